Background: an optimization exercise with open tools, aiming at small area. Do not read the settings as production practice.
Where RTL was checked, it was by simulation tests only, not by an equivalence proof against the original.
Runs are listed by start time; runs that overlapped did not see each other's results, and the first one shown may already differ from the original design.
The series may have gaps, and a smaller design here may also do less where the tests do not look.
For run 1, only the layout was checked, not whether the RTL still works.
Power is estimated from default activity; no workload was simulated.

==> flow/design.v <==
`default_nettype	none
module	bigadd(i_clk, i_sync, i_a, i_b, o_r, o_sync);
	parameter	NCLOCKS = 1;
	input	wire		i_clk, i_sync;
	input	wire	[63:0]	i_a, i_b;
	output	wire	[63:0]	o_r;
	output	wire	o_sync;
	generate
	if (NCLOCKS == 0)
	begin
		assign	o_sync= i_sync;
		assign	o_r = i_a + i_b;
	end else if (NCLOCKS == 1)
	begin
		reg		r_sync;
		reg	[63:0]	r_out;
		always @(posedge i_clk)
			r_sync <= i_sync;
		always @(posedge i_clk)
			r_out <= i_a+i_b;
		assign	o_sync = r_sync;
		assign	o_r = r_out;
	end else  
	begin
		reg		r_sync, r_pps;
		reg	[31:0]	r_hi, r_low;
		reg		f_sync;
		reg	[63:0]	f_r;
		always @(posedge i_clk)
			r_sync <= i_sync;
		always @(posedge i_clk)
			{ r_pps, r_low } <= i_a[31:0] + i_b[31:0];
		always @(posedge i_clk)
			r_hi <= i_a[63:32] + i_b[63:32];
		always @(posedge i_clk)
			f_sync <= r_sync;
		always @(posedge i_clk)
			f_r[31:0] <= r_low;
		always @(posedge i_clk)
			f_r[63:32] <= r_hi + { 31'h00, r_pps };
		assign	o_sync = f_sync;
		assign	o_r    = f_r;
	end endgenerate
endmodule
`default_nettype	none
module	bigsub(i_clk, i_sync, i_a, i_b, o_r, o_sync);
	parameter	NCLOCKS = 1;
	input	wire	i_clk, i_sync;
	input	wire	[63:0]	i_a, i_b;
	output	wire	[63:0]	o_r;
	output	wire	o_sync;
	generate
	if (NCLOCKS == 0)
	begin
		assign	o_sync= i_sync;
		assign	o_r = i_a - i_b;
	end else if (NCLOCKS == 1)
	begin
		reg		r_sync;
		reg	[63:0]	r_out;
		always @(posedge i_clk)
			r_sync <= i_sync;
		always @(posedge i_clk)
			r_out <= i_a - i_b;
		assign	o_sync = r_sync;
		assign	o_r = r_out;
	end else  
	begin
		reg		r_sync, r_pps;
		reg	[31:0]	r_hi, r_low;
		reg	[63:0]	f_r;
		reg		f_sync;
		wire	[63:0]	i_b_n;
		assign		i_b_n = ~i_b;
		always @(posedge i_clk)
			r_sync <= i_sync;
		always @(posedge i_clk)
			{ r_pps, r_low } <= i_a[31:0] + i_b_n[31:0] + 1'b1;
		always @(posedge i_clk)
			r_hi <= i_a[63:32] + i_b_n[63:32];
		always @(posedge i_clk)
			f_sync <= r_sync;
		always @(posedge i_clk)
			f_r[31:0] <= r_low;
		always @(posedge i_clk)
			f_r[63:32] <= r_hi + { 31'h00, r_pps };
		assign	o_sync = f_sync;
		assign	o_r    = f_r;
	end endgenerate
endmodule
`default_nettype	none
module	bigsmpy(i_clk, i_sync, i_sgn, i_a, i_b, o_r, o_sync);
	parameter	NCLOCKS = 1;
	input	wire		i_clk, i_sync, i_sgn;
	input	wire	[31:0]	i_a, i_b;
	output	reg	[63:0]	o_r;
	output	reg		o_sync;
	generate
	if (NCLOCKS == 1)
	begin
		wire	signed	[31:0]	w_sa, w_sb;
		wire		[31:0]	w_ua, w_ub;
		assign	w_sa = i_a;
		assign	w_sb = i_b;
		assign	w_ua = i_a;
		assign	w_ub = i_b;
		always @(posedge i_clk)
		begin
			o_sync <= i_sync;
			if (i_sgn)
				o_r <= w_sa * w_sb;
			else
				o_r <= w_ua * w_ub;
		end
	end else if (NCLOCKS == 2)
	begin
		reg	r_sync;
		reg	signed	[31:0]	r_sa, r_sb;
		wire		[31:0]	w_ua, w_ub;
		always @(posedge i_clk)
		begin
			r_sync <=i_sync;
			r_sa <= i_a;
			r_sb <= i_b;
		end
		assign	w_ua = r_sa;
		assign	w_ub = r_sb;
		always @(posedge i_clk)
		begin
			o_sync <= r_sync;
			if (i_sgn)
				o_r <= r_sa * r_sb;
			else
				o_r <= w_ua * w_ub;
		end
	end else if (NCLOCKS == 5)
	begin
		reg	[3:0]	r_s;
		reg		r_mpy_signed;
		reg	[31:0]	r_mpy_a_input, r_mpy_b_input;
		always @(posedge i_clk)
		begin
			if (i_sgn)
			begin
				r_mpy_a_input <= {(~i_a[31]), i_a[30:0] };
				r_mpy_b_input <= {(~i_b[31]), i_b[30:0] };
			end else begin
				r_mpy_a_input <= i_a[31:0];
				r_mpy_b_input <= i_b[31:0];
			end
			r_mpy_signed <= i_sgn;
			r_s[0] <= i_sync;
		end
		reg	[31:0]	pp_f, pp_o, pp_i, pp_l;
		reg	[32:0]	pp_s;
		always @(posedge i_clk)
		begin
			pp_f <= r_mpy_a_input[31:16] * r_mpy_b_input[31:16];
			pp_o <= r_mpy_a_input[31:16] * r_mpy_b_input[15: 0];
			pp_i <= r_mpy_a_input[15: 0] * r_mpy_b_input[31:16];
			pp_l <= r_mpy_a_input[15: 0] * r_mpy_b_input[15: 0];
			if (r_mpy_signed)
				pp_s <= 32'h8000_0000 - (r_mpy_a_input[31:0]
					+ r_mpy_b_input[31:0]);
			else
				pp_s <= 33'h0;
			r_s[1] <= r_s[0];
		end
		reg	[32:0]	partial_mpy_oi, partial_mpy_lo;
		reg	[31:0]	partial_mpy_hi;
		always @(posedge i_clk)
		begin
			partial_mpy_lo[30: 0] <= pp_l[30:0];
			partial_mpy_lo[32:31] <= pp_s[0] + pp_l[31];
			partial_mpy_oi[32: 0] <= pp_o + pp_i;
			partial_mpy_hi[31: 0] <= pp_s[32:1] + pp_f;
			r_s[2] <= r_s[1];
		end
		reg		partial_mpy_2cl, partial_mpy_2ch;
		reg	[31:0]	partial_mpy_2lo, partial_mpy_2hi;
		always @(posedge i_clk)
		begin
			partial_mpy_2lo[15:0] <= partial_mpy_lo[15:0];
			{ partial_mpy_2cl, partial_mpy_2lo[31:16] }
				<= { 1'b0, partial_mpy_oi[15:0]}
						+ partial_mpy_lo[32:16];
			{ partial_mpy_2ch, partial_mpy_2hi[16:0] }
				<= partial_mpy_oi[32:16] + partial_mpy_hi[16:0];
			partial_mpy_2hi[31:16] <= { partial_mpy_2hi[31:17],
							1'b0 };
			r_s[3] <= r_s[2];
		end
		always @(posedge i_clk)
		begin
			o_r[31: 0] <= partial_mpy_2lo[31:0];
			o_r[63:32] <= partial_mpy_2hi
				+ { 14'h0, partial_mpy_2ch, 1'b0,
						15'h0, partial_mpy_2cl };
			o_sync <= r_s[3];
		end
	end endgenerate
endmodule
`default_nettype    none
module    gpsclock(i_clk, i_rst, i_pps, o_pps, o_led,
            o_tracking, o_count, o_step, o_err, o_locked, o_dbg);
    parameter [31:0] DEFAULT_STEP = 32'h0fa0_3c21; 
    parameter   RW=64;  
    parameter   DW=32;  
    parameter   ONE_SECOND = 0;
    parameter   NPW=RW-DW;  
    parameter   HRW=RW/2;  
    input wire    i_clk, i_rst;
    input wire    i_pps;     
    output reg    o_pps;     
    output reg    o_led;     
    output reg              o_tracking;  
    output reg [(RW-1):0]   o_count,  
                            o_step,  
                            o_err;  
    output    reg           o_locked;  
    output    wire    [1:0] o_dbg;
    reg    pps_d, ck_pps, lst_pps;
    wire    tick;         
    wire                new_config;
    wire   [5:0]        r_alpha;
    wire   [(DW-1):0]   r_beta, r_gamma, r_def_step;
    wire   [(RW-1):0]   pre_step;
    reg  err_tick, shift_tick, mpy_aux, mpy_sync_two,
         delay_step_clk, step_carry_tick;
    wire sub_tick, fltr_tick;
    wire           config_filter_errors;
    reg    [(RW-1):0]    pre_count_correction, r_count_correction,
                r_filtered_err;
    wire    [(RW-1):0]    count_correction;
    reg    [(HRW-1):0]    step_correction;
    reg    [(HRW-1):0]    delayed_step_correction, delayed_step;
    reg    signed [(HRW-1):0]    mpy_input;
    wire        [(RW-1):0]    w_mpy_out;
    wire    signed [(RW-1):0]    filter_sub_count, filtered_err;
    reg    [7:0]    lost_ticks;
    reg        dly_config;
    wire        w_tick_enable;
    reg    [31:0]    tick_enable_counter;
    reg        tick_enable_carry;
    reg    cnt_carry;
    reg    [31:0]    p_count;
    reg    [(HRW):0]    step_correction_plus_carry;
    wire    w_step_correct_unused;
    wire    [(RW-1):0]    new_step;
    reg    delayed_carry;
    reg    signed [(RW-1):0] shift_hi, shift_lo;
    reg    [(RW-1):0]    r_mpy_err;
    reg    no_pulse;
    reg    [32:0]    time_since_pps;
    reg    [2:0]    count_valid_ticks;
    assign     r_def_step = DEFAULT_STEP;
    assign     pre_step = { 16'h00,
            (({ r_def_step[27:0], 20'h00 })>>r_def_step[31:28])};
    assign     config_filter_errors = 1'b1;
    assign     r_alpha = 6'h2;
    assign     r_beta  = 32'h14bda12f;
    assign     r_gamma = 32'h1f533ae8;
    assign     new_config = 1'b0;
    always @(posedge i_clk)
    if (i_rst)
        dly_config <= 1'b0;
    else
        dly_config <= new_config;
    always @(posedge i_clk)
    if (i_rst)
    begin
        pps_d  <= 1'b0;
        ck_pps <= 1'b0;
        lst_pps <= 1'b0;
    end else
    begin  
        pps_d <= i_pps;
        ck_pps <= pps_d;
        lst_pps <= ck_pps;
    end
    always @(posedge i_clk)
    if (i_rst) begin 
        tick_enable_carry   <= 0;
        tick_enable_counter <= 0;
    end 
    else 
    begin
        if ((ck_pps)&&(~lst_pps))
            { tick_enable_carry, tick_enable_counter } <= 0;
        else if (tick_enable_carry)
            tick_enable_counter <= 32'hffff_ffff;
        else
            {tick_enable_carry, tick_enable_counter}
                <= o_step[(RW-3):(RW-34)]
                    + tick_enable_counter + 1'b1;
    end
    assign    w_tick_enable = tick_enable_carry;
    assign    tick= (ck_pps)&&(~lst_pps)&&(w_tick_enable);
    always @(posedge i_clk)
        if (i_rst)
            lost_ticks <= 0;
        else if ((ck_pps)&&(~lst_pps)&&(!w_tick_enable))
            lost_ticks <= lost_ticks+1'b1;
    assign    o_dbg[0] = tick;
    assign    o_dbg[1] = w_tick_enable;
    always @(posedge i_clk)
    if (i_rst) begin 
        o_count    <= 0;
        p_count    <= 0;
        cnt_carry  <= 0;
        o_pps      <= 0;
    end
    else begin
        { cnt_carry, p_count }      <= p_count[31:0] + r_count_correction[31:0];
        { o_pps, o_count[63:32] }   <= o_count[63:32]
                + r_count_correction[63:32]
                + { 31'h00, cnt_carry };
        if (r_count_correction[(RW-1)])
            o_pps <= 1'b0;
        o_count[31:0] <= p_count;
    end
    always @(posedge i_clk)
    if (i_rst) 
        step_correction_plus_carry <= 0;
    else
        if (step_carry_tick)
            step_correction_plus_carry
                <= { step_correction[(HRW-1)],step_correction }
                    + { 32'h00, delayed_carry };
    bigadd    getnewstep(i_clk, 1'b0, o_step,
            { { (HRW-1){step_correction_plus_carry[HRW]} }, 
                step_correction_plus_carry},
            new_step, w_step_correct_unused);
    always @(posedge i_clk)
        if ((i_rst)||(dly_config))
            o_step <= pre_step;
        else if ((o_tracking) && (tick))
             o_step <= new_step;
    always @(posedge i_clk)
    if (i_rst)
        { delayed_carry, delayed_step } <= 0;
    else 
        if ((i_rst)||(dly_config))
            { delayed_carry, delayed_step } <= 0;
        else if (delay_step_clk)
            { delayed_carry, delayed_step } <= delayed_step
                    + delayed_step_correction;
    always @(posedge i_clk)
        if (i_rst)
            o_err <= 0;
        else if (tick)
            o_err <= ONE_SECOND - o_count;
    always @(posedge i_clk)
        if (i_rst)
            err_tick <= 1'b0;
        else
            err_tick <= tick;
    bigsub    suberri(i_clk, err_tick, o_err,
            filtered_err, filter_sub_count, sub_tick);
    always @(posedge i_clk)
    if (i_rst)
    begin
        shift_tick <= 1'b0;
        shift_hi   <= 0;
        shift_lo   <= 0;
    end else
    begin
        shift_tick<= sub_tick;
        if (sub_tick)
        begin
            shift_hi <= { {(HRW){filter_sub_count[(RW-1)]}},
                filter_sub_count[(RW-1):HRW] }>>r_alpha;
            shift_lo <= filter_sub_count[(RW-1):0]>>r_alpha;
        end else begin
            shift_hi <= 0;
            shift_lo <= 0;
        end
    end
    bigadd adderr(i_clk, shift_tick, r_filtered_err,
            { shift_hi[(HRW-1):0], shift_lo[(HRW-1):0] },
            filtered_err, fltr_tick);
    always @(posedge i_clk)
        if (i_rst)
            r_filtered_err <= 0;
        else if (fltr_tick)
            r_filtered_err <= filtered_err;
        else if ((dly_config)||(!o_tracking))
            r_filtered_err <= 0;
    always @(posedge i_clk)
        if (i_rst)
            r_mpy_err <= 0;
        else if (err_tick)
        r_mpy_err <= (config_filter_errors) ? r_filtered_err : o_err;
    always @(posedge i_clk)
        if (i_rst)
            mpy_input <= 0;
        else if (err_tick)
            mpy_input <= r_beta;
        else
            mpy_input <= r_gamma;
    always @(posedge i_clk)
        if (i_rst)
            mpy_aux <= 1'b0;
        else
            mpy_aux <= err_tick;
    wire       mpy_sync;
    wire signed [(RW-1):0]    w_mpy_input, w_mpy_err;
    assign w_mpy_input = { {(RW-DW){mpy_input[(DW-1)]}},
                        mpy_input[(DW-1):0]};
    assign w_mpy_err   = { {(RW-NPW){r_mpy_err[(RW-1)]}},
                        r_mpy_err[(RW-1):(RW-NPW)]};
    bigsmpy #(.NCLOCKS(1))
        mpyi(i_clk, mpy_aux, 1'b1, w_mpy_input[31:0], w_mpy_err[31:0],
            w_mpy_out, mpy_sync);
    always @(posedge i_clk)
        if (i_rst)
            mpy_sync_two <= 1'b0;
        else
            mpy_sync_two <= mpy_sync;
    always @(posedge i_clk)
    if (i_rst) begin
        step_correction         <= 0;
        delayed_step_correction <= 0;
        pre_count_correction    <= 0;
    end
    else begin 
        if (mpy_sync_two) begin  
            step_correction <= w_mpy_out[(RW-1):HRW];
            delayed_step_correction <= w_mpy_out[(HRW-1):0];
        end
        if (mpy_sync)     
            pre_count_correction <= w_mpy_out;
    end 
    wire    count_correction_strobe;
    bigadd    ccounts(i_clk, mpy_sync_two, o_step, pre_count_correction, 
            count_correction, count_correction_strobe);
    always @(posedge i_clk)
    if (i_rst) begin 
        r_count_correction <= 0 ;
    end 
    else begin 
        if (count_correction_strobe)
            r_count_correction <= count_correction;
        else
            r_count_correction <= o_step;
    end 
    always @(posedge i_clk)
    if (i_rst) begin
        delay_step_clk <= 0;
        step_carry_tick <= 1'b0;
    end 
    else begin 
        delay_step_clk <= mpy_sync_two;
        step_carry_tick <= delay_step_clk;
    end 
    always @(posedge i_clk)
    if (i_rst) begin 
        no_pulse <= 1'b1;
        time_since_pps <= 33'hffffffff;
    end 
    else begin 
        if (tick)
        begin
            time_since_pps <= 0;
            no_pulse <= 0;
        end else if (time_since_pps[32:29] == 4'hf)
        begin
            time_since_pps <= 33'hffffffff;
            no_pulse <= 1'b1;
        end else
            time_since_pps <= time_since_pps + pre_step[(RW-1):HRW];
    end 
    always @(posedge i_clk)
        if (i_rst)
            o_led <= 1'b0;
        else if (no_pulse)
            o_led <= o_count[(RW-1)];
        else
            o_led <= ((time_since_pps[31:28] == 4'h0)
                ||(o_count[(RW-1):(RW-4)]== 4'h0));
    always @(posedge i_clk)
        if (i_rst)
            count_valid_ticks <= 3'h0;
        else if ((tick)&&(count_valid_ticks < 3'h7))
            count_valid_ticks <= count_valid_ticks+1;
        else if (no_pulse)
            count_valid_ticks <= 3'h0;
    always @(posedge i_clk)
    if (i_rst) begin 
        o_tracking <= 1'b0;
    end
    else begin 
        if (dly_config)  
            o_tracking <= 1'b0;
        else if ((tick)&&(&count_valid_ticks))
            o_tracking <= 1'b1;
        else if ((tick)||(count_valid_ticks == 0))
            o_tracking <= 1'b0;
    end 
    always @(posedge i_clk)
        if (i_rst)
            o_locked <= 1'b0;
        else if ((o_tracking)&&(tick)&&(
            ((   o_err[(RW-1)])&&(o_err[(RW-1):(RW-8)]==8'hff))
            ||((~o_err[(RW-1)])&&(o_err[(RW-1):(RW-8)]==8'h00))))
            o_locked <= 1'b1;
        else if (tick)
            o_locked <= 1'b0;
endmodule
==> flow/run.sh <==
#!/bin/bash
# synth_recipe.tcl (not shown) runs the flow's synth.tcl, then flattens the netlist and writes it again
# the make line also repeats each setting of config.mk as NAME=value (left out here)
make -C /OpenROAD-flow-scripts/flow DESIGN_CONFIG=/design/flow/config.mk WORK_HOME=/design/flow/orfs CLKGATE_MAP_FILE= SYNTH_SCRIPT=/design/flow/synth_recipe.tcl finish
==> flow/config.mk <==
export PLATFORM = sky130hd
export DESIGN_NAME = gpsclock
export DESIGN_NICKNAME = gpsclock
export VERILOG_FILES = /design/flow/design.v
export SDC_FILE = /design/flow/constraint.sdc
export NUM_CORES = 4
export LEC_CHECK = 0
export CAP_MARGIN = 20
export CORE_MARGIN = 2
export CORE_UTILIZATION = 40
export SLEW_MARGIN = 20
==> flow/constraint.sdc <==
create_clock -name core_clock -period 10.0 [get_ports {i_clk}]
set_input_delay 2.0000 -clock core_clock [delete_from_list [all_inputs] [get_ports {i_clk}]]
set_output_delay 2.0000 -clock core_clock [all_outputs]
set_load 0.01 [all_outputs]
==> flow_metrics.py, run 1 <==
metrics = {
    "cts": {
        "post_cts_resized": 0,
        "tritoncts": "yes",
        "root_buffer": "clkbuf_16",
        "insertion_delay_ps": 760,
        "cts_hold_buf": 0,
        "clock_sinks": 1048,
        "ctsLongestPathBuffers": 3,
        "cts_max_level": 3,
        "cts_buffers": 113,
        "cts_setup_buffers": 0,
        "cts.clk_slew.worst_paths_ps": 70,
    },
    "place": {
        "dp_cells": 11000,
        "routabilityCongestion": 1.00,
        "place_hpwl_um": 195000,
        "numPortBuffers": 200,
    },
    "setup_path": {
        "worstSetupStartpoint": "mpy_input[23]",
        "cpMostUsedCell": "inv_1",
        "worstSetupStartpointType": "flop",
        "r2r_setup_slack_ps": 1060,
        "cp.required_ps": 10630,
        "crit_type": "reg2reg",
        "r2r-end": "mpyi.o_r[56]",
        "endpoint": "mpyi.o_r[56]",
        "critical_path.endpoint_type": "flop",
        "cp.arrival_ps": 9570,
        "cpPeakStageDelay_ps": 570,
        "cp_top_family": "adder cells",
        "timing.rr.start": "mpy_input[23]",
        "path_max_fanout": 12,
        "path_buf_inv": 8,
        "slowest_stage": "fa_1",
        "rr_worst_depth": 29,
        "crit_cells": 29,
    },
    "synthesis": {
        "yosysUniqueCellTypes": 89,
        "synth_fp_nets": 9942,
        "ys_seq_elements": 1048,
        "seq_area_frac_synth": 0.273,
        "ys_warn_count": 4,
        "synth-main-ff-cell": "dfxtp_1",
        "async_reset_ff_frac": 0,
        "avgSynthCellArea_um2": 9.02,
        "netlist_instances": 8532,
        "mappedNetlistArea_mm2": 0.0769,
        "synth_edf_count": 0,
    },
    "global_routing": {
        "grt_pass1_vias": 59200,
        "grt_pass1_wl_um": 360000,
        "antenna_found_initial": 12,
        "grt_max_degree": 133,
        "grt_overflow_total": 0,
        "track_usage": 0.238,
    },
    "route": {
        "met1Wirelength_um": 106000,
        "drt_drc_violations_left": 0,
        "antenna_left": 0,
        "wl_per_cell_um": 21.2,
        "viasPerCell": 5.33,
        "drt-pass1-iter-count": 7,
        "met2_length_um": 111000,
        "wl_um": 237000,
        "wl_met3_um": 12100,
        "drt_iter0_drc": 3753,
        "top_layer": "met5",
        "dr_total_vias": 59700,
    },
    "layout": {
        "regArea_mm2": 0.0210,
        "drive_gt1_frac": 0.0371,
        "final_cells": 11200,
        "multi_input_area_mm2": 0.0509,
        "nets": 10000,
        "area_growth_pct": 11.0,
        "fillers": 18500,
    },
    "floorplanning": {
        "fp-row-count": 160,
        "dieArea_mm2": 0.196,
        "die_h_um": 443,
        "coreArea_mm2": 0.191,
        "initial_utilization": 0.404,
        "die_x_um": 443,
        "ios": 201,
    },
    "power_and_ir_drop": {
        "power_density_mw_per_mm2": 111,
        "leakagePower_nw": 41.0,
        "vdd_drop_max_mv": 0.127,
    },
    "sta": {
        "worst_pin_slew_ps": 1080,
        "skew_ps": 34.4,
        "fin_crit_ps": 8940,
        "rsz0062_at_grt": "no",
        "tns_ps": 0,
        "maxSlewViolCount": 0,
        "fin_hold_ws_ps": 331,
        "relSlewSlack": 0.282,
        "period_share": 0.894,
        "finalHoldViolCount": 0,
        "setup_viol": 0,
        "clock.fmax_mhz": 112,
    },
    "status": {
        "status": "finished clean",
    },
    "run": {
        "maxCapViolCount": 0,
    },
    "min_path": {
        "hold_path_class": "reg2reg",
    },
}
==> cell families (layout without fill, tap and decap cells) <==
logic type / Yosys count / count (layout) / synth area share
other: 2 / 6 / 0.0000976
adder cells (fa/ha/maj): 1410 / 1410 / 0.291
flip-flops: 1048 / 1048 / 0.273
AND/OR/NAND/NOR: 2206 / 2206 / 0.134
multiplexers: 250 / 250 / 0.0325
AO/OA/AOI/OAI: 1721 / 1721 / 0.141
buffers and inverters: 1344 / 1498 / 0.0658
XOR/XNOR: 551 / 551 / 0.0627
==> registers in the layout (all words and copies together) (netlist names), 3 cells and up <==
| name | cells |
|---|---|
| adderr.genblk1.genblk1.r_out | 64 |
| ccounts.genblk1.genblk1.r_out | 64 |
| getnewstep.genblk1.genblk1.r_out | 64 |
| mpyi.o_r | 64 |
| o_count | 64 |
| o_err | 64 |
| o_step | 64 |
| pre_count_correction | 64 |
| r_count_correction | 64 |
| r_filtered_err | 64 |
| suberri.genblk1.genblk1.r_out | 62 |
| step_correction_plus_carry | 33 |
| time_since_pps | 33 |
| delayed_step | 32 |
| delayed_step_correction | 32 |
| p_count | 32 |
| r_mpy_err | 32 |
| shift_lo | 32 |
| step_correction | 32 |
| tick_enable_counter | 32 |
| adderr.i_b | 30 |
| count_valid_ticks | 3 |
| mpy_input | 3 |
==> cell type report <==
cell class	instances	share of cell area
multi-input combinational	6140	0.596
sequential	1048	0.246
inverter	1041	0.0458
clock buffer	151	0.0376
tap	2511	0.0368
timing repair buffer	247	0.0279
clock inverter	59	0.00931
antenna	4	0.000117
==> metal layers <==
layer  global-route usage  up-vias
li1                     -    28700
met1                0.320    29100
met2                0.396     1602
met3               0.0310      330
met4               0.0785        2
met5                    0        -
==> how the worst min path moves through the flow <==
| stage | start | end | slack, ps | depth (start not counted) |
|---|---|---|---|---|
| after floorplan | shift_tick | adderr.genblk1.genblk1.r_sync | 310 | 0 |
| final | shift_tick | adderr.genblk1.genblk1.r_sync | 330 | 0 |
| after CTS | shift_tick | adderr.genblk1.genblk1.r_sync | 330 | 0 |
| after global placement | shift_tick | adderr.genblk1.genblk1.r_sync | 310 | 0 |
| after detailed placement | shift_tick | adderr.genblk1.genblk1.r_sync | 320 | 0 |
| after global routing | shift_tick | adderr.genblk1.genblk1.r_sync | 330 | 0 |
==> per-stage QoR <==
stage | setup WS, ps | utilization | total power, mW | area (um2)
final | 1060 | 0.448 | 9.45 | 85400
after global routing | 499 | 0.448 | 9.79 | 85400
after CTS | 1150 | 0.448 | 9.55 | 85400
after detailed placement | 1190 | 0.427 | 5.06 | 81300
after global placement | 1300 | 0.427 | 5.04 | 81300
after floorplan | 1700 | - | 4.88 | 76900
==> power breakdown <==
part	internal (mW)	switching [mW]	total, mW
clock network	2.63	1.85	4.48
logic	0.264	0.344	0.609
registers	4.25	0.103	4.36
==> placed cells by master, fill, tap and decap left out, types with 275 or more instances in the layout <==
| master | instances |
|---|---|
| o21ai_0 | 275 |
| dfxtp_1 | 1039 |
| nand2_1 | 625 |
| nor2_1 | 745 |
| inv_1 | 1037 |
| fa_1 | 637 |
| xnor2_1 | 344 |
| a21o_1 | 292 |
| ha_1 | 770 |
| a21oi_1 | 635 |
==> Yosys cell counts, types with 68 or more instances <==
| library cell | instances | area share |
|---|---|---|
| dfxtp_1 | 1048 | 0.27 |
| xnor2_1 | 344 | 0.039 |
| nor3_1 | 84 | 0.0055 |
| inv_1 | 1037 | 0.051 |
| nand2_1 | 627 | 0.031 |
| mux2i_1 | 250 | 0.033 |
| o21bai_1 | 77 | 0.0075 |
| a211oi_1 | 81 | 0.0079 |
| nand3_1 | 136 | 0.0088 |
| a21oi_1 | 635 | 0.041 |
| ha_1 | 770 | 0.13 |
| o21a_1 | 75 | 0.0073 |
| nand4_1 | 98 | 0.0080 |
| clkbuf_1 | 272 | 0.013 |
| xor2_1 | 207 | 0.024 |
| and2_1 | 119 | 0.0097 |
| nand2b_1 | 68 | 0.0055 |
| nor2_1 | 747 | 0.036 |
| nor2b_1 | 110 | 0.0089 |
| fa_1 | 637 | 0.17 |
| a21o_1 | 292 | 0.028 |
| o21ai_0 | 275 | 0.018 |
==> run 2, diff against run 1 <==
==> flow/design.v (replaced) <==
`default_nettype    none
module    gpsclock(i_clk, i_rst, i_pps, o_pps, o_led,
            o_tracking, o_count, o_step, o_err, o_locked, o_dbg);
    parameter [31:0] DEFAULT_STEP = 32'h0fa0_3c21; 
    localparam  RW=64, HRW=32;
    input wire    i_clk, i_rst;
    input wire    i_pps;
    output reg    o_pps;
    output reg    o_led;
    output reg              o_tracking;
    output reg [(RW-1):0]   o_count, o_step, o_err;
    output reg              o_locked;
    output wire    [1:0]    o_dbg;
    localparam [47:0] PRE_STEP48 = { DEFAULT_STEP[27:0], 20'h00 }
                        >> DEFAULT_STEP[31:28];
    localparam [63:0] PRE_STEP = { 16'h00, PRE_STEP48 };
    localparam [32:0] TSTEP    = { 1'b0, PRE_STEP[63:32] };
    localparam [32:0] BETA   = 33'h0_14bd_a12f;
    localparam [32:0] GAMMA  = 33'h0_1f53_3ae8;
    localparam [32:0] NBETA  = -BETA;
    localparam [32:0] NGAMMA = -GAMMA;
    localparam [16:0] LED_END1   = 17'd4194;     
    localparam [16:0] LED_START2 = 17'd67106;    
    localparam [16:0] LED_END2   = 17'd71299;    
    localparam [16:0] TIMEOUT    = 17'd125824;   
    reg    pps_d, ck_pps, lst_pps;
    always @(posedge i_clk)
    if (i_rst)
        { pps_d, ck_pps, lst_pps } <= 3'b000;
    else
        { pps_d, ck_pps, lst_pps } <= { i_pps, pps_d, ck_pps };
    wire    pps_edge = ck_pps && !lst_pps;
    reg    [31:0]    tick_enable_counter;
    reg              tick_enable_carry;
    always @(posedge i_clk)
    if (i_rst)
        { tick_enable_carry, tick_enable_counter } <= 0;
    else if (pps_edge)
        { tick_enable_carry, tick_enable_counter } <= 0;
    else if (tick_enable_carry)
        tick_enable_counter <= 32'hffff_ffff;
    else
        { tick_enable_carry, tick_enable_counter }
            <= o_step[61:30] + tick_enable_counter + 1'b1;
    wire    tick = pps_edge && tick_enable_carry;
    assign  o_dbg = { tick_enable_carry, tick };
    reg    [6:1]    t;
    always @(posedge i_clk)
    if (i_rst)
        t <= 0;
    else
        t <= { t[5:1], tick };
    reg    [31:0]    p_count;
    reg              cnt_carry;
    reg    [63:0]    r_count_correction;
    always @(posedge i_clk)
    if (i_rst)
    begin
        o_count   <= 0;
        p_count   <= 0;
        cnt_carry <= 0;
        o_pps     <= 0;
    end else begin
        { cnt_carry, p_count } <= p_count + r_count_correction[31:0];
        { o_pps, o_count[63:32] } <= o_count[63:32]
                + r_count_correction[63:32]
                + { 31'h00, cnt_carry };
        if (r_count_correction[63])
            o_pps <= 1'b0;
        o_count[31:0] <= p_count;
    end
    reg    [63:0]    r_filtered_err;
    reg    [63:0]    beta_prod, gamma_prod;
    reg    [31:0]    step_correction, delayed_step;
    reg              delayed_carry;
    reg    [4:0]     mpy_idx;
    reg              mpy_busy;
    wire signed [63:0] filter_diff = o_err - r_filtered_err;
    wire signed [63:0] filter_step = filter_diff >>> 2;
    always @(posedge i_clk)
    if (i_rst)
        r_filtered_err <= 0;
    else if (!o_tracking)
        r_filtered_err <= 0;
    else if (t[1])
        r_filtered_err <= r_filtered_err + filter_step;
    wire            mpy_bit  = r_filtered_err[HRW + mpy_idx];
    wire            mpy_last = (mpy_idx == 5'd31);
    wire    [32:0]  beta_op  = (!mpy_bit) ? 33'h0
                            : (mpy_last ? NBETA : BETA);
    wire    [32:0]  gamma_op = (!mpy_bit) ? 33'h0
                            : (mpy_last ? NGAMMA : GAMMA);
    wire    [32:0]  beta_sum  = { beta_prod[63], beta_prod[63:32] }
                            + beta_op;
    wire    [32:0]  gamma_sum = { gamma_prod[63], gamma_prod[63:32] }
                            + gamma_op;
    wire            mpy_hold = |t[5:1];
    always @(posedge i_clk)
    if (i_rst)
    begin
        beta_prod  <= 0;
        gamma_prod <= 0;
        mpy_idx    <= 0;
        mpy_busy   <= 0;
    end else if (mpy_hold)
    begin
    end else if (t[6] || !o_tracking)
    begin
        beta_prod  <= 0;
        gamma_prod <= 0;
        mpy_idx    <= 0;
        mpy_busy   <= t[6] && o_tracking;
    end else if (mpy_busy)
    begin
        beta_prod  <= { beta_sum,  beta_prod[31:1] };
        gamma_prod <= { gamma_sum, gamma_prod[31:1] };
        mpy_idx    <= mpy_idx + 1'b1;
        if (mpy_last)
            mpy_busy <= 1'b0;
    end
    always @(posedge i_clk)
    if (i_rst)
        step_correction <= 0;
    else if (t[6])
        step_correction <= gamma_prod[63:32];
    always @(posedge i_clk)
    if (i_rst)
        { delayed_carry, delayed_step } <= 0;
    else if (t[5])
        { delayed_carry, delayed_step } <= delayed_step
                + gamma_prod[31:0];
    always @(posedge i_clk)
    if (i_rst)
        r_count_correction <= 0;
    else if (t[5])
        r_count_correction <= o_step + beta_prod;
    else
        r_count_correction <= o_step;
    always @(posedge i_clk)
    if (i_rst)
        o_step <= PRE_STEP;
    else if (o_tracking && tick)
        o_step <= o_step + { {(HRW){step_correction[HRW-1]}},
                    step_correction } + { 63'h0, delayed_carry };
    always @(posedge i_clk)
    if (i_rst)
        o_err <= 0;
    else if (tick)
        o_err <= 64'h0 - o_count;
    reg    [16:0]    since_tick;
    reg              no_pulse;
    always @(posedge i_clk)
    if (i_rst)
    begin
        no_pulse   <= 1'b1;
        since_tick <= 0;
    end else if (tick)
    begin
        no_pulse   <= 1'b0;
        since_tick <= 0;
    end else begin
        if (since_tick == TIMEOUT)
            no_pulse <= 1'b1;
        since_tick <= since_tick + 1'b1;
    end
    wire    led_window = (since_tick <= LED_END1)
            || ((since_tick >= LED_START2) && (since_tick <= LED_END2));
    always @(posedge i_clk)
    if (i_rst)
        o_led <= 1'b0;
    else if (no_pulse)
        o_led <= o_count[63];
    else
        o_led <= led_window || (o_count[63:60] == 4'h0);
    reg    [2:0]    count_valid_ticks;
    always @(posedge i_clk)
    if (i_rst)
        count_valid_ticks <= 3'h0;
    else if (tick && (count_valid_ticks < 3'h7))
        count_valid_ticks <= count_valid_ticks + 1'b1;
    else if (no_pulse)
        count_valid_ticks <= 3'h0;
    always @(posedge i_clk)
    if (i_rst)
        o_tracking <= 1'b0;
    else if (tick && (&count_valid_ticks))
        o_tracking <= 1'b1;
    else if (tick || (count_valid_ticks == 0))
        o_tracking <= 1'b0;
    always @(posedge i_clk)
    if (i_rst)
        o_locked <= 1'b0;
    else if (tick)
        o_locked <= o_tracking && ((o_err[63:56] == 8'hff)
                    || (o_err[63:56] == 8'h00));
endmodule
==> run 2 against run 1 <==
  * Clock skew is 9.7 ps lower
  * Power is 37% lower
  * Worst setup slack better by 2200 ps
  * Maximum frequency is 33% higher
  * Non-clock buffer count is 16 lower
  * Sequential power is 41% lower
  * Routed wire length is 45% lower
  * Clock power is 33% lower
==> flow_metrics.py, run 2 <==
metrics = {
    "sta": {
        "maxSlewViolCount": 0,
        "tns_ps": 0,
        "period_share": 0.670,
        "relSlewSlack": 0.198,
        "setup_viol": 0,
        "fin_crit_ps": 6700,
        "worst_pin_slew_ps": 1200,
        "skew_ps": 24.6,
        "clock.fmax_mhz": 149,
        "rsz0062_at_grt": "no",
        "finalHoldViolCount": 0,
    },
    "synthesis": {
        "synth.area.top_cells": "dfxtp_1, ha_1, a21oi_1",
        "ys_seq_elements": 619,
        "async_reset_ff_frac": 0,
        "mappedNetlistArea_mm2": 0.0439,
        "seq_area_frac_synth": 0.282,
        "synth_common_cells": "nor2_1, dfxtp_1, a21oi_1, ha_1, nand2_1",
        "synth_top_area_share": 0.282,
        "synth_area_leader_cell": "dfxtp_1",
        "synth_edf_count": 0,
        "netlist_instances": 5484,
        "avgSynthCellArea_um2": 8.01,
        "synth-main-ff-cell": "dfxtp_1",
        "yosysMostFrequentCell": "nor2_1",
        "yosysUniqueCellTypes": 83,
        "ys_warn_count": 1,
        "synth_fp_nets": 5946,
    },
    "cts": {
        "cts_setup_buffers": 0,
        "clock_sinks": 619,
        "cts_buffers": 76,
        "cts_hold_buf": 0,
        "tritoncts": "yes",
        "root_buffer": "clkbuf_16",
        "insertion_delay_ps": 640,
        "cts.clk_slew.worst_paths_ps": 60,
        "ctsLongestPathBuffers": 3,
        "cts_max_level": 3,
        "post_cts_resized": 0,
    },
    "global_routing": {
        "grt_pass1_wl_um": 206000,
        "grt_pass1_vias": 37000,
        "antenna_found_initial": 0,
        "track_usage": 0.227,
        "grt_max_degree": 211,
        "grt_overflow_total": 0,
    },
    "setup_path": {
        "critical_path.endpoint_type": "flop",
        "cp.required_ps": 10570,
        "crit_type": "reg2reg",
        "worstSetupStartpointType": "flop",
        "r2r_setup_slack_ps": 3300,
        "path_max_fanout": 6,
        "cp.arrival_ps": 7270,
    },
    "status": {
        "status": "finished clean",
    },
    "floorplanning": {
        "dieArea_mm2": 0.113,
        "die_h_um": 335,
        "die_x_um": 335,
        "fp-row-count": 121,
        "initial_utilization": 0.404,
        "ios": 201,
        "coreArea_mm2": 0.109,
    },
    "layout": {
        "fin_area_mm2": 0.0498,
        "area_growth_pct": 13.4,
        "nets": 6027,
        "drive_gt1_frac": 0.0440,
        "fillers": 10800,
        "mostFrequentLayoutCells": "nor2_1, dfxtp_1, a21oi_1",
        "n_antenna_cell": 0,
        "layout_commonest_cell": "nor2_1",
    },
    "power_and_ir_drop": {
        "p_switching_mw": 1.45,
        "fin_total_pwr_mw": 5.97,
        "p_int_mw": 4.52,
        "seqPwrFrac": 0.428,
        "vdd_drop_max_mv": 0.103,
        "switching_share": 0.243,
        "p_comb_frac": 0.072,
        "power_density_mw_per_mm2": 120,
        "leakagePower_nw": 21.8,
        "pwr-share-clk": 0.500,
    },
    "route": {
        "dr_total_vias": 39500,
        "antenna_left": 0,
        "wl_per_cell_um": 18.7,
        "drt_iter0_drc": 2588,
        "drt-pass1-iter-count": 6,
        "wl_um": 131000,
        "viasPerCell": 5.62,
        "drt_drc_violations_left": 0,
    },
    "run": {
        "maxCapViolCount": 0,
    },
    "place": {
        "place_hpwl_um": 97900,
        "placed_area_mm2": 0.0471,
        "routabilityCongestion": 0.922,
        "numPortBuffers": 200,
    },
    "min_path": {
        "hold_path_class": "reg2reg",
    },
}
-- run 2: changes by cell type after synthesis, sizes merged, moves of 40 or more --
cell    previous run  this run
dfxtp           1048       619
and2             120        41
nor2             748       630
ha               770       448
a21oi            635       531
a21o             292       248
nand2            629       447
mux2i            250       146
inv             1038       197
fa               637        11
nand4             99        59
xnor2            344       232
a22oi              6       107
clkbuf           272       204
-- run 2: cell families after synthesis --
family          after synthesis  share of synthesized area
simple gates               1768                      0.189
compound gates             1642                      0.239
flops                       619                      0.282
fa+ha+maj                   459                      0.133
buf+inv                     427                     0.0367
xor+xnor                    411                     0.0819
mux                         158                     0.0389
-- run 2: metal layers --
layer,global-route usage,vias to the layer above,part of all wire
met1,0.312,18500,0.48
met4,0.0759,0,0.031
met2,0.368,814,0.45
li1,-,20000,-
met5,0,-,0
met3,0.0249,181,0.042
-- run 2: path summary, 6_finish.rpt --
| path | from | end | cells after the start |
|---|---|---|---|
| worst max-delay path | r_filtered_err[27] | r_filtered_err[63] | 24 |
| worst min register to register | t[4] | t[5] | 1 |
| worst max register to register | r_filtered_err[27] | r_filtered_err[63] | 24 |
| worst min-delay path | t[4] | t[5] | 1 |
-- run 2: power groups by stage --
stage	sequential, mW	combinational [mW]	clock [mW]
after floorplan	2.59	0.316	0
after CTS	2.55	0.433	3.06
after detailed placement	2.61	0.431	0
after global placement	2.61	0.424	0
after global routing	2.56	0.482	3.15
final	2.56	0.433	2.98
-- run 2: layout make-up --
cell class	count	area, um2	share of cell area
well taps	1414	1770	0.0355
inverters	199	747	0.0150
clock buffers	97	2220	0.0445
flip-flops and latches	619	12400	0.249
multi-input cells	4438	30000	0.602
repair buffers	231	2250	0.0452
clock inverters	35	465	0.00934
-- run 2: metrics by stage --
stage / setup WS, ps / utilization / hold WS, ps / std cells
after global routing: 2790 / 0.458 / 463 / 7033
after detailed placement: 3390 / 0.433 / 446 / 6901
after CTS: 3380 / 0.458 / 454 / 7033
final: 3300 / 0.458 / 452 / 7033
after floorplan: 4390 / - / 403 / 5484
after global placement: 3460 / 0.433 / 432 / 6901
-- run 2: worst max-delay path, stage by stage, from the launching register on --
cell and delay [ps]:
dfxtp_1 370, inv_1 60, ha_1 360, a21oi_1 210, o21ai_0 160, a2111oi_0 970, nand2_1 130, o41ai_1 570
a211oi_1 290, nor3_1 460, nor3_1 170, nand2b_1 190, xnor2_1 130, ha_1 390, nand2_1 140, nor3_1 430
and3_1 270, and2_1 160, a2111o_1 170, nand2_1 100, o21ai_0 180, o22ai_1 90, or3_1 340, a31oi_1 180
a41o_1 100
==> run 3, diff against run 2 <==
--- a/flow/design.v
+++ b/flow/design.v
@@ -44,12 +44,26 @@
             <= o_step[61:30] + tick_enable_counter + 1'b1;
     wire    tick = pps_edge && tick_enable_carry;
     assign  o_dbg = { tick_enable_carry, tick };
-    reg    [6:1]    t;
-    always @(posedge i_clk)
-    if (i_rst)
-        t <= 0;
-    else
-        t <= { t[5:1], tick };
+    reg    [6:0]    seq_cnt;
+    reg             seq_active;
+    always @(posedge i_clk)
+    if (i_rst)
+        seq_active <= 1'b0;
+    else if (tick)
+        seq_active <= 1'b1;
+    else if (seq_cnt == 7'd98)
+        seq_active <= 1'b0;
+    always @(posedge i_clk)
+    if (tick)
+        seq_cnt <= 0;
+    else if (seq_active)
+        seq_cnt <= seq_cnt + 1'b1;
+    wire    filter_step = seq_active && (seq_cnt <= 7'd65);
+    wire    mpy_start   = seq_active && (seq_cnt == 7'd66);
+    wire    mpy_step    = seq_active && (seq_cnt >= 7'd67);
+    wire    mpy_last    = (seq_cnt == 7'd98);
+    wire    use_prod    = seq_active && (seq_cnt == 7'd4);
+    wire    hold_prod   = seq_active && (seq_cnt <= 7'd4);
     reg    [31:0]    p_count;
     reg              cnt_carry;
     reg    [63:0]    r_count_correction;
@@ -70,22 +84,43 @@
         o_count[31:0] <= p_count;
     end
     reg    [63:0]    r_filtered_err;
+    reg              f_dcarry, f_scarry, f_dly1, f_dly2, f_d63;
+    wire    f_ebit = o_err[seq_cnt[5:0]];
+    wire    f_fbit = r_filtered_err[0];
+    wire    f_dbit = f_ebit ^ !f_fbit ^ f_dcarry;
+    wire    f_dsel = seq_cnt[6] ? f_d63 : f_dbit;
+    wire    f_sbit = f_dly2 ^ f_dsel ^ f_scarry;
+    always @(posedge i_clk)
+    if (tick)
+    begin
+        f_dcarry <= 1'b1;
+        f_scarry <= 1'b0;
+    end else if (filter_step)
+    begin
+        f_dcarry <= (f_ebit & !f_fbit) | (f_ebit & f_dcarry)
+                    | (!f_fbit & f_dcarry);
+        if (seq_cnt >= 7'd2)
+            f_scarry <= (f_dly2 & f_dsel) | (f_dly2 & f_scarry)
+                    | (f_dsel & f_scarry);
+    end
+    always @(posedge i_clk)
+    begin
+        f_dly1 <= f_fbit;
+        f_dly2 <= f_dly1;
+        if (!seq_cnt[6])
+            f_d63 <= f_dbit;
+    end
+    always @(posedge i_clk)
+    if (i_rst || !o_tracking)
+        r_filtered_err <= 0;
+    else if (filter_step)
+        r_filtered_err <= { f_sbit, r_filtered_err[63:1] };
+    else if (mpy_step)
+        r_filtered_err[63:32] <= { r_filtered_err[32],
+                    r_filtered_err[63:33] };
     reg    [63:0]    beta_prod, gamma_prod;
     reg    [31:0]    step_correction, delayed_step;
-    reg              delayed_carry;
-    reg    [4:0]     mpy_idx;
-    reg              mpy_busy;
-    wire signed [63:0] filter_diff = o_err - r_filtered_err;
-    wire signed [63:0] filter_step = filter_diff >>> 2;
-    always @(posedge i_clk)
-    if (i_rst)
-        r_filtered_err <= 0;
-    else if (!o_tracking)
-        r_filtered_err <= 0;
-    else if (t[1])
-        r_filtered_err <= r_filtered_err + filter_step;
-    wire            mpy_bit  = r_filtered_err[HRW + mpy_idx];
-    wire            mpy_last = (mpy_idx == 5'd31);
+    wire            mpy_bit  = r_filtered_err[HRW];
     wire    [32:0]  beta_op  = (!mpy_bit) ? 33'h0
                             : (mpy_last ? NBETA : BETA);
     wire    [32:0]  gamma_op = (!mpy_bit) ? 33'h0
@@ -93,46 +128,31 @@
     wire    [32:0]  beta_sum  = { beta_prod[63], beta_prod[63:32] }
                             + beta_op;
     wire    [32:0]  gamma_sum = { gamma_prod[63], gamma_prod[63:32] }
-                            + gamma_op;
-    wire            mpy_hold = |t[5:1];
-    always @(posedge i_clk)
-    if (i_rst)
+                            + gamma_op + { 32'h0, gamma_prod[0] };
+    wire            mpy_clear = i_rst || mpy_start
+                            || (!o_tracking && !hold_prod);
+    always @(posedge i_clk)
+    if (mpy_clear)
     begin
         beta_prod  <= 0;
-        gamma_prod <= 0;
-        mpy_idx    <= 0;
-        mpy_busy   <= 0;
-    end else if (mpy_hold)
-    begin
-    end else if (t[6] || !o_tracking)
-    begin
-        beta_prod  <= 0;
-        gamma_prod <= 0;
-        mpy_idx    <= 0;
-        mpy_busy   <= t[6] && o_tracking;
-    end else if (mpy_busy)
+        gamma_prod <= { 32'h0, delayed_step };
+    end else if (mpy_step)
     begin
         beta_prod  <= { beta_sum,  beta_prod[31:1] };
         gamma_prod <= { gamma_sum, gamma_prod[31:1] };
-        mpy_idx    <= mpy_idx + 1'b1;
-        if (mpy_last)
-            mpy_busy <= 1'b0;
-    end
-    always @(posedge i_clk)
-    if (i_rst)
-        step_correction <= 0;
-    else if (t[6])
+    end
+    always @(posedge i_clk)
+    if (mpy_start)
         step_correction <= gamma_prod[63:32];
     always @(posedge i_clk)
     if (i_rst)
-        { delayed_carry, delayed_step } <= 0;
-    else if (t[5])
-        { delayed_carry, delayed_step } <= delayed_step
-                + gamma_prod[31:0];
+        delayed_step <= 0;
+    else if (use_prod)
+        delayed_step <= gamma_prod[31:0];
     always @(posedge i_clk)
     if (i_rst)
         r_count_correction <= 0;
-    else if (t[5])
+    else if (use_prod)
         r_count_correction <= o_step + beta_prod;
     else
         r_count_correction <= o_step;
@@ -141,7 +161,7 @@
         o_step <= PRE_STEP;
     else if (o_tracking && tick)
         o_step <= o_step + { {(HRW){step_correction[HRW-1]}},
-                    step_correction } + { 63'h0, delayed_carry };
+                    step_correction };
     always @(posedge i_clk)
     if (i_rst)
         o_err <= 0;
==> run 3 against run 2 <==
  * Still clean
  * Clock-buffer cell count is 3 higher
  * Critical path depth decreased by 10
  * Sequential share of layout area up 4.7 points
  * First-iteration DRC count up 38%
  * Non-clock buffer count is 14 higher
  * Utilization shrank 0.14 points
  * Register-to-register slack better by 1600 ps
  * Power fell by 7.0%
  * Critical endpoint is now beta_prod[57]
==> flow_metrics.py, run 3 <==
metrics = {
    "status": {
        "status": "finished clean",
    },
    "synthesis": {
        "seq_area_frac_synth": 0.335,
        "synth_common_cells": "nand2_1, a21oi_1, dfxtp_1, nor2_1, o21ai_0",
        "synth_mux_area_frac": 0.0150,
        "synth_top_area_share": 0.286,
        "synth.area.top_cells": "dfxtp_1, nand2_1, ha_1",
        "synth-main-ff-cell": "dfxtp_1",
        "yosys.area_share.simple": 0.216,
        "synth_edf_count": 64,
        "synth_fp_nets": 5260,
        "synth_compound_area_frac": 0.231,
        "async_reset_ff_frac": 0,
        "synth_fa_ha_area_frac": 0.0816,
        "ys_seq_elements": 619,
        "yosysUniqueCellTypes": 91,
        "mappedNetlistArea_mm2": 0.0389,
        "ys_warn_count": 1,
        "yosysMostFrequentCell": "nand2_1",
        "synth_top_family_by_area": "compound AO/OA/AOI/OAI gates",
        "netlist_instances": 5009,
        "synth_xor_area_frac": 0.0769,
        "avgSynthCellArea_um2": 7.76,
        "synth_area_leader_cell": "dfxtp_1",
    },
    "floorplanning": {
        "ios": 201,
        "fp-row-count": 114,
        "die_h_um": 316,
        "die_x_um": 316,
        "coreArea_mm2": 0.0964,
        "initial_utilization": 0.403,
        "dieArea_mm2": 0.0997,
    },
    "sta": {
        "maxSlewViolCount": 0,
        "rsz0062_at_grt": "no",
        "relSlewSlack": 0.287,
        "period_share": 0.513,
        "skew_ps": 31.9,
        "clock.fmax_mhz": 195,
        "tns_ps": 0,
        "fin_crit_ps": 5130,
        "finalHoldViolCount": 0,
        "worst_pin_slew_ps": 1070,
        "setup_viol": 0,
    },
    "global_routing": {
        "antenna_found_initial": 1,
        "grt_pass1_vias": 32900,
        "grt_pass1_wl_um": 183000,
        "grt_max_degree": 81,
        "track_usage": 0.226,
        "grt_overflow_total": 0,
    },
    "setup_path": {
        "worstSetupStartpointType": "flop",
        "critical_path.endpoint_type": "flop",
        "path_max_fanout": 72,
        "crit_type": "reg2reg",
        "cp.arrival_ps": 5650,
        "cp.required_ps": 10520,
    },
    "power_and_ir_drop": {
        "switching_share": 0.240,
        "pwr-share-clk": 0.475,
        "leakagePower_nw": 16.5,
        "seqPwrFrac": 0.463,
        "power_density_mw_per_mm2": 126,
        "vdd_drop_max_mv": 0.107,
        "p_int_mw": 4.22,
        "p_switching_mw": 1.33,
        "p_comb_frac": 0.062,
    },
    "route": {
        "wl_per_cell_um": 18.4,
        "drt-pass1-iter-count": 6,
        "viasPerCell": 5.67,
        "drt_drc_violations_left": 0,
        "drt_iter0_drc": 3569,
        "dr_total_vias": 35900,
        "antenna_left": 0,
        "wl_um": 117000,
    },
    "place": {
        "routabilityCongestion": 0.915,
        "numPortBuffers": 200,
        "place_hpwl_um": 83100,
    },
    "layout": {
        "n_antenna_cell": 0,
        "layout_commonest_cell": "nand2_1",
        "drive_gt1_frac": 0.0448,
        "nets": 5261,
        "mostFrequentLayoutCells": "nand2_1, a21oi_1, dfxtp_1",
        "final_core_util": 0.456,
        "area_growth_pct": 13.2,
    },
    "cts": {
        "cts_max_level": 3,
        "cts_setup_buffers": 0,
        "post_cts_resized": 0,
        "cts_buffers": 69,
        "ctsLongestPathBuffers": 3,
        "insertion_delay_ps": 640,
        "root_buffer": "clkbuf_16",
        "tritoncts": "yes",
        "cts_hold_buf": 0,
        "cts.clk_slew.worst_paths_ps": 60,
        "clock_sinks": 619,
    },
    "min_path": {
        "hold_path_class": "reg2reg",
    },
    "run": {
        "maxCapViolCount": 0,
    },
}
==> run 3: stage by stage <==
stage | instances | hold slack [ps] | worst slack, ps | total power [mW] | area [um2]
floorplan | 5009 | 310 | 5250 | 2.88 | 38900
global placement | 6215 | 314 | 5100 | 2.97 | 41700
detailed placement | 6215 | 315 | 5010 | 2.97 | 41700
CTS | 6342 | 335 | 4990 | 5.62 | 44000
global route | 6342 | 346 | 4550 | 5.76 | 44000
finish | 6342 | 334 | 4870 | 5.55 | 44000
==> run 3: logic make-up after synthesis <==
family                     Yosys count
xor gates and xnor gates           341
buffers and inverters              441
DFF                                619
muxes                               32
adders and majority gates          248
and+or+nand+nor                   1860
AOI/OAI and AO/OA                 1468
==> run 3: worst max-delay path, stage by stage, from the launching register on <==
cell      delay (ps)
dfxtp_4          670
buf_4            690
ha_1             310
inv_1             70
fa_1             410
nor2b_1          170
a211oi_1         330
a311oi_1         110
o41ai_1          670
a32oi_1          250
o32ai_2          460
a21oi_1          130
a211o_1          320
xor2_1           140
a22o_1           210
==> run 3: worst paths after layout <==
kind	from	end	slack, ps	depth (start not counted)
max	r_filtered_err[32]	beta_prod[57]	4870	14
min	f_dly1	f_dly2	330	0
max reg2reg	r_filtered_err[32]	beta_prod[57]	4870	14
min reg2reg	f_dly1	f_dly2	330	0
==> run 3: final cells by class <==
cell class	count	area (um2)
multi-input cells	3949	24200
inverters	126	473
well taps	1276	1600
fillers	9706	52400
repair buffers	245	2340
clock buffers	100	2030
flip-flops and latches	619	13000
clock inverters	27	320
==> run 3: metal layers <==
layer,vias to the layer above,global-route usage,routed length [um]
li1,17900,-,-
met1,16800,0.324,56100
met2,1108,0.343,49500
met3,188,0.0344,7270
met4,0,0.0848,3770
met5,-,0,0
==> run 3: power by group through the flow <==
stage / combinational, mW / clock [mW] / sequential, mW
floorplan: 0.259 / 0 / 2.62
global route: 0.390 / 2.80 / 2.57
detailed placement: 0.344 / 0 / 2.63
global placement: 0.341 / 0 / 2.63
finish: 0.345 / 2.64 / 2.57
CTS: 0.346 / 2.71 / 2.57
==> run 4, diff against run 3 <==
==> flow/design.v (replaced) <==
`default_nettype    none
module    gps_rca(i_a, i_b, i_c, o_s, o_c);
    parameter    W = 16;
    input   wire    [W-1:0]    i_a, i_b;
    input   wire               i_c;
    output  wire    [W-1:0]    o_s;
    output  wire               o_c;
    wire    [W:0]    c;
    assign  c[0] = i_c;
    genvar  k;
    generate for (k = 0; k < W; k = k + 1)
    begin : BIT
        assign o_s[k]   = i_a[k] ^ i_b[k] ^ c[k];
        assign c[k+1]   = (i_a[k] & i_b[k]) | (i_a[k] & c[k])
                        | (i_b[k] & c[k]);
    end endgenerate
    assign  o_c = c[W];
endmodule
module    gps_csadd32(i_a, i_b, i_c, o_s, o_c);
    input   wire    [31:0]    i_a, i_b;
    input   wire              i_c;
    output  wire    [31:0]    o_s;
    output  wire              o_c;
    wire    [15:0]    lo, hi0, hi1;
    wire              clo, c0, c1;
    gps_rca #(16) lower(i_a[15:0],  i_b[15:0],  i_c,  lo,  clo);
    gps_rca #(16) upper0(i_a[31:16], i_b[31:16], 1'b0, hi0, c0);
    gps_rca #(16) upper1(i_a[31:16], i_b[31:16], 1'b1, hi1, c1);
    assign  o_s = { (clo ? hi1 : hi0), lo };
    assign  o_c = clo ? c1 : c0;
endmodule
`default_nettype    none
module    gpsclock(i_clk, i_rst, i_pps, o_pps, o_led,
            o_tracking, o_count, o_step, o_err, o_locked, o_dbg);
    parameter [31:0] DEFAULT_STEP = 32'h0fa0_3c21; 
    input wire    i_clk, i_rst;
    input wire    i_pps;
    output reg    o_pps;
    output reg    o_led;
    output reg              o_tracking;
    output reg    [63:0]    o_count, o_step, o_err;
    output reg              o_locked;
    output wire    [1:0]    o_dbg;
    localparam [47:0] PRE_STEP48 = { DEFAULT_STEP[27:0], 20'h00 }
                        >> DEFAULT_STEP[31:28];
    localparam [63:0] PRE_STEP = { 16'h00, PRE_STEP48 };
    localparam [32:0] BETA   = 33'h0_14bd_a12f;
    localparam [32:0] GAMMA  = 33'h0_1f53_3ae8;
    localparam [32:0] NBETA  = -BETA;
    localparam [32:0] NGAMMA = -GAMMA;
    localparam [16:0] LED_END1   = 17'd4194;     
    localparam [16:0] LED_START2 = 17'd67106;    
    localparam [16:0] LED_END2   = 17'd71299;    
    localparam [16:0] TIMEOUT    = 17'd125824;   
    reg    pps_d, ck_pps, lst_pps;
    always @(posedge i_clk)
    if (i_rst)
        { pps_d, ck_pps, lst_pps } <= 3'b000;
    else
        { pps_d, ck_pps, lst_pps } <= { i_pps, pps_d, ck_pps };
    wire    pps_edge = ck_pps && !lst_pps;
    reg    [31:0]    tick_enable_counter;
    reg              tick_enable_carry;
    wire   [31:0]    tec_sum;
    wire             tec_carry;
    gps_csadd32 tecadd(o_step[61:30], tick_enable_counter, 1'b1,
                tec_sum, tec_carry);
    always @(posedge i_clk)
    if (i_rst)
        { tick_enable_carry, tick_enable_counter } <= 0;
    else if (pps_edge)
        { tick_enable_carry, tick_enable_counter } <= 0;
    else if (tick_enable_carry)
        tick_enable_counter <= 32'hffff_ffff;
    else
        { tick_enable_carry, tick_enable_counter }
            <= { tec_carry, tec_sum };
    wire    tick = pps_edge && tick_enable_carry;
    assign  o_dbg = { tick_enable_carry, tick };
    reg    [12:0]    seq_cnt;
    reg              seq_active;
    always @(posedge i_clk)
    if (i_rst)
        seq_active <= 1'b0;
    else if (tick)
        seq_active <= 1'b1;
    else if (seq_cnt == 13'h183f)
        seq_active <= 1'b0;
    always @(posedge i_clk)
    if (tick)
        seq_cnt <= 0;
    else if (seq_active)
        seq_cnt <= seq_cnt + 1'b1;
    wire    [5:0]    sq_r = seq_cnt[5:0];     
    wire    [4:0]    sq_i = seq_cnt[10:6];    
    wire    ph_gamma  = seq_active && (seq_cnt[12:11] == 2'b00);
    wire    ph_filter = seq_active && (seq_cnt[12:11] == 2'b01)
                    && (seq_cnt[10:7] == 4'h0) && (seq_cnt[6:0] <= 7'd65);
    wire    ph_beta   = seq_active && (seq_cnt[12:11] == 2'b10);
    wire    ph_step   = seq_active && (seq_cnt[12:11] == 2'b11);
    wire    ph_mpy    = ph_gamma || ph_beta;
    wire    use_prod  = seq_active && (seq_cnt == 13'd4);
    reg    step_changed;
    always @(posedge i_clk)
    if (tick)
        step_changed <= o_tracking;
    reg    [31:0]    p_count;
    reg              cnt_carry;
    reg    [63:0]    r_count_correction;
    wire   [31:0]    cnt_lo_sum, cnt_hi_sum;
    wire             cnt_lo_carry, cnt_hi_carry;
    gps_csadd32 cntlo(p_count, r_count_correction[31:0], 1'b0,
                cnt_lo_sum, cnt_lo_carry);
    gps_csadd32 cnthi(o_count[63:32], r_count_correction[63:32], cnt_carry,
                cnt_hi_sum, cnt_hi_carry);
    always @(posedge i_clk)
    if (i_rst)
    begin
        o_count   <= 0;
        p_count   <= 0;
        cnt_carry <= 0;
        o_pps     <= 0;
    end else begin
        { cnt_carry, p_count } <= { cnt_lo_carry, cnt_lo_sum };
        o_count[63:32] <= cnt_hi_sum;
        o_pps <= cnt_hi_carry && !r_count_correction[63];
        o_count[31:0] <= p_count;
    end
    reg    [63:0]    r_filtered_err;
    reg    [63:0]    beta_acc;     
    reg    [63:0]    gamma_acc;    
    always @(posedge i_clk)
    if (i_rst)
        r_count_correction <= 0;
    else if (use_prod && step_changed)
        r_count_correction <= beta_acc;
    else
        r_count_correction <= o_step;
    wire            m_x    = r_filtered_err[32];
    wire    [5:0]   m_k    = sq_r - { 1'b0, sq_i };
    wire            m_inb  = (sq_r >= { 1'b0, sq_i });
    wire    [32:0]  m_c33  = (sq_i == 5'd31)
                        ? (ph_gamma ? NGAMMA : NBETA)
                        : (ph_gamma ? GAMMA  : BETA);
    wire    [63:0]  m_c    = { 31'h0, m_c33 };
    wire            m_cbit = m_inb && m_c[m_k];
    wire            m_abit = m_x && m_cbit;
    wire            m_pbit = ph_gamma ? gamma_acc[0] : beta_acc[0];
    reg             m_carry;
    wire            m_cin  = (sq_r != 0) && m_carry;
    wire            m_sum  = m_pbit ^ m_abit ^ m_cin;
    always @(posedge i_clk)
        m_carry <= (m_pbit & m_abit) | (m_pbit & m_cin) | (m_abit & m_cin);
    wire            n_obit = o_step[sq_r];
    wire            n_hi   = sq_r[5];
    reg             n_sign, n_c32, n_carry, r_carry;
    wire            n_sbit = n_hi ? n_sign : gamma_acc[32];
    wire            n_cin  = (sq_r != 0) && n_carry;
    wire            n_bit  = n_obit ^ n_sbit ^ n_cin;
    wire            n_cout = (n_obit & n_sbit) | (n_obit & n_cin)
                        | (n_sbit & n_cin);
    wire            r_cin  = (sq_r != 0) && r_carry;
    wire            r_bit  = beta_acc[0] ^ n_bit ^ r_cin;
    always @(posedge i_clk)
    begin
        n_carry <= n_cout;
        r_carry <= (beta_acc[0] & n_bit) | (beta_acc[0] & r_cin)
                | (n_bit & r_cin);
        if (ph_step && (sq_r == 6'd0))
            n_sign <= gamma_acc[63];
        if (ph_step && (sq_r == 6'd31))
            n_c32 <= n_cout;
    end
    reg              f_dcarry, f_scarry, f_dly1, f_dly2, f_d63;
    wire    [6:0]    f_j    = seq_cnt[6:0];
    wire             f_ebit = o_err[f_j[5:0]];
    wire             f_fbit = r_filtered_err[0];
    wire             f_dbit = f_ebit ^ !f_fbit ^ f_dcarry;
    wire             f_dsel = f_j[6] ? f_d63 : f_dbit;
    wire             f_sbit = f_dly2 ^ f_dsel ^ f_scarry;
    always @(posedge i_clk)
    if (!ph_filter)
    begin
        f_dcarry <= 1'b1;
        f_scarry <= 1'b0;
    end else begin
        f_dcarry <= (f_ebit & !f_fbit) | (f_ebit & f_dcarry)
                    | (!f_fbit & f_dcarry);
        if (f_j >= 7'd2)
            f_scarry <= (f_dly2 & f_dsel) | (f_dly2 & f_scarry)
                    | (f_dsel & f_scarry);
    end
    always @(posedge i_clk)
    begin
        f_dly1 <= f_fbit;
        f_dly2 <= f_dly1;
        if (!f_j[6])
            f_d63 <= f_dbit;
    end
    always @(posedge i_clk)
    if (i_rst || (!o_tracking && !ph_gamma))
        r_filtered_err <= 0;
    else if (ph_filter)
        r_filtered_err <= { f_sbit, r_filtered_err[63:1] };
    else if (ph_mpy && (sq_r == 6'd63))
        r_filtered_err[63:32] <= { r_filtered_err[32],
                    r_filtered_err[63:33] };
    always @(posedge i_clk)
    if (i_rst)
        gamma_acc <= 0;
    else if (tick)
        gamma_acc <= { 32'h0, gamma_acc[31:0] };
    else if (ph_gamma)
        gamma_acc <= { m_sum, gamma_acc[63:1] };
    else if (ph_step)
        gamma_acc <= { gamma_acc[0], gamma_acc[63:33],
                (n_hi ? gamma_acc[32] : n_bit), gamma_acc[31:1] };
    always @(posedge i_clk)
    if (ph_filter)
        beta_acc <= 0;
    else if (ph_beta)
        beta_acc <= { m_sum, beta_acc[63:1] };
    else if (ph_step)
        beta_acc <= { r_bit, beta_acc[63:1] };
    wire            s_up = n_c32 && !n_sign;
    wire            s_dn = n_sign && !n_c32;
    wire    [32:0]  s_flip;
    assign  s_flip[0] = s_up || s_dn;
    genvar  gk;
    generate for (gk = 0; gk < 32; gk = gk + 1)
    begin : STEPHI
        assign s_flip[gk+1] = s_flip[gk] && (o_step[32+gk] ^ s_dn);
    end endgenerate
    always @(posedge i_clk)
    if (i_rst)
        o_step <= PRE_STEP;
    else if (o_tracking && tick)
        o_step <= { o_step[63:32] ^ s_flip[31:0], gamma_acc[63:32] };
    reg              cnt_lo_nz;
    wire    [63:0]   neg_or;
    assign  neg_or[0]  = 1'b0;
    assign  neg_or[32] = cnt_lo_nz;
    generate for (gk = 1; gk < 64; gk = gk + 1)
    begin : NEG
        if (gk != 32)
        begin : OR
            assign neg_or[gk] = neg_or[gk-1] | o_count[gk-1];
        end
    end endgenerate
    always @(posedge i_clk)
    if (i_rst)
        cnt_lo_nz <= 1'b0;
    else
        cnt_lo_nz <= |p_count;
    always @(posedge i_clk)
    if (i_rst)
        o_err <= 0;
    else if (tick)
        o_err <= o_count ^ neg_or;
    reg    [16:0]    since_tick;
    reg              no_pulse;
    always @(posedge i_clk)
    if (i_rst)
    begin
        no_pulse   <= 1'b1;
        since_tick <= 0;
    end else if (tick)
    begin
        no_pulse   <= 1'b0;
        since_tick <= 0;
    end else begin
        if (since_tick == TIMEOUT)
            no_pulse <= 1'b1;
        since_tick <= since_tick + 1'b1;
    end
    wire    led_window = (since_tick <= LED_END1)
            || ((since_tick >= LED_START2) && (since_tick <= LED_END2));
    always @(posedge i_clk)
    if (i_rst)
        o_led <= 1'b0;
    else if (no_pulse)
        o_led <= o_count[63];
    else
        o_led <= led_window || (o_count[63:60] == 4'h0);
    reg    [2:0]    count_valid_ticks;
    always @(posedge i_clk)
    if (i_rst)
        count_valid_ticks <= 3'h0;
    else if (tick && (count_valid_ticks < 3'h7))
        count_valid_ticks <= count_valid_ticks + 1'b1;
    else if (no_pulse)
        count_valid_ticks <= 3'h0;
    always @(posedge i_clk)
    if (i_rst)
        o_tracking <= 1'b0;
    else if (tick && (&count_valid_ticks))
        o_tracking <= 1'b1;
    else if (tick || (count_valid_ticks == 0))
        o_tracking <= 1'b0;
    always @(posedge i_clk)
    if (i_rst)
        o_locked <= 1'b0;
    else if (tick)
        o_locked <= o_tracking && ((o_err[63:56] == 8'hff)
                    || (o_err[63:56] == 8'h00));
endmodule
==> run 4 against run 3 <==
  * Maximum frequency decreased by 43%
  * Die area decreased by 34%
  * Clock power decreased by 18%
  * Still clean
  * Sequential power decreased by 9.3%
  * Combinational power decreased by 22%
  * Clock-buffer cell count decreased by 6
  * Clock skew decreased by 12 ps
  * Sequential share of layout area increased by 8.4 points
==> flow_metrics.py, run 4 <==
metrics = {
    "status": {
        "status": "finished clean",
    },
    "sta": {
        "worst_pin_slew_ps": 1010,
        "tns_ps": 0,
        "relSlewSlack": 0.322,
        "setup_viol": 0,
        "finalHoldViolCount": 0,
        "fin_crit_ps": 9000,
        "skew_ps": 19.4,
        "period_share": 0.900,
        "rsz0062_at_grt": "no",
        "fin_ws_ps": 1000,
        "clock.fmax_mhz": 111,
        "maxSlewViolCount": 0,
    },
    "place": {
        "place_hpwl_um": 43600,
        "dp_cells": 3836,
        "post-place-ws_ps": 963,
        "routabilityCongestion": 0.831,
        "numPortBuffers": 200,
    },
    "synthesis": {
        "synth_top_area_share": 0.444,
        "synth_fp_nets": 3131,
        "synth.area.top_cells": "dfxtp_1, nand2_1, a21oi_1",
        "synth_area_leader_cell": "dfxtp_1",
        "synth-main-ff-cell": "dfxtp_1",
        "synth_common_cells": "nand2_1, dfxtp_1, a21oi_1, nor2_1, clkbuf_1",
        "yosysMostFrequentCell": "nand2_1",
        "ys_seq_elements": 568,
        "mappedNetlistArea_mm2": 0.0255,
        "async_reset_ff_frac": 0,
        "netlist_instances": 2943,
        "yosysUniqueCellTypes": 73,
        "seq_area_frac_synth": 0.448,
        "synth_edf_count": 3,
        "avgSynthCellArea_um2": 8.65,
        "ys_warn_count": 1,
    },
    "route": {
        "wl_um": 64000,
        "drt_drc_violations_left": 0,
        "wl_per_cell_um": 16.2,
        "viasPerCell": 5.11,
        "antenna_left": 0,
        "drt-pass1-iter-count": 5,
        "dr_total_vias": 20200,
        "drt_iter0_drc": 1385,
    },
    "setup_path": {
        "crit_type": "reg2reg",
        "cp.required_ps": 10510,
        "path_max_fanout": 5,
        "worstSetupStartpointType": "flop",
        "rr_worst_depth": 25,
        "critical_path.endpoint_type": "flop",
        "cp.arrival_ps": 9510,
    },
    "cts": {
        "clock_sinks": 568,
        "insertion_delay_ps": 630,
        "post_cts_resized": 0,
        "cts.clk_slew.worst_paths_ps": 60,
        "ctsLongestPathBuffers": 3,
        "cts_hold_buf": 0,
        "root_buffer": "clkbuf_16",
        "cts_buffers": 59,
        "tritoncts": "yes",
        "cts_setup_buffers": 0,
        "cts_max_level": 2,
    },
    "global_routing": {
        "busiest_layer": "met2",
        "grt_use_met2": 0.331,
        "use_met1": 0.248,
        "track_usage": 0.193,
        "antenna_found_initial": 2,
        "grt_pass1_wl_um": 104000,
        "grt_max_degree": 122,
        "grt_overflow_total": 0,
        "grt_pass1_vias": 19900,
        "grt_util_met3": 0.0278,
    },
    "floorplanning": {
        "ios": 201,
        "initial_utilization": 0.404,
        "die_h_um": 256,
        "fp-row-count": 92,
        "die_x_um": 256,
        "dieArea_mm2": 0.0657,
        "coreArea_mm2": 0.0630,
    },
    "run": {
        "maxCapViolCount": 0,
    },
    "power_and_ir_drop": {
        "vdd_drop_max_mv": 0.141,
        "leakagePower_nw": 10.9,
        "fin_total_pwr_mw": 4.77,
        "power_density_mw_per_mm2": 159,
    },
    "layout": {
        "nets": 3239,
        "drive_gt1_frac": 0.0674,
        "area_growth_pct": 17.8,
        "final_cells": 3946,
        "fillers": 5967,
        "final_core_util": 0.476,
        "layout_commonest_cell": "nand2_1",
        "mostFrequentLayoutCells": "nand2_1, dfxtp_1, a21oi_1",
    },
    "min_path": {
        "holdPathStages": 0,
        "hold_path_class": "reg2reg",
    },
}
-- run 4: power by group --
group	switching (mW)	internal (mW)
clock network	0.921	1.24
logic	0.142	0.127
registers	0.0344	2.30
-- run 4: routing by layer --
layer  part of all wire  wire (um)  up-vias
met1               0.45      28600     9640
li1                   -          -     9977
met5                  0          0        -
met3              0.043       2750      111
met4              0.030       1920        0
met2               0.48      30700      448
-- run 4: kinds of logic (layout without fill, tap and decap cells) --
family | count (synthesis) | count (layout) | synth area share
buffers and inverters | 288 | 444 | 0.0437
flip-flops | 568 | 568 | 0.448
adder cells (fa/ha/maj) | 185 | 185 | 0.106
AND/OR/NAND/NOR | 1187 | 1187 | 0.203
AO/OA/AOI/OAI | 549 | 549 | 0.118
XOR/XNOR | 109 | 109 | 0.0375
other | 0 | 1 | 0
multiplexers | 57 | 57 | 0.0440
-- run 4: cell type report --
cell class	count	area, um2	share of cell area
Antenna cell	1	2.50	0.0000835
Clock buffer	94	1780	0.0593
Clock inverter	15	148	0.00493
Inverter	110	413	0.0138
Multi-Input combinational cell	2087	13000	0.433
Sequential cell	568	11400	0.380
Tap cell	846	1060	0.0353
Timing Repair Buffer	225	2190	0.0732
-- run 4: path summary, 6_finish.rpt --
check,endpoint,slack [ps],from
max,tick_enable_carry,1000,o_step[30]
min,f_dly2,320,f_dly1
max reg2reg,tick_enable_carry,1000,o_step[30]
min reg2reg,f_dly2,320,f_dly1
-- run 4: through the flow --
step	instance area (um2)	hold WS, ps
2_1_floorplan	25500	310
3_3_place_gp	28000	312
3_5_place_dp	28000	313
4_1_cts	30000	327
5_1_grt	30000	344
6_report	30000	324
-- run 4: critical path, stage by stage, from the launching register on --
cell,delay [ps]
dfxtp_1,340
inv_1,70
ha_1,140
inv_1,50
fa_1,400
fa_1,440
fa_1,420
fa_1,430
fa_1,430
fa_1,430
fa_1,420
fa_1,430
fa_1,440
fa_1,430
fa_1,430
fa_1,430
fa_1,430
fa_1,430
fa_1,450
nor2b_1,160
o211ai_1,220
o2bb2ai_1,230
o21ai_0,200
a2111oi_0,660
nor3_1,110
o31a_1,250
==> run 5, diff against run 4 <==
--- a/flow/config.mk
+++ b/flow/config.mk
@@ -8,4 +8,6 @@
 export CAP_MARGIN = 20
 export CORE_MARGIN = 2
 export CORE_UTILIZATION = 40
+export CTS_BUF_LIST = sky130_fd_sc_hd__clkbuf_4
+export CTS_CLUSTER_SIZE = 20
 export SLEW_MARGIN = 20
==> run 5 against run 4 <==
  * Still clean on timing, DRC and antenna
  * Synthesized area did not move
  * Cell count rose by 4.1%
  * Die area did not move
  * Clock skew rose by 42 ps
  * Routed wire length rose by 0.96%
  * Design area barely moved
  * Largest power group unchanged
==> flow_metrics.py, run 5 <==
metrics = {
    "power_and_ir_drop": {
        "seqPwrFrac": 0.503,
        "switching_share": 0.251,
        "p_switching_mw": 1.16,
        "leakagePower_nw": 11.1,
        "pwr-share-clk": 0.439,
        "vdd_drop_max_mv": 0.104,
        "p_comb_frac": 0.058,
        "p_int_mw": 3.47,
        "power_density_mw_per_mm2": 155,
    },
    "cts": {
        "cts_max_level": 4,
        "root_buffer": "clkbuf_4",
        "cts_buffers": 156,
        "cts_setup_buffers": 0,
        "ctsLongestPathBuffers": 3,
        "post_cts_resized": 0,
        "insertion_delay_ps": 990,
        "tritoncts": "yes",
        "clock_sinks": 568,
        "cts.clk_slew.worst_paths_ps": 60,
        "cts_hold_buf": 0,
    },
    "setup_path": {
        "r2r_setup_slack_ps": 1020,
        "cp.required_ps": 10840,
        "cp.arrival_ps": 9820,
        "path_max_fanout": 4,
        "crit_type": "reg2reg",
        "critical_path.endpoint_type": "flop",
        "worstSetupStartpointType": "flop",
    },
    "route": {
        "dr_total_vias": 20700,
        "drt-pass1-iter-count": 6,
        "viasPerCell": 5.05,
        "wl_per_cell_um": 15.7,
        "wl_um": 64600,
        "antenna_left": 0,
        "drt_iter0_drc": 1233,
        "drt_drc_violations_left": 0,
    },
    "synthesis": {
        "synth_top_family_by_area": "simple AND/OR/NAND/NOR gates",
        "synth_edf_count": 3,
        "synth_area_leader_cell": "dfxtp_1",
        "ys_warn_count": 1,
        "synth-main-ff-cell": "dfxtp_1",
        "yosysMostFrequentCell": "nand2_1",
        "synth.area.top_cells": "dfxtp_1, nand2_1, a21oi_1",
        "synth_common_cells": "nand2_1, dfxtp_1, a21oi_1, nor2_1, clkbuf_1",
        "ys_seq_elements": 568,
        "synth_fp_nets": 3131,
        "synth_xor_area_frac": 0.0375,
        "synth_mux_area_frac": 0.0440,
        "yosys.area_share.simple": 0.203,
        "synth_compound_area_frac": 0.118,
        "yosysUniqueCellTypes": 73,
        "avgSynthCellArea_um2": 8.65,
        "netlist_instances": 2943,
        "synth_fa_ha_area_frac": 0.106,
        "async_reset_ff_frac": 0,
        "mappedNetlistArea_mm2": 0.0255,
        "seq_area_frac_synth": 0.448,
        "synth_top_area_share": 0.444,
    },
    "floorplanning": {
        "ios": 201,
        "fp-row-count": 92,
        "die_x_um": 256,
        "dieArea_mm2": 0.0657,
        "initial_utilization": 0.404,
        "coreArea_mm2": 0.0630,
        "die_h_um": 256,
    },
    "global_routing": {
        "grt_max_degree": 122,
        "antenna_found_initial": 4,
        "grt_overflow_total": 0,
        "track_usage": 0.197,
        "grt_pass1_wl_um": 105000,
        "grt_pass1_vias": 20600,
    },
    "sta": {
        "relSlewSlack": 0.301,
        "skew_ps": 61.0,
        "worst_pin_slew_ps": 1050,
        "period_share": 0.898,
        "maxSlewViolCount": 0,
        "finalHoldViolCount": 0,
        "tns_ps": 0,
        "fin_crit_ps": 8980,
        "rsz0062_at_grt": "no",
        "clock.fmax_mhz": 111,
        "setup_viol": 0,
    },
    "min_path": {
        "hold_path_class": "reg2reg",
    },
    "place": {
        "numPortBuffers": 200,
        "place_hpwl_um": 43600,
        "dp_cells": 3836,
        "routabilityCongestion": 0.831,
    },
    "layout": {
        "mostFrequentLayoutCells": "nand2_1, dfxtp_1, a21oi_1",
        "final_cells": 4106,
        "area_growth_pct": 17.8,
        "drive_gt1_frac": 0.110,
        "fillers": 6072,
        "final_core_util": 0.476,
        "layout_commonest_cell": "nand2_1",
        "nets": 3336,
    },
    "run": {
        "maxCapViolCount": 0,
    },
    "status": {
        "status": "finished clean",
    },
}
## run 5: kinds of logic after synthesis
family | after synthesis
AND/OR/NAND/NOR | 1187
flip-flops | 568
adder cells (fa/ha/maj) | 185
buffers and inverters | 288
AO/OA/AOI/OAI | 549
multiplexers | 57
XOR/XNOR | 109
## run 5: path summary, 6_finish.rpt
kind | start | end | cells past startpoint
max | o_count[32] | o_count[63] | 25
min | f_dly1 | f_dly2 | 0
max reg2reg | o_count[32] | o_count[63] | 25
min reg2reg | f_dly1 | f_dly2 | 0
## run 5: power groups by stage
| stage | Sequential, mW | Clock [mW] | Combinational, mW |
|---|---|---|---|
| 6_report | 2.33 | 2.03 | 0.269 |
| 5_1_grt | 2.34 | 2.23 | 0.309 |
| 4_1_cts | 2.33 | 2.11 | 0.274 |
| 3_5_place_dp | 2.38 | 0 | 0.269 |
| 3_3_place_gp | 2.38 | 0 | 0.263 |
| 2_1_floorplan | 2.38 | 0 | 0.189 |
## run 5: metrics by stage
stage | worst slack (ps) | hold slack [ps] | total power [mW] | cell area [um2]
after floorplan | 1470 | 310 | 2.56 | 25500
after global placement | 1130 | 312 | 2.65 | 28000
after detailed placement | 963 | 313 | 2.65 | 28000
after CTS | 936 | 328 | 4.72 | 30000
after global routing | 518 | 343 | 4.88 | 30000
final | 1020 | 327 | 4.64 | 30000
## run 5: routing by layer
layer  routed length [um]  vias to the layer above  part of all wire  global-route usage
li1                     -                    10300                 -                   -
met1                28400                     9854              0.44               0.242
met2                31300                      501              0.48               0.333
met3                 3350                      108             0.052              0.0436
met4                 1620                        0             0.025              0.0841
met5                    0                        -                 0                   0
## run 5: layout make-up
type / count / area, um2 / area share
multi-input cells: 2087 / 13000 / 0.433
well taps: 846 / 1060 / 0.0353
repair buffers: 225 / 2190 / 0.0732
clock inverters: 47 / 282 / 0.00939
flip-flops and latches: 568 / 11400 / 0.380
clock buffers: 220 / 1650 / 0.0551
diodes: 3 / 7.51 / 0.000250
inverters: 110 / 413 / 0.0138
## run 5: worst max-delay path: stages (launching register included)
cell and delay [ps]:
dfxtp_1 310, inv_1 100, fa_1 190, inv_1 50, fa_1 420, fa_1 430, fa_1 430, fa_1 440
fa_1 430, fa_1 420, fa_1 420, fa_1 430, fa_1 420, fa_1 420, fa_1 430, fa_1 430
fa_1 430, fa_1 430, fa_1 460, nor2b_1 190, o211ai_1 220, a21o_1 290, o21ai_0 330, a21oi_1 160
o21bai_1 230, mux2_2 350
==> run 6, diff against run 5 <==
--- a/flow/design.v
+++ b/flow/design.v
@@ -48,10 +48,10 @@
     localparam [32:0] GAMMA  = 33'h0_1f53_3ae8;
     localparam [32:0] NBETA  = -BETA;
     localparam [32:0] NGAMMA = -GAMMA;
-    localparam [16:0] LED_END1   = 17'd4194;     
-    localparam [16:0] LED_START2 = 17'd67106;    
-    localparam [16:0] LED_END2   = 17'd71299;    
-    localparam [16:0] TIMEOUT    = 17'd125824;   
+    localparam [16:0] LFSR_LED_OFF1 = 17'h04389;    
+    localparam [16:0] LFSR_LED_ON2  = 17'h1a60b;    
+    localparam [16:0] LFSR_LED_OFF2 = 17'h0fae8;    
+    localparam [16:0] LFSR_TIMEOUT  = 17'h110c3;    
     reg    pps_d, ck_pps, lst_pps;
     always @(posedge i_clk)
     if (i_rst)
@@ -59,53 +59,81 @@
     else
         { pps_d, ck_pps, lst_pps } <= { i_pps, pps_d, ck_pps };
     wire    pps_edge = ck_pps && !lst_pps;
-    reg    [31:0]    tick_enable_counter;
-    reg              tick_enable_carry;
-    wire   [31:0]    tec_sum;
-    wire             tec_carry;
-    gps_csadd32 tecadd(o_step[61:30], tick_enable_counter, 1'b1,
-                tec_sum, tec_carry);
-    always @(posedge i_clk)
-    if (i_rst)
-        { tick_enable_carry, tick_enable_counter } <= 0;
-    else if (pps_edge)
-        { tick_enable_carry, tick_enable_counter } <= 0;
-    else if (tick_enable_carry)
-        tick_enable_counter <= 32'hffff_ffff;
-    else
-        { tick_enable_carry, tick_enable_counter }
-            <= { tec_carry, tec_sum };
+    reg    [15:0]    tec_lo, tec_hi;
+    reg              tec_c, tick_enable_carry;
+    wire   [15:0]    tec_lo_sum, tec_hi_sum;
+    wire             tec_lo_carry, tec_hi_carry;
+    gps_rca #(16) teclo(tec_lo, o_step[45:30], 1'b1,
+                tec_lo_sum, tec_lo_carry);
+    gps_rca #(16) techi(tec_hi, o_step[61:46], tec_c,
+                tec_hi_sum, tec_hi_carry);
+    always @(posedge i_clk)
+    if (i_rst || pps_edge)
+    begin
+        tick_enable_carry <= 1'b0;
+        { tec_hi, tec_c, tec_lo } <= 0;
+    end else begin
+        tick_enable_carry <= tick_enable_carry || tec_hi_carry
+                    || ((&tec_hi_sum) && tec_lo_carry);
+        { tec_hi, tec_c, tec_lo } <= { tec_hi_sum, tec_lo_carry,
+                    tec_lo_sum };
+    end
     wire    tick = pps_edge && tick_enable_carry;
     assign  o_dbg = { tick_enable_carry, tick };
-    reg    [12:0]    seq_cnt;
-    reg              seq_active;
+    reg    [5:0]     rot;
+    reg    [6:0]     seq_blk;
+    reg              seq_pend, seq_active;
+    reg    [2:0]     tick_dly;     
+    always @(posedge i_clk)
+    if (i_rst)
+        rot <= 0;
+    else
+        rot <= rot + 1'b1;
+    wire    blk_end = (rot == 6'd63);
     always @(posedge i_clk)
     if (i_rst)
+    begin
+        seq_pend   <= 1'b0;
         seq_active <= 1'b0;
-    else if (tick)
-        seq_active <= 1'b1;
-    else if (seq_cnt == 13'h183f)
+    end else if (tick)
+    begin
+        seq_pend   <= 1'b1;
         seq_active <= 1'b0;
+    end else if (blk_end)
+    begin
+        if (seq_pend)
+            seq_active <= 1'b1;
+        else if (seq_blk == 7'd96)
+            seq_active <= 1'b0;
+        seq_pend <= 1'b0;
+    end
     always @(posedge i_clk)
-    if (tick)
-        seq_cnt <= 0;
-    else if (seq_active)
-        seq_cnt <= seq_cnt + 1'b1;
-    wire    [5:0]    sq_r = seq_cnt[5:0];     
-    wire    [4:0]    sq_i = seq_cnt[10:6];    
-    wire    ph_gamma  = seq_active && (seq_cnt[12:11] == 2'b00);
-    wire    ph_filter = seq_active && (seq_cnt[12:11] == 2'b01)
-                    && (seq_cnt[10:7] == 4'h0) && (seq_cnt[6:0] <= 7'd65);
-    wire    ph_beta   = seq_active && (seq_cnt[12:11] == 2'b10);
-    wire    ph_step   = seq_active && (seq_cnt[12:11] == 2'b11);
+    if (blk_end)
+        seq_blk <= seq_pend ? 7'h7f : (seq_blk + 1'b1);
+    always @(posedge i_clk)
+    if (i_rst)
+        tick_dly <= 0;
+    else if (tick)
+        tick_dly <= 3'd1;
+    else if (tick_dly != 0)
+        tick_dly <= tick_dly + 1'b1;
+    wire    [5:0]    sq_r = rot;              
+    wire    [4:0]    sq_i = seq_blk[4:0];     
+    wire    ph_gamma  = seq_active && (seq_blk[6:5] == 2'b00);
+    wire    ph_filter = seq_active && ((seq_blk == 7'd32)
+                    || ((seq_blk == 7'd33) && (rot[5:1] == 0)));
+    wire    ph_beta   = seq_active && (seq_blk[6:5] == 2'b10);
+    wire    ph_step   = seq_active && (seq_blk == 7'd96);
     wire    ph_mpy    = ph_gamma || ph_beta;
-    wire    use_prod  = seq_active && (seq_cnt == 13'd4);
+    wire    use_prod  = (tick_dly == 3'd5);
+    wire    gamma_hold = seq_pend || ph_gamma
+                    || (seq_active && (seq_blk == 7'h7f));
     reg    step_changed;
     always @(posedge i_clk)
     if (tick)
         step_changed <= o_tracking;
     reg    [31:0]    p_count;
-    reg              cnt_carry;
+    reg              cnt_carry, rst_d;
     reg    [63:0]    r_count_correction;
     wire   [31:0]    cnt_lo_sum, cnt_hi_sum;
     wire             cnt_lo_carry, cnt_hi_carry;
@@ -114,7 +142,9 @@
     gps_csadd32 cnthi(o_count[63:32], r_count_correction[63:32], cnt_carry,
                 cnt_hi_sum, cnt_hi_carry);
     always @(posedge i_clk)
-    if (i_rst)
+        rst_d <= i_rst;
+    always @(posedge i_clk)
+    if (i_rst || rst_d)
     begin
         o_count   <= 0;
         p_count   <= 0;
@@ -130,13 +160,18 @@
     reg    [63:0]    beta_acc;     
     reg    [63:0]    gamma_acc;    
     always @(posedge i_clk)
-    if (i_rst)
-        r_count_correction <= 0;
-    else if (use_prod && step_changed)
+    if (use_prod && step_changed)
         r_count_correction <= beta_acc;
     else
         r_count_correction <= o_step;
-    wire            m_x    = r_filtered_err[32];
+    reg             m_x, m_xnext, f_zero;
+    always @(posedge i_clk)
+    begin
+        if (rot == { 1'b0, sq_i + 1'b1 })
+            m_xnext <= r_filtered_err[32] && !f_zero;
+        if (blk_end)
+            m_x <= m_xnext;
+    end
     wire    [5:0]   m_k    = sq_r - { 1'b0, sq_i };
     wire            m_inb  = (sq_r >= { 1'b0, sq_i });
     wire    [32:0]  m_c33  = (sq_i == 5'd31)
@@ -145,7 +180,9 @@
     wire    [63:0]  m_c    = { 31'h0, m_c33 };
     wire            m_cbit = m_inb && m_c[m_k];
     wire            m_abit = m_x && m_cbit;
-    wire            m_pbit = ph_gamma ? gamma_acc[0] : beta_acc[0];
+    wire            m_first = (sq_i == 5'd0);
+    wire            m_pbit = ph_gamma ? (gamma_acc[0] && !(m_first && rot[5]))
+                        : (beta_acc[0] && !m_first);
     reg             m_carry;
     wire            m_cin  = (sq_r != 0) && m_carry;
     wire            m_sum  = m_pbit ^ m_abit ^ m_cin;
@@ -172,9 +209,9 @@
             n_c32 <= n_cout;
     end
     reg              f_dcarry, f_scarry, f_dly1, f_dly2, f_d63;
-    wire    [6:0]    f_j    = seq_cnt[6:0];
+    wire    [6:0]    f_j    = { seq_blk[0], rot };
     wire             f_ebit = o_err[f_j[5:0]];
-    wire             f_fbit = r_filtered_err[0];
+    wire             f_fbit = r_filtered_err[0] && !f_zero;
     wire             f_dbit = f_ebit ^ !f_fbit ^ f_dcarry;
     wire             f_dsel = f_j[6] ? f_d63 : f_dbit;
     wire             f_sbit = f_dly2 ^ f_dsel ^ f_scarry;
@@ -198,27 +235,28 @@
             f_d63 <= f_dbit;
     end
     always @(posedge i_clk)
-    if (i_rst || (!o_tracking && !ph_gamma))
-        r_filtered_err <= 0;
-    else if (ph_filter)
-        r_filtered_err <= { f_sbit, r_filtered_err[63:1] };
-    else if (ph_mpy && (sq_r == 6'd63))
-        r_filtered_err[63:32] <= { r_filtered_err[32],
-                    r_filtered_err[63:33] };
+    if (i_rst || (!o_tracking && !gamma_hold))
+        f_zero <= 1'b1;
+    else if (ph_filter && (f_j == 7'd65))
+        f_zero <= 1'b0;
+    always @(posedge i_clk)
+        r_filtered_err <= { r_filtered_err[0], r_filtered_err[63],
+            (ph_filter && (f_j >= 7'd2)) ? f_sbit : r_filtered_err[62],
+            r_filtered_err[61:1] };
     always @(posedge i_clk)
-    if (i_rst)
-        gamma_acc <= 0;
-    else if (tick)
-        gamma_acc <= { 32'h0, gamma_acc[31:0] };
-    else if (ph_gamma)
-        gamma_acc <= { m_sum, gamma_acc[63:1] };
+    if (ph_gamma)
+        gamma_acc[63:32] <= { m_sum, gamma_acc[63:33] };
     else if (ph_step)
-        gamma_acc <= { gamma_acc[0], gamma_acc[63:33],
-                (n_hi ? gamma_acc[32] : n_bit), gamma_acc[31:1] };
+        gamma_acc[63:32] <= { gamma_acc[0], gamma_acc[63:33] };
+    always @(posedge i_clk)
+    if (i_rst)
+        gamma_acc[31:0] <= 0;
+    else
+        gamma_acc[31:0] <= { ph_gamma ? gamma_acc[32]
+                    : ph_step ? (n_hi ? gamma_acc[32] : n_bit)
+                    : gamma_acc[0], gamma_acc[31:1] };
     always @(posedge i_clk)
-    if (ph_filter)
-        beta_acc <= 0;
-    else if (ph_beta)
+    if (ph_beta)
         beta_acc <= { m_sum, beta_acc[63:1] };
     else if (ph_step)
         beta_acc <= { r_bit, beta_acc[63:1] };
@@ -248,7 +286,7 @@
         end
     end endgenerate
     always @(posedge i_clk)
-    if (i_rst)
+    if (i_rst || rst_d)
         cnt_lo_nz <= 1'b0;
     else
         cnt_lo_nz <= |p_count;
@@ -258,23 +296,30 @@
     else if (tick)
         o_err <= o_count ^ neg_or;
     reg    [16:0]    since_tick;
-    reg              no_pulse;
+    reg              no_pulse, led_window;
+    always @(posedge i_clk)
+    if (i_rst || tick)
+        since_tick <= 17'h1;
+    else
+        since_tick <= { since_tick[15:0],
+                    since_tick[16] ^ since_tick[13] };
     always @(posedge i_clk)
     if (i_rst)
     begin
         no_pulse   <= 1'b1;
-        since_tick <= 0;
+        led_window <= 1'b1;
     end else if (tick)
     begin
         no_pulse   <= 1'b0;
-        since_tick <= 0;
+        led_window <= 1'b1;
     end else begin
-        if (since_tick == TIMEOUT)
+        if (since_tick == LFSR_TIMEOUT)
             no_pulse <= 1'b1;
-        since_tick <= since_tick + 1'b1;
+        if ((since_tick == LFSR_LED_OFF1) || (since_tick == LFSR_LED_OFF2))
+            led_window <= 1'b0;
+        else if (since_tick == LFSR_LED_ON2)
+            led_window <= 1'b1;
     end
-    wire    led_window = (since_tick <= LED_END1)
-            || ((since_tick >= LED_START2) && (since_tick <= LED_END2));
     always @(posedge i_clk)
     if (i_rst)
         o_led <= 1'b0;
==> flow/flow/run.sh (new file) <==
#!/bin/bash
# Standard layout, except that the port buffers use the smallest buffer
# and clock tree synthesis adds no dummy loads.
export BUFFER_PORTS_ARGS="-buffer_cell sky130_fd_sc_hd__buf_1"
export CTS_ARGS="-sink_clustering_enable -repair_clock_nets -dont_use_dummy_load"
bash standard.sh > standard.log 2>&1
==> flow/standard.sh (new file) <==
#!/bin/bash
# synth_recipe.tcl (not shown) runs the flow's synth.tcl, then flattens the netlist and writes it again
# the make line also repeats each setting of config.mk as NAME=value (left out here)
make -C /OpenROAD-flow-scripts/flow DESIGN_CONFIG=/design/flow/config.mk WORK_HOME=/design/flow/orfs CLKGATE_MAP_FILE= SYNTH_SCRIPT=/design/flow/synth_recipe.tcl "${@:-finish}"
==> flow/config.mk (replaced) <==
export PLATFORM = sky130hd
export DESIGN_NAME = gpsclock
export DESIGN_NICKNAME = gpsclock
export VERILOG_FILES = /design/flow/design.v
export SDC_FILE = /design/flow/constraint.sdc
export NUM_CORES = 4
export LEC_CHECK = 0
export CAP_MARGIN = 20
export CORE_AREA = 2 2 254.255 254.255
export DIE_AREA = 0 0 256.255 256.255
export SLEW_MARGIN = 20
removed: flow/run.sh
==> run 6 against run 5 <==
  * Combinational power shrank 31%
  * Clock power fell by 11%
  * Synthesized area is 7.1% lower
  * Die area is the same
  * Critical path depth decreased by 2
  * Routed wire length down 16%
  * Still clean
  * Clock-buffer cell count shrank 163
  * Largest power group unchanged
  * Sequential share of layout area rose by 9.5 points
  * Register-to-register slack gained 610 ps
  * Worst hold slack worse by 1.0 ps
==> flow_metrics.py, run 6 <==
metrics = {
    "layout": {
        "nets": 2477,
        "area_growth_pct": 12.7,
        "drive_gt1_frac": 0.0950,
        "final_cells": 3130,
        "n_antenna_cell": 0,
        "layout_commonest_cell": "dfxtp_1",
        "mostFrequentLayoutCells": "dfxtp_1, nand2_1, buf_1",
    },
    "synthesis": {
        "synth_fp_nets": 2300,
        "yosysMostFrequentCell": "dfxtp_1",
        "synth.area.top_cells": "dfxtp_1, edfxtp_1, ha_1",
        "synth_area_leader_cell": "dfxtp_1",
        "synth-main-ff-cell": "dfxtp_1",
        "avgSynthCellArea_um2": 11.2,
        "async_reset_ff_frac": 0,
        "mappedNetlistArea_mm2": 0.0236,
        "synth_edf_count": 108,
        "synth_common_cells": "dfxtp_1, nand2_1, a21oi_1, inv_1, ha_1",
        "synth_top_area_share": 0.398,
        "seq_area_frac_synth": 0.535,
        "ys_warn_count": 1,
        "netlist_instances": 2109,
        "ys_seq_elements": 578,
        "yosysUniqueCellTypes": 70,
    },
    "power_and_ir_drop": {
        "vdd_drop_max_mv": 0.121,
        "leakagePower_nw": 9.77,
        "power_density_mw_per_mm2": 165,
    },
    "status": {
        "status": "finished clean",
    },
    "setup_path": {
        "cp.required_ps": 10410,
        "cp_top_family": "adder cells",
        "crit_type": "reg2reg",
        "cp.arrival_ps": 8790,
        "worstSetupStartpointType": "flop",
        "path_max_fanout": 5,
        "cpPeakStageDelay_ps": 690,
        "critical_path.endpoint_type": "flop",
        "cpMostUsedCell": "fa_1",
        "slowest_stage": "o32ai_1",
        "path_buf_inv": 0,
        "path_cells": "ha_1, fa_1, fa_1, fa_1, fa_1, fa_1, fa_1, fa_1, fa_1, fa_1, fa_1, fa_1, fa_1, fa_1, fa_1, fa_1, nand2b_1, a21oi_1, o32ai_1, o211ai_1, a21boi_0, xor2_1, nor2_1",
    },
    "floorplanning": {
        "ios": 201,
        "die_x_um": 256,
        "fp-row-count": 92,
        "die_h_um": 256,
        "dieArea_mm2": 0.0657,
        "initial_utilization": 0.375,
        "coreArea_mm2": 0.0630,
    },
    "place": {
        "post-place-ws_ps": 1750,
        "dp_cells": 3073,
        "routabilityCongestion": 0.809,
        "place_hpwl_um": 38100,
        "numPortBuffers": 200,
    },
    "sta": {
        "setup_viol": 0,
        "fin_ws_ps": 1630,
        "skew_ps": 62.5,
        "fin_crit_ps": 8370,
        "finalHoldViolCount": 0,
        "clock.fmax_mhz": 119,
        "relSlewSlack": 0.355,
        "period_share": 0.837,
        "maxSlewViolCount": 0,
        "tns_ps": 0,
        "worst_pin_slew_ps": 964,
        "rsz0062_at_grt": "no",
    },
    "global_routing": {
        "grt_pass1_wl_um": 86400,
        "grt_overflow_total": 0,
        "antenna_found_initial": 1,
        "grt_max_degree": 73,
        "grt_pass1_vias": 15300,
        "track_usage": 0.164,
    },
    "cts": {
        "cts_max_level": 2,
        "cts.clk_slew.worst_paths_ps": 60,
        "post_cts_resized": 0,
        "clock_sinks": 578,
        "cts_hold_buf": 0,
        "cts_setup_buffers": 0,
        "insertion_delay_ps": 610,
        "ctsLongestPathBuffers": 3,
        "root_buffer": "clkbuf_16",
        "cts_buffers": 57,
        "tritoncts": "yes",
    },
    "route": {
        "dr_total_vias": 15400,
        "drt-pass1-iter-count": 6,
        "drt_drc_violations_left": 0,
        "wl_per_cell_um": 17.3,
        "wl_um": 54200,
        "drt_iter0_drc": 968,
        "viasPerCell": 4.91,
        "antenna_left": 0,
    },
    "min_path": {
        "hold_path_class": "reg2reg",
    },
    "run": {
        "maxCapViolCount": 0,
    },
}
## run 6: changes by cell type in the layout (fill, tap and decap cells not counted), sizes merged, moves of 71 or more
cell           change
a21oi            -270
and2              +92
buf              +187
clkbuf           -162
clkdlybuf4s50    -199
dfxtp             -95
edfxtp           +105
nand2            -510
nor2              -71
## run 6: power breakdown
group / total (mW) / leakage (nW) / internal [mW] / switching, mW
sequential: 2.40 / 4.71 / 2.38 / 0.0198
clock: 1.81 / 0.702 / 0.993 / 0.818
combinational: 0.185 / 4.36 / 0.0757 / 0.109
total: 4.40 / 9.77 / 3.45 / 0.947
## run 6: logic make-up after synthesis
group,after synthesis,share of synthesized area
adder cells (fa/ha/maj),188,0.121
flip-flops,578,0.535
AND/OR/NAND/NOR,668,0.142
AO/OA/AOI/OAI,246,0.0602
buffers and inverters,232,0.0377
multiplexers,118,0.0747
XOR/XNOR,79,0.0293
## run 6: stage by stage
step           hold WS (ps)  utilization  instance area (um2)  power (mW)
2_1_floorplan           310            -                23600        2.58
3_3_place_gp            311        0.400                25200        2.63
3_5_place_dp            312        0.400                25200        2.64
4_1_cts                 326        0.423                26600        4.45
5_1_grt                 332        0.423                26600        4.57
6_report                325        0.423                26600        4.40
## run 6: final timing paths
kind / from / endpoint / slack (ps) / depth (start not counted)
setup / recovery: p_count[0] / p_count[29] / 1630 / 23
hold / removal: r_filtered_err[14] / r_filtered_err[13] / 330 / 0
setup reg to reg: p_count[0] / p_count[29] / 1630 / 23
hold reg to reg: r_filtered_err[14] / r_filtered_err[13] / 330 / 0
## run 6: final cells by class
| cell class | instances | area [um2] |
|---|---|---|
| flip-flops and latches | 578 | 12700 |
| repair buffers | 214 | 860 |
| well taps | 846 | 1060 |
| inverters | 136 | 510 |
| fillers | 5933 | 36300 |
| clock buffers | 57 | 1430 |
| multi-input cells | 1299 | 10100 |
## run 6: per-layer routing
metal	vias to the layer above	track usage	part of all wire
met2	355	0.271	0.47
met4	0	0.0413	0.020
li1	7442	-	-
met3	82	0.0405	0.068
met1	7496	0.215	0.44
met5	-	0	0
==> run 7, diff against run 6 <==
==> flow/run.sh (new file) <==
#!/bin/bash
# synth_recipe.tcl (not shown) runs the flow's synth.tcl, then flattens the netlist and writes it again
# the make line also repeats each setting of config.mk as NAME=value (left out here)
make -C /OpenROAD-flow-scripts/flow DESIGN_CONFIG=/design/flow/config.mk WORK_HOME=/design/flow/orfs CLKGATE_MAP_FILE= SYNTH_SCRIPT=/design/flow/synth_recipe.tcl finish
removed: flow/flow/run.sh
removed: flow/standard.sh
==> run 7 against run 6 <==
  * Utilization rose by 2.7 points
  * Clock-buffer cell count rose by 40
  * First-iteration DRC count fell by 1.8%
  * Critical path type unchanged
  * Largest cell class unchanged
  * Highest routed layer unchanged
==> flow_metrics.py, run 7 <==
metrics = {
    "setup_path": {
        "crit_type": "reg2reg",
        "critical_path.endpoint_type": "flop",
        "cp.required_ps": 10470,
        "path_max_fanout": 5,
        "worstSetupStartpointType": "flop",
        "cp.arrival_ps": 8850,
    },
    "global_routing": {
        "antenna_found_initial": 1,
        "grt_pass1_wl_um": 86900,
        "track_usage": 0.166,
        "grt_overflow_total": 0,
        "grt_max_degree": 108,
        "grt_pass1_vias": 15500,
    },
    "power_and_ir_drop": {
        "vdd_drop_max_mv": 0.128,
        "leakagePower_nw": 10.5,
        "power_density_mw_per_mm2": 167,
    },
    "synthesis": {
        "avgSynthCellArea_um2": 11.2,
        "seq_area_frac_synth": 0.535,
        "synth_edf_count": 108,
        "synth-main-ff-cell": "dfxtp_1",
        "synth_fp_nets": 2300,
        "ys_seq_elements": 578,
        "synth.area.top_cells": "dfxtp_1, edfxtp_1, ha_1",
        "yosysUniqueCellTypes": 70,
        "synth_area_leader_cell": "dfxtp_1",
        "async_reset_ff_frac": 0,
        "mappedNetlistArea_mm2": 0.0236,
        "netlist_instances": 2109,
        "ys_warn_count": 1,
        "synth_common_cells": "dfxtp_1, nand2_1, a21oi_1, inv_1, ha_1",
        "yosysMostFrequentCell": "dfxtp_1",
        "synth_top_area_share": 0.398,
    },
    "layout": {
        "fillers": 5797,
        "area_growth_pct": 19.9,
        "n_antenna_cell": 0,
        "layout_commonest_cell": "dfxtp_1",
        "drive_gt1_frac": 0.105,
        "multi_input_area_mm2": 0.0101,
        "nets": 2478,
        "mostFrequentLayoutCells": "dfxtp_1, nand2_1, clkdlybuf4s50_1",
        "regArea_mm2": 0.0127,
        "fin_area_mm2": 0.0283,
    },
    "floorplanning": {
        "initial_utilization": 0.375,
        "die_h_um": 256,
        "die_x_um": 256,
        "fp-row-count": 92,
        "ios": 201,
        "coreArea_mm2": 0.0630,
        "dieArea_mm2": 0.0657,
    },
    "cts": {
        "cts_max_level": 2,
        "tritoncts": "yes",
        "cts_buffers": 60,
        "cts_setup_buffers": 0,
        "post_cts_resized": 0,
        "cts_hold_buf": 0,
        "clock_sinks": 578,
        "root_buffer": "clkbuf_16",
        "cts.clk_slew.worst_paths_ps": 60,
        "ctsLongestPathBuffers": 3,
        "insertion_delay_ps": 620,
    },
    "route": {
        "drt-pass1-iter-count": 5,
        "dr_total_vias": 15400,
        "drt_drc_violations_left": 0,
        "wl_um": 54800,
        "antenna_left": 0,
        "drt_iter0_drc": 951,
        "viasPerCell": 4.83,
        "wl_per_cell_um": 17.2,
    },
    "sta": {
        "clock.fmax_mhz": 119,
        "fin_crit_ps": 8390,
        "tns_ps": 0,
        "setup_viol": 0,
        "relSlewSlack": 0.341,
        "worst_pin_slew_ps": 985,
        "maxSlewViolCount": 0,
        "skew_ps": 28.1,
        "finalHoldViolCount": 0,
        "period_share": 0.839,
        "rsz0062_at_grt": "no",
    },
    "min_path": {
        "hold_path_class": "reg2reg",
    },
    "place": {
        "routabilityCongestion": 0.837,
        "placed_area_mm2": 0.0264,
        "numPortBuffers": 200,
        "place_hpwl_um": 38400,
    },
    "run": {
        "maxCapViolCount": 0,
    },
    "status": {
        "status": "finished clean",
    },
}
run 7: where the power goes:
| part | internal [mW] | leakage (nW) | total [mW] | switching (mW) |
|---|---|---|---|---|
| clock network | 1.23 | 0.931 | 2.14 | 0.909 |
| logic | 0.0809 | 4.81 | 0.192 | 0.111 |
| registers | 2.38 | 4.71 | 2.40 | 0.0172 |
| total | 3.69 | 10.5 | 4.73 | 1.04 |
run 7: cell families (layout without fill, tap and decap cells):
group / after synthesis / in the layout / synth area share
and+or+nand+nor: 668 / 668 / 0.142
buffers and inverters: 232 / 460 / 0.0377
DFF: 578 / 578 / 0.535
muxes: 118 / 118 / 0.0747
xor gates and xnor gates: 79 / 79 / 0.0293
adders and majority gates: 188 / 188 / 0.121
AOI/OAI and AO/OA: 246 / 246 / 0.0602
run 7: worst max-delay path, stage by stage (launching register included):
cell      delay, ps
dfxtp_1         330
ha_1            200
fa_1            380
fa_1            400
fa_1            400
fa_1            390
fa_1            390
fa_1            390
fa_1            400
fa_1            400
fa_1            390
fa_1            400
fa_1            390
fa_1            390
fa_1            390
fa_1            390
fa_1            430
nand2b_1        110
a21oi_1          80
o32ai_1         660
o211ai_1        230
a21boi_0        420
xor2_1          200
nor2_1           60
run 7: worst paths after layout:
path / startpoint / to / slack (ps) / depth (start not counted)
setup / recovery: p_count[0] / p_count[29] / 1610 / 23
hold / removal: r_filtered_err[13] / r_filtered_err[12] / 330 / 0
setup reg to reg: p_count[0] / p_count[29] / 1610 / 23
hold reg to reg: r_filtered_err[13] / r_filtered_err[12] / 330 / 0
run 7: layout make-up:
class                      count  area share
inverter                     136      0.0180
timing repair buffer         212      0.0740
clock inverter                15     0.00322
clock buffer                  97      0.0636
sequential                   578       0.446
multi-input combinational   1299       0.357
tap                          846      0.0373
run 7: metrics by stage:
stage | hold WS, ps | setup slack, ps | total power [mW] | utilization | instances
floorplan | 310 | 2370 | 2.58 | - | 2109
global placement | 311 | 1820 | 2.64 | 0.420 | 3071
detailed placement | 312 | 1690 | 2.64 | 0.420 | 3071
CTS | 325 | 1650 | 4.79 | 0.450 | 3183
global route | 330 | 1200 | 4.91 | 0.450 | 3183
finish | 325 | 1610 | 4.73 | 0.450 | 3183
run 7: metal layers:
metal	global-route usage	share of wire	vias up
li1	-	-	7490
met1	0.223	0.46	7453
met2	0.271	0.46	344
met3	0.0334	0.052	89
met4	0.0499	0.026	0
met5	0	0	-
==> run 8, diff against run 7 <==
==> flow/flow/run.sh (new file) <==
#!/bin/bash
# Standard layout, except that the port buffers use the smallest buffer
# and clock tree synthesis adds no dummy loads.
export BUFFER_PORTS_ARGS="-buffer_cell sky130_fd_sc_hd__buf_1"
export CTS_ARGS="-sink_clustering_enable -repair_clock_nets -dont_use_dummy_load -sink_clustering_size 20 -sink_clustering_max_diameter 100"
bash standard.sh > standard.log 2>&1
==> flow/standard.sh (new file) <==
#!/bin/bash
# synth_recipe.tcl (not shown) runs the flow's synth.tcl, then flattens the netlist and writes it again
# the make line also repeats each setting of config.mk as NAME=value (left out here)
make -C /OpenROAD-flow-scripts/flow DESIGN_CONFIG=/design/flow/config.mk WORK_HOME=/design/flow/orfs CLKGATE_MAP_FILE= SYNTH_SCRIPT=/design/flow/synth_recipe.tcl "${@:-finish}"
removed: flow/run.sh
==> run 8 against run 7 <==
  * Cell count shrank 2.4%
  * Global-route usage shrank 0.34 points
  * Routed wire length shrank 2.1%
  * Register-to-register slack gained 90 ps
  * Maximum frequency grew 1.1%
  * Power shrank 17%
  * Utilization shrank 3.6 points
  * Synthesized area is the same
  * Combinational power shrank 4%
  * Sequential share of layout area grew 3.9 points
  * Clock power shrank 36%
  * Largest cell class unchanged
==> flow_metrics.py, run 8 <==
metrics = {
    "status": {
        "status": "finished clean",
    },
    "synthesis": {
        "synth_fp_nets": 2300,
        "seq_area_frac_synth": 0.535,
        "synth.area.top_cells": "dfxtp_1, edfxtp_1, ha_1",
        "synth-main-ff-cell": "dfxtp_1",
        "synth_area_leader_cell": "dfxtp_1",
        "synth_edf_count": 108,
        "yosysMostFrequentCell": "dfxtp_1",
        "mappedNetlistArea_mm2": 0.0236,
        "yosysUniqueCellTypes": 70,
        "netlist_instances": 2109,
        "synth_top_area_share": 0.398,
        "ys_seq_elements": 578,
        "synth_common_cells": "dfxtp_1, nand2_1, a21oi_1, inv_1, ha_1",
        "async_reset_ff_frac": 0,
        "avgSynthCellArea_um2": 11.2,
        "ys_warn_count": 1,
    },
    "place": {
        "numPortBuffers": 200,
        "routabilityCongestion": 0.809,
        "place_hpwl_um": 38100,
        "placed_area_mm2": 0.0252,
    },
    "setup_path": {
        "cp.required_ps": 10420,
        "critical_path.endpoint_type": "flop",
        "crit_type": "reg2reg",
        "cp.arrival_ps": 8720,
        "worstSetupStartpointType": "flop",
        "path_max_fanout": 5,
    },
    "route": {
        "met2_length_um": 25300,
        "dr_total_vias": 15200,
        "wl_per_cell_um": 17.3,
        "met1Wirelength_um": 23700,
        "antenna_left": 0,
        "viasPerCell": 4.90,
        "drt_iter0_drc": 1091,
        "drt-pass1-iter-count": 5,
        "wl_met3_um": 3540,
        "drt_drc_violations_left": 0,
        "top_layer": "met4",
        "wl_um": 53600,
    },
    "layout": {
        "area_growth_pct": 10.4,
        "final_core_util": 0.414,
        "fin_area_mm2": 0.0261,
        "mostFrequentLayoutCells": "dfxtp_1, nand2_1, buf_1",
        "drive_gt1_frac": 0.0862,
        "layout_commonest_cell": "dfxtp_1",
        "n_antenna_cell": 0,
        "nets": 2455,
    },
    "sta": {
        "period_share": 0.830,
        "worst_pin_slew_ps": 964,
        "clock.fmax_mhz": 121,
        "setup_viol": 0,
        "maxSlewViolCount": 0,
        "fin_crit_ps": 8300,
        "skew_ps": 65.2,
        "finalHoldViolCount": 0,
        "tns_ps": 0,
        "rsz0062_at_grt": "no",
        "relSlewSlack": 0.355,
        "fin_hold_ws_ps": 299,
    },
    "cts": {
        "ctsLongestPathBuffers": 3,
        "cts_buffers": 35,
        "root_buffer": "clkbuf_16",
        "tritoncts": "yes",
        "cts.clk_slew.worst_paths_ps": 90,
        "cts_hold_buf": 0,
        "post_cts_resized": 0,
        "cts_setup_buffers": 0,
        "insertion_delay_ps": 560,
        "clock_sinks": 578,
        "cts_max_level": 2,
    },
    "floorplanning": {
        "initial_utilization": 0.375,
        "fp-row-count": 92,
        "die_x_um": 256,
        "ios": 201,
        "dieArea_mm2": 0.0657,
        "die_h_um": 256,
        "coreArea_mm2": 0.0630,
    },
    "power_and_ir_drop": {
        "p_comb_frac": 0.047,
        "seqPwrFrac": 0.608,
        "vdd_drop_max_mv": 0.0921,
        "switching_share": 0.219,
        "power_density_mw_per_mm2": 151,
        "p_int_mw": 3.08,
        "p_switching_mw": 0.865,
        "leakagePower_nw": 9.50,
        "pwr-share-clk": 0.345,
    },
    "run": {
        "maxCapViolCount": 0,
    },
    "min_path": {
        "hold_path_class": "reg2reg",
    },
    "global_routing": {
        "grt_pass1_vias": 15200,
        "grt_pass1_wl_um": 85600,
        "antenna_found_initial": 1,
        "grt_overflow_total": 0,
        "grt_max_degree": 73,
        "track_usage": 0.163,
    },
}
==> run 8: cell counts after synthesis <==
No cell type changed its count.
==> run 8: through the flow <==
step           setup WS, ps  std cells  power [mW]
3_5_place_dp           1750       3073        2.64
3_3_place_gp           1820       3073        2.63
4_1_cts                1710       3108        4.00
2_1_floorplan          2370       2109        2.58
5_1_grt                1390       3108        4.11
6_report               1700       3108        3.95
==> run 8: worst paths after layout <==
path,startpoint,to,slack (ps),cells past startpoint
max,p_count[0],p_count[29],1700,23
min,r_filtered_err[13],r_filtered_err[12],300,0
max reg2reg,p_count[0],p_count[29],1700,23
min reg2reg,r_filtered_err[13],r_filtered_err[12],300,0
==> run 8: cell type report <==
type	instances	area (um2)
clock buffers	35	876
fillers	5974	36900
inverters	136	510
multi-input cells	1299	10100
flip-flops and latches	578	12700
well taps	846	1060
repair buffers	214	860
==> run 8: logic make-up (layout without fill, tap and decap cells) <==
group                      after synthesis  after routing  share of synthesized area
buffers and inverters                  232            385                     0.0377
and+or+nand+nor                        668            668                      0.142
adders and majority gates              188            188                      0.121
xor gates and xnor gates                79             79                     0.0293
DFF                                    578            578                      0.535
muxes                                  118            118                     0.0747
AOI/OAI and AO/OA                      246            246                     0.0602
==> run 8: power groups by stage <==
stage / sequential (mW) / clock, mW / combinational (mW)
after floorplan: 2.45 / 0 / 0.134
after global placement: 2.45 / 0 / 0.178
after detailed placement: 2.45 / 0 / 0.184
after CTS: 2.40 / 1.42 / 0.186
after global routing: 2.40 / 1.50 / 0.210
final: 2.40 / 1.36 / 0.185
==> run 8: worst max-delay path: stages (launching register included) <==
cell      delay, ps
dfxtp_1         330
ha_1            200
fa_1            380
fa_1            400
fa_1            400
fa_1            400
fa_1            390
fa_1            400
fa_1            400
fa_1            400
fa_1            400
fa_1            390
fa_1            390
fa_1            390
fa_1            390
fa_1            390
fa_1            430
nand2b_1        110
a21oi_1          80
o32ai_1         680
o211ai_1        220
a21boi_0        350
xor2_1          180
nor2_1           50
==> run 8: metal layers <==
| layer | vias to the layer above | GRT usage |
|---|---|---|
| met3 | 68 | 0.0336 |
| met1 | 7438 | 0.215 |
| met5 | - | 0 |
| li1 | 7392 | - |
| met4 | 0 | 0.0447 |
| met2 | 330 | 0.271 |
==> run 9, diff against run 8 <==
--- a/flow/config.mk
+++ b/flow/config.mk
@@ -6,6 +6,6 @@
 export NUM_CORES = 4
 export LEC_CHECK = 0
 export CAP_MARGIN = 20
-export CORE_AREA = 2 2 254.255 254.255
-export DIE_AREA = 0 0 256.255 256.255
+export CORE_AREA = 2 2 198.1 198.1
+export DIE_AREA = 0 0 200.1 200.1
 export SLEW_MARGIN = 20
==> run 9 against run 8 <==
  * Clock skew down 47 ps
  * First-iteration DRC count down 30%
  * Clock power about the same
  * Critical endpoint unchanged
  * Largest cell class unchanged
==> flow_metrics.py, run 9 <==
metrics = {
    "layout": {
        "area_growth_pct": 8.63,
        "fillers": 2952,
        "fin_area_mm2": 0.0257,
        "mostFrequentLayoutCells": "dfxtp_1, nand2_1, buf_1",
        "layout_commonest_cell": "dfxtp_1",
        "n_antenna_cell": 0,
        "final_cells": 2774,
        "drive_gt1_frac": 0.0866,
        "nets": 2456,
        "final_core_util": 0.680,
    },
    "min_path": {
        "holdPathStages": 0,
        "hold_start": "f_dly1",
        "hold_path_class": "reg2reg",
        "hold_end": "f_dly2",
    },
    "sta": {
        "skew_ps": 17.8,
        "setup_viol": 0,
        "clock.fmax_mhz": 119,
        "fin_crit_ps": 8400,
        "fin_hold_ws_ps": 317,
        "maxSlewViolCount": 0,
        "worst_pin_slew_ps": 988,
        "tns_ps": 0,
        "finalHoldViolCount": 0,
        "relSlewSlack": 0.339,
        "period_share": 0.840,
        "rsz0062_at_grt": "no",
    },
    "synthesis": {
        "synth_compound_area_frac": 0.0602,
        "netlist_instances": 2109,
        "ys_warn_count": 1,
        "synth_xor_area_frac": 0.0293,
        "yosysMostFrequentCell": "dfxtp_1",
        "synth_mux_area_frac": 0.0747,
        "synth.area.top_cells": "dfxtp_1, edfxtp_1, ha_1",
        "synth_area_leader_cell": "dfxtp_1",
        "async_reset_ff_frac": 0,
        "yosys.area_share.simple": 0.142,
        "synth-main-ff-cell": "dfxtp_1",
        "synth_edf_count": 108,
        "seq_area_frac_synth": 0.535,
        "avgSynthCellArea_um2": 11.2,
        "yosysUniqueCellTypes": 70,
        "synth_common_cells": "dfxtp_1, nand2_1, a21oi_1, inv_1, ha_1",
        "mappedNetlistArea_mm2": 0.0236,
        "ys_seq_elements": 578,
        "synth_top_area_share": 0.398,
        "synth_fa_ha_area_frac": 0.121,
        "synth_fp_nets": 2300,
        "synth_top_family_by_area": "simple AND/OR/NAND/NOR gates",
    },
    "global_routing": {
        "grt_max_degree": 72,
        "track_usage": 0.257,
        "grt_overflow_total": 0,
        "antenna_found_initial": 2,
        "grt_pass1_wl_um": 82100,
        "grt_pass1_vias": 15500,
    },
    "cts": {
        "tritoncts": "yes",
        "root_buffer": "clkbuf_16",
        "cts_buffers": 34,
        "cts_max_level": 2,
        "cts_setup_buffers": 0,
        "ctsLongestPathBuffers": 3,
        "cts_hold_buf": 0,
        "insertion_delay_ps": 550,
        "cts.clk_slew.worst_paths_ps": 90,
        "clock_sinks": 578,
        "post_cts_resized": 0,
    },
    "status": {
        "status": "finished clean",
    },
    "setup_path": {
        "path_max_fanout": 5,
        "timing.rr.start": "p_count[0]",
        "crit_type": "reg2reg",
        "cp.required_ps": 10420,
        "critical_path.endpoint_type": "flop",
        "cp.arrival_ps": 8820,
        "worstSetupStartpointType": "flop",
        "r2r-end": "p_count[29]",
        "r2r_setup_slack_ps": 1600,
        "rr_worst_depth": 23,
    },
    "route": {
        "drt-pass1-iter-count": 5,
        "wl_per_cell_um": 18.1,
        "antenna_left": 0,
        "drt_iter0_drc": 763,
        "drt_drc_violations_left": 0,
        "viasPerCell": 5.47,
        "wl_um": 50100,
        "dr_total_vias": 15200,
    },
    "place": {
        "place_hpwl_um": 35700,
        "placed_area_mm2": 0.0248,
        "dp_cells": 2739,
        "routabilityCongestion": 0.850,
        "numPortBuffers": 200,
    },
    "run": {
        "maxCapViolCount": 0,
    },
    "power_and_ir_drop": {
        "leakagePower_nw": 9.51,
        "vdd_drop_max_mv": 0.137,
        "power_density_mw_per_mm2": 152,
    },
    "floorplanning": {
        "dieArea_mm2": 0.0400,
        "die_x_um": 200,
        "initial_utilization": 0.626,
        "die_h_um": 200,
        "ios": 201,
        "coreArea_mm2": 0.0378,
        "fp-row-count": 71,
    },
}
[run 9: changes by cell type in the layout (fill, tap and decap cells not counted)]
cell       before  now
buf_16          0    1
buf_4          14   15
clkbuf_16      35   34
[run 9: where the power goes]
| part | total, mW | internal [mW] | switching [mW] |
|---|---|---|---|
| combinational | 0.184 | 0.0765 | 0.107 |
| clock | 1.33 | 0.608 | 0.719 |
| sequential | 2.40 | 2.38 | 0.0203 |
| total | 3.91 | 3.06 | 0.847 |
[run 9: logic make-up after synthesis]
| family | Yosys count |
|---|---|
| compound gates | 246 |
| xor+xnor | 79 |
| fa+ha+maj | 188 |
| buf+inv | 232 |
| flops | 578 |
| mux | 118 |
| simple gates | 668 |
[run 9: final cells by class]
type	count	area [um2]	area share
Sequential cell	578	12700	0.493
Multi-Input combinational cell	1299	10100	0.394
Timing Repair Buffer	216	895	0.0348
Clock buffer	34	851	0.0331
Tap cell	511	639	0.0249
Inverter	136	510	0.0199
[run 9: metal layers]
metal,global-route usage,up-vias,routed length [um]
met5,0,-,0
met1,0.339,7368,22100
li1,-,7371,-
met3,0.0410,101,2380
met4,0.109,0,2000
met2,0.424,343,23600
[run 9: critical path: stages, from the launching register on]
cell      delay (ps)
dfxtp_1          330
ha_1             190
fa_1             380
fa_1             390
fa_1             410
fa_1             410
fa_1             410
fa_1             390
fa_1             400
fa_1             400
fa_1             410
fa_1             400
fa_1             390
fa_1             400
fa_1             400
fa_1             400
fa_1             430
nand2b_1         110
a21oi_1           80
o32ai_1          730
o211ai_1         200
a21boi_0         370
xor2_1           170
nor2_1            50
[run 9: per-stage QoR]
stage / setup WS [ps] / total power [mW]
6_report: 1600 / 3.91
5_1_grt: 1150 / 4.06
4_1_cts: 1590 / 3.95
3_5_place_dp: 1610 / 2.64
3_3_place_gp: 1820 / 2.63
2_1_floorplan: 2370 / 2.58
[run 9: worst max-delay path by stage]
stage	startpoint	end	slack (ps)
after floorplan	o_count[32]	o_count[62]	2370
after global placement	p_count[0]	p_count[29]	1820
after detailed placement	p_count[0]	p_count[29]	1610
after CTS	p_count[0]	p_count[29]	1590
after global routing	p_count[0]	p_count[30]	1150
final	p_count[0]	p_count[29]	1600
==> run 10, diff against run 9 <==
==> flow/flow/run.sh (replaced) <==
#!/bin/bash
# Standard layout, except that the port buffers use the smallest buffer
# and clock tree synthesis adds no dummy loads.
export BUFFER_PORTS_ARGS="-buffer_cell sky130_fd_sc_hd__buf_1"
export CTS_ARGS="-sink_clustering_enable -repair_clock_nets -dont_use_dummy_load -sink_clustering_size 28 -sink_clustering_max_diameter 120"
bash standard.sh > standard.log 2>&1
--- a/flow/config.mk
+++ b/flow/config.mk
@@ -6,6 +6,6 @@
 export NUM_CORES = 4
 export LEC_CHECK = 0
 export CAP_MARGIN = 20
-export CORE_AREA = 2 2 198.1 198.1
-export DIE_AREA = 0 0 200.1 200.1
+export CORE_AREA = 2 2 254.255 254.255
+export DIE_AREA = 0 0 256.255 256.255
 export SLEW_MARGIN = 20
==> run 10 against run 9 <==
  * Clock power fell by 16%
  * Worst hold slack improved by 3.9 ps
  * Non-clock buffer count fell by 2
  * Sequential power barely moved
  * Synthesized cell count did not move
  * Largest cell class unchanged
  * Clock skew rose by 18 ps
  * Utilization fell by 27 points
  * Largest power group unchanged
  * Critical path depth did not move
  * Via count barely moved
==> flow_metrics.py, run 10 <==
metrics = {
    "synthesis": {
        "synth-main-ff-cell": "dfxtp_1",
        "synth.area.top_cells": "dfxtp_1, edfxtp_1, ha_1",
        "synth_top_area_share": 0.398,
        "synth_compound_area_frac": 0.0602,
        "yosys.area_share.simple": 0.142,
        "avgSynthCellArea_um2": 11.2,
        "synth_edf_count": 108,
        "netlist_instances": 2109,
        "synth_area_leader_cell": "dfxtp_1",
        "ys_seq_elements": 578,
        "synth_common_cells": "dfxtp_1, nand2_1, a21oi_1, inv_1, ha_1",
        "synth_xor_area_frac": 0.0293,
        "ys_warn_count": 1,
        "yosysUniqueCellTypes": 70,
        "synth_mux_area_frac": 0.0747,
        "async_reset_ff_frac": 0,
        "synth_top_family_by_area": "simple AND/OR/NAND/NOR gates",
        "synth_fp_nets": 2300,
        "seq_area_frac_synth": 0.535,
        "synth_fa_ha_area_frac": 0.121,
        "mappedNetlistArea_mm2": 0.0236,
        "yosysMostFrequentCell": "dfxtp_1",
    },
    "sta": {
        "rsz0062_at_grt": "no",
        "fin_crit_ps": 8320,
        "tns_ps": 0,
        "clock.fmax_mhz": 120,
        "relSlewSlack": 0.355,
        "worst_pin_slew_ps": 967,
        "maxSlewViolCount": 0,
        "period_share": 0.832,
        "skew_ps": 35.9,
        "fin_hold_ws_ps": 321,
        "setup_viol": 0,
        "finalHoldViolCount": 0,
    },
    "global_routing": {
        "grt_pass1_wl_um": 84900,
        "grt_pass1_vias": 15000,
        "track_usage": 0.160,
        "antenna_found_initial": 1,
        "grt_max_degree": 73,
        "grt_overflow_total": 0,
    },
    "power_and_ir_drop": {
        "vdd_drop_max_mv": 0.121,
        "power_density_mw_per_mm2": 144,
        "leakagePower_nw": 9.37,
    },
    "cts": {
        "clock_sinks": 578,
        "cts_hold_buf": 0,
        "cts_max_level": 1,
        "insertion_delay_ps": 580,
        "post_cts_resized": 0,
        "cts_setup_buffers": 0,
        "ctsLongestPathBuffers": 3,
        "cts.clk_slew.worst_paths_ps": 110,
        "cts_buffers": 24,
        "root_buffer": "clkbuf_16",
        "tritoncts": "yes",
    },
    "setup_path": {
        "crit_type": "reg2reg",
        "path_max_fanout": 5,
        "critical_path.endpoint_type": "flop",
        "cp.required_ps": 10440,
        "cp.arrival_ps": 8760,
        "worstSetupStartpointType": "flop",
    },
    "layout": {
        "final_cells": 3097,
        "mostFrequentLayoutCells": "dfxtp_1, nand2_1, buf_1",
        "layout_commonest_cell": "dfxtp_1",
        "nets": 2444,
        "final_core_util": 0.410,
        "fin_area_mm2": 0.0258,
        "drive_gt1_frac": 0.0817,
        "area_growth_pct": 9.19,
        "n_antenna_cell": 0,
    },
    "route": {
        "viasPerCell": 4.90,
        "antenna_left": 0,
        "drt_drc_violations_left": 0,
        "wl_um": 53100,
        "drt-pass1-iter-count": 8,
        "wl_per_cell_um": 17.2,
        "dr_total_vias": 15200,
        "drt_iter0_drc": 1071,
    },
    "place": {
        "place_hpwl_um": 38100,
        "dp_cells": 3073,
        "routabilityCongestion": 0.809,
        "numPortBuffers": 200,
        "placed_area_mm2": 0.0252,
    },
    "floorplanning": {
        "dieArea_mm2": 0.0657,
        "coreArea_mm2": 0.0630,
        "fp-row-count": 92,
        "die_x_um": 256,
        "ios": 201,
        "die_h_um": 256,
        "initial_utilization": 0.375,
    },
    "run": {
        "maxCapViolCount": 0,
    },
    "min_path": {
        "hold_path_class": "reg2reg",
    },
    "status": {
        "status": "finished clean",
    },
}
run 10: changes by cell type in the layout (fill, tap and decap cells not counted), sizes merged:
cell / previous run / this run
buf: 215 / 213
clkbuf: 35 / 25
run 10: power breakdown:
group | leakage, nW | switching, mW | internal, mW | total, mW
logic | 4.36 | 0.109 | 0.0757 | 0.185
clock network | 0.296 | 0.688 | 0.434 | 1.12
registers | 4.71 | 0.0197 | 2.38 | 2.40
run 10: worst max-delay path, stage by stage, from the launching register on:
cell	delay (ps)
dfxtp_1	340
ha_1	200
fa_1	380
fa_1	400
fa_1	410
fa_1	400
fa_1	390
fa_1	400
fa_1	400
fa_1	400
fa_1	400
fa_1	390
fa_1	390
fa_1	390
fa_1	390
fa_1	390
fa_1	430
nand2b_1	110
a21oi_1	80
o32ai_1	690
o211ai_1	230
a21boi_0	360
xor2_1	180
nor2_1	50
run 10: path summary, 6_finish.rpt:
kind / slack, ps / to / cells past startpoint / startpoint
worst min-delay path: 320 / r_filtered_err[12] / 0 / r_filtered_err[13]
worst max register to register: 1680 / p_count[29] / 23 / p_count[0]
worst min register to register: 320 / r_filtered_err[12] / 0 / r_filtered_err[13]
worst max-delay path: 1680 / p_count[29] / 23 / p_count[0]
run 10: layer usage:
metal | track usage | up-vias | part of all wire
li1 | - | 7368 | -
met1 | 0.216 | 7415 | 0.45
met2 | 0.269 | 337 | 0.47
met3 | 0.0302 | 50 | 0.062
met4 | 0.0315 | 0 | 0.013
met5 | 0 | - | 0
run 10: kinds of logic after synthesis:
| logic type | Yosys count |
|---|---|
| compound gates | 246 |
| xor+xnor | 79 |
| fa+ha+maj | 188 |
| buf+inv | 232 |
| flops | 578 |
| mux | 118 |
| simple gates | 668 |
run 10: through the flow:
| step | power, mW | worst slack, ps |
|---|---|---|
| CTS | 3.75 | 1710 |
| floorplan | 2.58 | 2370 |
| global route | 3.87 | 1390 |
| global placement | 2.63 | 1820 |
| finish | 3.71 | 1680 |
| detailed placement | 2.64 | 1750 |
run 10: layout make-up:
class	count	area (um2)
fillers	5997	37200
flip-flops and latches	578	12700
multi-input cells	1299	10100
well taps	846	1060
repair buffers	214	860
clock buffers	24	601
inverters	136	510
==> run 11, diff against run 10 <==
==> flow/flow/run.sh (replaced) <==
#!/bin/bash
# Standard layout, except that the port buffers use the smallest buffer
# and clock tree synthesis adds no dummy loads.
export BUFFER_PORTS_ARGS="-buffer_cell sky130_fd_sc_hd__buf_1"
export CTS_ARGS="-sink_clustering_enable -repair_clock_nets -dont_use_dummy_load -sink_clustering_size 15 -sink_clustering_max_diameter 80 -buf_list sky130_fd_sc_hd__clkbuf_8"
bash standard.sh > standard.log 2>&1
==> run 11 against run 10 <==
  * Sequential power hardly changed
  * First-iteration DRC count decreased by 1.9%
  * Die area unchanged
  * Sequential cell count did not move
  * Via count rose by 0.99%
  * Still clean on timing, DRC and antenna
  * Sequential share of layout area about the same
  * Worst setup slack lost 48 ps
  * Maximum frequency shrank 0.58%
  * Power grew 0.24%
  * Largest cell class unchanged
  * Design area about the same
  * Clock-buffer cell count up 21
==> flow_metrics.py, run 11 <==
metrics = {
    "synthesis": {
        "synth-main-ff-cell": "dfxtp_1",
        "synth_common_cells": "dfxtp_1, nand2_1, a21oi_1, inv_1, ha_1",
        "synth_edf_count": 108,
        "synth_area_leader_cell": "dfxtp_1",
        "yosysUniqueCellTypes": 70,
        "synth.area.top_cells": "dfxtp_1, edfxtp_1, ha_1",
        "ys_warn_count": 1,
        "seq_area_frac_synth": 0.535,
        "avgSynthCellArea_um2": 11.2,
        "ys_seq_elements": 578,
        "yosysMostFrequentCell": "dfxtp_1",
        "mappedNetlistArea_mm2": 0.0236,
        "synth_fp_nets": 2300,
        "netlist_instances": 2109,
        "synth_top_area_share": 0.398,
        "async_reset_ff_frac": 0,
    },
    "cts": {
        "cts.clk_slew.worst_paths_ps": 100,
        "cts_max_level": 2,
        "post_cts_resized": 0,
        "cts_hold_buf": 0,
        "tritoncts": "yes",
        "ctsLongestPathBuffers": 3,
        "root_buffer": "clkbuf_8",
        "cts_buffers": 45,
        "insertion_delay_ps": 650,
        "clock_sinks": 578,
        "cts_setup_buffers": 0,
    },
    "route": {
        "drt_drc_violations_left": 0,
        "dr_total_vias": 15300,
        "drt_iter0_drc": 1051,
        "drt-pass1-iter-count": 7,
        "wl_per_cell_um": 17.3,
        "viasPerCell": 4.91,
        "wl_um": 54100,
        "antenna_left": 0,
    },
    "layout": {
        "regArea_mm2": 0.0127,
        "mostFrequentLayoutCells": "dfxtp_1, nand2_1, buf_1",
        "drive_gt1_frac": 0.0902,
        "final_core_util": 0.410,
        "layout_commonest_cell": "dfxtp_1",
        "final_cells": 3119,
        "fin_area_mm2": 0.0258,
        "multi_input_area_mm2": 0.0101,
        "fillers": 6037,
        "nets": 2465,
        "area_growth_pct": 9.28,
    },
    "sta": {
        "rsz0062_at_grt": "no",
        "fin_crit_ps": 8370,
        "setup_viol": 0,
        "maxSlewViolCount": 0,
        "period_share": 0.837,
        "relSlewSlack": 0.356,
        "skew_ps": 102,
        "clock.fmax_mhz": 119,
        "tns_ps": 0,
        "worst_pin_slew_ps": 967,
        "fin_ws_ps": 1630,
        "fin_hold_ws_ps": 250,
        "finalHoldViolCount": 0,
    },
    "global_routing": {
        "grt_pass1_vias": 15300,
        "track_usage": 0.164,
        "grt_max_degree": 73,
        "grt_pass1_wl_um": 86100,
        "antenna_found_initial": 2,
        "grt_overflow_total": 0,
    },
    "place": {
        "place_hpwl_um": 38100,
        "routabilityCongestion": 0.809,
        "placed_area_mm2": 0.0252,
        "numPortBuffers": 200,
        "dp_cells": 3073,
        "post-place-ws_ps": 1750,
    },
    "min_path": {
        "hold_start": "r_filtered_err[13]",
        "hold_path_class": "reg2reg",
    },
    "power_and_ir_drop": {
        "vdd_drop_max_mv": 0.0737,
        "leakagePower_nw": 9.40,
        "fin_total_pwr_mw": 3.71,
        "power_density_mw_per_mm2": 144,
    },
    "floorplanning": {
        "die_h_um": 256,
        "dieArea_mm2": 0.0657,
        "initial_utilization": 0.375,
        "fp-row-count": 92,
        "ios": 201,
        "die_x_um": 256,
        "coreArea_mm2": 0.0630,
    },
    "setup_path": {
        "timing.rr.start": "p_count[0]",
        "worstSetupStartpointType": "flop",
        "cp.required_ps": 10470,
        "path_max_fanout": 5,
        "critical_path.endpoint_type": "flop",
        "crit_type": "reg2reg",
        "cp.arrival_ps": 8840,
        "worstSetupStartpoint": "p_count[0]",
    },
    "status": {
        "status": "finished clean",
    },
    "run": {
        "maxCapViolCount": 0,
    },
}
[run 11: cell type report]
cell class | instances | area share
multi-input cells | 1299 | 0.392
well taps | 846 | 0.0410
clock buffers | 45 | 0.0240
flip-flops and latches | 578 | 0.490
diodes | 1 | 0.0000969
inverters | 136 | 0.0198
repair buffers | 214 | 0.0333
[run 11: logic make-up after synthesis]
group,Yosys count,synth area share
xor gates and xnor gates,79,0.0293
DFF,578,0.535
and+or+nand+nor,668,0.142
adders and majority gates,188,0.121
buffers and inverters,232,0.0377
muxes,118,0.0747
AOI/OAI and AO/OA,246,0.0602
[run 11: power breakdown]
part	internal, mW	switching (mW)
logic	0.0756	0.109
registers	2.38	0.0196
clock network	0.404	0.728
total	2.86	0.856
[run 11: worst paths after layout]
kind | endpoint | slack [ps] | cells after the start
setup / recovery | p_count[29] | 1630 | 23
hold / removal | r_filtered_err[12] | 250 | 0
setup reg to reg | p_count[29] | 1630 | 23
hold reg to reg | r_filtered_err[12] | 250 | 0
[run 11: layer usage]
| layer | part of all wire | GRT usage |
|---|---|---|
| met1 | 0.45 | 0.215 |
| met2 | 0.47 | 0.270 |
| met3 | 0.064 | 0.0388 |
| met4 | 0.021 | 0.0429 |
| met5 | 0 | 0 |
[run 11: critical path: stages (launching register included)]
cell      delay (ps)
dfxtp_1          340
ha_1             200
fa_1             380
fa_1             400
fa_1             400
fa_1             400
fa_1             390
fa_1             400
fa_1             400
fa_1             400
fa_1             400
fa_1             390
fa_1             390
fa_1             390
fa_1             390
fa_1             390
fa_1             430
nand2b_1         110
a21oi_1           80
o32ai_1          700
o211ai_1         220
a21boi_0         350
xor2_1           180
nor2_1            50
==> run 12, diff against run 11 <==
==> flow/run.sh (new file) <==
#!/bin/bash
# synth_recipe.tcl (not shown) runs the flow's synth.tcl, then flattens the netlist and writes it again
# the make line also repeats each setting of config.mk as NAME=value (left out here)
make -C /OpenROAD-flow-scripts/flow DESIGN_CONFIG=/design/flow/config.mk WORK_HOME=/design/flow/orfs CLKGATE_MAP_FILE= SYNTH_SCRIPT=/design/flow/synth_recipe.tcl finish
--- a/flow/config.mk
+++ b/flow/config.mk
@@ -7,5 +7,8 @@
 export LEC_CHECK = 0
 export CAP_MARGIN = 20
 export CORE_AREA = 2 2 254.255 254.255
+export CTS_BUF_LIST = sky130_fd_sc_hd__clkbuf_8
+export CTS_CLUSTER_DIAMETER = 80
+export CTS_CLUSTER_SIZE = 15
 export DIE_AREA = 0 0 256.255 256.255
 export SLEW_MARGIN = 20
removed: flow/flow/run.sh
removed: flow/standard.sh
==> run 12 against run 11 <==
  * Still clean on timing, DRC and antenna
  * Worst hold slack improved by 70 ps
  * Clock-buffer cell count did not move
  * First-iteration DRC count down 16%
  * Design area up 5.4%
  * Clock power grew 6%
  * Sequential cell count unchanged
  * Die area did not move
  * Synthesized area stayed put
  * Critical path type unchanged
==> flow_metrics.py, run 12 <==
metrics = {
    "global_routing": {
        "grt_max_degree": 108,
        "grt_pass1_vias": 15300,
        "grt_pass1_wl_um": 86500,
        "antenna_found_initial": 1,
        "track_usage": 0.165,
        "grt_overflow_total": 0,
    },
    "synthesis": {
        "synth_edf_count": 108,
        "synth_common_cells": "dfxtp_1, nand2_1, a21oi_1, inv_1, ha_1",
        "ys_warn_count": 1,
        "netlist_instances": 2109,
        "synth_top_area_share": 0.398,
        "mappedNetlistArea_mm2": 0.0236,
        "synth.area.top_cells": "dfxtp_1, edfxtp_1, ha_1",
        "synth_fp_nets": 2300,
        "async_reset_ff_frac": 0,
        "yosysUniqueCellTypes": 70,
        "avgSynthCellArea_um2": 11.2,
        "synth_area_leader_cell": "dfxtp_1",
        "ys_seq_elements": 578,
        "synth-main-ff-cell": "dfxtp_1",
        "seq_area_frac_synth": 0.535,
        "yosysMostFrequentCell": "dfxtp_1",
    },
    "min_path": {
        "hold_start": "r_filtered_err[16]",
        "hold_path_class": "reg2reg",
    },
    "sta": {
        "skew_ps": 34.9,
        "fin_crit_ps": 8370,
        "setup_viol": 0,
        "rsz0062_at_grt": "no",
        "worst_pin_slew_ps": 1010,
        "finalHoldViolCount": 0,
        "fin_ws_ps": 1630,
        "relSlewSlack": 0.324,
        "period_share": 0.837,
        "tns_ps": 0,
        "clock.fmax_mhz": 120,
        "maxSlewViolCount": 0,
    },
    "cts": {
        "tritoncts": "yes",
        "root_buffer": "clkbuf_8",
        "insertion_delay_ps": 660,
        "cts_buffers": 45,
        "cts_hold_buf": 0,
        "clock_sinks": 578,
        "ctsLongestPathBuffers": 3,
        "cts.clk_slew.worst_paths_ps": 100,
        "cts_setup_buffers": 0,
        "post_cts_resized": 0,
        "cts_max_level": 2,
    },
    "power_and_ir_drop": {
        "p_comb_frac": 0.051,
        "vdd_drop_max_mv": 0.0913,
        "switching_share": 0.236,
        "p_switching_mw": 0.895,
        "leakagePower_nw": 10.0,
        "power_density_mw_per_mm2": 139,
        "pwr-share-clk": 0.316,
        "p_int_mw": 2.89,
        "seqPwrFrac": 0.633,
    },
    "place": {
        "routabilityCongestion": 0.837,
        "place_hpwl_um": 38400,
        "post-place-ws_ps": 1690,
        "numPortBuffers": 200,
        "placed_area_mm2": 0.0264,
    },
    "route": {
        "viasPerCell": 4.82,
        "antenna_left": 0,
        "drt-pass1-iter-count": 5,
        "wl_um": 54100,
        "drt_drc_violations_left": 0,
        "wl_per_cell_um": 17.2,
        "drt_iter0_drc": 884,
        "dr_total_vias": 15200,
    },
    "layout": {
        "fillers": 5923,
        "fin_area_mm2": 0.0272,
        "nets": 2463,
        "regArea_mm2": 0.0127,
        "mostFrequentLayoutCells": "dfxtp_1, nand2_1, clkdlybuf4s50_1",
        "layout_commonest_cell": "dfxtp_1",
        "multi_input_area_mm2": 0.0101,
        "drive_gt1_frac": 0.0908,
        "area_growth_pct": 15.2,
    },
    "setup_path": {
        "worstSetupStartpoint": "p_count[0]",
        "worstSetupStartpointType": "flop",
        "critical_path.endpoint_type": "flop",
        "path_max_fanout": 5,
        "cp.required_ps": 10500,
        "cp.arrival_ps": 8870,
        "crit_type": "reg2reg",
        "timing.rr.start": "p_count[0]",
    },
    "status": {
        "status": "finished clean",
    },
    "floorplanning": {
        "ios": 201,
        "coreArea_mm2": 0.0630,
        "initial_utilization": 0.375,
        "die_x_um": 256,
        "dieArea_mm2": 0.0657,
        "die_h_um": 256,
        "fp-row-count": 92,
    },
    "run": {
        "maxCapViolCount": 0,
    },
}
[run 12: cell count changes in the layout (fill, tap and decap cells not counted), moves of 2 or more]
cell             before  now
buf_6                 0    2
buf_4                14   11
clkdlybuf4s50_1       0  199
buf_1               199    0
inv_1               135  162
inv_6                 0    2
clkinv_4              0    2
[run 12: metal layers]
layer	global-route usage	part of all wire	vias to the layer above
met5	0	0	-
met4	0.0414	0.021	0
met3	0.0302	0.050	80
met2	0.271	0.46	299
met1	0.224	0.47	7388
li1	-	-	7425
[run 12: logic make-up (layout without fill, tap and decap cells)]
kind of cell	after synthesis	after routing	share of synthesized area
buf+inv	232	426	0.0377
compound gates	246	246	0.0602
simple gates	668	668	0.142
other cells	0	1	0
xor+xnor	79	79	0.0293
fa+ha+maj	188	188	0.121
mux	118	118	0.0747
flops	578	578	0.535
[run 12: path summary, 6_finish.rpt]
| path | endpoint | slack, ps | cells after the start |
|---|---|---|---|
| worst max-delay path | p_count[29] | 1630 | 23 |
| worst min-delay path | r_filtered_err[15] | 320 | 0 |
| worst max register to register | p_count[29] | 1630 | 23 |
| worst min register to register | r_filtered_err[15] | 320 | 0 |
[run 12: layout make-up]
class,instances,area share
Tap cell,846,0.0389
Clock buffer,45,0.0227
Clock inverter,33,0.00570
Antenna cell,1,0.0000919
Timing Repair Buffer,212,0.0770
Sequential cell,578,0.465
Inverter,136,0.0188
Multi-Input combinational cell,1299,0.372
[run 12: metrics by stage]
stage | hold slack (ps) | power, mW | utilization | instances
floorplan | 310 | 2.58 | - | 2109
global placement | 311 | 2.64 | 0.420 | 3071
detailed placement | 312 | 2.64 | 0.420 | 3071
CTS | 326 | 3.85 | 0.432 | 3149
global route | 337 | 3.96 | 0.432 | 3150
finish | 320 | 3.79 | 0.432 | 3150
[run 12: power groups by stage]
stage	registers (mW)	logic (mW)	clock network, mW
2_1_floorplan	2.45	0.134	0
3_3_place_gp	2.45	0.187	0
3_5_place_dp	2.45	0.193	0
4_1_cts	2.40	0.195	1.26
5_1_grt	2.40	0.218	1.34
6_report	2.40	0.193	1.20
[run 12: critical path, cell delays in order, from the launching register on]
cell	delay, ps
dfxtp_1	350
ha_1	200
fa_1	370
fa_1	400
fa_1	400
fa_1	390
fa_1	390
fa_1	390
fa_1	400
fa_1	390
fa_1	390
fa_1	400
fa_1	390
fa_1	390
fa_1	390
fa_1	390
fa_1	430
nand2b_1	110
a21oi_1	80
o32ai_1	650
o211ai_1	230
a21boi_0	410
xor2_1	200
nor2_1	50
==> run 13, diff against run 12 <==
--- a/flow/design.v
+++ b/flow/design.v
@@ -181,13 +181,20 @@
     wire            m_cbit = m_inb && m_c[m_k];
     wire            m_abit = m_x && m_cbit;
     wire            m_first = (sq_i == 5'd0);
-    wire            m_pbit = ph_gamma ? (gamma_acc[0] && !(m_first && rot[5]))
+    reg             ds_zero;
+    wire            m_pbit = ph_gamma ? (gamma_acc[0]
+                            && !(m_first && (rot[5] || ds_zero)))
                         : (beta_acc[0] && !m_first);
     reg             m_carry;
     wire            m_cin  = (sq_r != 0) && m_carry;
     wire            m_sum  = m_pbit ^ m_abit ^ m_cin;
     always @(posedge i_clk)
         m_carry <= (m_pbit & m_abit) | (m_pbit & m_cin) | (m_abit & m_cin);
+    always @(posedge i_clk)
+    if (i_rst)
+        ds_zero <= 1'b1;
+    else if (ph_gamma && m_first && blk_end)
+        ds_zero <= 1'b0;
     wire            n_obit = o_step[sq_r];
     wire            n_hi   = sq_r[5];
     reg             n_sign, n_c32, n_carry, r_carry;
@@ -249,9 +256,6 @@
     else if (ph_step)
         gamma_acc[63:32] <= { gamma_acc[0], gamma_acc[63:33] };
     always @(posedge i_clk)
-    if (i_rst)
-        gamma_acc[31:0] <= 0;
-    else
         gamma_acc[31:0] <= { ph_gamma ? gamma_acc[32]
                     : ph_step ? (n_hi ? gamma_acc[32] : n_bit)
                     : gamma_acc[0], gamma_acc[31:1] };
==> flow/flow/run.sh (new file) <==
#!/bin/bash
# The standard layout (standard.sh), except that the port buffers use the
# smallest buffer, and clock tree synthesis adds no dummy loads and builds
# leaf clusters of up to 15 flip-flops driven by clkbuf_8.
export BUFFER_PORTS_ARGS="-buffer_cell sky130_fd_sc_hd__buf_1"
export CTS_ARGS="-sink_clustering_enable -repair_clock_nets -dont_use_dummy_load -sink_clustering_size 15 -sink_clustering_max_diameter 80 -buf_list sky130_fd_sc_hd__clkbuf_8"
bash standard.sh > standard.log 2>&1
==> flow/standard.sh (new file) <==
#!/bin/bash
# synth_recipe.tcl (not shown) runs the flow's synth.tcl, then flattens the netlist and writes it again
# the make line also repeats each setting of config.mk as NAME=value (left out here)
make -C /OpenROAD-flow-scripts/flow DESIGN_CONFIG=/design/flow/config.mk WORK_HOME=/design/flow/orfs CLKGATE_MAP_FILE= SYNTH_SCRIPT=/design/flow/synth_recipe.tcl "${@:-finish}"
--- a/flow/config.mk
+++ b/flow/config.mk
@@ -7,8 +7,5 @@
 export LEC_CHECK = 0
 export CAP_MARGIN = 20
 export CORE_AREA = 2 2 254.255 254.255
-export CTS_BUF_LIST = sky130_fd_sc_hd__clkbuf_8
-export CTS_CLUSTER_DIAMETER = 80
-export CTS_CLUSTER_SIZE = 15
 export DIE_AREA = 0 0 256.255 256.255
 export SLEW_MARGIN = 20
removed: flow/run.sh
==> run 13 against run 12 <==
  * Worst setup slack got worse by 100 ps
  * Worst hold slack got worse by 53 ps
  * Routed wire length increased by 1.6%
  * Clock skew increased by 62 ps
  * Still clean on timing, DRC and antenna
  * Critical path depth increased by 2
  * Global-route usage increased by 0.37 points
==> flow_metrics.py, run 13 <==
metrics = {
    "status": {
        "status": "finished clean",
    },
    "cts": {
        "clock_sinks": 579,
        "root_buffer": "clkbuf_8",
        "cts.clk_slew.worst_paths_ps": 100,
        "cts_hold_buf": 0,
        "cts_buffers": 45,
        "cts_max_level": 2,
        "insertion_delay_ps": 670,
        "post_cts_resized": 0,
        "tritoncts": "yes",
        "cts_setup_buffers": 0,
        "ctsLongestPathBuffers": 3,
    },
    "route": {
        "dr_total_vias": 15400,
        "drt_iter0_drc": 913,
        "drt_drc_violations_left": 0,
        "drt-pass1-iter-count": 7,
        "antenna_left": 0,
        "wl_per_cell_um": 17.6,
        "wl_um": 55000,
        "viasPerCell": 4.92,
    },
    "synthesis": {
        "ys_seq_elements": 579,
        "ys_warn_count": 1,
        "synth_common_cells": "dfxtp_1, nand2_1, a21oi_1, inv_1, nor2_1",
        "yosysMostFrequentCell": "dfxtp_1",
        "async_reset_ff_frac": 0,
        "synth_top_area_share": 0.401,
        "yosysUniqueCellTypes": 69,
        "netlist_instances": 2104,
        "synth_edf_count": 108,
        "avgSynthCellArea_um2": 11.2,
        "synth.area.top_cells": "dfxtp_1, edfxtp_1, ha_1",
        "synth_fp_nets": 2295,
        "synth_area_leader_cell": "dfxtp_1",
        "synth-main-ff-cell": "dfxtp_1",
        "mappedNetlistArea_mm2": 0.0235,
        "seq_area_frac_synth": 0.540,
    },
    "sta": {
        "skew_ps": 97.2,
        "fin_crit_ps": 8470,
        "worst_pin_slew_ps": 966,
        "relSlewSlack": 0.353,
        "maxSlewViolCount": 0,
        "tns_ps": 0,
        "setup_viol": 0,
        "period_share": 0.847,
        "clock.fmax_mhz": 118,
        "finalHoldViolCount": 0,
        "rsz0062_at_grt": "no",
    },
    "floorplanning": {
        "dieArea_mm2": 0.0657,
        "fp-row-count": 92,
        "die_x_um": 256,
        "ios": 201,
        "initial_utilization": 0.373,
        "coreArea_mm2": 0.0630,
        "die_h_um": 256,
    },
    "setup_path": {
        "worstSetupStartpointType": "flop",
        "cpPeakStageDelay_ps": 440,
        "slowest_stage": "fa_1",
        "path_max_fanout": 5,
        "cp.required_ps": 10600,
        "cp.arrival_ps": 9070,
        "rr_worst_depth": 25,
        "cpMostUsedCell": "fa_1",
        "cp_top_family": "adder cells",
        "critical_path.endpoint_type": "flop",
        "crit_cells": 25,
        "crit_type": "reg2reg",
        "path_buf_inv": 2,
    },
    "min_path": {
        "holdPathStages": 0,
        "hold_path_class": "reg2reg",
    },
    "global_routing": {
        "grt_max_degree": 76,
        "grt_pass1_vias": 15400,
        "busiest_layer": "met2",
        "track_usage": 0.168,
        "grt_util_met3": 0.0307,
        "use_met1": 0.231,
        "grt_use_met2": 0.275,
        "grt_pass1_wl_um": 88300,
        "grt_overflow_total": 0,
        "antenna_found_initial": 1,
    },
    "run": {
        "maxCapViolCount": 0,
    },
    "layout": {
        "layout_commonest_cell": "dfxtp_1",
        "mostFrequentLayoutCells": "dfxtp_1, nand2_1, buf_1",
        "area_growth_pct": 9.49,
        "nets": 2463,
        "fillers": 6000,
        "regArea_mm2": 0.0127,
        "drive_gt1_frac": 0.0868,
        "multi_input_area_mm2": 0.00997,
    },
    "power_and_ir_drop": {
        "power_density_mw_per_mm2": 145,
        "fin_total_pwr_mw": 3.72,
        "vdd_drop_max_mv": 0.109,
        "leakagePower_nw": 9.36,
    },
    "place": {
        "numPortBuffers": 200,
        "place_hpwl_um": 38600,
        "routabilityCongestion": 0.842,
    },
}
-- run 13: layout make-up --
| cell class | count | area share |
|---|---|---|
| Clock buffer | 45 | 0.0241 |
| Inverter | 134 | 0.0196 |
| Multi-Input combinational cell | 1297 | 0.388 |
| Antenna cell | 2 | 0.000195 |
| Sequential cell | 579 | 0.493 |
| Tap cell | 846 | 0.0412 |
| Timing Repair Buffer | 215 | 0.0342 |
-- run 13: layer usage --
layer	part of all wire	vias up
li1	-	7412
met1	0.47	7564
met2	0.46	297
met3	0.048	78
met4	0.021	0
met5	0	-
-- run 13: where the power goes --
part / internal (mW) / switching (mW)
logic: 0.0756 / 0.114
clock network: 0.403 / 0.728
registers: 2.38 / 0.0173
-- run 13: metrics by stage --
stage               std cells  hold slack (ps)  setup WS, ps  cell area [um2]  utilization
finish                   3118              268          1530            25700        0.408
global route             3117              286          1130            25700        0.408
CTS                      3115              273          1570            25700        0.408
floorplan                2104              310          2370            23500            -
detailed placement       3070              312          1640            25100        0.398
global placement         3070              310          1680            25100        0.398
-- run 13: worst paths after layout --
kind / end / slack, ps / start
worst max-delay path: o_count[62] / 1530 / o_count[32]
worst min-delay path: r_filtered_err[4] / 270 / r_filtered_err[5]
worst max register to register: o_count[62] / 1530 / o_count[32]
worst min register to register: r_filtered_err[4] / 270 / r_filtered_err[5]
-- run 13: cells by family after synthesis --
| logic type | share of synthesized area |
|---|---|
| AND/OR/NAND/NOR | 0.136 |
| flip-flops | 0.540 |
| AO/OA/AOI/OAI | 0.0648 |
| buffers and inverters | 0.0373 |
| adder cells (fa/ha/maj) | 0.122 |
| multiplexers | 0.0709 |
| XOR/XNOR | 0.0298 |
==> run 14, diff against run 13 <==
==> flow/run.sh (new file) <==
#!/bin/bash
# synth_recipe.tcl (not shown) runs the flow's synth.tcl, then flattens the netlist and writes it again
# the make line also repeats each setting of config.mk as NAME=value (left out here)
make -C /OpenROAD-flow-scripts/flow DESIGN_CONFIG=/design/flow/config.mk WORK_HOME=/design/flow/orfs CLKGATE_MAP_FILE= SYNTH_SCRIPT=/design/flow/synth_recipe.tcl finish
--- a/flow/config.mk
+++ b/flow/config.mk
@@ -7,5 +7,8 @@
 export LEC_CHECK = 0
 export CAP_MARGIN = 20
 export CORE_AREA = 2 2 254.255 254.255
+export CTS_BUF_LIST = sky130_fd_sc_hd__clkbuf_8
+export CTS_CLUSTER_DIAMETER = 80
+export CTS_CLUSTER_SIZE = 15
 export DIE_AREA = 0 0 256.255 256.255
 export SLEW_MARGIN = 20
removed: flow/flow/run.sh
removed: flow/standard.sh
==> run 14 against run 13 <==
  * Critical path type unchanged
  * Worst setup slack lost 52 ps
  * Sequential cell count did not move
  * Largest cell class unchanged
  * Highest routed layer unchanged
  * Synthesized cell count is the same
==> flow_metrics.py, run 14 <==
metrics = {
    "place": {
        "place_hpwl_um": 39500,
        "dp_cells": 3069,
        "numPortBuffers": 200,
        "routabilityCongestion": 0.810,
    },
    "global_routing": {
        "grt_overflow_total": 0,
        "grt_max_degree": 72,
        "antenna_found_initial": 1,
        "grt_pass1_vias": 15600,
        "grt_pass1_wl_um": 89800,
        "track_usage": 0.172,
    },
    "synthesis": {
        "yosysMostFrequentCell": "dfxtp_1",
        "mappedNetlistArea_mm2": 0.0235,
        "synth_edf_count": 108,
        "async_reset_ff_frac": 0,
        "synth_top_area_share": 0.401,
        "synth-main-ff-cell": "dfxtp_1",
        "synth_fp_nets": 2295,
        "synth_common_cells": "dfxtp_1, nand2_1, a21oi_1, inv_1, nor2_1",
        "ys_seq_elements": 579,
        "synth_area_leader_cell": "dfxtp_1",
        "synth.area.top_cells": "dfxtp_1, edfxtp_1, ha_1",
        "ys_warn_count": 1,
        "yosysUniqueCellTypes": 69,
        "netlist_instances": 2104,
        "seq_area_frac_synth": 0.540,
        "avgSynthCellArea_um2": 11.2,
    },
    "sta": {
        "rsz0062_at_grt": "no",
        "setup_viol": 0,
        "maxSlewViolCount": 0,
        "fin_hold_ws_ps": 320,
        "skew_ps": 41.2,
        "tns_ps": 0,
        "clock.fmax_mhz": 117,
        "finalHoldViolCount": 0,
        "relSlewSlack": 0.335,
        "period_share": 0.852,
        "fin_crit_ps": 8520,
        "worst_pin_slew_ps": 993,
    },
    "cts": {
        "cts.clk_slew.worst_paths_ps": 100,
        "post_cts_resized": 0,
        "cts_max_level": 2,
        "root_buffer": "clkbuf_8",
        "cts_hold_buf": 0,
        "cts_buffers": 45,
        "cts_setup_buffers": 0,
        "tritoncts": "yes",
        "clock_sinks": 579,
        "insertion_delay_ps": 650,
        "ctsLongestPathBuffers": 3,
    },
    "route": {
        "wl_per_cell_um": 18.0,
        "drt-pass1-iter-count": 5,
        "antenna_left": 0,
        "drt_drc_violations_left": 0,
        "dr_total_vias": 15400,
        "wl_um": 56700,
        "viasPerCell": 4.90,
        "drt_iter0_drc": 791,
    },
    "layout": {
        "regArea_mm2": 0.0127,
        "mostFrequentLayoutCells": "dfxtp_1, nand2_1, clkdlybuf4s50_1",
        "final_core_util": 0.431,
        "drive_gt1_frac": 0.0887,
        "layout_commonest_cell": "dfxtp_1",
        "nets": 2462,
        "fillers": 5860,
        "multi_input_area_mm2": 0.00998,
        "final_cells": 3147,
        "area_growth_pct": 15.6,
    },
    "floorplanning": {
        "initial_utilization": 0.373,
        "die_h_um": 256,
        "dieArea_mm2": 0.0657,
        "fp-row-count": 92,
        "die_x_um": 256,
        "ios": 201,
        "coreArea_mm2": 0.0630,
    },
    "setup_path": {
        "worstSetupStartpointType": "flop",
        "timing.rr.start": "o_count[32]",
        "path_max_fanout": 5,
        "cp.arrival_ps": 9090,
        "crit_type": "reg2reg",
        "critical_path.endpoint_type": "flop",
        "rr_worst_depth": 25,
        "cp.required_ps": 10570,
        "worstSetupStartpoint": "o_count[32]",
    },
    "power_and_ir_drop": {
        "vdd_drop_max_mv": 0.0790,
        "power_density_mw_per_mm2": 141,
        "leakagePower_nw": 9.99,
    },
    "min_path": {
        "hold_start": "gamma_acc[4]",
        "hold_path_class": "reg2reg",
        "holdPathStages": 0,
    },
    "run": {
        "maxCapViolCount": 0,
    },
    "status": {
        "status": "finished clean",
    },
}
[run 14: cell counts after synthesis]
Identical to the previous run, type by type.
[run 14: report_power, final]
part | internal [mW] | leakage [nW] | switching (mW) | total, mW
Clock | 0.472 | 0.491 | 0.765 | 1.24
Sequential | 2.38 | 4.72 | 0.0213 | 2.40
Combinational | 0.0800 | 4.78 | 0.110 | 0.190
[run 14: area by class of cell]
type,count,area share
Tap cell,846,0.0390
Inverter,134,0.0185
Antenna cell,2,0.000184
Clock inverter,27,0.00512
Clock buffer,48,0.0243
Sequential cell,579,0.467
Multi-Input combinational cell,1297,0.368
Timing Repair Buffer,214,0.0780
[run 14: kinds of logic after synthesis]
group                    share of synthesized area
AND/OR/NAND/NOR                              0.136
flip-flops                                   0.540
AO/OA/AOI/OAI                               0.0648
buffers and inverters                       0.0373
adder cells (fa/ha/maj)                      0.122
multiplexers                                0.0709
XOR/XNOR                                    0.0298
[run 14: critical path, cell delays in order, from the launching register on]
cell and delay [ps]:
dfxtp_1 330, inv_1 100, fa_1 180, inv_1 50, fa_1 370, fa_1 400, fa_1 410, fa_1 410
fa_1 420, fa_1 420, fa_1 420, fa_1 400, fa_1 400, fa_1 420, fa_1 400, fa_1 420
fa_1 400, fa_1 410, fa_1 440, nand2b_1 180, a21oi_1 270, o22ai_1 260, o211ai_1 340, a21oi_1 150
o21ai_0 240, mux2i_1 200
[run 14: final timing paths]
| kind | end | slack (ps) |
|---|---|---|
| max | o_count[62] | 1480 |
| min | gamma_acc[3] | 320 |
| max reg2reg | o_count[62] | 1480 |
| min reg2reg | gamma_acc[3] | 320 |
[run 14: per-layer routing]
| layer | track usage | part of all wire | wire, um | up-vias |
|---|---|---|---|---|
| met4 | 0.0364 | 0.014 | 796 | 0 |
| met1 | 0.235 | 0.47 | 26500 | 7631 |
| met5 | 0 | 0 | 0 | - |
| li1 | - | - | - | 7426 |
| met3 | 0.0294 | 0.045 | 2550 | 46 |
| met2 | 0.286 | 0.47 | 26900 | 310 |
[run 14: metrics by stage]
stage,worst slack (ps),cell area (um2),total power [mW]
after floorplan,2370,23500,2.58
after global placement,1700,26300,2.65
after detailed placement,1580,26300,2.65
after CTS,1490,27100,3.89
after global routing,1060,27100,4.00
final,1480,27100,3.83
==> run 15, diff against run 14 <==
==> flow/flow/run.sh (new file) <==
#!/bin/bash
# The standard layout (standard.sh), except that the port buffers use the
# smallest buffer, and clock tree synthesis adds no dummy loads and builds
# leaf clusters of up to 15 flip-flops driven by clkbuf_8.
export BUFFER_PORTS_ARGS="-buffer_cell sky130_fd_sc_hd__buf_1"
export CTS_ARGS="-sink_clustering_enable -repair_clock_nets -dont_use_dummy_load -sink_clustering_size 15 -sink_clustering_max_diameter 80 -buf_list sky130_fd_sc_hd__clkbuf_8"
bash standard.sh > standard.log 2>&1
==> flow/standard.sh (new file) <==
#!/bin/bash
# synth_recipe.tcl (not shown) runs the flow's synth.tcl, then flattens the netlist and writes it again
# the make line also repeats each setting of config.mk as NAME=value (left out here)
make -C /OpenROAD-flow-scripts/flow DESIGN_CONFIG=/design/flow/config.mk WORK_HOME=/design/flow/orfs CLKGATE_MAP_FILE= SYNTH_SCRIPT=/design/flow/synth_recipe.tcl "${@:-finish}"
--- a/flow/config.mk
+++ b/flow/config.mk
@@ -7,8 +7,6 @@
 export LEC_CHECK = 0
 export CAP_MARGIN = 20
 export CORE_AREA = 2 2 254.255 254.255
-export CTS_BUF_LIST = sky130_fd_sc_hd__clkbuf_8
-export CTS_CLUSTER_DIAMETER = 80
-export CTS_CLUSTER_SIZE = 15
 export DIE_AREA = 0 0 256.255 256.255
+export PLACE_DENSITY = 0.85
 export SLEW_MARGIN = 20
removed: flow/run.sh
==> run 15 against run 14 <==
  * Still clean
  * Worst hold slack got worse by 22 ps
  * Via count rose by 1.6%
  * Sequential cell count is the same
  * Sequential share of layout area rose by 2.5 points
  * Critical path depth stayed put
  * Die area unchanged
  * Clock-buffer cell count fell by 2
  * Synthesized cell count did not move
  * Critical path type unchanged
  * Power fell by 2.3%
  * Largest cell class unchanged
  * Synthesized area unchanged
==> flow_metrics.py, run 15 <==
metrics = {
    "floorplanning": {
        "die_x_um": 256,
        "coreArea_mm2": 0.0630,
        "dieArea_mm2": 0.0657,
        "fp-row-count": 92,
        "initial_utilization": 0.373,
        "ios": 201,
        "die_h_um": 256,
    },
    "synthesis": {
        "netlist_instances": 2104,
        "synth_fp_nets": 2295,
        "ys_seq_elements": 579,
        "mappedNetlistArea_mm2": 0.0235,
        "avgSynthCellArea_um2": 11.2,
        "synth_area_leader_cell": "dfxtp_1",
        "synth-main-ff-cell": "dfxtp_1",
        "synth_edf_count": 108,
        "seq_area_frac_synth": 0.540,
        "ys_warn_count": 1,
        "synth.area.top_cells": "dfxtp_1, edfxtp_1, ha_1",
        "synth_common_cells": "dfxtp_1, nand2_1, a21oi_1, inv_1, nor2_1",
        "async_reset_ff_frac": 0,
        "synth_top_area_share": 0.401,
        "yosysMostFrequentCell": "dfxtp_1",
        "yosysUniqueCellTypes": 69,
    },
    "place": {
        "place_hpwl_um": 38700,
        "routabilityCongestion": 0.837,
        "numPortBuffers": 200,
    },
    "min_path": {
        "hold_path_class": "reg2reg",
        "holdPathStages": 0,
        "hold_start": "r_filtered_err[30]",
    },
    "cts": {
        "post_cts_resized": 0,
        "cts_hold_buf": 0,
        "insertion_delay_ps": 640,
        "root_buffer": "clkbuf_8",
        "cts.clk_slew.worst_paths_ps": 100,
        "cts_max_level": 2,
        "ctsLongestPathBuffers": 3,
        "clock_sinks": 579,
        "cts_buffers": 46,
        "tritoncts": "yes",
        "cts_setup_buffers": 0,
    },
    "global_routing": {
        "grt_overflow_total": 0,
        "grt_pass1_wl_um": 87200,
        "grt_pass1_vias": 15500,
        "track_usage": 0.168,
        "antenna_found_initial": 3,
        "grt_max_degree": 90,
    },
    "power_and_ir_drop": {
        "p_int_mw": 2.87,
        "p_switching_mw": 0.869,
        "switching_share": 0.232,
        "leakagePower_nw": 9.39,
        "p_comb_frac": 0.050,
        "power_density_mw_per_mm2": 145,
        "pwr-share-clk": 0.307,
        "fin_total_pwr_mw": 3.74,
        "vdd_drop_max_mv": 0.111,
        "seqPwrFrac": 0.643,
    },
    "sta": {
        "rsz0062_at_grt": "no",
        "period_share": 0.850,
        "setup_viol": 0,
        "fin_hold_ws_ps": 298,
        "fin_crit_ps": 8500,
        "relSlewSlack": 0.295,
        "worst_pin_slew_ps": 1060,
        "finalHoldViolCount": 0,
        "maxSlewViolCount": 0,
        "tns_ps": 0,
        "skew_ps": 54.4,
        "clock.fmax_mhz": 118,
    },
    "layout": {
        "mostFrequentLayoutCells": "dfxtp_1, nand2_1, buf_1",
        "layout_commonest_cell": "dfxtp_1",
        "nets": 2468,
        "fillers": 5882,
        "final_core_util": 0.409,
        "area_growth_pct": 9.78,
        "drive_gt1_frac": 0.0888,
    },
    "route": {
        "viasPerCell": 5.01,
        "drt_drc_violations_left": 0,
        "wl_met3_um": 3880,
        "wl_um": 55500,
        "drt_iter0_drc": 1143,
        "antenna_left": 0,
        "met2_length_um": 26100,
        "drt-pass1-iter-count": 6,
        "dr_total_vias": 15700,
        "wl_per_cell_um": 17.8,
        "met1Wirelength_um": 24000,
        "top_layer": "met5",
    },
    "setup_path": {
        "slowest_stage": "o22ai_1",
        "cpPeakStageDelay_ps": 480,
        "critical_path.endpoint_type": "flop",
        "cpMostUsedCell": "fa_1",
        "worstSetupStartpointType": "flop",
        "path_max_fanout": 5,
        "crit_type": "reg2reg",
        "timing.rr.start": "o_count[32]",
        "cp.required_ps": 10490,
        "worstSetupStartpoint": "o_count[32]",
        "cp.arrival_ps": 8990,
        "rr_worst_depth": 25,
    },
    "run": {
        "maxCapViolCount": 0,
    },
    "status": {
        "status": "finished clean",
    },
}
## run 15: cell counts after synthesis
No cell type changed its count.
## run 15: layout make-up
cell class,instances,area [um2],area share
Timing Repair Buffer,219,930,0.0361
Antenna cell,4,10.0,0.000388
Inverter,134,503,0.0195
Sequential cell,579,12700,0.492
Tap cell,846,1060,0.0411
Clock buffer,46,633,0.0246
Multi-Input combinational cell,1297,9970,0.387
## run 15: cells by family (layout without fill, tap and decap cells)
logic type,count (synthesis),in the layout,share of synthesized area
compound gates,261,261,0.0648
xor+xnor,80,80,0.0298
fa+ha+maj,188,188,0.122
buf+inv,228,399,0.0373
flops,579,579,0.540
mux,120,120,0.0709
other cells,0,4,0
simple gates,648,648,0.136
## run 15: path summary, 6_finish.rpt
kind,end,slack (ps)
max,o_count[63],1500
min,r_filtered_err[29],300
max reg2reg,o_count[63],1500
min reg2reg,r_filtered_err[29],300
## run 15: per-stage QoR
step	cells	cell area (um2)	setup slack, ps
finish	3125	25800	1500
global route	3122	25800	1050
CTS	3118	25700	1540
detailed placement	3072	25100	1600
global placement	3072	25100	1710
floorplan	2104	23500	2370
## run 15: power groups by stage
stage                     logic, mW  clock network (mW)  registers (mW)
after global routing          0.215                1.26            2.41
after CTS                     0.190                1.19            2.40
final                         0.189                1.15            2.40
after floorplan               0.134                   0            2.45
after detailed placement      0.188                   0            2.46
after global placement        0.182                   0            2.46
## run 15: worst max-delay path, delay by kind of cell, from the launching register on
family	cells	cell delay [ps]
AOI/OAI and AO/OA	4	1180
xor gates and xnor gates	1	180
adders and majority gates	16	6360
buffers and inverters	2	150
DFF	1	330
and+or+nand+nor	2	180
## run 15: metal layers
layer | track usage | up-vias
li1 | - | 7420
met1 | 0.219 | 7705
met2 | 0.277 | 441
met3 | 0.0384 | 84
met4 | 0.0551 | 2
met5 | 0 | -
==> run 16, diff against run 15 <==
--- a/flow/config.mk
+++ b/flow/config.mk
@@ -8,5 +8,5 @@
 export CAP_MARGIN = 20
 export CORE_AREA = 2 2 254.255 254.255
 export DIE_AREA = 0 0 256.255 256.255
-export PLACE_DENSITY = 0.85
+export PLACE_DENSITY = 0.4
 export SLEW_MARGIN = 20
==> run 16 against run 15 <==
  * Worst hold slack gained 17 ps
  * Utilization is essentially flat
  * Die area is the same
  * Register-to-register slack gained 90 ps
  * Highest routed layer unchanged
  * Sequential share of layout area is essentially flat
==> flow_metrics.py, run 16 <==
metrics = {
    "cts": {
        "cts_max_level": 2,
        "post_cts_resized": 0,
        "cts_setup_buffers": 0,
        "cts_hold_buf": 0,
        "ctsLongestPathBuffers": 3,
        "cts.clk_slew.worst_paths_ps": 100,
        "clock_sinks": 579,
        "tritoncts": "yes",
        "insertion_delay_ps": 650,
        "root_buffer": "clkbuf_8",
        "cts_buffers": 46,
    },
    "sta": {
        "maxSlewViolCount": 0,
        "setup_viol": 0,
        "fin_crit_ps": 8410,
        "period_share": 0.841,
        "clock.fmax_mhz": 119,
        "rsz0062_at_grt": "no",
        "worst_pin_slew_ps": 995,
        "finalHoldViolCount": 0,
        "tns_ps": 0,
        "skew_ps": 57.5,
        "relSlewSlack": 0.336,
        "fin_ws_ps": 1590,
    },
    "floorplanning": {
        "ios": 201,
        "die_h_um": 256,
        "initial_utilization": 0.373,
        "fp-row-count": 92,
        "die_x_um": 256,
        "dieArea_mm2": 0.0657,
        "coreArea_mm2": 0.0630,
    },
    "place": {
        "dp_cells": 3072,
        "placed_area_mm2": 0.0251,
        "numPortBuffers": 200,
        "place_hpwl_um": 40900,
        "post-place-ws_ps": 1600,
        "routabilityCongestion": 0.806,
    },
    "synthesis": {
        "netlist_instances": 2104,
        "async_reset_ff_frac": 0,
        "yosysMostFrequentCell": "dfxtp_1",
        "synth.area.top_cells": "dfxtp_1, edfxtp_1, ha_1",
        "synth_edf_count": 108,
        "yosysUniqueCellTypes": 69,
        "synth_top_area_share": 0.401,
        "synth-main-ff-cell": "dfxtp_1",
        "ys_warn_count": 1,
        "mappedNetlistArea_mm2": 0.0235,
        "seq_area_frac_synth": 0.540,
        "synth_area_leader_cell": "dfxtp_1",
        "avgSynthCellArea_um2": 11.2,
        "synth_fp_nets": 2295,
        "ys_seq_elements": 579,
        "synth_common_cells": "dfxtp_1, nand2_1, a21oi_1, inv_1, nor2_1",
    },
    "layout": {
        "final_cells": 3122,
        "mostFrequentLayoutCells": "dfxtp_1, nand2_1, buf_1",
        "area_growth_pct": 9.73,
        "fin_area_mm2": 0.0258,
        "drive_gt1_frac": 0.0884,
        "layout_commonest_cell": "dfxtp_1",
        "nets": 2467,
    },
    "min_path": {
        "holdPathStages": 0,
        "hold_end": "r_filtered_err[60]",
        "hold_path_class": "reg2reg",
        "hold_start": "r_filtered_err[61]",
    },
    "power_and_ir_drop": {
        "p_switching_mw": 0.882,
        "fin_total_pwr_mw": 3.76,
        "switching_share": 0.235,
        "pwr-share-clk": 0.309,
        "seqPwrFrac": 0.640,
        "vdd_drop_max_mv": 0.0917,
        "power_density_mw_per_mm2": 146,
        "leakagePower_nw": 9.41,
        "p_int_mw": 2.87,
        "p_comb_frac": 0.051,
    },
    "setup_path": {
        "cpMostUsedCell": "fa_1",
        "slowest_stage": "fa_1",
        "cp.required_ps": 10550,
        "path_buf_inv": 3,
        "cp.arrival_ps": 8960,
        "worstSetupStartpointType": "flop",
        "critical_path.endpoint_type": "flop",
        "crit_type": "reg2reg",
        "cp_top_family": "adder cells",
        "rr_worst_depth": 26,
        "timing.rr.start": "o_count[32]",
        "path_max_fanout": 5,
        "r2r-end": "o_count[62]",
        "cpPeakStageDelay_ps": 440,
        "r2r_setup_slack_ps": 1590,
    },
    "status": {
        "status": "finished clean",
    },
    "global_routing": {
        "antenna_found_initial": 5,
        "grt_max_degree": 72,
        "grt_pass1_vias": 15500,
        "grt_overflow_total": 0,
        "grt_pass1_wl_um": 92900,
        "track_usage": 0.181,
    },
    "route": {
        "wl_per_cell_um": 18.9,
        "viasPerCell": 4.84,
        "dr_total_vias": 15100,
        "drt-pass1-iter-count": 5,
        "drt_drc_violations_left": 0,
        "drt_iter0_drc": 752,
        "antenna_left": 0,
        "wl_um": 59100,
    },
    "run": {
        "maxCapViolCount": 0,
    },
}
run 16: cell counts after synthesis:
No cell type changed its count.
run 16: per-stage QoR:
stage               utilization  hold WS, ps
global placement          0.398          311
CTS                       0.409          317
finish                    0.409          315
detailed placement        0.398          312
global route              0.409          305
floorplan                     -          310
run 16: how the worst max path moves through the flow:
stage,start,endpoint,slack [ps],depth (start not counted)
after global placement,o_count[32],o_count[62],1680,26
after detailed placement,o_count[32],o_count[62],1600,26
after CTS,o_count[32],o_count[62],1490,26
after global routing,o_count[32],o_count[62],1130,26
final,o_count[32],o_count[62],1590,26
after floorplan,o_count[32],o_count[62],2370,25
run 16: routing by layer:
layer,up-vias,global-route usage,part of all wire
li1,7403,-,-
met1,7386,0.253,0.48
met2,227,0.290,0.45
met3,83,0.0320,0.042
met4,2,0.0471,0.022
met5,-,0,0.00027
run 16: logic make-up after synthesis:
| logic type | Yosys count | share of synthesized area |
|---|---|---|
| mux | 120 | 0.0709 |
| fa+ha+maj | 188 | 0.122 |
| simple gates | 648 | 0.136 |
| flops | 579 | 0.540 |
| buf+inv | 228 | 0.0373 |
| xor+xnor | 80 | 0.0298 |
| compound gates | 261 | 0.0648 |
run 16: power groups by stage:
stage | Combinational, mW | Clock (mW) | Sequential, mW
CTS | 0.188 | 1.24 | 2.41
finish | 0.191 | 1.16 | 2.40
global route | 0.219 | 1.31 | 2.41
floorplan | 0.134 | 0 | 2.45
detailed placement | 0.186 | 0 | 2.46
global placement | 0.185 | 0 | 2.46
run 16: area by class of cell:
type / instances / area, um2
fillers: 6216 / 37200
flip-flops and latches: 579 / 12700
multi-input cells: 1297 / 9980
well taps: 846 / 1060
repair buffers: 218 / 910
clock buffers: 46 / 633
inverters: 134 / 503
diodes: 2 / 5.00
==> run 17, diff against run 16 <==
--- a/flow/design.v
+++ b/flow/design.v
@@ -280,13 +280,17 @@
         o_step <= { o_step[63:32] ^ s_flip[31:0], gamma_acc[63:32] };
     reg              cnt_lo_nz;
     wire    [63:0]   neg_or;
-    assign  neg_or[0]  = 1'b0;
-    assign  neg_or[32] = cnt_lo_nz;
-    generate for (gk = 1; gk < 64; gk = gk + 1)
+    generate for (gk = 0; gk < 64; gk = gk + 2)
     begin : NEG
-        if (gk != 32)
-        begin : OR
-            assign neg_or[gk] = neg_or[gk-1] | o_count[gk-1];
+        if ((gk == 0) || (gk == 32))
+        begin : FIRST
+            assign neg_or[gk]   = (gk == 0) ? 1'b0 : cnt_lo_nz;
+            assign neg_or[gk+1] = neg_or[gk] | o_count[gk];
+        end else begin : NEXT
+            assign neg_or[gk]   = neg_or[gk-2] | o_count[gk-2]
+                            | o_count[gk-1];
+            assign neg_or[gk+1] = neg_or[gk-2] | o_count[gk-2]
+                            | o_count[gk-1] | o_count[gk];
         end
     end endgenerate
     always @(posedge i_clk)
--- a/flow/config.mk
+++ b/flow/config.mk
@@ -8,5 +8,4 @@
 export CAP_MARGIN = 20
 export CORE_AREA = 2 2 254.255 254.255
 export DIE_AREA = 0 0 256.255 256.255
-export PLACE_DENSITY = 0.4
 export SLEW_MARGIN = 20
==> run 17 against run 16 <==
  * Worst hold slack got worse by 37 ps
  * Die area did not move
  * Via count rose by 0.29%
  * Combinational power fell by 3%
  * Sequential cell count did not move
  * Cell count fell by 0.86%
  * Largest cell class unchanged
==> flow_metrics.py, run 17 <==
metrics = {
    "global_routing": {
        "grt_max_degree": 75,
        "grt_pass1_vias": 15400,
        "grt_pass1_wl_um": 86600,
        "grt_overflow_total": 0,
        "antenna_found_initial": 2,
        "track_usage": 0.166,
    },
    "route": {
        "wl_um": 54200,
        "drt_drc_violations_left": 0,
        "dr_total_vias": 15100,
        "viasPerCell": 4.89,
        "wl_per_cell_um": 17.5,
        "antenna_left": 0,
        "drt-pass1-iter-count": 6,
        "drt_iter0_drc": 925,
    },
    "cts": {
        "root_buffer": "clkbuf_8",
        "ctsLongestPathBuffers": 3,
        "cts_setup_buffers": 0,
        "cts_buffers": 47,
        "insertion_delay_ps": 660,
        "cts_hold_buf": 0,
        "cts_max_level": 2,
        "tritoncts": "yes",
        "clock_sinks": 579,
        "post_cts_resized": 0,
        "cts.clk_slew.worst_paths_ps": 100,
    },
    "synthesis": {
        "synth_area_leader_cell": "dfxtp_1",
        "netlist_instances": 2080,
        "synth_edf_count": 108,
        "synth_common_cells": "dfxtp_1, nand2_1, a21oi_1, inv_1, ha_1",
        "synth_top_area_share": 0.403,
        "mappedNetlistArea_mm2": 0.0234,
        "ys_seq_elements": 579,
        "synth-main-ff-cell": "dfxtp_1",
        "ys_warn_count": 1,
        "synth.area.top_cells": "dfxtp_1, edfxtp_1, ha_1",
        "avgSynthCellArea_um2": 11.3,
        "seq_area_frac_synth": 0.541,
        "yosysUniqueCellTypes": 59,
        "synth_fp_nets": 2271,
        "async_reset_ff_frac": 0,
        "yosysMostFrequentCell": "dfxtp_1",
    },
    "power_and_ir_drop": {
        "vdd_drop_max_mv": 0.0878,
        "power_density_mw_per_mm2": 146,
        "leakagePower_nw": 9.28,
    },
    "sta": {
        "maxSlewViolCount": 0,
        "fin_hold_ws_ps": 278,
        "tns_ps": 0,
        "rsz0062_at_grt": "no",
        "finalHoldViolCount": 0,
        "worst_pin_slew_ps": 1030,
        "skew_ps": 73.3,
        "relSlewSlack": 0.311,
        "clock.fmax_mhz": 120,
        "setup_viol": 0,
        "fin_ws_ps": 1650,
        "period_share": 0.835,
        "fin_crit_ps": 8350,
    },
    "floorplanning": {
        "die_h_um": 256,
        "fp-row-count": 92,
        "coreArea_mm2": 0.0630,
        "initial_utilization": 0.372,
        "dieArea_mm2": 0.0657,
        "die_x_um": 256,
        "ios": 201,
    },
    "place": {
        "dp_cells": 3046,
        "place_hpwl_um": 37800,
        "post-place-ws_ps": 1690,
        "numPortBuffers": 200,
        "routabilityCongestion": 0.824,
    },
    "layout": {
        "final_cells": 3095,
        "area_growth_pct": 9.55,
        "layout_commonest_cell": "dfxtp_1",
        "drive_gt1_frac": 0.0886,
        "mostFrequentLayoutCells": "dfxtp_1, nand2_1, buf_1",
        "nets": 2440,
    },
    "setup_path": {
        "cp.arrival_ps": 8940,
        "cp.required_ps": 10590,
        "critical_path.endpoint_type": "flop",
        "path_max_fanout": 5,
        "worstSetupStartpointType": "flop",
        "crit_type": "reg2reg",
    },
    "min_path": {
        "hold_path_class": "reg2reg",
    },
    "run": {
        "maxCapViolCount": 0,
    },
    "status": {
        "status": "finished clean",
    },
}
[run 17: changes by cell type after synthesis, sizes merged, moves of 3 or more]
cell and change:
a21oi +4, a221oi -3, and3 -5, mux2 -4, mux2i -9, mux4 +10
nand2 -15, nor2 -3, nor3 +3, nor4 +3, o22ai -3
[run 17: critical path, cell delays in order, from the launching register on]
cell and delay [ps]:
dfxtp_1 320, inv_1 90, fa_1 180, inv_1 50, fa_1 370, fa_1 390
fa_1 390, fa_1 380, fa_1 390, fa_1 380, fa_1 390, fa_1 400
fa_1 390, fa_1 390, fa_1 390, fa_1 390, fa_1 430, fa_1 400
fa_1 430, nand2b_1 190, a21oi_1 240, o22ai_1 240, o211ai_1 380, a21oi_1 180
o21ai_0 310, mux2i_1 210
[run 17: metrics by stage]
step                      utilization  cell area, um2  power (mW)
final                           0.407           25600        3.75
after global routing            0.407           25600        3.92
after CTS                       0.407           25600        3.81
after detailed placement        0.397           25000        2.65
after global placement          0.397           25000        2.64
after floorplan                     -           23400        2.58
[run 17: worst paths after layout]
path / cells after the start / from / to / slack (ps)
setup reg to reg: 25 / o_count[32] / o_count[62] / 1650
hold / removal: 0 / r_filtered_err[45] / r_filtered_err[44] / 280
hold reg to reg: 0 / r_filtered_err[45] / r_filtered_err[44] / 280
setup / recovery: 25 / o_count[32] / o_count[62] / 1650
[run 17: routing by layer]
metal,track usage,part of all wire,vias to the layer above
met1,0.226,0.47,7426
met4,0.0443,0.022,0
li1,-,-,7319
met5,0,0,-
met3,0.0306,0.050,75
met2,0.269,0.46,325
[run 17: area by class of cell]
cell class,instances,area [um2]
antenna,2,5.00
clock buffer,47,647
fill,6105,37300
inverter,135,507
multi-input combinational,1273,9890
sequential,579,12700
tap,846,1060
timing repair buffer,213,852
[run 17: cells by family (layout without fill, tap and decap cells)]
family,after synthesis,in the layout,share of synthesized area
DFF,579,579,0.541
muxes,117,117,0.0750
AOI/OAI and AO/OA,253,253,0.0612
other,0,2,0
buffers and inverters,228,395,0.0373
and+or+nand+nor,637,637,0.134
xor gates and xnor gates,78,78,0.0292
adders and majority gates,188,188,0.122
[run 17: report_power, final]
part	internal, mW	total, mW	switching [mW]
clock network	0.421	1.16	0.736
logic	0.0772	0.186	0.108
registers	2.38	2.41	0.0256
total	2.88	3.75	0.870

## afterwards: timing with drivers on the ports
How much do the figures lean on ideal ports? The routed layouts below were timed once more, with nothing changed but the port constraints. Step 1: set_driving_cell puts a clkbuf_16 on i_clk and a buf_2 on each other input, an assumption about the parent block. Step 2 also shifts input and output timing later by t, the mid clock arrival at the registers, as if the neighbouring blocks saw the same clock. a / b / c = no drivers / after step 1 / after step 2; a / b = the first two.
run | t, ns | slack for setup (ns) | hold WS [ns] | clock arrival spread, ns
run 1 | 0.839 | 1.060 / 1.060 / 1.060 | 0.331 / 0.331 / 0.331 | 0.042 / 0.041
run 2 | 0.695 | 3.302 / 3.302 / 3.302 | 0.452 / 0.452 / 0.452 | 0.025 / 0.024
run 3 | 0.693 | 4.874 / 4.874 / 4.874 | 0.334 / 0.334 / 0.334 | 0.033 / 0.033
run 4 | 0.678 | 1.005 / 1.005 / 1.005 | 0.324 / 0.324 / 0.324 | 0.020 / 0.020
run 5 | 1.008 | 1.019 / 1.019 / 1.019 | 0.327 / 0.327 / 0.327 | 0.072 / 0.072
run 6 | 0.637 | 1.626 / 1.626 / 1.626 | 0.325 / 0.325 / 0.325 | 0.062 / 0.062
run 7 | 0.663 | 1.613 / 1.613 / 1.613 | 0.325 / 0.325 / 0.325 | 0.029 / 0.029
run 8 | 0.590 | 1.705 / 1.705 / 1.705 | 0.299 / 0.299 / 0.299 | 0.067 / 0.067
run 9 | 0.595 | 1.597 / 1.597 / 1.597 | 0.317 / 0.317 / 0.317 | 0.019 / 0.019
run 10 | 0.621 | 1.678 / 1.678 / 1.678 | 0.321 / 0.321 / 0.321 | 0.037 / 0.037
run 11 | 0.657 | 1.629 / 1.629 / 1.629 | 0.250 / 0.250 / 0.250 | 0.117 / 0.118
run 12 | 0.691 | 1.634 / 1.634 / 1.634 | 0.320 / 0.320 / 0.320 | 0.046 / 0.046
run 13 | 0.677 | 1.530 / 1.530 / 1.530 | 0.268 / 0.268 / 0.268 | 0.101 / 0.100
run 14 | 0.679 | 1.478 / 1.478 / 1.478 | 0.320 / 0.320 / 0.320 | 0.042 / 0.042
run 15 | 0.675 | 1.499 / 1.499 / 1.499 | 0.298 / 0.298 / 0.298 | 0.055 / 0.055
run 16 | 0.681 | 1.589 / 1.589 / 1.589 | 0.315 / 0.315 / 0.315 | 0.058 / 0.057
run 17 | 0.678 | 1.653 / 1.653 / 1.653 | 0.278 / 0.278 / 0.278 | 0.079 / 0.079
After both steps every run listed still meets setup and hold.
